This is an optimization exercise on Yosys and OpenROAD, whose aim is small area and few clock cycles, not a production implementation. Only simulation tests tie the RTL to the original design; equivalence was not proved. The runs stand in the order in which they began. Some may have run side by side, so a run need not build on the results above it, and the first need not be the original design. Some runs may be left out. An edit can pass the tests and still lose a function that they never use. Power is estimated from default activity; no workload was simulated.

File: design/flow/run.sh
#!/bin/bash
# synth_recipe.tcl (not shown) runs the flow's synth.tcl, then flattens the netlist and writes it again
# the make line also repeats each setting of config.mk as NAME=value (left out here)
make -C /OpenROAD-flow-scripts/flow DESIGN_CONFIG=/design/flow/config.mk WORK_HOME=/design/flow/orfs CLKGATE_MAP_FILE= SYNTH_SCRIPT=/design/flow/synth_recipe.tcl finish
File: design/flow/config.mk
export PLATFORM = sky130hd
export DESIGN_NAME = d_cache
export DESIGN_NICKNAME = d_cache
export VERILOG_FILES = /design/flow/design.v
export SDC_FILE = /design/flow/constraint.sdc
export NUM_CORES = 4
export LEC_CHECK = 0
export CAP_MARGIN = 20
export CORE_MARGIN = 2
export CORE_UTILIZATION = 45
export SLEW_MARGIN = 20
File: design/flow/constraint.sdc
create_clock -name core_clock -period 9.0 [get_ports {clk}]
set_input_delay 1.8000 -clock core_clock [delete_from_list [all_inputs] [get_ports {clk}]]
set_output_delay 1.8000 -clock core_clock [all_outputs]
set_load 0.01 [all_outputs]
File: design/flow/design.v
`timescale 1ns/1ps
module d_cache #(
  parameter ADDR_WIDTH = 32,
  parameter DATA_WIDTH = 32,
  parameter NUM_SETS = 8,
  parameter ASSOC = 4,
  parameter LINE_WORDS = 1
)(
  input  logic                    clk,
  input  logic                    rst_n,
  input  logic [ADDR_WIDTH-1:0]   cpu_addr,
  input  logic                    cpu_rd,
  input  logic                    cpu_wr,
  input  logic [DATA_WIDTH-1:0]   cpu_wdata,
  output logic [DATA_WIDTH-1:0]   cpu_rdata,
  output logic                    cpu_ready,
  output logic [ADDR_WIDTH-1:0]   mem_addr,
  output logic                    mem_rd,
  output logic                    mem_wr,
  output logic [DATA_WIDTH-1:0]   mem_wdata,
  input  logic [DATA_WIDTH-1:0]   mem_rdata,
  input  logic                    mem_ready
);
  localparam SET_BITS = $clog2(NUM_SETS);
  localparam WAY_BITS = $clog2(ASSOC);
  localparam TAG_BITS = ADDR_WIDTH - SET_BITS;
  localparam LINES = NUM_SETS * ASSOC;
  wire [SET_BITS-1:0] set = cpu_addr[SET_BITS-1:0];
  wire [TAG_BITS-1:0] tag = cpu_addr[ADDR_WIDTH-1 -: TAG_BITS];
  logic [LINES-1:0]                 line_valid;
  logic [LINES-1:0]                 line_dirty;
  logic [LINES-1:0][TAG_BITS-1:0]   line_tag;
  logic [LINES-1:0][DATA_WIDTH-1:0] line_data;
  logic [LINES-1:0][WAY_BITS-1:0]   lru_age;
  function automatic [SET_BITS+WAY_BITS-1:0] idx(input [SET_BITS-1:0] s, input [WAY_BITS-1:0] w);
    idx = {s, w};
  endfunction
  logic hit;
  logic [WAY_BITS-1:0] hit_way;
  integer i;
  always_comb begin
    hit = 0;
    hit_way = '0;
    for (i=0;i<ASSOC;i=i+1) begin
      if (line_valid[idx(set, i)] && line_tag[idx(set, i)] == tag) begin
        hit = 1;
        hit_way = i;
      end
    end
  end
  logic pending_miss;
  logic pending_writeback;
  logic [WAY_BITS-1:0] repl_way;
  logic [WAY_BITS-1:0] wb_way;
  logic [WAY_BITS-1:0] victim;
  always_comb begin
    victim = 0;
    for (int w=0; w<ASSOC; w=w+1) begin
      if (lru_age[idx(set, w)] > lru_age[idx(set, victim)]) victim = w;
    end
  end
  always_ff @(posedge clk or negedge rst_n) begin
    if (!rst_n) begin
      cpu_ready <= 0;
      cpu_rdata <= '0;
      mem_rd <= 0;
      mem_wr <= 0;
      mem_addr <= '0;
      mem_wdata <= '0;
      pending_miss <= 0;
      pending_writeback <= 0;
      repl_way <= '0;
      wb_way <= '0;
      for (int s=0; s<NUM_SETS; s=s+1) begin
        for (int w=0; w<ASSOC; w=w+1) begin
          line_valid[idx(s, w)] <= 1'b0;
          line_dirty[idx(s, w)] <= 1'b0;
          line_tag[idx(s, w)] <= '0;
          line_data[idx(s, w)] <= '0;
          lru_age[idx(s, w)] <= w;
        end
      end
    end else begin
      cpu_ready <= 0;
      mem_rd <= 0;
      mem_wr <= 0;
      if (!pending_miss && !pending_writeback) begin
        if (cpu_rd || cpu_wr) begin
          if (hit) begin
            cpu_ready <= 1;
            if (cpu_rd) cpu_rdata <= line_data[idx(set, hit_way)];
            if (cpu_wr) begin
              line_data[idx(set, hit_way)] <= cpu_wdata;
              line_dirty[idx(set, hit_way)] <= 1;
            end
            for (int w=0; w<ASSOC; w=w+1) begin
              if (w==hit_way) lru_age[idx(set, w)] <= 0;
              else if (lru_age[idx(set, w)] < lru_age[idx(set, hit_way)]) lru_age[idx(set, w)] <= lru_age[idx(set, w)] + 1;
            end
          end else begin
            repl_way <= victim;
            if (line_valid[idx(set, victim)] && line_dirty[idx(set, victim)]) begin
              pending_writeback <= 1;
              wb_way <= victim;
              mem_addr <= {line_tag[idx(set, victim)], set};
              mem_wdata <= line_data[idx(set, victim)];
              mem_wr <= 1;
            end else begin
              pending_miss <= 1;
              mem_addr <= cpu_addr;
              mem_rd <= 1;
            end
          end
        end
      end else if (pending_writeback) begin
        if (mem_ready) begin
          pending_writeback <= 0;
          pending_miss <= 1;
          mem_addr <= cpu_addr;
          mem_rd <= 1;
        end
      end else if (pending_miss) begin
        if (mem_ready) begin
          line_data[idx(set, repl_way)] <= mem_rdata;
          line_tag[idx(set, repl_way)] <= tag;
          line_valid[idx(set, repl_way)] <= 1;
          line_dirty[idx(set, repl_way)] <= 0;
          for (int w=0; w<ASSOC; w=w+1) begin
            if (w==repl_way) lru_age[idx(set, w)] <= 0;
            else lru_age[idx(set, w)] <= lru_age[idx(set, w)] + 1;
          end
          cpu_ready <= 1;
          if (cpu_rd) cpu_rdata <= mem_rdata;
          else if (cpu_wr) begin
            line_data[idx(set, repl_way)] <= cpu_wdata;
            line_dirty[idx(set, repl_way)] <= 1;
          end
          pending_miss <= 0;
        end
      end
    end
  end
endmodule
==> PnR_summary.wiki, run 1 <==
{| class="wikitable"
! Metric !! Value
|-
| Critical path required time || around 9.8 ns
|-
| Crit path DAT || approximately 9.1 ns
|-
| Drt via density || 7.36
|-
| Headroom to the max-slew limit || 0.118
|-
| Mean instance size in the synthesized netlist || about 8.6 µm²
|-
| Max FO, Critical Path || 50
|-
| Share of the clock period used by the worst path after layout || 0.921
|-
| Setup Fix Bufs, Post-CTS || 0
|-
| Max incr delay on CP || just over 0.7 ns
|-
| Global-route wire length before repair || about 1000000 µm
|-
| Overall routed net length || roughly 730000 µm
|-
| Maximum number of pins on one net before global-route repair || 207
|-
| Part of the Yosys area used for sequential elements || 0.398
|-
| Clock tree skew after final layout || about 0.046 ns
|-
| Worst setup path class || primary input to flop
|-
| Post-synth ARST share || 1.00
|-
| Ratio of total power to cell area || 408 mW/mm²
|-
| Final Instance Count excl. Fillers || approximately 20000
|-
| Total Die Area || 0.310 mm²
|-
| Number of vias after detailed routing || about 140k
|-
| Synth-to-Final Area Change || 12.2%
|-
| Clock tree from TritonCTS || built
|-
| All-Layer GR Usage || 0.458
|-
| Nets@finish || around 15000
|-
| Setup repair after global routing missed its margin || no
|-
| Design area || approximately 0.15 mm²
|-
| Cell count after synthesis || roughly 16000
|-
| Root buf cell || clkbuf_16
|-
| Synth cell types || a little under 100
|-
| Starting density of the core || 0.453
|-
| Cts repair resizes || 0
|-
| Pins over their slew limit || 0
|-
| Number of H-tree levels || 5
|-
| Synth Area in Simple Gates || 0.147
|-
| Fraction of power consumed by sequential logic || 0.268
|-
| Number of inserted filler cells in the final layout || ~28000
|-
| Total internal power || 31.5 mW
|-
| Num rows || about 200
|-
| Number of global-route vias before repair || ~130k
|-
| Post-Syn Nets || 16160
|-
| DRC violations left || 0
|-
| Outcome || finished clean
|-
| Setup slack after placement || -0.0948 ns
|-
| Adder and majority cell fraction of the synthesized area || 0.00255
|-
| Critical path capture point type || flop
|-
| Count of warnings emitted by yosys || 1
|-
| Number of buffers created by CTS || 267
|-
| Switching share of power || 0.500
|-
| Reported leakage power || 63.9 nW
|-
| Post-layout total power || ~63 mW
|-
| Slowest stage cell, crit path || a211oi_1
|-
| Tmin final || around 8.3 ns
|-
| Accumulated negative setup slack || 0 ns
|-
| Cell total after placement || between 15000 and 20000
|-
| Post-DP HPWL || between 400000 and 500000 µm
|-
| Peak supply drop || between 0.0005 and 0.0006 V
|-
| Transition at the pin with the smallest max-transition slack || approximately 1.3 ns
|-
| Height of the die || 557 µm
|-
| WL/cell || roughly 37 µm
|-
| HP Class || flop to flop
|-
| Dominant combinational cell family by area after synthesis || compound AO/OA/AOI/OAI gates
|-
| Aggregate global routing overflow || 0
|-
| Upper clock frequency limit || ~120 MHz
|-
| Most used flip-flop cell after synthesis || dfrtp_1
|-
| Number of buffers between clock root and the deepest sink || 4
|-
| Number of detailed-route iterations in the first pass || 9
|-
| Share of the synthesized area in compound gates (AO/OA/AOI/OAI) || 0.274
|-
| Number of top-level design ports || 200
|-
| Finish-stage setup viols || 0
|-
| Clock Pin Slew Worst Setup and Hold Paths || roughly 0.060 ns
|-
| Startpoint kind of the worst setup timing path || primary input
|-
| Post-synthesis register bit count || roughly 2200
|-
| Psw || between 30 and 40 mW
|-
| Initial antenna violation count || 75
|-
| Buffers added on ports || 199
|-
| Share of power burned in the clock network || 0.178
|-
| Worst Setup Slack, final || slightly above 0.7 ns
|-
| Clock latency reported for the late side of the worst-skew pair || 0.97 ns
|-
| First-iteration detailed-routing DRC count || ~24000
|-
| Portion of netlist area occupied by mux cells || 0.120
|-
| Cell mode on critical path || mux4_2
|-
| Number of buffers added to fix hold violations after cts || 0
|-
| Width of the chip || 557 µm
|-
| Number of clock sinks || roughly 2200
|-
| Post-synthesis share of cell area spent on xor and xnor gates || 0.00529
|-
| Area of the mapped netlist || between 0.1 and 0.15 mm²
|-
| Count of flip-flops with a built-in enable after synthesis || 0
|-
| Detail Route Antenna Nets || 0
|-
| Layout cell share with drive strength beyond 1 || 0.140
|-
| Post-DP Area || ~0.15 mm²
|-
| Gate power share || 0.555
|-
| Routability congestion estimate || between 0.9 and 1
|-
| Final Hold Fails || 0
|-
| Core outline area || between 0.3 and 0.4 mm²
|-
| Maximum capacitance violations || 0
|}
cell type report:
cell class / count / area, µm² / area share
clock buffers: 394 / 7830 / 0.0508
diodes: 62 / 155 / 0.00101
inverters: 36 / 148 / 0.000958
clock inverters: 79 / 825 / 0.00535
repair buffers: 866 / 8640 / 0.0560
well taps: 3978 / 4980 / 0.0323
multi-input cells: 11976 / 76900 / 0.499
flip-flops and latches: 2183 / 54700 / 0.355
worst max-delay path: cells and delay by family:
kind,cells,cell delay (ns)
and+or+nand+nor,3,0.47
adders and majority gates,3,0.83
buffers and inverters,6,1.13
AOI/OAI and AO/OA,10,2.57
muxes,5,2.27
placed cells by master, fill, tap and decap left out, types with 378 or more instances in the layout:
cell / netlist / routed
nand2_1: 2597 / 2527
dfrtp_1: 2151 / 2151
nor2_1: 1633 / 1585
o21ai_0: 1514 / 1496
a21oi_1: 1200 / 1192
a211oi_1: 595 / 594
buf_4: 25 / 540
mux2_2: 493 / 493
a32o_1: 480 / 480
a22o_1: 420 / 420
a311oi_1: 378 / 378
worst paths after layout:
path	start	cells past startpoint	slack [ns]	to
setup / recovery	cpu_addr[0]	27	0.71	mem_wdata[0]$_DFFE_PN0P_
hold / removal	cpu_rdata[5]$_DFFE_PN0P_	2	0.48	cpu_rdata[5]$_DFFE_PN0P_
setup reg to reg	lru_age[51]$_DFFE_PN0P_	26	1.22	mem_wdata[0]$_DFFE_PN0P_
hold reg to reg	cpu_rdata[5]$_DFFE_PN0P_	2	0.48	cpu_rdata[5]$_DFFE_PN0P_
max in group asynchronous	rst_n	3	6.04	line_tag[139]$_DFFE_PN0P_
min in group asynchronous	rst_n	1	0.81	line_data[284]$_DFFE_PN0P_
cell usage after synthesis, types with 167 or more instances:
master    number  area [µm²]
a211oi_1     595        4470
a21oi_1     1200        6010
a22o_1       420        3680
a311oi_1     378        3310
a31oi_1      186        1160
a32o_1       480        4800
buf_1        167         627
clkbuf_1    1514        5680
dfrtp_1     2151       53800
mux2_2       493        5550
mux2i_1      396        3960
mux4_2       308        6940
nand2_1     2597        9750
nand3_1      299        1500
nor2_1      1633        6130
o211ai_1     190        1430
o21ai_0     1514        7580
o22ai_1      335        2100
flip-flops by register name, summed over array words and instances, names as in the netlist, 2 cells and up, named ones only:
register	flops
cpu_rdata	32
mem_addr	32
line_tag	928
mem_wdata	32
line_data	1024
lru_age	64
line_valid	32
repl_way	2
kinds of logic (layout without fill, tap and decap cells):
logic type,Yosys count,in the layout
mux,1198,1198
compound gates,5690,5690
xor+xnor,83,83
flops,2183,2183
simple gates,4977,4977
fa+ha+maj,28,28
other cells,0,62
buf+inv,1872,1375
routing by layer:
layer | share of wire | track usage
met1 | 0.35 | 0.561
met2 | 0.40 | 0.625
met3 | 0.15 | 0.174
met4 | 0.11 | 0.404
met5 | 0.00049 | 0.000156
power groups by stage:
stage	clock network (mW)	logic, mW	registers [mW]
floorplan	0	22.8	15.5
global placement	0	33.0	16.7
detailed placement	0	33.2	16.8
CTS	11.1	33.3	16.7
global route	11.5	36.5	17.2
finish	11.2	34.9	16.9
metrics by stage:
step	util	hold WS, ns
floorplan	-	0.451
global placement	0.479	0.468
detailed placement	0.479	0.471
CTS	0.507	0.483
global route	0.508	0.506
finish	0.508	0.481
Testbench counts, summed over its fixed seeds: cycles 80,897.
==> inputs of run 2 (changes only) <==
==> design/flow/design.v (replaced) <==
`timescale 1ns/1ps
module d_cache #(
  parameter ADDR_WIDTH = 32,
  parameter DATA_WIDTH = 32,
  parameter NUM_SETS = 8,
  parameter ASSOC = 4,
  parameter LINE_WORDS = 1
)(
  input  logic                    clk,
  input  logic                    rst_n,
  input  logic [ADDR_WIDTH-1:0]   cpu_addr,
  input  logic                    cpu_rd,
  input  logic                    cpu_wr,
  input  logic [DATA_WIDTH-1:0]   cpu_wdata,
  output logic [DATA_WIDTH-1:0]   cpu_rdata,
  output logic                    cpu_ready,
  output logic [ADDR_WIDTH-1:0]   mem_addr,
  output logic                    mem_rd,
  output logic                    mem_wr,
  output logic [DATA_WIDTH-1:0]   mem_wdata,
  input  logic [DATA_WIDTH-1:0]   mem_rdata,
  input  logic                    mem_ready
);
  localparam SET_BITS = 3;
  localparam WAY_BITS = 2;
  localparam TAG_BITS = ADDR_WIDTH - SET_BITS;
  localparam LINES = NUM_SETS * ASSOC;
  wire [SET_BITS-1:0] set = cpu_addr[SET_BITS-1:0];
  wire [TAG_BITS-1:0] tag = cpu_addr[ADDR_WIDTH-1 -: TAG_BITS];
  logic [LINES-1:0]                 line_dirty;
  logic [LINES-1:0][TAG_BITS-1:0]   line_tag;
  logic [LINES-1:0][DATA_WIDTH-1:0] line_data;
  logic [NUM_SETS-1:0][5:0] mru;
  logic [NUM_SETS-1:0]      v0;
  logic st_wb;     
  logic st_rd;     
  logic [SET_BITS+WAY_BITS-1:0] ridx;   
  logic [5:0] m;
  logic [3:0] valid;
  logic [ASSOC-1:0][TAG_BITS-1:0] stag;
  logic [ASSOC-1:0] sdirty;
  always_comb begin
    m = mru[set];
    valid[0] = v0[set];
    valid[1] = v0[set] | m[0];
    valid[2] = v0[set] | m[1];
    valid[3] = v0[set] | m[2];
    stag = '0;
    sdirty = '0;
    for (int s = 0; s < NUM_SETS; s++)
      for (int w = 0; w < ASSOC; w++) begin
        stag[w] = stag[w] | (line_tag[s*ASSOC+w] & {TAG_BITS{set == s}});
        sdirty[w] = sdirty[w] | (line_dirty[s*ASSOC+w] & (set == s));
      end
  end
  logic hit;
  logic [WAY_BITS-1:0] hit_way;
  always_comb begin
    hit = 0;
    hit_way = '0;
    for (int w = 0; w < ASSOC; w++) begin
      if (valid[w] && stag[w] == tag) begin
        hit = 1;
        hit_way = w;
      end
    end
  end
  logic [WAY_BITS-1:0] victim;
  always_comb begin
    if (m[0] && m[1] && m[2])         victim = 2'd0;
    else if (!m[0] && m[3] && m[4])   victim = 2'd1;
    else if (!m[1] && !m[3] && m[5])  victim = 2'd2;
    else                              victim = 2'd3;
  end
  wire idle = !st_wb && !st_rd;
  wire req  = cpu_rd || cpu_wr;
  wire miss_start = idle && req && !hit;
  wire victim_dirty = valid[victim] && sdirty[victim];
  wire fill = st_rd && mem_ready;
  wire hit_wr = idle && cpu_wr && hit;
  wire touch = (idle && req && hit) || fill;
  wire [WAY_BITS-1:0] tway = fill ? ridx[1:0] : hit_way;
  logic [5:0] mnew;
  always_comb begin
    mnew = m;
    case (tway)
      2'd0: begin mnew[0] = 0; mnew[1] = 0; mnew[2] = 0; end
      2'd1: begin mnew[0] = 1; mnew[3] = 0; mnew[4] = 0; end
      2'd2: begin mnew[1] = 1; mnew[3] = 1; mnew[5] = 0; end
      2'd3: begin mnew[2] = 1; mnew[4] = 1; mnew[5] = 1; end
    endcase
  end
  always_ff @(posedge clk or negedge rst_n) begin
    if (!rst_n) begin
      cpu_ready <= 0;
      mem_rd <= 0;
      mem_wr <= 0;
      st_wb <= 0;
      st_rd <= 0;
      ridx <= '0;
      mru <= '0;
      v0 <= '0;
    end else begin
      cpu_ready <= (idle && req && hit) || fill;
      mem_wr <= miss_start && victim_dirty;
      mem_rd <= (miss_start && !victim_dirty) || (st_wb && mem_ready);
      if (miss_start && victim_dirty) st_wb <= 1;
      else if (mem_ready) st_wb <= 0;
      if ((miss_start && !victim_dirty) || (st_wb && mem_ready)) st_rd <= 1;
      else if (mem_ready) st_rd <= 0;
      if (idle) ridx <= {set, hit ? hit_way : victim};
      if (touch) mru[set] <= mnew;
      if (fill && ridx[1:0] == 2'd0) v0[set] <= 1;
    end
  end
  wire [SET_BITS+WAY_BITS-1:0] widx = fill ? ridx : {set, hit_way};
  wire [DATA_WIDTH-1:0] wdata = (fill && !cpu_wr) ? mem_rdata : cpu_wdata;
  wire data_we = fill || hit_wr;
  always_ff @(posedge clk) begin
    for (int l = 0; l < LINES; l++) begin
      if (data_we && widx == l) begin
        line_data[l] <= wdata;
        line_dirty[l] <= cpu_wr;
      end
      if (fill && ridx == l) line_tag[l] <= tag;
    end
  end
  logic [DATA_WIDTH-1:0] rdata;
  always_comb begin
    rdata = '0;
    for (int l = 0; l < LINES; l++)
      rdata = rdata | (line_data[l] & {DATA_WIDTH{ridx == l}});
  end
  assign cpu_rdata = rdata;
  assign mem_wdata = rdata;
  assign mem_addr  = mem_wr ? {stag[ridx[1:0]], set} : cpu_addr;
endmodule
==> run 2 against run 1 <==
Still clean on timing, DRC and antenna. Clock skew increased by 0.0037 ns. Sequential share of layout area increased by 30 points. Non-clock buffer count decreased by 410. Via count decreased by 64%. Clock power decreased by 25%. Final area decreased by 40%. Combinational power decreased by 86%. Count of clock-buffer cells in the layout decreased by 149. Total power decreased by 61%. Fmax increased by 0.47%. Register-to-register slack improved by 2.2 ns. Utilization increased by 1.9 points. Critical path type is now primary input to primary output.
==> PnR_summary.wiki, run 2 <==
{| class="wikitable"
! Metric !! Value
|-
| Leading cell type in the layout, fill and taps excluded || edfxtp_1
|-
| Registers with the most flip-flops || line_data (1024), line_tag (928), mru (48)
|-
| Clock latency reported for the late side of the worst-skew pair || 0.88 ns (-0.09 ns)
|-
| Routability congestion estimate || 0.979 (-0.92%)
|-
| Portion of netlist area occupied by mux cells || 0.0193 (-0.101)
|-
| Accumulated negative setup slack || 0 ns (unchanged)
|-
| Cell accounting for the most synthesized area || edfxtp_1
|-
| Initial antenna violation count || 5 (-93%)
|-
| Critical path required time || 7.20 ns (-2.63 ns)
|-
| Cts repair resizes || 0 (unchanged)
|-
| Crit path DAT || 6.45 ns (-2.67 ns)
|-
| Finish-stage setup viols || 0 (unchanged)
|-
| Post-synth ARST share || 0.0322 (-0.968)
|-
| Most frequent cells after synthesis || 1984 x edfxtp_1, 477 x a22oi_1, 176 x nor2_1
|-
| Num rows || 154 (-24%)
|-
| Number of buffers between clock root and the deepest sink || 3 (-1)
|-
| Post-Syn Nets || 4944 (-69%)
|-
| Startpoint kind of the worst setup timing path || primary input
|-
| Number of top-level design ports || 200 (unchanged)
|-
| Global-route wire length before repair || 390000 µm (-62%)
|-
| Post-DP HPWL || 165000 µm (-62%)
|-
| Setup Fix Bufs, Post-CTS || 0 (unchanged)
|-
| DRC violations left || 0 (unchanged)
|-
| Part of the Yosys area used for sequential elements || 0.763 (+0.366)
|-
| Share of the synthesized area in compound gates (AO/OA/AOI/OAI) || 0.133 (-0.142)
|-
| Count of flip-flops with a built-in enable after synthesis || 1984 (+1984)
|-
| Maximum capacitance violations || 0 (unchanged)
|-
| First-iteration detailed-routing DRC count || 9295 (-61%)
|-
| Peak supply drop || 0.000234 V (-60%)
|-
| Reported leakage power || 29.7 nW (-54%)
|-
| Nets@finish || 5277 (-66%)
|-
| Launching instance or port of the critical path || cpu_addr[1]
|-
| Max FO, Critical Path || 71 (+42%)
|-
| Largest register by flop count || line_data
|-
| Number of buffers added to fix hold violations after cts || 0 (unchanged)
|-
| Cells along the critical path || clkdlybuf4s50_1, buf_4, ha_4, buf_12, inv_1, o22ai_1, nor3_1, a311oi_1, a31oi_1, a21oi_1, clkdlybuf4s50_1
|-
| Slowest stage cell, crit path || a311oi_1
|-
| Layout cell share with drive strength beyond 1 || 0.142 (+0.00169)
|-
| Setup slack after placement || 0.694 ns (+0.789 ns)
|-
| Upper clock frequency limit || 121 MHz (+0.47%)
|-
| Cells taking the most area after synthesis || edfxtp_1 74%, a22oi_1 4.5%, dfrtp_1 2.1%
|-
| Headroom to the max-slew limit || 0.180 (+0.0615)
|-
| Max reg flops || 1024 (unchanged)
|-
| All-Layer GR Usage || 0.307 (-0.152)
|-
| Tmin final || 8.25 ns (-0.0386 ns)
|-
| Buffers added on ports || 199 (unchanged)
|-
| HP Class || flop to flop
|-
| Number of buffers created by CTS || 203 (-24%)
|-
| Number of detailed-route iterations in the first pass || 8 (-1)
|-
| Adder and majority cell fraction of the synthesized area || 0.00290 (+0.000352)
|-
| Root buf cell || clkbuf_16
|-
| Detail Route Antenna Nets || 0 (unchanged)
|-
| Clock tree skew after final layout || 0.0501 ns (+0.00366 ns)
|-
| Outcome || finished clean
|-
| Most repeated cell in the gate-level netlist after synthesis || edfxtp_1
|-
| Share of the clock period used by the worst path after layout || 0.917 (-0.00429)
|-
| Post-synthesis register bit count || 2050 (-6.1%)
|-
| Number of global-route vias before repair || 49039 (-63%)
|-
| Cell count after synthesis || 4825 (-70%)
|-
| Drt via density || 6.76 (-8.2%)
|-
| Height of the die || 426 µm (-23%)
|-
| Max incr delay on CP || 0.64 ns (-0.07 ns)
|-
| Setup repair after global routing missed its margin || no
|-
| Dominant combinational cell family by area after synthesis || compound AO/OA/AOI/OAI gates
|-
| Synth Area in Simple Gates || 0.0564 (-0.0902)
|-
| Transition at the pin with the smallest max-transition slack || 1.20 ns (-0.126 ns)
|-
| Overall routed net length || 282000 µm (-61%)
|-
| Final Hold Fails || 0 (unchanged)
|-
| Synth-to-Final Area Change || 16.1%
|-
| Area of the mapped netlist || 0.0802 mm² (-42%)
|-
| Synth cell types || 91 (-7.1%)
|-
| WL/cell || 36.7 µm (-1.7%)
|-
| Count of warnings emitted by yosys || 1 (unchanged)
|-
| Launch instance of the worst min-delay path || v0[4]$_DFFE_PN0P_
|-
| Maximum number of pins on one net before global-route repair || 93 (-55%)
|-
| Clock tree from TritonCTS || built
|-
| Mean instance size in the synthesized netlist || 16.6 µm² (+94%)
|-
| Number of clock sinks || 2050 (-6.1%)
|-
| Number of H-tree levels || 4 (-1)
|-
| Number of vias after detailed routing || 51868 (-64%)
|-
| Critical R2R Launch || v0[1]$_DFFE_PN0P_
|-
| Fraction of post-synthesis cell area in the top cell type by area || 0.743 (+0.351)
|-
| Critical path capture point type || primary output
|-
| Starting density of the core || 0.454 (+0.000844)
|-
| Aggregate global routing overflow || 0 (unchanged)
|-
| Worst setup path class || primary input to primary output
|-
| Cell mode on critical path || clkdlybuf4s50_1
|-
| Total Die Area || 0.182 mm² (-41%)
|-
| Clock Pin Slew Worst Setup and Hold Paths || 0.06 ns (about the same)
|-
| Post-synthesis share of cell area spent on xor and xnor gates || 0.00273 (-0.00256)
|-
| Most used flip-flop cell after synthesis || edfxtp_1
|-
| Worst Setup Slack, final || 0.747 ns (+0.0386 ns)
|-
| Commonest cells after routing, fill and taps aside || 1984 x edfxtp_1, 477 x a22oi_1, 228 x buf_4
|-
| Pins over their slew limit || 0 (unchanged)
|-
| Ratio of total power to cell area || 264 mW/mm² (-35%)
|-
| Core outline area || 0.177 mm² (-42%)
|-
| Width of the chip || 426 µm (-23%)
|}
## run 2: worst max-delay path: cells and delay by family
kind | cells | cell delay (ns)
compound gates | 4 | 1.59
fa+ha+maj | 1 | 0.53
buf+inv | 5 | 2.16
simple gates | 1 | 0.14
## run 2: metal layers
metal | vias up | share of wire | global-route usage
li1 | 20833 | - | -
met1 | 26736 | 0.38 | 0.429
met2 | 3748 | 0.46 | 0.477
met3 | 551 | 0.12 | 0.0617
met4 | 0 | 0.040 | 0.112
met5 | - | 0 | 0
## run 2: final cells by class
class	count	area, µm²
diodes	2	5.00
fillers	14142	83600
clock inverters	132	1320
flip-flops and latches	2050	61200
clock buffers	245	5260
repair buffers	456	4280
well taps	2340	2930
inverters	41	154
multi-input cells	2406	17900
## run 2: path summary, 6_finish.rpt
kind,end,cells past startpoint,slack [ns]
min in group asynchronous,mru[26]$_DFFE_PN0P_,1,1.08
worst min-delay path,v0[4]$_DFFE_PN0P_,1,0.46
worst max register to register,line_data[600]$_DFFE_PP_,12,3.45
max in group asynchronous,ridx[4]$_DFFE_PN0P_,1,7.23
worst max-delay path,mem_addr[4],11,0.75
worst min register to register,v0[4]$_DFFE_PN0P_,1,0.46
## run 2: stage by stage
| stage | util | power, mW | area, µm² | instances | hold slack (ns) |
|---|---|---|---|---|---|
| 5_1_grt | 0.527 | 25.2 | 93100 | 7670 | 0.479 |
| 4_1_cts | 0.527 | 24.5 | 93100 | 7669 | 0.459 |
| 3_3_place_gp | 0.490 | 16.2 | 86500 | 7292 | 0.437 |
| 6_report | 0.527 | 24.5 | 93100 | 7672 | 0.457 |
| 3_5_place_dp | 0.489 | 16.2 | 86500 | 7292 | 0.445 |
| 2_1_floorplan | - | 13.7 | 80200 | 4825 | 0.423 |
## run 2: cells by family after synthesis
| family | count (synthesis) |
|---|---|
| XOR/XNOR | 25 |
| AO/OA/AOI/OAI | 1367 |
| adder cells (fa/ha/maj) | 18 |
| AND/OR/NAND/NOR | 873 |
| flip-flops | 2050 |
| buffers and inverters | 369 |
| multiplexers | 123 |
## run 2: report_power, final
part	internal, mW	switching [mW]
sequential	10.9	0.170
combinational	1.72	3.27
clock	4.75	3.69
total	17.4	7.13
Testbench counts for the RTL of run 2, summed over its fixed seeds: cycles 80,897.
==> inputs of run 3 (changes only) <==
--- a/design/flow/design.v
+++ b/design/flow/design.v
@@ -133,5 +133,11 @@
   end
   assign cpu_rdata = rdata;
   assign mem_wdata = rdata;
-  assign mem_addr  = mem_wr ? {stag[ridx[1:0]], set} : cpu_addr;
+  logic [TAG_BITS-1:0] atag;
+  always_comb begin
+    atag = tag & {TAG_BITS{!mem_wr}};
+    for (int w = 0; w < ASSOC; w++)
+      atag = atag | (stag[w] & {TAG_BITS{mem_wr && ridx[1:0] == w}});
+  end
+  assign mem_addr = {atag, set};
 endmodule
==> design/flow/flow/run.sh (new file) <==
#!/bin/bash
# The standard layout, with two changes: synthesis maps the logic with an
# area-recovery ABC script (flow/area.abc), and the layout uses small port
# buffers and a clock tree of clkbuf_16 leaf clusters of up to 20 sinks without dummy loads.
# make's output goes to flow_make.log; each tool's log is under orfs/logs.
set -euo pipefail
W=$(pwd)
ORFS=$W/orfs
RES=$ORFS/results/$FLOW_PLATFORM/d_cache/base
export AREA_ABC_SCRIPT=$W/flow/area.abc
{ echo "source $W/flow/abc_wrap.tcl"; cat $W/synth_recipe.tcl; } > $W/flow_synth.tcl
export BUFFER_PORTS_ARGS="-buffer_cell sky130_fd_sc_hd__buf_1"
export CTS_ARGS="-sink_clustering_enable -repair_clock_nets -sink_clustering_size 20 -sink_clustering_max_diameter 80 -buf_list sky130_fd_sc_hd__clkbuf_16 -dont_use_dummy_load"
make -C $FLOW_HOME DESIGN_CONFIG=$FLOW_CONFIG WORK_HOME=$ORFS CLKGATE_MAP_FILE= \
  SYNTH_SCRIPT=$W/flow_synth.tcl finish > $W/flow_make.log 2>&1
: # left out here: write the final layout as DEF
==> design/flow/flow/abc_wrap.tcl (new file) <==
# Run ABC with the area-recovery mapping script beside this file instead of
# the one the synthesis script names. Registers are mapped before this step,
# so they stay exactly as the standard synthesis makes them.
proc abc {args} {
  set i [lsearch -exact $args -script]
  if {$i >= 0} { lset args [expr {$i + 1}] $::env(AREA_ABC_SCRIPT) }
  yosys abc {*}$args
}
==> design/flow/flow/area.abc (new file) <==
strash
&get -n
&st
&dch
&nf -R 1000
&put
==> design/flow/standard.sh (new file) <==
#!/bin/bash
# synth_recipe.tcl (not shown) runs the flow's synth.tcl, then flattens the netlist and writes it again
# the make line also repeats each setting of config.mk as NAME=value (left out here)
make -C /OpenROAD-flow-scripts/flow DESIGN_CONFIG=/design/flow/config.mk WORK_HOME=/design/flow/orfs CLKGATE_MAP_FILE= SYNTH_SCRIPT=/design/flow/synth_recipe.tcl "${@:-finish}"
removed: design/flow/run.sh
==> run 3 against run 2 <==
Still clean on timing, DRC and antenna. Count of clock-buffer cells in the layout fell by 130. Sequential power is essentially flat. Sequential cell count is the same. Final cell count decreased by 11%. Critical path type is now primary input to flop. Largest power group unchanged.
==> PnR_summary.wiki, run 3 <==
{| class="wikitable"
! Metric !! Value
|-
| Outcome || finished clean
|-
| Aggregate global routing overflow || 0 (unchanged)
|-
| Number of top-level design ports || 200 (unchanged)
|-
| Setup repair after global routing missed its margin || no
|-
| Reg2reg setup slack || 3.15 ns (-0.30 ns)
|-
| Endpoint of the most critical register-to-register path || line_data[252]$_DFFE_PP_
|-
| Clock tree skew after final layout || 0.102 ns (+0.0518 ns)
|-
| Number of buffers created by CTS || 115 (-43%)
|-
| Number of cells on the worst reg-to-reg path || 15 (+3)
|-
| Post-layout total power || 20.1 mW (-18%)
|-
| Critical path capture point type || flop
|-
| Post-synthesis register bit count || 2050 (unchanged)
|-
| Width of the chip || 414 µm (-2.8%)
|-
| Initial antenna violation count || 7 (+2)
|-
| Switching share of power || 0.292 (+0.00153)
|-
| Tmin final || 8.08 ns (-0.169 ns)
|-
| Maximum number of pins on one net before global-route repair || 67 (-28%)
|-
| Drt via density || 6.58 (-2.6%)
|-
| Launch instance of the worst min-delay path || mru[40]$_DFFE_PN0P_
|-
| Endpoint of the worst hold path || mru[40]$_DFFE_PN0P_
|-
| Registers with the most flip-flops || line_data (1024), line_tag (928), mru (48)
|-
| Synth cell types || 55 (-40%)
|-
| Peak supply drop || 0.000232 V (-0.81%)
|-
| Cells taking the most area after synthesis || edfxtp_1 79%, a222oi_1 5.9%, dfrtp_1 2.2%
|-
| Fraction of post-synthesis cell area in the top cell type by area || 0.786 (+0.0433)
|-
| Transition at the pin with the smallest max-transition slack || 1.17 ns (-0.0294 ns)
|-
| Global-route wire length before repair || 324000 µm (-17%)
|-
| Most repeated cell in the gate-level netlist after synthesis || edfxtp_1
|-
| Buffers added on ports || 199 (unchanged)
|-
| WL/cell || 33.6 µm (-8.5%)
|-
| Gate power share || 0.192 (-0.011)
|-
| Synth-to-Final Area Change || 11.3%
|-
| Number of clock sinks || 2050 (unchanged)
|-
| Root buf cell || clkbuf_16
|-
| Worst Setup Slack, final || 0.915 ns (+0.169 ns)
|-
| Number of global-route vias before repair || 43808 (-11%)
|-
| Maximum capacitance violations || 0 (unchanged)
|-
| Headroom to the max-slew limit || 0.219 (+0.0395)
|-
| Largest register by flop count || line_data
|-
| Upper clock frequency limit || 124 MHz (+2.1%)
|-
| Layout cell share with drive strength beyond 1 || 0.100 (-0.0419)
|-
| Pins over their slew limit || 0 (unchanged)
|-
| Ratio of total power to cell area || 238 mW/mm² (-9.6%)
|-
| Hold depth || 2 (+1)
|-
| Cell accounting for the most synthesized area || edfxtp_1
|-
| Max reg flops || 1024 (unchanged)
|-
| Most frequent cells after synthesis || 1984 x edfxtp_1, 443 x a222oi_1, 347 x nand2_1
|-
| Finish-stage setup viols || 0 (unchanged)
|-
| Critical R2R Launch || mru[0]$_DFFE_PN0P_
|-
| HP Class || flop to flop
|-
| Reported leakage power || 26.2 nW (-12%)
|-
| Count of flip-flops with a built-in enable after synthesis || 1984 (unchanged)
|-
| Worst setup path class || primary input to flop
|-
| Post-synth ARST share || 0.0322 (unchanged)
|-
| Leading cell type in the layout, fill and taps excluded || edfxtp_1
|-
| Clock Pin Slew Worst Setup and Hold Paths || 0.08 ns (+0.02 ns)
|-
| Cts repair resizes || 0 (unchanged)
|-
| Psw || 5.87 mW (-18%)
|-
| Total Die Area || 0.172 mm² (-5.5%)
|-
| Critical path required time || 9.38 ns (+2.18 ns)
|-
| Number of H-tree levels || 3 (-1)
|-
| First-iteration detailed-routing DRC count || 7772 (-16%)
|-
| Startpoint kind of the worst setup timing path || primary input
|-
| Setup slack after placement || 0.234 ns (-0.460 ns)
|-
| Mean instance size in the synthesized netlist || 18.2 µm² (+9.6%)
|-
| Cell count after synthesis || 4160 (-14%)
|-
| Share of power burned in the clock network || 0.255 (-0.089)
|-
| Part of the Yosys area used for sequential elements || 0.808 (+0.0445)
|-
| Final Hold Fails || 0 (unchanged)
|-
| Height of the die || 414 µm (-2.8%)
|-
| Starting density of the core || 0.453 (-0.000696)
|-
| Most used flip-flop cell after synthesis || edfxtp_1
|-
| Number of buffers between clock root and the deepest sink || 3 (unchanged)
|-
| Fraction of power consumed by sequential logic || 0.553 (+0.100)
|-
| Core outline area || 0.167 mm² (-5.4%)
|-
| Overall routed net length || 230000 µm (-18%)
|-
| Area of the mapped netlist || 0.0758 mm² (-5.5%)
|-
| Hold WS || 0.475 ns (+0.0181 ns)
|-
| Post-Syn Nets || 4281 (-13%)
|-
| Crit path DAT || 8.47 ns (+2.02 ns)
|-
| Detail Route Antenna Nets || 0 (unchanged)
|-
| Total internal power || 14.2 mW (-18%)
|-
| Utilization of the core after routing || 0.504 (-0.0226)
|-
| Number of detailed-route iterations in the first pass || 7 (-1)
|-
| Clock tree from TritonCTS || built
|-
| Count of warnings emitted by yosys || 1 (unchanged)
|-
| Nets@finish || 4768 (-9.6%)
|-
| DRC violations left || 0 (unchanged)
|-
| Post-DP HPWL || 129000 µm (-22%)
|-
| Routability congestion estimate || 0.877 (-10%)
|-
| Max FO, Critical Path || 32 (-55%)
|-
| Number of buffers added to fix hold violations after cts || 0 (unchanged)
|-
| Setup Fix Bufs, Post-CTS || 0 (unchanged)
|-
| Share of the clock period used by the worst path after layout || 0.898 (-0.0188)
|-
| Commonest cells after routing, fill and taps aside || 1984 x edfxtp_1, 443 x a222oi_1, 347 x nand2_1
|-
| Number of vias after detailed routing || 45098 (-13%)
|-
| Clock latency reported for the late side of the worst-skew pair || 0.79 ns (-0.09 ns)
|-
| All-Layer GR Usage || 0.261 (-0.0451)
|-
| Num rows || 150 (-2.6%)
|}
[run 3: cell count changes after synthesis, sizes merged, moves of 54 or more]
cell    delta
clkbuf   -137
a22o     -143
nand2    +194
buf      -156
a221oi    -92
a22oi    -258
and3      +79
nand3     -68
a222oi   +372
xnor2     +54
[run 3: how the worst max path moves through the flow]
stage                     start                  endpoint  slack (ns)
floorplan           cpu_addr[0]  line_data[192]$_DFFE_PP_       -0.73
global placement    cpu_addr[1]       mru[13]$_DFFE_PN0P_        0.26
detailed placement  cpu_addr[1]       mru[10]$_DFFE_PN0P_        0.23
CTS                 cpu_addr[1]       mru[13]$_DFFE_PN0P_        1.07
global route        cpu_addr[1]       mru[10]$_DFFE_PN0P_        0.50
finish              cpu_addr[1]  line_data[252]$_DFFE_PP_        0.92
[run 3: layout make-up]
type,instances,area [µm²]
antenna,2,5.00
clock buffer,115,2880
fill,13592,82900
inverter,28,105
multi-input combinational,2047,14800
sequential,2050,61200
tap,2204,2760
timing repair buffer,405,2520
[run 3: cells by family (layout without fill, tap and decap cells)]
kind of cell,after synthesis,after routing,synth area share
flops,2050,2050,0.808
fa+ha+maj,20,20,0.00340
buf+inv,63,548,0.00485
other cells,0,2,0
mux,55,55,0.0101
simple gates,919,919,0.0561
compound gates,951,951,0.106
xor+xnor,102,102,0.0118
[run 3: worst max-delay path, stage by stage]
cell,delay (ns)
buf_1,0.27
clkinv_1,0.32
ha_1,0.39
ha_4,0.38
buf_4,0.30
a222oi_1,0.35
clkinv_1,0.12
a221oi_1,0.26
nand2_1,0.14
xor2_1,0.16
nor4_1,0.55
nand4_1,0.27
nor4_1,0.91
nand2_1,0.13
nand2_1,0.14
mux2i_1,0.22
clkinv_1,0.17
ha_1,0.24
nand2_1,0.39
nor3_4,0.32
buf_4,0.54
[run 3: per-stage QoR]
stage | TNS [ns] | std cells | cell area (µm²)
after floorplan | -140.63 | 4160 | 75900
after global placement | 0 | 6734 | 81400
after detailed placement | 0 | 6734 | 81400
after CTS | 0 | 6849 | 84300
after global routing | 0 | 6851 | 84300
final | 0 | 6851 | 84300
[run 3: power by group through the flow]
stage                     clock [mW]  combinational [mW]  sequential (mW)
after floorplan                    0                2.20             11.3
after detailed placement           0                3.83             11.3
after CTS                       5.18                3.84             11.1
after global routing            5.50                4.08             11.1
final                           5.13                3.85             11.1
after global placement             0                3.82             11.3
[run 3: per-layer routing]
layer,track usage,part of all wire
met2,0.442,0.49
met1,0.346,0.37
met3,0.0345,0.092
met4,0.0988,0.043
met5,0,0.000056
Testbench counts for the RTL of run 3, summed over its fixed seeds: cycles 80,897.
==> inputs of run 4 (changes only) <==
==> design/flow/flow/run.sh (replaced) <==
#!/bin/bash
# The standard layout, with two changes: synthesis maps the logic with an
# area-recovery ABC script (flow/area.abc), and the layout uses small port
# buffers and a clock tree of clkbuf_16 leaf clusters of up to 25 sinks without dummy loads.
# make's output goes to flow_make.log; each tool's log is under orfs/logs.
set -euo pipefail
W=$(pwd)
ORFS=$W/orfs
RES=$ORFS/results/$FLOW_PLATFORM/d_cache/base
export AREA_ABC_SCRIPT=$W/flow/area.abc
{ echo "source $W/flow/abc_wrap.tcl"; cat $W/synth_recipe.tcl; } > $W/flow_synth.tcl
export BUFFER_PORTS_ARGS="-buffer_cell sky130_fd_sc_hd__buf_1"
export CTS_ARGS="-sink_clustering_enable -repair_clock_nets -sink_clustering_size 25 -sink_clustering_max_diameter 80 -buf_list sky130_fd_sc_hd__clkbuf_16 -dont_use_dummy_load"
make -C $FLOW_HOME DESIGN_CONFIG=$FLOW_CONFIG WORK_HOME=$ORFS CLKGATE_MAP_FILE= \
  SYNTH_SCRIPT=$W/flow_synth.tcl finish > $W/flow_make.log 2>&1
: # left out here: write the final layout as DEF
==> run 4 against run 3 <==
Clock skew decreased by 0.017 ns. Highest routed layer is now met4. Synthesized cell count did not move. Total power decreased by 1.8%. Combinational power about the same. Clock power down 7.2%. Critical path type unchanged.
==> PnR_summary.wiki, run 4 <==
{| class="wikitable"
! Metric !! Value
|-
| Outcome || finished clean
|-
| CP Capture Point || mru[10]$_DFFE_PN0P_
|-
| Num rows || 150 (unchanged)
|-
| Area of the mapped netlist || 0.0758 mm² (unchanged)
|-
| Maximum number of pins on one net before global-route repair || 67 (unchanged)
|-
| Layout cell share with drive strength beyond 1 || 0.0970 (-0.00311)
|-
| Cell accounting for the most synthesized area || edfxtp_1
|-
| Finish-stage setup viols || 0 (unchanged)
|-
| Worst Setup Slack, final || 0.880 ns (-0.0357 ns)
|-
| Tmin final || 8.12 ns (+0.0357 ns)
|-
| Count of warnings emitted by yosys || 1 (unchanged)
|-
| Clock tree skew after final layout || 0.0853 ns (-0.0166 ns)
|-
| Cell count after synthesis || 4160 (unchanged)
|-
| Number of vias after detailed routing || 45129 (+0.069%)
|-
| Cts repair resizes || 0 (unchanged)
|-
| Core outline area || 0.167 mm² (unchanged)
|-
| Headroom to the max-slew limit || 0.220 (+0.000381)
|-
| Nets@finish || 4752 (-0.34%)
|-
| Buffers added on ports || 199 (unchanged)
|-
| Setup slack after placement || 0.234 ns (unchanged)
|-
| Root buf cell || clkbuf_16
|-
| Cells taking the most area after synthesis || edfxtp_1 79%, a222oi_1 5.9%, dfrtp_1 2.2%
|-
| Number of cells on the worst reg-to-reg path || 15 (unchanged)
|-
| WL/cell || 33.6 µm (about the same)
|-
| Critical R2R Launch || mru[0]$_DFFE_PN0P_
|-
| Commonest cells after routing, fill and taps aside || 1984 x edfxtp_1, 443 x a222oi_1, 347 x nand2_1
|-
| Pins over their slew limit || 0 (unchanged)
|-
| Detail Route Antenna Nets || 0 (unchanged)
|-
| Drt via density || 6.60 (+0.30%)
|-
| Max reg flops || 1024 (unchanged)
|-
| Post-synthesis register bit count || 2050 (unchanged)
|-
| Count of flip-flops with a built-in enable after synthesis || 1984 (unchanged)
|-
| Largest register by flop count || line_data
|-
| Aggregate global routing overflow || 0 (unchanged)
|-
| Critical path required time || 9.60 ns (+0.22 ns)
|-
| Share of the clock period used by the worst path after layout || 0.902 (+0.00397)
|-
| Clock Pin Slew Worst Setup and Hold Paths || 0.10 ns (+0.02 ns)
|-
| Height of the die || 414 µm (unchanged)
|-
| Number of detailed-route iterations in the first pass || 8 (+1)
|-
| DRC violations left || 0 (unchanged)
|-
| Clock tree from TritonCTS || built
|-
| Registers with the most flip-flops || line_data (1024), line_tag (928), mru (48)
|-
| Number of top-level design ports || 200 (unchanged)
|-
| Peak supply drop || 0.000256 V (+10%)
|-
| First-iteration detailed-routing DRC count || 7494 (-3.6%)
|-
| Most frequent cells after synthesis || 1984 x edfxtp_1, 443 x a222oi_1, 347 x nand2_1
|-
| Number of buffers added to fix hold violations after cts || 0 (unchanged)
|-
| HP Class || flop to flop
|-
| All-Layer GR Usage || 0.261 (-0.000267)
|-
| Transition at the pin with the smallest max-transition slack || 1.17 ns (-0.000570 ns)
|-
| Upper clock frequency limit || 123 MHz (-0.44%)
|-
| Total Die Area || 0.172 mm² (unchanged)
|-
| Reg2reg setup slack || 3.19 ns (+0.04 ns)
|-
| Leading cell type in the layout, fill and taps excluded || edfxtp_1
|-
| Overall routed net length || 230000 µm (-0.15%)
|-
| Crit path DAT || 8.72 ns (+0.25 ns)
|-
| Number of buffers created by CTS || 99 (-14%)
|-
| Worst setup path class || primary input to flop
|-
| Part of the Yosys area used for sequential elements || 0.808 (unchanged)
|-
| Clock latency reported for the late side of the worst-skew pair || 0.77 ns (-0.02 ns)
|-
| Maximum capacitance violations || 0 (unchanged)
|-
| Width of the chip || 414 µm (unchanged)
|-
| Global-route wire length before repair || 323000 µm (-0.20%)
|-
| Post-synth ARST share || 0.0322 (unchanged)
|-
| Most repeated cell in the gate-level netlist after synthesis || edfxtp_1
|-
| Synth cell types || 55 (unchanged)
|-
| Post-Syn Nets || 4281 (unchanged)
|-
| Utilization of the core after routing || 0.502 (-0.00239)
|-
| Endpoint of the most critical register-to-register path || line_data[237]$_DFFE_PP_
|-
| Number of clock sinks || 2050 (unchanged)
|-
| Max FO, Critical Path || 31 (-3.1%)
|-
| Fraction of post-synthesis cell area in the top cell type by area || 0.786 (unchanged)
|-
| Number of global-route vias before repair || 43621 (-0.43%)
|-
| Synth-to-Final Area Change || 10.7%
|-
| Final Hold Fails || 0 (unchanged)
|-
| Number of H-tree levels || 3 (unchanged)
|-
| Most used flip-flop cell after synthesis || edfxtp_1
|-
| Launching instance or port of the critical path || cpu_addr[1]
|-
| Post-DP HPWL || 129000 µm (unchanged)
|-
| Starting density of the core || 0.453 (unchanged)
|-
| Setup repair after global routing missed its margin || no
|-
| Startpoint kind of the worst setup timing path || primary input
|-
| Reported leakage power || 26.0 nW (-0.75%)
|-
| Mean instance size in the synthesized netlist || 18.2 µm² (unchanged)
|-
| Critical path capture point type || flop
|-
| Setup Fix Bufs, Post-CTS || 0 (unchanged)
|-
| Initial antenna violation count || 6 (-1)
|-
| Routability congestion estimate || 0.877 (unchanged)
|-
| Number of buffers between clock root and the deepest sink || 3 (unchanged)
|-
| Ratio of total power to cell area || 235 mW/mm² (-1.4%)
|}
[run 4: cell counts after synthesis]
Identical to the previous run, type by type.
[run 4: worst min path at each step]
| stage | start | to | slack [ns] | cells after the start |
|---|---|---|---|---|
| floorplan | v0[0]$_DFFE_PN0P_ | v0[0]$_DFFE_PN0P_ | 0.43 | 1 |
| global placement | v0[3]$_DFFE_PN0P_ | v0[3]$_DFFE_PN0P_ | 0.45 | 1 |
| detailed placement | v0[1]$_DFFE_PN0P_ | v0[1]$_DFFE_PN0P_ | 0.46 | 1 |
| CTS | v0[6]$_DFFE_PN0P_ | v0[6]$_DFFE_PN0P_ | 0.48 | 1 |
| global route | v0[2]$_DFFE_PN0P_ | v0[2]$_DFFE_PN0P_ | 0.49 | 1 |
| finish | mru[40]$_DFFE_PN0P_ | mru[40]$_DFFE_PN0P_ | 0.47 | 2 |
[run 4: routing by layer]
metal,vias up,GRT usage,part of all wire
met4,0,0.0984,0.043
met5,-,0,0
li1,18711,-,-
met2,2753,0.440,0.49
met3,411,0.0368,0.093
met1,23254,0.345,0.37
[run 4: cells by family (layout without fill, tap and decap cells)]
logic type | after synthesis | after routing | share of synthesized area
buf+inv | 63 | 532 | 0.00485
flops | 2050 | 2050 | 0.808
xor+xnor | 102 | 102 | 0.0118
fa+ha+maj | 20 | 20 | 0.00340
mux | 55 | 55 | 0.0101
other cells | 0 | 2 | 0
compound gates | 951 | 951 | 0.106
simple gates | 919 | 919 | 0.0561
[run 4: layout make-up]
class | instances | area, µm²
clock buffer | 99 | 2480
inverter | 28 | 105
fill | 13608 | 83300
sequential | 2050 | 61200
tap | 2204 | 2760
antenna | 2 | 5.00
timing repair buffer | 405 | 2520
multi-input combinational | 2047 | 14800
[run 4: where the power goes]
part           internal (mW)  switching, mW  total [mW]
Clock                   1.96           2.80        4.76
Combinational           1.03           2.82        3.84
Sequential              10.9          0.172        11.1
[run 4: metrics by stage]
stage	TNS, ns	instances	instance area, µm²	hold WS, ns	total power, mW
after CTS	0	6833	83900	0.479	19.8
after global routing	0	6835	83900	0.494	20.3
after floorplan	-140.63	4160	75900	0.432	13.5
after detailed placement	0	6734	81400	0.457	15.2
after global placement	0	6734	81400	0.447	15.1
final	0	6835	83900	0.474	19.7
[run 4: worst max-delay path, cell delays in order]
cell and delay [ns]:
buf_1 0.26, clkinv_1 0.31, ha_1 0.39, ha_4 0.38, buf_4 0.31, a222oi_1 0.34, nand4_1 0.16, a221oi_1 0.62
xnor2_1 0.31, nand4_1 0.17, nor4_1 0.60, nand4_1 0.43, nand2_1 0.17, nand2_1 0.08, mux2i_1 0.51, clkinv_1 0.27
ha_1 0.30, a21oi_1 0.14, nor2_1 0.08, nand2_1 0.09, nor2_1 0.05, a31oi_1 0.22, nor2_1 0.10, o21ai_0 0.34
or2_0 0.17, o21ai_0 0.09
==> inputs of run 5 (changes only) <==
==> design/flow/config.mk (replaced) <==
export PLATFORM = sky130hd
export DESIGN_NAME = d_cache
export DESIGN_NICKNAME = d_cache
export VERILOG_FILES = /design/flow/design.v
export SDC_FILE = /design/flow/constraint.sdc
export NUM_CORES = 4
export LEC_CHECK = 0
export CAP_MARGIN = 0
export CORE_MARGIN = 2
export CORE_UTILIZATION = 60
export SLEW_MARGIN = 0
==> run 5 against run 4 <==
Still clean. Non-clock buffer count rose by 11. Total power is 0.94% lower. Setup slack gained 0.35 ns. Clock power fell by 3%. Sequential share of layout area up 0.44 points. First-iteration DRC count grew 2.7%. Sequential cell count unchanged. Combinational power fell by 2%. Area after synthesis stayed put. Critical path depth is 3 higher. Synthesized cell count stayed put. Final area down 0.60%. Highest routed layer is now met5.
==> PnR_summary.wiki, run 5 <==
{| class="wikitable"
! Metric !! Value
|-
| Detailed-routed wire length on met2 || 109000 µm (-3.0%)
|-
| HP Class || flop to flop
|-
| Gate power share || 0.192 (-0.003)
|-
| Post-synthesis register bit count || 2050 (unchanged)
|-
| Number of buffers added to fix hold violations after cts || 0 (unchanged)
|-
| Psw || 5.67 mW (-2.0%)
|-
| Switching share of power || 0.290 (-0.00325)
|-
| Part of the Yosys area used for sequential elements || 0.808 (unchanged)
|-
| WL/cell || 35.2 µm (+4.8%)
|-
| Length of routed met3 wiring || 20400 µm (-4.2%)
|-
| Worst setup path class || primary input to flop
|-
| First-iteration detailed-routing DRC count || 7695 (+2.7%)
|-
| Number of clock sinks || 2050 (unchanged)
|-
| Post-Syn Nets || 4281 (unchanged)
|-
| Number of buffers between clock root and the deepest sink || 3 (unchanged)
|-
| DRC violations left || 0 (unchanged)
|-
| Cells taking the most area after synthesis || edfxtp_1 79%, a222oi_1 5.9%, dfrtp_1 2.2%
|-
| Final Instance Count excl. Fillers || 6286 (-8.0%)
|-
| Synth cell types || 55 (unchanged)
|-
| Number of cells on the worst reg-to-reg path || 23 (+8)
|-
| All-Layer GR Usage || 0.338 (+0.0773)
|-
| Pins over their slew limit || 0 (unchanged)
|-
| Setup repair after global routing missed its margin || no
|-
| Launch instance of the worst min-delay path || v0[7]$_DFFE_PN0P_
|-
| Hold depth || 1 (-1)
|-
| Endpoint of the most critical register-to-register path || mru[7]$_DFFE_PN0P_
|-
| Num rows || 130 (-13%)
|-
| Global-route wire length before repair || 313000 µm (-3.2%)
|-
| Finish-stage setup viols || 0 (unchanged)
|-
| Crit path DAT || 8.37 ns (-0.35 ns)
|-
| Number of H-tree levels || 3 (unchanged)
|-
| Starting density of the core || 0.604 (+0.151)
|-
| Clock tree from TritonCTS || built
|-
| Area of the mapped netlist || 0.0758 mm² (unchanged)
|-
| Commonest cells after routing, fill and taps aside || 1984 x edfxtp_1, 443 x a222oi_1, 347 x nand2_1
|-
| Most used flip-flop cell after synthesis || edfxtp_1
|-
| Upper clock frequency limit || 129 MHz (+4.6%)
|-
| Width of the chip || 359 µm (-13%)
|-
| Critical path capture point type || flop
|-
| Initial antenna violation count || 2 (-4)
|-
| Count of warnings emitted by yosys || 1 (unchanged)
|-
| Aggregate global routing overflow || 0 (unchanged)
|-
| Startpoint kind of the worst setup timing path || primary input
|-
| Number of vias after detailed routing || 44913 (-0.48%)
|-
| Mean instance size in the synthesized netlist || 18.2 µm² (unchanged)
|-
| Share of the clock period used by the worst path after layout || 0.863 (-0.0393)
|-
| Cell accounting for the most synthesized area || edfxtp_1
|-
| Largest register by flop count || line_data
|-
| Setup Fix Bufs, Post-CTS || 0 (unchanged)
|-
| Endpoint of the worst hold path || v0[7]$_DFFE_PN0P_
|-
| Detail Route Antenna Nets || 0 (unchanged)
|-
| Routability congestion estimate || 0.905 (+3.2%)
|-
| Transition at the pin with the smallest max-transition slack || 1.34 ns (+0.171 ns)
|-
| Clock Pin Slew Worst Setup and Hold Paths || 0.10 ns (about the same)
|-
| Height of the die || 359 µm (-13%)
|-
| Post-layout total power || 19.5 mW (-0.94%)
|-
| Ratio of total power to cell area || 234 mW/mm² (-0.34%)
|-
| Most repeated cell in the gate-level netlist after synthesis || edfxtp_1
|-
| Reg2reg setup slack || 3.36 ns (+0.17 ns)
|-
| Count of flip-flops with a built-in enable after synthesis || 1984 (unchanged)
|-
| Registers with the most flip-flops || line_data (1024), line_tag (928), mru (48)
|-
| Cts repair resizes || 0 (unchanged)
|-
| Cell total after placement || 6191 (-8.1%)
|-
| Max incr delay on CP || 0.56 ns (-0.06 ns)
|-
| Number of detailed-route iterations in the first pass || 8 (unchanged)
|-
| Detailed-routing wirelength on met1 || 82000 µm (-4.4%)
|-
| Clock latency reported for the late side of the worst-skew pair || 0.73 ns (-0.04 ns)
|-
| Antenna diode count || 0 (-2)
|-
| Most frequent cells after synthesis || 1984 x edfxtp_1, 443 x a222oi_1, 347 x nand2_1
|-
| Layout cell share with drive strength beyond 1 || 0.0962 (-0.000794)
|-
| Buffers added on ports || 199 (unchanged)
|-
| Synth-to-Final Area Change || 10.1%
|-
| Number of buffers created by CTS || 95 (-4.0%)
|-
| Leading cell type in the layout, fill and taps excluded || edfxtp_1
|-
| Share of power burned in the clock network || 0.236 (-0.005)
|-
| Cell count after synthesis || 4160 (unchanged)
|-
| Final Hold Fails || 0 (unchanged)
|-
| Clock tree skew after final layout || 0.0585 ns (-0.0268 ns)
|-
| Post-DP HPWL || 129000 µm (-0.20%)
|-
| Peak supply drop || 0.000269 V (+5.4%)
|-
| Fraction of post-synthesis cell area in the top cell type by area || 0.786 (unchanged)
|-
| Uppermost signal routing layer after detailed routing || met5
|-
| Number of global-route vias before repair || 42844 (-1.8%)
|-
| Tmin final || 7.77 ns (-0.354 ns)
|-
| Post-synth ARST share || 0.0322 (unchanged)
|-
| Maximum number of pins on one net before global-route repair || 67 (unchanged)
|-
| Max FO, Critical Path || 41 (+32%)
|-
| Cell mode on critical path || nor2_1
|-
| Maximum capacitance violations || 0 (unchanged)
|-
| Max reg flops || 1024 (unchanged)
|-
| Outcome || finished clean
|-
| Nets@finish || 4759 (+0.15%)
|-
| Fraction of power consumed by sequential logic || 0.571 (+0.007)
|-
| Headroom to the max-slew limit || 0.106 (-0.114)
|-
| Overall routed net length || 221000 µm (-3.6%)
|-
| Total internal power || 13.9 mW (-0.48%)
|-
| Root buf cell || clkbuf_16
|-
| Critical R2R Launch || v0[5]$_DFFE_PN0P_
|-
| Utilization of the core after routing || 0.665 (+0.163)
|-
| Core outline area || 0.125 mm² (-25%)
|-
| Number of top-level design ports || 200 (unchanged)
|-
| Drt via density || 7.14 (+8.2%)
|-
| Critical path required time || 9.60 ns (about the same)
|-
| Reported leakage power || 26.1 nW (+0.25%)
|-
| Slowest stage cell, crit path || nor4_1
|-
| Total Die Area || 0.129 mm² (-25%)
|}
run 5: cell counts after synthesis:
Identical to the previous run, type by type.
run 5: cell type report:
type / instances / area [µm²]
Clock buffer: 95 / 2380
Fill cell: 8586 / 42000
Inverter: 28 / 105
Multi-Input combinational cell: 2047 / 14800
Sequential cell: 2050 / 61200
Tap cell: 1650 / 2060
Timing Repair Buffer: 416 / 2810
run 5: how the worst max path moves through the flow:
stage / startpoint / slack, ns / end / cells past startpoint
floorplan: cpu_addr[0] / -0.73 / line_data[192]$_DFFE_PP_ / 15
global placement: cpu_addr[1] / 0.76 / mru[7]$_DFFE_PN0P_ / 29
detailed placement: cpu_addr[1] / 0.61 / mru[15]$_DFFE_PN0P_ / 26
CTS: cpu_addr[1] / 1.38 / mru[7]$_DFFE_PN0P_ / 26
global route: cpu_addr[1] / 0.96 / mru[7]$_DFFE_PN0P_ / 26
finish: cpu_addr[1] / 1.23 / mru[7]$_DFFE_PN0P_ / 29
run 5: logic make-up (layout without fill, tap and decap cells):
group	Yosys count	in the layout	synth area share
AO/OA/AOI/OAI	951	951	0.106
XOR/XNOR	102	102	0.0118
adder cells (fa/ha/maj)	20	20	0.00340
buffers and inverters	63	539	0.00485
flip-flops	2050	2050	0.808
multiplexers	55	55	0.0101
AND/OR/NAND/NOR	919	919	0.0561
run 5: power groups by stage:
stage               registers [mW]  logic [mW]  clock network [mW]
floorplan                     11.3        2.20                   0
global placement              11.4        3.72                   0
detailed placement            11.4        3.74                   0
CTS                           11.2        3.75                4.65
global route                  11.2        3.97                4.96
finish                        11.2        3.76                4.62
run 5: critical path, delay by kind of cell:
family	cells	cell delay [ns]
AO/OA/AOI/OAI	5	1.31
XOR/XNOR	1	0.12
adder cells (fa/ha/maj)	3	1.01
buffers and inverters	7	1.50
multiplexers	1	0.30
AND/OR/NAND/NOR	12	2.29
run 5: per-stage QoR:
stage          instance area [µm²]  TNS (ns)  hold WS, ns  setup WS (ns)
6_report                     83400         0        0.472           1.23
5_1_grt                      83400         0        0.495          0.955
4_1_cts                      83400         0        0.476           1.38
3_5_place_dp                 81000         0        0.453          0.614
3_3_place_gp                 81000         0        0.445          0.760
2_1_floorplan                75900   -140.63        0.432         -0.729
run 5: per-layer routing:
metal,up-vias,track usage
met2,2722,0.564
met1,23063,0.457
met5,-,0
li1,18722,-
met4,2,0.137
met3,404,0.0453
==> inputs of run 6 (changes only) <==
==> design/flow/flow/run.sh (replaced) <==
#!/bin/bash
# The standard layout, with two changes: synthesis maps the logic with an
# area-recovery ABC script (flow/area.abc), and the layout uses small port
# buffers and a clock tree of clkbuf_16 leaf clusters of up to 30 sinks without dummy loads.
# make's output goes to flow_make.log; each tool's log is under orfs/logs.
set -euo pipefail
W=$(pwd)
ORFS=$W/orfs
RES=$ORFS/results/$FLOW_PLATFORM/d_cache/base
export AREA_ABC_SCRIPT=$W/flow/area.abc
{ echo "source $W/flow/abc_wrap.tcl"; cat $W/synth_recipe.tcl; } > $W/flow_synth.tcl
export BUFFER_PORTS_ARGS="-buffer_cell sky130_fd_sc_hd__buf_1"
export CTS_ARGS="-sink_clustering_enable -repair_clock_nets -sink_clustering_size 30 -sink_clustering_max_diameter 60 -buf_list sky130_fd_sc_hd__clkbuf_16 -dont_use_dummy_load"
make -C $FLOW_HOME DESIGN_CONFIG=$FLOW_CONFIG WORK_HOME=$ORFS CLKGATE_MAP_FILE= \
  SYNTH_SCRIPT=$W/flow_synth.tcl finish > $W/flow_make.log 2>&1
: # left out here: write the final layout as DEF
==> run 6 against run 5 <==
Still clean on timing, DRC and antenna. Total power is 5.5% higher. Utilization increased by 0.92 points. Non-clock buffer count did not move. Clock skew shrank 0.0016 ns. Setup slack got worse by 0.11 ns. Fmax fell by 1.4%. Die area did not move. Sequential share of layout area down 1.0 points. Clock power increased by 23%. Final cell count rose by 0.75%. Via count rose by 0.64%. Global-route usage rose by 0.38 points.
==> PnR_summary.wiki, run 6 <==
{| class="wikitable"
! Metric !! Value
|-
| Share of the synthesized area in compound gates (AO/OA/AOI/OAI) || 0.106 (unchanged)
|-
| Count of flip-flops with a built-in enable after synthesis || 1984 (unchanged)
|-
| Number of clock sinks || 2050 (unchanged)
|-
| Utilization of the core after routing || 0.674 (+0.00920)
|-
| Number of detailed-route iterations in the first pass || 8 (unchanged)
|-
| Post-synthesis share of cell area spent on xor and xnor gates || 0.0118 (unchanged)
|-
| Share of the clock period used by the worst path after layout || 0.876 (+0.0126)
|-
| Number of top-level design ports || 200 (unchanged)
|-
| Number of global-route vias before repair || 43226 (+0.89%)
|-
| Dominant combinational cell family by area after synthesis || compound AO/OA/AOI/OAI gates
|-
| Routability congestion estimate || 0.905 (unchanged)
|-
| Maximum number of pins on one net before global-route repair || 67 (unchanged)
|-
| Number of inserted filler cells in the final layout || 8488 (-1.1%)
|-
| Cell count after synthesis || 4160 (unchanged)
|-
| Clock Pin Slew Worst Setup and Hold Paths || 0.07 ns (-0.03 ns)
|-
| Accumulated negative setup slack || 0 ns (unchanged)
|-
| DRC violations left || 0 (unchanged)
|-
| Adder and majority cell fraction of the synthesized area || 0.00340 (unchanged)
|-
| All-Layer GR Usage || 0.342 (+0.00378)
|-
| Setup repair after global routing missed its margin || no
|-
| Cell accounting for the most synthesized area || edfxtp_1
|-
| Leading cell type in the layout, fill and taps excluded || edfxtp_1
|-
| Post-synth ARST share || 0.0322 (unchanged)
|-
| Core outline area || 0.125 mm² (unchanged)
|-
| First-iteration detailed-routing DRC count || 7691 (-0.052%)
|-
| Post-synthesis register bit count || 2050 (unchanged)
|-
| Layout cell share with drive strength beyond 1 || 0.105 (+0.00888)
|-
| Most frequent cells after synthesis || 1984 x edfxtp_1, 443 x a222oi_1, 347 x nand2_1
|-
| Post-DP Area || 0.0810 mm² (unchanged)
|-
| Drt via density || 7.14 (-0.11%)
|-
| Upper clock frequency limit || 127 MHz (-1.4%)
|-
| Commonest cells after routing, fill and taps aside || 1984 x edfxtp_1, 443 x a222oi_1, 347 x nand2_1
|-
| Clock tree from TritonCTS || built
|-
| Startpoint kind of the worst setup timing path || primary input
|-
| Nets@finish || 4805 (+0.97%)
|-
| Total Die Area || 0.129 mm² (unchanged)
|-
| Fraction of post-synthesis cell area in the top cell type by area || 0.786 (unchanged)
|-
| Overall routed net length || 223000 µm (+0.51%)
|-
| Maximum capacitance violations || 0 (unchanged)
|-
| Final Instance Count excl. Fillers || 6333 (+0.75%)
|-
| Num rows || 130 (unchanged)
|-
| Cells taking the most area after synthesis || edfxtp_1 79%, a222oi_1 5.9%, dfrtp_1 2.2%
|-
| Part of the Yosys area used for sequential elements || 0.808 (unchanged)
|-
| Worst setup path class || primary input to flop
|-
| Aggregate global routing overflow || 0 (unchanged)
|-
| Post-layout total power || 20.6 mW (+5.5%)
|-
| Clock latency reported for the late side of the worst-skew pair || 0.80 ns (+0.07 ns)
|-
| Max reg flops || 1024 (unchanged)
|-
| Synth cell types || 55 (unchanged)
|-
| Mean instance size in the synthesized netlist || 18.2 µm² (unchanged)
|-
| Worst Setup Slack, final || 1.12 ns (-0.114 ns)
|-
| Length of routed met3 wiring || 21300 µm (+4.1%)
|-
| Post-DP HPWL || 129000 µm (unchanged)
|-
| Finish-stage setup viols || 0 (unchanged)
|-
| Detailed-routing wirelength on met1 || 81700 µm (-0.32%)
|-
| Most repeated cell in the gate-level netlist after synthesis || edfxtp_1
|-
| Setup slack after placement || 0.614 ns (unchanged)
|-
| Number of buffers added to fix hold violations after cts || 0 (unchanged)
|-
| Number of buffers created by CTS || 141 (+48%)
|-
| Number of vias after detailed routing || 45201 (+0.64%)
|-
| Outcome || finished clean
|-
| Critical path capture point type || flop
|-
| Post-Syn Nets || 4281 (unchanged)
|-
| Synth-to-Final Area Change || 11.6%
|-
| Largest register by flop count || line_data
|-
| Most used flip-flop cell after synthesis || edfxtp_1
|-
| Starting density of the core || 0.604 (unchanged)
|-
| Global-route wire length before repair || 315000 µm (+0.66%)
|-
| Peak supply drop || 0.000261 V (-3.2%)
|-
| Height of the die || 359 µm (unchanged)
|-
| WL/cell || 35.1 µm (-0.23%)
|-
| Critical path required time || 9.65 ns (+0.05 ns)
|-
| HP Class || flop to flop
|-
| Final Hold Fails || 0 (unchanged)
|-
| Crit path DAT || 8.53 ns (+0.16 ns)
|-
| Cell total after placement || 6191 (unchanged)
|-
| Headroom to the max-slew limit || 0.0890 (-0.0169)
|-
| Buffers added on ports || 199 (unchanged)
|-
| Hold WS || 0.466 ns (-0.00598 ns)
|-
| Number of H-tree levels || 4 (+1)
|-
| Count of warnings emitted by yosys || 1 (unchanged)
|-
| Ratio of total power to cell area || 244 mW/mm² (+4.0%)
|-
| Uppermost signal routing layer after detailed routing || met5
|-
| Number of buffers between clock root and the deepest sink || 3 (unchanged)
|-
| Area of the mapped netlist || 0.0758 mm² (unchanged)
|-
| Root buf cell || clkbuf_16
|-
| Reported leakage power || 26.7 nW (+2.2%)
|-
| Detailed-routed wire length on met2 || 109000 µm (about the same)
|-
| Design area || 0.0846 mm² (+1.4%)
|-
| Initial antenna violation count || 2 (unchanged)
|-
| Tmin final || 7.88 ns (+0.114 ns)
|-
| Cts repair resizes || 0 (unchanged)
|-
| Setup Fix Bufs, Post-CTS || 0 (unchanged)
|-
| Synth Area in Simple Gates || 0.0561 (unchanged)
|-
| Detail Route Antenna Nets || 0 (unchanged)
|-
| Clock tree skew after final layout || 0.0570 ns (-0.00156 ns)
|-
| Pins over their slew limit || 0 (unchanged)
|-
| Registers with the most flip-flops || line_data (1024), line_tag (928), mru (48)
|-
| Portion of netlist area occupied by mux cells || 0.0101 (unchanged)
|-
| Max FO, Critical Path || 36 (-12%)
|-
| Width of the chip || 359 µm (unchanged)
|-
| Transition at the pin with the smallest max-transition slack || 1.36 ns (+0.0253 ns)
|}
## run 6: logic make-up after synthesis
kind of cell | Yosys count
DFF | 2050
AOI/OAI and AO/OA | 951
and+or+nand+nor | 919
xor gates and xnor gates | 102
buffers and inverters | 63
muxes | 55
adders and majority gates | 20
## run 6: routing by layer
metal | global-route usage | vias up
met5 | 0 | -
met4 | 0.145 | 2
met3 | 0.0509 | 456
met2 | 0.567 | 2746
met1 | 0.459 | 23155
li1 | - | 18842
## run 6: critical path, cell delays in order
cell and delay [ns]:
buf_1 0.30, clkinv_1 0.11, buf_4 0.18, ha_1 0.30
ha_4 0.32, buf_12 0.22, a222oi_1 0.38, nand4_1 0.13
a221oi_1 0.56, xnor2_1 0.13, nor4_1 1.12, nand4_1 0.29
nand2_1 0.24, mux2_1 0.30, clkinv_1 0.19, ha_1 0.35
nor2_1 0.11, nor2_1 0.05, nor2_1 0.20, and2_0 0.20
nor2_1 0.05, a21oi_1 0.24, o21ai_0 0.17, nor2_1 0.18
nand2_1 0.09, o21ai_0 0.20
## run 6: area by class of cell
class | count | area, µm² | area share
multi-input cells | 2047 | 14800 | 0.175
well taps | 1650 | 2060 | 0.0244
inverters | 28 | 105 | 0.00124
diodes | 1 | 2.50 | 0.0000296
repair buffers | 416 | 2810 | 0.0332
clock buffers | 141 | 3530 | 0.0417
flip-flops and latches | 2050 | 61200 | 0.724
## run 6: report_power, final
group	switching [mW]	internal (mW)
registers	0.218	11.0
clock network	2.92	2.77
logic	2.72	1.04
## run 6: worst paths after layout
path	to	cells after the start	slack, ns	startpoint
worst max-delay path	mru[7]$_DFFE_PN0P_	26	1.12	cpu_addr[1]
worst min-delay path	v0[7]$_DFFE_PN0P_	1	0.47	v0[7]$_DFFE_PN0P_
worst max register to register	mru[7]$_DFFE_PN0P_	20	3.29	line_tag[76]$_DFFE_PP_
worst min register to register	v0[7]$_DFFE_PN0P_	1	0.47	v0[7]$_DFFE_PN0P_
max in group asynchronous	ridx[4]$_DFFE_PN0P_	2	7.14	rst_n
min in group asynchronous	v0[3]$_DFFE_PN0P_	2	1.24	rst_n
==> inputs of run 7 (changes only) <==
--- a/design/flow/design.v
+++ b/design/flow/design.v
@@ -34,7 +34,11 @@
   logic [NUM_SETS-1:0]      v0;
   logic st_wb;     
   logic st_rd;     
+  logic st_ww;     
+  logic bg_wr;     
+  logic bg_rd;     
   logic [SET_BITS+WAY_BITS-1:0] ridx;   
+  logic [ADDR_WIDTH-1:0] maddr;
   logic [5:0] m;
   logic [3:0] valid;
   logic [ASSOC-1:0][TAG_BITS-1:0] stag;
@@ -72,18 +76,23 @@
     else if (!m[1] && !m[3] && m[5])  victim = 2'd2;
     else                              victim = 2'd3;
   end
-  wire idle = !st_wb && !st_rd;
   wire req  = cpu_rd || cpu_wr;
-  wire miss_start = idle && req && !hit;
+  wire idle = !st_wb && !st_rd && !st_ww;
+  wire mem_free = !bg_wr && (!bg_rd || mem_ready);
   wire victim_dirty = valid[victim] && sdirty[victim];
-  wire fill = st_rd && mem_ready;
-  wire hit_wr = idle && cpu_wr && hit;
-  wire touch = (idle && req && hit) || fill;
-  wire [WAY_BITS-1:0] tway = fill ? ridx[1:0] : hit_way;
+  wire hit_ok   = idle && req && hit;
+  wire miss_go  = idle && req && !hit && mem_free;
+  wire wm_clean = miss_go && cpu_wr && !victim_dirty;   
+  wire ww_done  = st_ww;                                
+  wire fill     = st_rd && mem_ready;
+  wire hit_wr   = hit_ok && cpu_wr;
+  wire alloc    = wm_clean || ww_done || fill;          
+  wire [WAY_BITS-1:0] wway = idle ? (hit ? hit_way : victim) : ridx[1:0];
+  wire touch = hit_ok || alloc;
   logic [5:0] mnew;
   always_comb begin
     mnew = m;
-    case (tway)
+    case (wway)
       2'd0: begin mnew[0] = 0; mnew[1] = 0; mnew[2] = 0; end
       2'd1: begin mnew[0] = 1; mnew[3] = 0; mnew[4] = 0; end
       2'd2: begin mnew[1] = 1; mnew[3] = 1; mnew[5] = 0; end
@@ -97,32 +106,39 @@
       mem_wr <= 0;
       st_wb <= 0;
       st_rd <= 0;
+      st_ww <= 0;
+      bg_wr <= 0;
+      bg_rd <= 0;
       ridx <= '0;
+      maddr <= '0;
       mru <= '0;
       v0 <= '0;
     end else begin
-      cpu_ready <= (idle && req && hit) || fill;
-      mem_wr <= miss_start && victim_dirty;
-      mem_rd <= (miss_start && !victim_dirty) || (st_wb && mem_ready);
-      if (miss_start && victim_dirty) st_wb <= 1;
-      else if (mem_ready) st_wb <= 0;
-      if ((miss_start && !victim_dirty) || (st_wb && mem_ready)) st_rd <= 1;
-      else if (mem_ready) st_rd <= 0;
-      if (idle) ridx <= {set, hit ? hit_way : victim};
+      cpu_ready <= hit_ok || alloc;
+      mem_wr <= miss_go && victim_dirty;
+      mem_rd <= (miss_go && !victim_dirty) || (st_wb && mem_ready) || (bg_wr && mem_ready);
+      st_wb <= miss_go && victim_dirty && cpu_rd || st_wb && !mem_ready;
+      st_rd <= miss_go && !victim_dirty && cpu_rd || st_wb && mem_ready || st_rd && !mem_ready;
+      st_ww <= miss_go && victim_dirty && cpu_wr;
+      bg_wr <= ww_done || bg_wr && !mem_ready;
+      bg_rd <= wm_clean || bg_wr && mem_ready || bg_rd && !mem_ready;
+      if (idle) ridx <= {set, wway};
+      if (miss_go || ww_done || (st_wb && mem_ready))
+        maddr <= (miss_go && victim_dirty) ? {stag[victim], set} : cpu_addr;
       if (touch) mru[set] <= mnew;
-      if (fill && ridx[1:0] == 2'd0) v0[set] <= 1;
+      if (alloc && wway == 2'd0) v0[set] <= 1;
     end
   end
-  wire [SET_BITS+WAY_BITS-1:0] widx = fill ? ridx : {set, hit_way};
-  wire [DATA_WIDTH-1:0] wdata = (fill && !cpu_wr) ? mem_rdata : cpu_wdata;
-  wire data_we = fill || hit_wr;
+  wire [SET_BITS+WAY_BITS-1:0] widx = {set, wway};
+  wire [DATA_WIDTH-1:0] wdata = fill ? mem_rdata : cpu_wdata;
+  wire data_we = hit_wr || alloc;
   always_ff @(posedge clk) begin
     for (int l = 0; l < LINES; l++) begin
       if (data_we && widx == l) begin
         line_data[l] <= wdata;
-        line_dirty[l] <= cpu_wr;
+        line_dirty[l] <= !fill;
       end
-      if (fill && ridx == l) line_tag[l] <= tag;
+      if (alloc && widx == l) line_tag[l] <= tag;
     end
   end
   logic [DATA_WIDTH-1:0] rdata;
@@ -133,11 +149,5 @@
   end
   assign cpu_rdata = rdata;
   assign mem_wdata = rdata;
-  logic [TAG_BITS-1:0] atag;
-  always_comb begin
-    atag = tag & {TAG_BITS{!mem_wr}};
-    for (int w = 0; w < ASSOC; w++)
-      atag = atag | (stag[w] & {TAG_BITS{mem_wr && ridx[1:0] == w}});
-  end
-  assign mem_addr = {atag, set};
+  assign mem_addr  = maddr;
 endmodule
==> design/flow/flow/run.sh (replaced) <==
#!/bin/bash
# The standard layout, with two changes: synthesis maps the logic with an
# area-recovery ABC script (flow/area.abc), and the layout uses small port
# buffers and a clock tree of clkbuf_16 leaf clusters of up to 25 sinks without dummy loads.
# make's output goes to flow_make.log; each tool's log is under orfs/logs.
set -euo pipefail
W=$(pwd)
ORFS=$W/orfs
RES=$ORFS/results/$FLOW_PLATFORM/d_cache/base
export AREA_ABC_SCRIPT=$W/flow/area.abc
{ echo "source $W/flow/abc_wrap.tcl"; cat $W/synth_recipe.tcl; } > $W/flow_synth.tcl
export BUFFER_PORTS_ARGS="-buffer_cell sky130_fd_sc_hd__buf_1"
export CTS_ARGS="-sink_clustering_enable -repair_clock_nets -sink_clustering_size 25 -sink_clustering_max_diameter 80 -buf_list sky130_fd_sc_hd__clkbuf_16 -dont_use_dummy_load"
make -C $FLOW_HOME DESIGN_CONFIG=$FLOW_CONFIG WORK_HOME=$ORFS CLKGATE_MAP_FILE= \
  SYNTH_SCRIPT=$W/flow_synth.tcl finish > $W/flow_make.log 2>&1
: # left out here: write the final layout as DEF
==> design/flow/config.mk (replaced) <==
export PLATFORM = sky130hd
export DESIGN_NAME = d_cache
export DESIGN_NICKNAME = d_cache
export VERILOG_FILES = /design/flow/design.v
export SDC_FILE = /design/flow/constraint.sdc
export NUM_CORES = 4
export LEC_CHECK = 0
export CAP_MARGIN = 20
export CORE_MARGIN = 2
export CORE_UTILIZATION = 45
export SLEW_MARGIN = 20
==> run 7 against run 6 <==
Still clean on timing, DRC and antenna. Critical path depth grew 3. Global-route usage shrank 9.0 points. Count of clock-buffer cells in the layout shrank 38. Synthesized cell count grew 5.0%. Clock skew grew 0.062 ns. Register-to-register slack lost 0.37 ns. Sequential share of layout area shrank 0.81 points. Wire length grew 0.70%. Non-clock buffer count grew 52. Hold slack is essentially flat. Critical path type unchanged. Largest cell class unchanged.
==> PnR_summary.wiki, run 7 <==
{| class="wikitable"
! Metric !! Value
|-
| Share of the synthesized area in compound gates (AO/OA/AOI/OAI) || 0.0995 (-0.00629)
|-
| Peak supply drop || 0.000211 V (-19%)
|-
| Number of global-route vias before repair || 44503 (+3.0%)
|-
| WL/cell || 31.4 µm (-11%)
|-
| Clock tree skew after final layout || 0.119 ns (+0.0619 ns)
|-
| Post-synth ARST share || 0.0484 (+0.0162)
|-
| Commonest cells after routing, fill and taps aside || 1984 x edfxtp_1, 448 x nand2_1, 390 x a222oi_1
|-
| Number of top-level design ports || 200 (unchanged)
|-
| Detail Route Antenna Nets || 0 (unchanged)
|-
| Headroom to the max-slew limit || 0.212 (+0.123)
|-
| Most repeated cell in the gate-level netlist after synthesis || edfxtp_1
|-
| Worst setup path class || primary input to flop
|-
| Core outline area || 0.171 mm² (+36%)
|-
| Upper clock frequency limit || 123 MHz (-2.8%)
|-
| Tmin final || 8.11 ns (+0.231 ns)
|-
| Share of the clock period used by the worst path after layout || 0.901 (+0.0257)
|-
| First-iteration detailed-routing DRC count || 7425 (-3.5%)
|-
| Post-Syn Nets || 4485 (+4.8%)
|-
| Maximum capacitance violations || 0 (unchanged)
|-
| Critical path capture point type || flop
|-
| Number of buffers created by CTS || 103 (-27%)
|-
| Synth cell types || 52 (-5.5%)
|-
| Length of routed met3 wiring || 19200 µm (-9.7%)
|-
| Height of the die || 418 µm (+16%)
|-
| Uppermost signal routing layer after detailed routing || met5
|-
| Num rows || 152 (+17%)
|-
| Cell count after synthesis || 4367 (+5.0%)
|-
| Overall routed net length || 224000 µm (+0.70%)
|-
| Buffers added on ports || 199 (unchanged)
|-
| Critical path required time || 9.61 ns (-0.04 ns)
|-
| Hold depth || 1 (unchanged)
|-
| Detailed-routed wire length on met2 || 109000 µm (-0.38%)
|-
| Synth-to-Final Area Change || 12.2%
|-
| Startpoint kind of the worst setup timing path || primary input
|-
| Adder and majority cell fraction of the synthesized area || 0.00285 (-0.000553)
|-
| Aggregate global routing overflow || 0 (unchanged)
|-
| Portion of netlist area occupied by mux cells || 0.0138 (+0.00364)
|-
| Hold WS || 0.467 ns (+0.000188 ns)
|-
| Transition at the pin with the smallest max-transition slack || 1.18 ns (-0.181 ns)
|-
| Initial antenna violation count || 2 (unchanged)
|-
| Clock Pin Slew Worst Setup and Hold Paths || 0.05 ns (-0.02 ns)
|-
| Part of the Yosys area used for sequential elements || 0.803 (-0.00460)
|-
| Ratio of total power to cell area || 244 mW/mm² (+0.15%)
|-
| Clock latency reported for the late side of the worst-skew pair || 0.81 ns (about the same)
|-
| DRC violations left || 0 (unchanged)
|-
| Number of vias after detailed routing || 46149 (+2.1%)
|-
| Pins over their slew limit || 0 (unchanged)
|-
| Maximum number of pins on one net before global-route repair || 65 (-3.0%)
|-
| Cts repair resizes || 0 (unchanged)
|-
| Starting density of the core || 0.452 (-0.153)
|-
| Post-synthesis register bit count || 2085 (+1.7%)
|-
| Crit path DAT || 8.72 ns (+0.19 ns)
|-
| Number of cells on the worst reg-to-reg path || 18 (-10%)
|-
| Cell mode on critical path || nor2_1
|-
| Fraction of post-synthesis cell area in the top cell type by area || 0.771 (-0.0155)
|-
| Number of clock sinks || 2085 (+1.7%)
|-
| Most used flip-flop cell after synthesis || edfxtp_1
|-
| Routability congestion estimate || 0.845 (-6.6%)
|-
| Outcome || finished clean
|-
| Post-layout total power || 21.2 mW (+2.7%)
|-
| Setup repair after global routing missed its margin || no
|-
| Max reg flops || 1024 (unchanged)
|-
| Detailed-routing wirelength on met1 || 88200 µm (+8.0%)
|-
| Count of warnings emitted by yosys || 1 (unchanged)
|-
| Number of detailed-route iterations in the first pass || 9 (+1)
|-
| Dominant combinational cell family by area after synthesis || compound AO/OA/AOI/OAI gates
|-
| Setup Fix Bufs, Post-CTS || 0 (unchanged)
|-
| Drt via density || 6.46 (-9.4%)
|-
| Finish-stage setup viols || 0 (unchanged)
|-
| Count of flip-flops with a built-in enable after synthesis || 1984 (unchanged)
|-
| Max FO, Critical Path || 56 (+56%)
|-
| All-Layer GR Usage || 0.253 (-0.0896)
|-
| Total Die Area || 0.175 mm² (+36%)
|-
| Number of buffers added to fix hold violations after cts || 0 (unchanged)
|-
| Layout cell share with drive strength beyond 1 || 0.107 (+0.00152)
|-
| Number of H-tree levels || 3 (-1)
|-
| Clock tree from TritonCTS || built
|-
| Largest register by flop count || line_data
|-
| Leading cell type in the layout, fill and taps excluded || edfxtp_1
|-
| Number of inserted filler cells in the final layout || 13987 (+65%)
|-
| Number of buffers between clock root and the deepest sink || 3 (unchanged)
|-
| HP Class || flop to flop
|-
| Post-synthesis share of cell area spent on xor and xnor gates || 0.0137 (+0.00192)
|-
| Slowest stage cell, crit path || or4_1
|-
| Mean instance size in the synthesized netlist || 17.7 µm² (-2.8%)
|-
| Root buf cell || clkbuf_16
|-
| Global-route wire length before repair || 321000 µm (+2.0%)
|-
| Most frequent cells after synthesis || 1984 x edfxtp_1, 450 x nand2_1, 390 x a222oi_1
|-
| Cell accounting for the most synthesized area || edfxtp_1
|-
| Antenna diode count || 0 (-1)
|-
| Post-DP HPWL || 132000 µm (+3.0%)
|-
| Cells taking the most area after synthesis || edfxtp_1 77%, a222oi_1 5.0%, dfrtp_1 3.3%
|-
| Width of the chip || 418 µm (+16%)
|-
| Nets@finish || 5026 (+4.6%)
|-
| Max incr delay on CP || 0.58 ns (-0.54 ns)
|-
| Area of the mapped netlist || 0.0773 mm² (+2.0%)
|-
| Synth Area in Simple Gates || 0.0631 (+0.00700)
|-
| Reported leakage power || 26.9 nW (+0.93%)
|-
| Registers with the most flip-flops || line_data (1024), line_tag (928), mru (48)
|-
| Final Hold Fails || 0 (unchanged)
|}
==> run 7: kinds of logic (layout without fill, tap and decap cells) <==
logic type      after synthesis  in the layout
compound gates              936            936
xor+xnor                    121            121
mux                          81             81
fa+ha+maj                    17             17
buf+inv                      45            584
simple gates               1082           1082
flops                      2085           2085
==> run 7: per-stage QoR <==
stage / TNS (ns) / util / cells / worst slack, ns / instance area, µm²
finish: 0 / 0.507 / 7139 / 0.889 / 86700
global route: 0 / 0.507 / 7139 / 0.602 / 86700
CTS: 0 / 0.507 / 7137 / 0.923 / 86700
detailed placement: 0 / 0.492 / 7034 / 0.155 / 84100
global placement: 0 / 0.491 / 7027 / 0.183 / 84000
floorplan: -452.65 / - / 4367 / -0.514 / 77400
==> run 7: per-layer routing <==
layer | track usage | up-vias
met4 | 0.0829 | 2
met5 | 0 | -
met3 | 0.0293 | 310
li1 | - | 19424
met2 | 0.419 | 2510
met1 | 0.349 | 23903
==> run 7: worst max-delay path: cells and delay by family <==
kind                       cells  cell delay [ns]
xor gates and xnor gates       1             0.11
AOI/OAI and AO/OA              8             1.93
adders and majority gates      2             0.57
and+or+nand+nor               13             3.13
buffers and inverters          5             1.10
==> run 7: final cells by class <==
class	count	area, µm²	share of cell area
repair buffers	468	3600	0.0415
flip-flops and latches	2085	62100	0.716
inverters	13	48.8	0.000563
multi-input cells	2237	15600	0.180
well taps	2233	2790	0.0322
clock buffers	103	2580	0.0297
==> run 7: power by group <==
part | leakage, nW | switching [mW] | internal [mW]
combinational | 6.57 | 3.42 | 1.37
clock | 1.27 | 2.86 | 2.03
sequential | 19.1 | 0.221 | 11.3
total | 26.9 | 6.50 | 14.7
==> run 7: path summary, 6_finish.rpt <==
| path | startpoint | to | slack [ns] |
|---|---|---|---|
| setup reg to reg | line_tag[100]$_DFFE_PP_ | line_tag[167]$_DFFE_PP_ | 2.92 |
| min in group asynchronous | rst_n | mru[4]$_DFFE_PN0P_ | 1.17 |
| hold reg to reg | v0[5]$_DFFE_PN0P_ | v0[5]$_DFFE_PN0P_ | 0.47 |
| hold / removal | v0[5]$_DFFE_PN0P_ | v0[5]$_DFFE_PN0P_ | 0.47 |
| setup / recovery | cpu_addr[1] | mru[13]$_DFFE_PN0P_ | 0.89 |
| max in group asynchronous | rst_n | maddr[19]$_DFFE_PN0P_ | 6.53 |
Testbench counts for the RTL of run 7, summed over its fixed seeds: cycles 74,111.
==> inputs of run 8 (changes only) <==
--- a/design/flow/design.v
+++ b/design/flow/design.v
@@ -109,8 +109,6 @@
       st_ww <= 0;
       bg_wr <= 0;
       bg_rd <= 0;
-      ridx <= '0;
-      maddr <= '0;
       mru <= '0;
       v0 <= '0;
     end else begin
@@ -122,12 +120,14 @@
       st_ww <= miss_go && victim_dirty && cpu_wr;
       bg_wr <= ww_done || bg_wr && !mem_ready;
       bg_rd <= wm_clean || bg_wr && mem_ready || bg_rd && !mem_ready;
-      if (idle) ridx <= {set, wway};
-      if (miss_go || ww_done || (st_wb && mem_ready))
-        maddr <= (miss_go && victim_dirty) ? {stag[victim], set} : cpu_addr;
       if (touch) mru[set] <= mnew;
       if (alloc && wway == 2'd0) v0[set] <= 1;
     end
+  end
+  always_ff @(posedge clk) begin
+    if (idle) ridx <= {set, wway};
+    if (miss_go || ww_done || (st_wb && mem_ready))
+      maddr <= (miss_go && victim_dirty) ? {stag[victim], set} : cpu_addr;
   end
   wire [SET_BITS+WAY_BITS-1:0] widx = {set, wway};
   wire [DATA_WIDTH-1:0] wdata = fill ? mem_rdata : cpu_wdata;
==> run 8 against run 7 <==
Fmax shrank 1.2%. Sequential share of layout area is 0.57 points higher. Critical path depth grew 2. Non-clock buffer count down 8. Area after synthesis about the same. Utilization shrank 0.20 points. Sequential power is essentially flat. Global-route usage up 0.39 points.
==> PnR_summary.wiki, run 8 <==
{| class="wikitable"
! Metric !! Value
|-
| Slowest stage cell, crit path || nor3_1
|-
| Number of vias after detailed routing || 45812 (-0.73%)
|-
| Launch instance of the worst min-delay path || v0[1]$_DFFE_PN0P_
|-
| Crit path DAT || 8.85 ns (+0.13 ns)
|-
| Pins over their slew limit || 0 (unchanged)
|-
| Number of buffers between clock root and the deepest sink || 3 (unchanged)
|-
| Detail Route Antenna Nets || 0 (unchanged)
|-
| Psw || 6.72 mW (+3.4%)
|-
| Startpoint kind of the worst setup timing path || primary input
|-
| Post-DP HPWL || 132000 µm (-0.22%)
|-
| Registers with the most flip-flops || line_data (1024), line_tag (928), mru (48)
|-
| Accumulated negative setup slack || 0 ns (unchanged)
|-
| Mean instance size in the synthesized netlist || 17.7 µm² (+0.23%)
|-
| Routability congestion estimate || 0.832 (-1.5%)
|-
| Num rows || 152 (unchanged)
|-
| Cell total after placement || 7013 (-0.30%)
|-
| Endpoint of the worst hold path || v0[1]$_DFFE_PN0P_
|-
| Number of top-level design ports || 200 (unchanged)
|-
| Number of global-route vias before repair || 44349 (-0.35%)
|-
| Post-synthesis register bit count || 2085 (unchanged)
|-
| Setup Fix Bufs, Post-CTS || 0 (unchanged)
|-
| Peak supply drop || 0.000244 V (+16%)
|-
| Buffers added on ports || 199 (unchanged)
|-
| Synth-to-Final Area Change || 11.8%
|-
| Outcome || finished clean
|-
| Largest register by flop count || line_data
|-
| Total area of multi-input combinational cells || 0.0153 mm² (-2.0%)
|-
| Number of H-tree levels || 3 (unchanged)
|-
| Count of flip-flops with a built-in enable after synthesis || 2021 (+1.9%)
|-
| Critical path capture point type || flop
|-
| Commonest cells after routing, fill and taps aside || 2021 x edfxtp_1, 536 x nand2_1, 383 x a222oi_1
|-
| Gate power share || 0.231 (+0.005)
|-
| Clock tree skew after final layout || 0.152 ns (+0.0334 ns)
|-
| Clock tree from TritonCTS || built
|-
| Setup repair after global routing missed its margin || no
|-
| Transition at the pin with the smallest max-transition slack || 1.16 ns (-0.0202 ns)
|-
| Cts repair resizes || 0 (unchanged)
|-
| Post-Syn Nets || 4474 (-0.25%)
|-
| Final Hold Fails || 0 (unchanged)
|-
| Aggregate global routing overflow || 0 (unchanged)
|-
| Critical R2R Launch || line_tag[13]$_DFFE_PP_
|-
| Most repeated cell in the gate-level netlist after synthesis || edfxtp_1
|-
| Height of the die || 418 µm (about the same)
|-
| Leading cell type in the layout, fill and taps excluded || edfxtp_1
|-
| Starting density of the core || 0.452 (about the same)
|-
| Most frequent cells after synthesis || 2021 x edfxtp_1, 538 x nand2_1, 383 x a222oi_1
|-
| Max FO, Critical Path || 30 (-46%)
|-
| Overall routed net length || 228000 µm (+1.7%)
|-
| Number of buffers created by CTS || 103 (unchanged)
|-
| HP Class || flop to flop
|-
| Global-route wire length before repair || 323000 µm (+0.69%)
|-
| Max incr delay on CP || 0.50 ns (-0.08 ns)
|-
| Cell mode on critical path || o21ai_0
|-
| Nets@finish || 5007 (-0.38%)
|-
| Initial antenna violation count || 4 (+2)
|-
| First-iteration detailed-routing DRC count || 6843 (-7.8%)
|-
| Reported leakage power || 26.9 nW (-0.15%)
|-
| Endpoint of the most critical register-to-register path || mru[38]$_DFFE_PN0P_
|-
| Count of warnings emitted by yosys || 1 (unchanged)
|-
| Critical path required time || 9.64 ns (+0.03 ns)
|-
| Share of power burned in the clock network || 0.226 (-0.005)
|-
| Post-synth ARST share || 0.0307 (-0.0177)
|-
| Share of the clock period used by the worst path after layout || 0.912 (+0.0110)
|-
| Number of detailed-route iterations in the first pass || 10 (+1)
|-
| Cell count after synthesis || 4353 (-0.32%)
|-
| Number of clock sinks || 2085 (unchanged)
|-
| Max reg flops || 1024 (unchanged)
|-
| Cells taking the most area after synthesis || edfxtp_1 79%, a222oi_1 5.0%, nand2_1 2.6%
|-
| Area of the mapped netlist || 0.0772 mm² (about the same)
|-
| Cell accounting for the most synthesized area || edfxtp_1
|-
| Layout cell share with drive strength beyond 1 || 0.101 (-0.00546)
|-
| WL/cell || 32.0 µm (+1.9%)
|-
| Final Instance Count excl. Fillers || 7119 (-0.28%)
|-
| Part of the Yosys area used for sequential elements || 0.806 (+0.00311)
|-
| Headroom to the max-slew limit || 0.226 (+0.0134)
|-
| Ratio of total power to cell area || 249 mW/mm² (+2.1%)
|-
| Root buf cell || clkbuf_16
|-
| Worst setup path class || primary input to flop
|-
| Number of inserted filler cells in the final layout || 13925 (-0.44%)
|-
| Tmin final || 8.21 ns (+0.0988 ns)
|-
| Width of the chip || 418 µm (about the same)
|-
| Fraction of power consumed by sequential logic || 0.543 (about the same)
|-
| Number of cells on the worst reg-to-reg path || 26 (+8)
|-
| DRC violations left || 0 (unchanged)
|-
| Number of buffers added to fix hold violations after cts || 0 (unchanged)
|-
| All-Layer GR Usage || 0.257 (+0.00391)
|-
| Total Die Area || 0.175 mm² (about the same)
|-
| Maximum number of pins on one net before global-route repair || 65 (unchanged)
|-
| Drt via density || 6.44 (-0.45%)
|-
| Reg2reg setup slack || 3.05 ns (+0.13 ns)
|-
| Seq. cell area || 0.0623 mm² (+0.30%)
|-
| Most used flip-flop cell after synthesis || edfxtp_1
|-
| Total internal power || 14.8 mW (+0.85%)
|-
| Hold depth || 1 (unchanged)
|-
| Upper clock frequency limit || 122 MHz (-1.2%)
|-
| Switching share of power || 0.312 (+0.00526)
|-
| Core outline area || 0.171 mm² (-0.11%)
|-
| Fraction of post-synthesis cell area in the top cell type by area || 0.786 (+0.0151)
|-
| Finish-stage setup viols || 0 (unchanged)
|-
| Maximum capacitance violations || 0 (unchanged)
|-
| Synth cell types || 49 (-5.8%)
|-
| Clock Pin Slew Worst Setup and Hold Paths || 0.10 ns (+0.05 ns)
|-
| Clock latency reported for the late side of the worst-skew pair || 0.79 ns (-0.02 ns)
|}
[run 8: cell count changes after synthesis, sizes merged, moves of 15 or more]
cell and delta:
nor2 -91, nand2 +88, dfrtp -37, edfxtp +37, mux2 -27, nand4 -17, a221oi +15
[run 8: power groups by stage]
stage               Sequential (mW)  Clock [mW]  Combinational [mW]
finish                         11.7        4.86                4.96
CTS                            11.7        4.93                4.96
global placement               11.9           0                4.91
global route                   11.7        5.23                5.31
floorplan                      11.9           0                2.68
detailed placement             11.9           0                4.95
[run 8: per-stage QoR]
| stage | area [µm²] | total power, mW | setup slack, ns | hold WS [ns] | util |
|---|---|---|---|---|---|
| 3_3_place_gp | 83700 | 16.8 | 0.102 | 0.447 | 0.490 |
| 3_5_place_dp | 83700 | 16.9 | 0.193 | 0.456 | 0.490 |
| 2_1_floorplan | 77300 | 14.6 | 0.0391 | 0.432 | - |
| 4_1_cts | 86300 | 21.6 | 0.965 | 0.474 | 0.505 |
| 6_report | 86300 | 21.5 | 0.790 | 0.472 | 0.505 |
| 5_1_grt | 86300 | 22.3 | 0.380 | 0.495 | 0.505 |
[run 8: worst max-delay path by stage]
stage                start                       to  slack, ns  depth (start not counted)
6_report       cpu_addr[1]      mru[38]$_DFFE_PN0P_       0.79                         31
5_1_grt        cpu_addr[1]      mru[38]$_DFFE_PN0P_       0.38                         31
4_1_cts        cpu_addr[1]      mru[18]$_DFFE_PN0P_       0.96                         29
3_5_place_dp   cpu_addr[1]      mru[18]$_DFFE_PN0P_       0.19                         29
3_3_place_gp   cpu_addr[1]      mru[19]$_DFFE_PN0P_       0.10                         30
2_1_floorplan  cpu_addr[1]  line_tag[100]$_DFFE_PP_       0.04                         20
[run 8: logic make-up (layout without fill, tap and decap cells)]
group                    Yosys count  after routing  synth area share
flip-flops                      2085           2085             0.806
AND/OR/NAND/NOR                 1078           1078            0.0630
AO/OA/AOI/OAI                    935            935            0.0988
XOR/XNOR                         123            123            0.0139
multiplexers                      57             57            0.0102
buffers and inverters             55            586           0.00423
adder cells (fa/ha/maj)           20             20           0.00334
other                              0              2                 0
[run 8: cell type report]
class,count,area share
diodes,2,0.0000580
repair buffers,460,0.0377
multi-input cells,2213,0.177
well taps,2233,0.0324
flip-flops and latches,2085,0.722
clock buffers,103,0.0299
inverters,23,0.00100
[run 8: layer usage]
metal  vias up  GRT usage  part of all wire
met1     23765      0.351              0.39
met4         0     0.0789             0.029
li1      19299          -                 -
met2      2463      0.431              0.50
met5         -          0                 0
met3       285     0.0322             0.089
[run 8: critical path: cells and delay by family]
family	cells	cell delay (ns)
simple gates	12	2.66
xor+xnor	1	0.08
compound gates	9	1.62
fa+ha+maj	3	1.10
buf+inv	6	1.60
Testbench counts for the RTL of run 8, summed over its fixed seeds: cycles 74,111.
==> inputs of run 9 (changes only) <==
--- a/design/flow/config.mk
+++ b/design/flow/config.mk
@@ -8,4 +8,5 @@
 export CAP_MARGIN = 20
 export CORE_MARGIN = 2
 export CORE_UTILIZATION = 45
+export GPL_TIMING_DRIVEN = 0
 export SLEW_MARGIN = 20
==> run 9 against run 8 <==
Register-to-register slack worse by 0.55 ns. Wire length down 1.8%. Fmax down 7.0%. Critical path type unchanged.
==> PnR_summary.wiki, run 9 <==
{| class="wikitable"
! Metric !! Value
|-
| Registers with the most flip-flops || line_data (1024), line_tag (928), mru (48)
|-
| Mean instance size in the synthesized netlist || 17.7 µm² (unchanged)
|-
| Synth-to-Final Area Change || 15.4%
|-
| Most frequent cells after synthesis || 2021 x edfxtp_1, 538 x nand2_1, 383 x a222oi_1
|-
| Most used flip-flop cell after synthesis || edfxtp_1
|-
| Synth cell types || 49 (unchanged)
|-
| Transition at the pin with the smallest max-transition slack || 1.23 ns (+0.0721 ns)
|-
| Startpoint kind of the worst setup timing path || primary input
|-
| Cell total after placement || 7061 (+0.68%)
|-
| Maximum number of pins on one net before global-route repair || 48 (-26%)
|-
| Clock latency reported for the late side of the worst-skew pair || 0.78 ns (about the same)
|-
| Worst Setup Slack, final || 0.170 ns (-0.620 ns)
|-
| Number of detailed-route iterations in the first pass || 11 (+1)
|-
| Commonest cells after routing, fill and taps aside || 2021 x edfxtp_1, 534 x nand2_1, 383 x a222oi_1
|-
| Finish-stage setup viols || 0 (unchanged)
|-
| Cell count after synthesis || 4353 (unchanged)
|-
| Count of flip-flops with a built-in enable after synthesis || 2021 (unchanged)
|-
| Max FO, Critical Path || 34 (+13%)
|-
| WL/cell || 31.1 µm (-2.7%)
|-
| First-iteration detailed-routing DRC count || 7063 (+3.2%)
|-
| Count of warnings emitted by yosys || 1 (unchanged)
|-
| Layout cell share with drive strength beyond 1 || 0.127 (+0.0263)
|-
| Cell mode on critical path || nand2_1
|-
| Post-synthesis register bit count || 2085 (unchanged)
|-
| Max reg flops || 1024 (unchanged)
|-
| Seq. cell area || 0.0623 mm² (unchanged)
|-
| Number of top-level design ports || 200 (unchanged)
|-
| Core outline area || 0.171 mm² (unchanged)
|-
| Number of vias after detailed routing || 46145 (+0.73%)
|-
| Share of the clock period used by the worst path after layout || 0.981 (+0.0688)
|-
| Peak supply drop || 0.000202 V (-17%)
|-
| Aggregate global routing overflow || 0 (unchanged)
|-
| Number of H-tree levels || 3 (unchanged)
|-
| DRC violations left || 0 (unchanged)
|-
| Critical path required time || 9.42 ns (-0.22 ns)
|-
| Initial antenna violation count || 10 (+6)
|-
| Global-route wire length before repair || 318000 µm (-1.5%)
|-
| Height of the die || 418 µm (unchanged)
|-
| Root buf cell || clkbuf_16
|-
| Worst setup path class || primary input to flop
|-
| Width of the chip || 418 µm (unchanged)
|-
| Number of global-route vias before repair || 44641 (+0.66%)
|-
| Critical path capture point type || flop
|-
| Setup slack after placement || -2.24 ns (-2.43 ns)
|-
| Num rows || 152 (unchanged)
|-
| Upper clock frequency limit || 113 MHz (-7.0%)
|-
| Clock tree from TritonCTS || built
|-
| Detail Route Antenna Nets || 0 (unchanged)
|-
| Overall routed net length || 224000 µm (-1.8%)
|-
| Outcome || finished clean
|-
| All-Layer GR Usage || 0.251 (-0.00525)
|-
| Cell accounting for the most synthesized area || edfxtp_1
|-
| Final Hold Fails || 0 (unchanged)
|-
| Post-synth ARST share || 0.0307 (unchanged)
|-
| Drt via density || 6.43 (-0.13%)
|-
| Number of buffers created by CTS || 107 (+3.9%)
|-
| Area of the mapped netlist || 0.0772 mm² (unchanged)
|-
| Ratio of total power to cell area || 248 mW/mm² (-0.60%)
|-
| Headroom to the max-slew limit || 0.169 (-0.0568)
|-
| Part of the Yosys area used for sequential elements || 0.806 (unchanged)
|-
| Crit path DAT || 9.25 ns (+0.40 ns)
|-
| Cells taking the most area after synthesis || edfxtp_1 79%, a222oi_1 5.0%, nand2_1 2.6%
|-
| Slowest stage cell, crit path || nor3_2
|-
| Max incr delay on CP || 0.65 ns (+0.15 ns)
|-
| Tmin final || 8.83 ns (+0.620 ns)
|-
| Number of clock sinks || 2085 (unchanged)
|-
| Hold WS || 0.483 ns (+0.0103 ns)
|-
| Leading cell type in the layout, fill and taps excluded || edfxtp_1
|-
| Maximum capacitance violations || 0 (unchanged)
|-
| Starting density of the core || 0.452 (unchanged)
|-
| Clock Pin Slew Worst Setup and Hold Paths || 0.10 ns (about the same)
|-
| Fraction of post-synthesis cell area in the top cell type by area || 0.786 (unchanged)
|-
| Most repeated cell in the gate-level netlist after synthesis || edfxtp_1
|-
| Clock tree skew after final layout || 0.129 ns (-0.0233 ns)
|-
| Post-Syn Nets || 4474 (unchanged)
|-
| Final Instance Count excl. Fillers || 7180 (+0.86%)
|-
| Total Die Area || 0.175 mm² (unchanged)
|-
| Buffers added on ports || 199 (unchanged)
|-
| Number of inserted filler cells in the final layout || 13486 (-3.2%)
|-
| Routability congestion estimate || 0.841 (+1.1%)
|-
| Total area of multi-input combinational cells || 0.0155 mm² (+1.3%)
|-
| HP Class || flop to flop
|-
| Nets@finish || 5066 (+1.2%)
|-
| Reported leakage power || 27.9 nW (+4.0%)
|-
| Number of buffers between clock root and the deepest sink || 3 (unchanged)
|-
| Pins over their slew limit || 0 (unchanged)
|-
| Largest register by flop count || line_data
|-
| Post-DP HPWL || 148000 µm (+12%)
|}
[run 9: cell counts after synthesis]
Identical to the previous run, type by type.
[run 9: worst paths after layout]
kind / start / to / slack (ns) / depth (start not counted)
min in group asynchronous: rst_n / cpu_ready$_DFF_PN0_ / 0.99 / 1
setup reg to reg: mru[37]$_DFFE_PN0P_ / line_data[153]$_DFFE_PP_ / 2.50 / 16
hold / removal: v0[7]$_DFFE_PN0P_ / v0[7]$_DFFE_PN0P_ / 0.48 / 1
setup / recovery: cpu_addr[0] / line_tag[81]$_DFFE_PP_ / 0.17 / 29
hold reg to reg: v0[7]$_DFFE_PN0P_ / v0[7]$_DFFE_PN0P_ / 0.48 / 1
max in group asynchronous: rst_n / mru[32]$_DFFE_PN0P_ / 7.30 / 3
[run 9: critical path: cells and delay by family]
| kind | cells | cell delay, ns |
|---|---|---|
| AO/OA/AOI/OAI | 6 | 1.32 |
| XOR/XNOR | 1 | 0.12 |
| adder cells (fa/ha/maj) | 3 | 1.17 |
| buffers and inverters | 9 | 2.09 |
| AND/OR/NAND/NOR | 10 | 2.60 |
[run 9: power by group]
group	switching [mW]	internal (mW)	leakage, nW
logic	3.71	1.74	7.63
clock network	2.86	2.11	1.32
registers	0.212	11.5	19.0
total	6.78	15.3	27.9
[run 9: logic make-up after synthesis]
family / synth area share
DFF: 0.806
and+or+nand+nor: 0.0630
adders and majority gates: 0.00334
buffers and inverters: 0.00423
AOI/OAI and AO/OA: 0.0988
muxes: 0.0102
xor gates and xnor gates: 0.0139
[run 9: area by class of cell]
type	count	area share
Antenna cell	4	0.000112
Buffer	32	0.00270
Clock buffer	107	0.0301
Inverter	23	0.00110
Multi-Input combinational cell	2214	0.174
Sequential cell	2085	0.699
Tap cell	2233	0.0314
Timing Repair Buffer	482	0.0614
[run 9: what timing repair did]
item                       4_1_cts  5_1_grt
hold buffers                     0        0
pin swaps                        3        0
gates cloned                     1        0
gates resized for setup         21       14
buffers inserted                 6        0
setup endpoints to repair     2041      185
[run 9: through the flow]
stage	TNS (ns)	power (mW)	util	cell area, µm²
floorplan	0	14.6	-	77300
global placement	-	16.7	0.473	80800
detailed placement	-2976.62	17.2	0.504	86200
CTS	0	22.1	0.521	89000
global route	-0.170	22.9	0.521	89100
finish	0	22.1	0.521	89100
[run 9: routing by layer]
| layer | track usage | part of all wire | vias to the layer above |
|---|---|---|---|
| met4 | 0.0991 | 0.043 | 6 |
| li1 | - | - | 19447 |
| met5 | 0 | 0.00018 | - |
| met1 | 0.340 | 0.39 | 23780 |
| met3 | 0.0343 | 0.086 | 427 |
| met2 | 0.413 | 0.48 | 2485 |
==> inputs of run 10 (changes only) <==
==> design/flow/flow/area.abc (replaced) <==
strash
&get -n
&st
&syn2
&dch
&nf -R 1000
&put
--- a/design/flow/config.mk
+++ b/design/flow/config.mk
@@ -8,5 +8,4 @@
 export CAP_MARGIN = 20
 export CORE_MARGIN = 2
 export CORE_UTILIZATION = 45
-export GPL_TIMING_DRIVEN = 0
 export SLEW_MARGIN = 20
==> run 10 against run 9 <==
Still clean on timing, DRC and antenna. Register-to-register slack improved by 0.72 ns. Hold slack got worse by 0.018 ns. Fmax up 13%. Largest power group unchanged. Setup slack gained 0.99 ns. Total power is 5.3% lower. Non-clock buffer count is 114 lower.
==> PnR_summary.wiki, run 10 <==
{| class="wikitable"
! Metric !! Value
|-
| Outcome || finished clean
|-
| Layout cell share with drive strength beyond 1 || 0.102 (-0.0254)
|-
| Global-route wire length before repair || 320000 µm (+0.33%)
|-
| Critical R2R Launch || mru[36]$_DFFE_PN0P_
|-
| Area of the mapped netlist || 0.0766 mm² (-0.83%)
|-
| Initial antenna violation count || 4 (-6)
|-
| Final Hold Fails || 0 (unchanged)
|-
| Synth cell types || 49 (unchanged)
|-
| Number of clock sinks || 2085 (unchanged)
|-
| Share of the clock period used by the worst path after layout || 0.871 (-0.110)
|-
| Finish-stage setup viols || 0 (unchanged)
|-
| Launch instance of the worst min-delay path || v0[2]$_DFFE_PN0P_
|-
| Number of buffers created by CTS || 103 (-3.7%)
|-
| Routability congestion estimate || 0.892 (+6.0%)
|-
| Drt via density || 6.53 (+1.7%)
|-
| Number of vias after detailed routing || 44100 (-4.4%)
|-
| First-iteration detailed-routing DRC count || 7182 (+1.7%)
|-
| Post-Syn Nets || 4179 (-6.6%)
|-
| Synth-to-Final Area Change || 11.3%
|-
| Critical path capture point type || flop
|-
| Part of the Yosys area used for sequential elements || 0.813 (+0.00678)
|-
| Width of the chip || 417 µm (-0.41%)
|-
| Clock tree from TritonCTS || built
|-
| Transition at the pin with the smallest max-transition slack || 1.10 ns (-0.138 ns)
|-
| Launching instance or port of the critical path || cpu_addr[1]
|-
| Number of inserted filler cells in the final layout || 13749 (+2.0%)
|-
| Peak supply drop || 0.000197 V (-2.2%)
|-
| Overall routed net length || 226000 µm (+1.2%)
|-
| Aggregate global routing overflow || 0 (unchanged)
|-
| Commonest cells after routing, fill and taps aside || 2021 x edfxtp_1, 432 x a222oi_1, 231 x a22oi_1
|-
| Max incr delay on CP || 0.60 ns (-0.05 ns)
|-
| Setup Fix Bufs, Post-CTS || 0 (-6)
|-
| Cells taking the most area after synthesis || edfxtp_1 79%, a222oi_1 5.6%, a22oi_1 2.3%
|-
| Registers with the most flip-flops || line_data (1024), line_tag (928), mru (48)
|-
| Cts repair resizes || 0 (-100%)
|-
| Most repeated cell in the gate-level netlist after synthesis || edfxtp_1
|-
| Accumulated negative setup slack || 0 ns (unchanged)
|-
| WL/cell || 33.5 µm (+7.7%)
|-
| Crit path DAT || 8.43 ns (-0.82 ns)
|-
| Number of global-route vias before repair || 42667 (-4.4%)
|-
| Worst Setup Slack, final || 1.16 ns (+0.988 ns)
|-
| Number of detailed-route iterations in the first pass || 9 (-2)
|-
| Slowest stage cell, crit path || nor2_1
|-
| Starting density of the core || 0.452 (+0.000708)
|-
| Num rows || 151 (-0.66%)
|-
| Worst setup path class || primary input to flop
|-
| Total area of multi-input combinational cells || 0.0148 mm² (-4.7%)
|-
| Root buf cell || clkbuf_16
|-
| Most frequent cells after synthesis || 2021 x edfxtp_1, 432 x a222oi_1, 231 x a22oi_1
|-
| Largest register by flop count || line_data
|-
| Clock latency reported for the late side of the worst-skew pair || 0.79 ns (about the same)
|-
| Detail Route Antenna Nets || 0 (unchanged)
|-
| Number of buffers between clock root and the deepest sink || 3 (unchanged)
|-
| Max FO, Critical Path || 32 (-5.9%)
|-
| Maximum number of pins on one net before global-route repair || 65 (+35%)
|-
| Nets@finish || 4652 (-8.2%)
|-
| Upper clock frequency limit || 128 MHz (+13%)
|-
| Height of the die || 417 µm (-0.41%)
|-
| Post-DP HPWL || 131000 µm (-12%)
|-
| Core outline area || 0.169 mm² (-0.99%)
|-
| Leading cell type in the layout, fill and taps excluded || edfxtp_1
|-
| Cell count after synthesis || 4058 (-6.8%)
|-
| Setup slack after placement || 0.595 ns (+2.83 ns)
|-
| DRC violations left || 0 (unchanged)
|-
| HP Class || flop to flop
|-
| Post-synthesis register bit count || 2085 (unchanged)
|-
| Clock tree skew after final layout || 0.102 ns (-0.0272 ns)
|-
| Seq. cell area || 0.0623 mm² (unchanged)
|-
| Cells along the critical path || buf_1, clkinv_1, ha_1, ha_4, buf_4, buf_4, a222oi_1, and3_1, xnor2_1, nor4_1, nand2_1, nor3_1, nand2b_1, or2_0, or3_1, nor2_1, nand2_1, nand3_1, nand3_1, nor2_1, nand2_1, o21ai_0, o21ai_0
|-
| Buffers added on ports || 199 (unchanged)
|-
| Cell accounting for the most synthesized area || edfxtp_1
|-
| Number of H-tree levels || 3 (unchanged)
|-
| Startpoint kind of the worst setup timing path || primary input
|-
| Count of warnings emitted by yosys || 1 (unchanged)
|-
| Most used flip-flop cell after synthesis || edfxtp_1
|-
| Count of flip-flops with a built-in enable after synthesis || 2021 (unchanged)
|-
| Cell mode on critical path || nand2_1
|-
| All-Layer GR Usage || 0.256 (+0.00497)
|-
| Total Die Area || 0.174 mm² (-0.83%)
|-
| Ratio of total power to cell area || 245 mW/mm² (-1.0%)
|-
| Mean instance size in the synthesized netlist || 18.9 µm² (+6.4%)
|-
| Critical path required time || 9.59 ns (+0.17 ns)
|-
| Post-synth ARST share || 0.0307 (unchanged)
|-
| Headroom to the max-slew limit || 0.269 (+0.100)
|-
| Number of buffers added to fix hold violations after cts || 0 (unchanged)
|-
| Pins over their slew limit || 0 (unchanged)
|-
| Clock Pin Slew Worst Setup and Hold Paths || 0.09 ns (about the same)
|-
| Number of top-level design ports || 200 (unchanged)
|-
| Tmin final || 7.84 ns (-0.988 ns)
|-
| Reported leakage power || 26.1 nW (-6.6%)
|-
| Setup repair after global routing missed its margin || no
|-
| Maximum capacitance violations || 0 (unchanged)
|-
| Max reg flops || 1024 (unchanged)
|-
| Utilization of the core after routing || 0.504 (-0.0176)
|-
| Fraction of post-synthesis cell area in the top cell type by area || 0.792 (+0.00661)
|}
==> run 10: metrics by stage <==
stage / power (mW) / std cells / cell area [µm²] / hold slack [ns]
floorplan: 14.2 / 4058 / 76600 / 0.423
detailed placement: 16.3 / 6644 / 82700 / 0.439
global placement: 16.2 / 6644 / 82700 / 0.442
global route: 21.6 / 6750 / 85200 / 0.485
finish: 20.9 / 6750 / 85200 / 0.465
CTS: 21.0 / 6747 / 85200 / 0.468
==> run 10: power by group <==
group | switching (mW) | internal, mW
Sequential | 0.191 | 11.4
Clock | 2.84 | 2.03
Combinational | 3.22 | 1.19
==> run 10: routing by layer <==
| metal | wire length, µm | track usage | vias up |
|---|---|---|---|
| met2 | 112000 | 0.430 | 2357 |
| met4 | 8910 | 0.0926 | 0 |
| met1 | 86300 | 0.343 | 22902 |
| met3 | 19200 | 0.0362 | 350 |
| li1 | - | - | 18491 |
| met5 | 0 | 0 | - |
==> run 10: logic make-up (layout without fill, tap and decap cells) <==
group / count (synthesis) / after routing / share of synthesized area
other cells: 0 / 3 / 0
flops: 2085 / 2085 / 0.813
xor+xnor: 123 / 123 / 0.0141
mux: 50 / 50 / 0.00936
simple gates: 754 / 754 / 0.0479
compound gates: 972 / 972 / 0.108
fa+ha+maj: 20 / 20 / 0.00337
buf+inv: 54 / 525 / 0.00421
==> run 10: area by class of cell <==
| class | instances | area share |
|---|---|---|
| inverter | 22 | 0.000969 |
| antenna | 3 | 0.0000881 |
| sequential | 2085 | 0.731 |
| tap | 2218 | 0.0326 |
| clock buffer | 103 | 0.0302 |
| multi-input combinational | 1919 | 0.174 |
| timing repair buffer | 400 | 0.0319 |
==> run 10: final timing paths <==
check / to / slack, ns / cells after the start
setup / recovery: mru[30]$_DFFE_PN0P_ / 1.16 / 23
hold / removal: v0[2]$_DFFE_PN0P_ / 0.46 / 1
setup reg to reg: mru[30]$_DFFE_PN0P_ / 3.22 / 16
hold reg to reg: v0[2]$_DFFE_PN0P_ / 0.46 / 1
max in group asynchronous: v0[1]$_DFFE_PN0P_ / 7.17 / 2
min in group asynchronous: v0[5]$_DFFE_PN0P_ / 1.22 / 2
==> run 10: critical path: cells and delay by family <==
kind,cells,cell delay (ns)
AO/OA/AOI/OAI,3,0.64
AND/OR/NAND/NOR,13,3.78
XOR/XNOR,1,0.17
buffers and inverters,4,1.15
adder cells (fa/ha/maj),2,0.85
==> inputs of run 11 (changes only) <==
--- a/design/flow/config.mk
+++ b/design/flow/config.mk
@@ -8,4 +8,5 @@
 export CAP_MARGIN = 20
 export CORE_MARGIN = 2
 export CORE_UTILIZATION = 45
+export PLACE_DENSITY = 0.8
 export SLEW_MARGIN = 20
==> run 11 against run 10 <==
Still clean. Total power is 0.67% lower. First-iteration DRC count is 39% higher. Area after synthesis unchanged. Sequential power about the same. Final area decreased by 0.55%. Combinational power increased by 0.9%. Non-clock buffer count is 33 lower. Critical endpoint is now mru[15]$_DFFE_PN0P_.
==> PnR_summary.wiki, run 11 <==
{| class="wikitable"
! Metric !! Value
|-
| Psw || 6.25 mW (about the same)
|-
| WP buf/inv || 6 (+2)
|-
| Accumulated negative setup slack || 0 ns (unchanged)
|-
| Number of detailed-route iterations in the first pass || 10 (+1)
|-
| Post-synthesis register bit count || 2085 (unchanged)
|-
| Width of the chip || 417 µm (unchanged)
|-
| Max reg flops || 1024 (unchanged)
|-
| Clock latency reported for the late side of the worst-skew pair || 0.76 ns (-0.03 ns)
|-
| All-Layer GR Usage || 0.244 (-0.0118)
|-
| Max FO, Critical Path || 36 (+13%)
|-
| Fraction of post-synthesis cell area in the top cell type by area || 0.792 (unchanged)
|-
| Total internal power || 14.5 mW (-0.96%)
|-
| Most repeated cell in the gate-level netlist after synthesis || edfxtp_1
|-
| WL/cell || 32.5 µm (-3.2%)
|-
| DRC violations left || 0 (unchanged)
|-
| Number of top-level design ports || 200 (unchanged)
|-
| Number of H-tree levels || 3 (unchanged)
|-
| Post-synth ARST share || 0.0307 (unchanged)
|-
| Number of buffers added to fix hold violations after cts || 0 (unchanged)
|-
| Part of the Yosys area used for sequential elements || 0.813 (unchanged)
|-
| Root buf cell || clkbuf_16
|-
| Post-DP Area || 0.0823 mm² (-0.44%)
|-
| Count of flip-flops with a built-in enable after synthesis || 2021 (unchanged)
|-
| Cells taking the most area after synthesis || edfxtp_1 79%, a222oi_1 5.6%, a22oi_1 2.3%
|-
| Number of buffers between clock root and the deepest sink || 3 (unchanged)
|-
| Slowest stage cell, crit path || a21oi_1
|-
| Cell mode on critical path || o21ai_0
|-
| Crit path DAT || 8.69 ns (+0.26 ns)
|-
| Mean instance size in the synthesized netlist || 18.9 µm² (unchanged)
|-
| First-iteration detailed-routing DRC count || 9962 (+39%)
|-
| Registers with the most flip-flops || line_data (1024), line_tag (928), mru (48)
|-
| Clock tree skew after final layout || 0.0661 ns (-0.0356 ns)
|-
| Cts repair resizes || 0 (unchanged)
|-
| Seq. cell area || 0.0623 mm² (unchanged)
|-
| Cell accounting for the most synthesized area || edfxtp_1
|-
| Initial antenna violation count || 9 (+5)
|-
| Core outline area || 0.169 mm² (unchanged)
|-
| Overall routed net length || 218000 µm (-3.8%)
|-
| Upper clock frequency limit || 124 MHz (-3.0%)
|-
| Largest register by flop count || line_data
|-
| Number of inserted filler cells in the final layout || 13139 (-4.4%)
|-
| Post-DP HPWL || 121000 µm (-7.0%)
|-
| Share of power burned in the clock network || 0.224 (-0.009)
|-
| Maximum number of pins on one net before global-route repair || 85 (+31%)
|-
| Gate power share || 0.215 (+0.004)
|-
| Max incr delay on CP || 0.59 ns (about the same)
|-
| Reg2reg setup slack || 3.12 ns (-0.10 ns)
|-
| HP Class || flop to flop
|-
| Finish-stage setup viols || 0 (unchanged)
|-
| Aggregate global routing overflow || 0 (unchanged)
|-
| Detail Route Antenna Nets || 0 (unchanged)
|-
| Leading cell type in the layout, fill and taps excluded || edfxtp_1
|-
| Number of global-route vias before repair || 44228 (+3.7%)
|-
| Worst setup path class || primary input to flop
|-
| Buffers added on ports || 199 (unchanged)
|-
| Critical path capture point type || flop
|-
| Total Die Area || 0.174 mm² (unchanged)
|-
| Ratio of total power to cell area || 245 mW/mm² (-0.12%)
|-
| Routability congestion estimate || 0.898 (+0.74%)
|-
| Headroom to the max-slew limit || 0.225 (-0.0441)
|-
| Number of buffers created by CTS || 95 (-7.8%)
|-
| Count of warnings emitted by yosys || 1 (unchanged)
|-
| Pins over their slew limit || 0 (unchanged)
|-
| Area of the mapped netlist || 0.0766 mm² (unchanged)
|-
| Cell count after synthesis || 4058 (unchanged)
|-
| Commonest cells after routing, fill and taps aside || 2021 x edfxtp_1, 432 x a222oi_1, 231 x a22oi_1
|-
| Number of vias after detailed routing || 45869 (+4.0%)
|-
| Peak supply drop || 0.000232 V (+18%)
|-
| Final Hold Fails || 0 (unchanged)
|-
| Number of clock sinks || 2085 (unchanged)
|-
| Setup repair after global routing missed its margin || no
|-
| Global-route wire length before repair || 310000 µm (-3.1%)
|-
| Startpoint kind of the worst setup timing path || primary input
|-
| Clock tree from TritonCTS || built
|-
| Maximum capacitance violations || 0 (unchanged)
|-
| Design area || 0.0848 mm² (-0.55%)
|-
| Gate family responsible for the most delay along the worst path || compound AO/OA/AOI/OAI gates
|-
| Clock Pin Slew Worst Setup and Hold Paths || 0.09 ns (about the same)
|-
| Outcome || finished clean
|-
| Most used flip-flop cell after synthesis || edfxtp_1
|-
| Synth cell types || 49 (unchanged)
|-
| Reported leakage power || 25.8 nW (-1.1%)
|-
| Layout cell share with drive strength beyond 1 || 0.0929 (-0.00909)
|-
| Transition at the pin with the smallest max-transition slack || 1.16 ns (+0.0662 ns)
|-
| Num rows || 151 (unchanged)
|-
| Most frequent cells after synthesis || 2021 x edfxtp_1, 432 x a222oi_1, 231 x a22oi_1
|-
| Critical path required time || 9.60 ns (about the same)
|-
| Drt via density || 6.84 (+4.6%)
|-
| Starting density of the core || 0.452 (unchanged)
|-
| Nets@finish || 4611 (-0.88%)
|-
| Total area of multi-input combinational cells || 0.0148 mm² (about the same)
|-
| Tmin final || 8.09 ns (+0.244 ns)
|-
| Setup Fix Bufs, Post-CTS || 0 (unchanged)
|-
| Share of the clock period used by the worst path after layout || 0.898 (+0.0271)
|-
| Height of the die || 417 µm (unchanged)
|-
| Fraction of power consumed by sequential logic || 0.561 (+0.005)
|-
| Post-Syn Nets || 4179 (unchanged)
|-
| Switching share of power || 0.301 (+0.00208)
|-
| Synth-to-Final Area Change || 10.7%
|}
[run 11: path summary, 6_finish.rpt]
kind / depth (start not counted) / to / startpoint
worst max-delay path: 26 / mru[15]$_DFFE_PN0P_ / cpu_addr[1]
worst max register to register: 21 / mru[15]$_DFFE_PN0P_ / line_tag[430]$_DFFE_PP_
min in group asynchronous: 2 / mru[25]$_DFFE_PN0P_ / rst_n
max in group asynchronous: 2 / mru[37]$_DFFE_PN0P_ / rst_n
worst min register to register: 1 / v0[6]$_DFFE_PN0P_ / v0[6]$_DFFE_PN0P_
worst min-delay path: 1 / v0[6]$_DFFE_PN0P_ / v0[6]$_DFFE_PN0P_
[run 11: layout make-up]
| class | instances | share of cell area |
|---|---|---|
| inverters | 22 | 0.000974 |
| multi-input cells | 1919 | 0.174 |
| repair buffers | 367 | 0.0289 |
| flip-flops and latches | 2085 | 0.735 |
| clock buffers | 95 | 0.0280 |
| well taps | 2218 | 0.0327 |
| diodes | 3 | 0.0000886 |
[run 11: per-stage QoR]
step	utilization	hold WS [ns]	instances	worst slack (ns)	power, mW
floorplan	-	0.423	4058	0.142	14.2
global placement	0.485	0.433	6600	0.573	16.1
detailed placement	0.486	0.457	6607	0.473	16.2
CTS	0.500	0.475	6702	1.25	20.7
global route	0.501	0.497	6709	0.682	21.3
finish	0.501	0.478	6709	0.915	20.8
[run 11: kinds of logic (layout without fill, tap and decap cells)]
family	count (synthesis)	in the layout	synth area share
XOR/XNOR	123	123	0.0141
AND/OR/NAND/NOR	754	754	0.0479
adder cells (fa/ha/maj)	20	20	0.00337
AO/OA/AOI/OAI	972	972	0.108
flip-flops	2085	2085	0.813
multiplexers	50	50	0.00936
other	0	3	0
buffers and inverters	54	484	0.00421
[run 11: power groups by stage]
stage               combinational [mW]  clock, mW  sequential, mW
finish                            4.46       4.65            11.7
global route                      4.68       4.95            11.7
CTS                               4.37       4.64            11.7
detailed placement                4.35          0            11.9
global placement                  4.26          0            11.8
floorplan                         2.41          0            11.8
[run 11: worst reg2reg max path, stage by stage (launching register included)]
cell	delay (ns)
edfxtp_1	0.39
a221oi_1	0.31
a21oi_1	0.16
a221o_1	0.32
a221oi_1	0.57
xnor2_1	0.16
nor4_1	0.25
nand3_1	0.11
nor3_1	0.46
o21ai_0	0.29
nor4_1	0.24
o21ai_0	0.13
o21a_1	0.22
ha_1	0.35
clkinv_1	0.08
a21oi_1	0.17
nor3_1	0.12
o21ai_0	0.26
or2_0	0.29
nor2_1	0.07
a21oi_1	0.59
o21ai_0	0.20
[run 11: layer usage]
metal | vias to the layer above | track usage | wire [µm]
met2 | 4283 | 0.392 | 102000
met5 | - | 0 | 35
li1 | 18371 | - | -
met1 | 22565 | 0.317 | 71800
met3 | 644 | 0.0582 | 32100
met4 | 6 | 0.113 | 11500
==> inputs of run 12 (changes only) <==
--- a/design/flow/config.mk
+++ b/design/flow/config.mk
@@ -8,5 +8,5 @@
 export CAP_MARGIN = 20
 export CORE_MARGIN = 2
 export CORE_UTILIZATION = 45
-export PLACE_DENSITY = 0.8
+export PLACE_DENSITY = 0.9
 export SLEW_MARGIN = 20
==> run 12 against run 11 <==
Highest routed layer unchanged. Sequential cell count unchanged. Critical path type unchanged. Setup slack worse by 0.21 ns. Register-to-register slack better by 0.25 ns. Sequential power about the same. Synthesized cell count unchanged. Still clean. Count of clock-buffer cells in the layout up 1. Global-route usage up 0.50 points. Total power up 0.64%. First-iteration DRC count up 20%. Clock power up 1%. Utilization about the same. Final cell count up 0.37%. Critical endpoint is now line_data[352]$_DFFE_PP_.
==> PnR_summary.wiki, run 12 <==
{| class="wikitable"
! Metric !! Value
|-
| Outcome || finished clean
|-
| Leading cell type in the layout, fill and taps excluded || edfxtp_1
|-
| Fraction of post-synthesis cell area in the top cell type by area || 0.792 (unchanged)
|-
| Total Die Area || 0.174 mm² (unchanged)
|-
| Design area || 0.0848 mm² (about the same)
|-
| Maximum capacitance violations || 0 (unchanged)
|-
| Clock latency reported for the late side of the worst-skew pair || 0.76 ns (about the same)
|-
| Maximum number of pins on one net before global-route repair || 65 (-24%)
|-
| Part of the Yosys area used for sequential elements || 0.813 (unchanged)
|-
| Number of inserted filler cells in the final layout || 12693 (-3.4%)
|-
| Routability congestion estimate || 0.923 (+2.7%)
|-
| Accumulated negative setup slack || 0 ns (unchanged)
|-
| Area of the mapped netlist || 0.0766 mm² (unchanged)
|-
| Slowest stage cell, crit path || nor2b_4
|-
| Buffers added on ports || 199 (unchanged)
|-
| Max reg flops || 1024 (unchanged)
|-
| Registers with the most flip-flops || line_data (1024), line_tag (928), mru (48)
|-
| Number of detailed-route iterations in the first pass || 12 (+2)
|-
| Critical path required time || 9.42 ns (-0.18 ns)
|-
| Clock tree from TritonCTS || built
|-
| Crit path DAT || 8.71 ns (+0.02 ns)
|-
| Cell mode on critical path || buf_4
|-
| Width of the chip || 417 µm (unchanged)
|-
| Post-DP Area || 0.0822 mm² (about the same)
|-
| Count of warnings emitted by yosys || 1 (unchanged)
|-
| Number of buffers between clock root and the deepest sink || 3 (unchanged)
|-
| Core outline area || 0.169 mm² (unchanged)
|-
| Most used flip-flop cell after synthesis || edfxtp_1
|-
| Setup Fix Bufs, Post-CTS || 0 (unchanged)
|-
| Setup repair after global routing missed its margin || no
|-
| Num rows || 151 (unchanged)
|-
| Finish-stage setup viols || 0 (unchanged)
|-
| Nets@finish || 4630 (+0.41%)
|-
| Number of vias after detailed routing || 47594 (+3.8%)
|-
| Commonest cells after routing, fill and taps aside || 2021 x edfxtp_1, 432 x a222oi_1, 231 x a22oi_1
|-
| Clock Pin Slew Worst Setup and Hold Paths || 0.10 ns (about the same)
|-
| Detail Route Antenna Nets || 0 (unchanged)
|-
| Max FO, Critical Path || 58 (+61%)
|-
| Post-synthesis register bit count || 2085 (unchanged)
|-
| Cell accounting for the most synthesized area || edfxtp_1
|-
| Headroom to the max-slew limit || 0.215 (-0.0104)
|-
| Peak supply drop || 0.000247 V (+6.5%)
|-
| HP Class || flop to flop
|-
| Global-route wire length before repair || 318000 µm (+2.7%)
|-
| Starting density of the core || 0.452 (unchanged)
|-
| Startpoint kind of the worst setup timing path || primary input
|-
| Number of buffers created by CTS || 96 (+1.1%)
|-
| Post-DP HPWL || 125000 µm (+2.6%)
|-
| First-iteration detailed-routing DRC count || 11965 (+20%)
|-
| Post-synth ARST share || 0.0307 (unchanged)
|-
| Post-Syn Nets || 4179 (unchanged)
|-
| DRC violations left || 0 (unchanged)
|-
| Initial antenna violation count || 17 (+8)
|-
| Drt via density || 7.07 (+3.4%)
|-
| Aggregate global routing overflow || 0 (unchanged)
|-
| Mean instance size in the synthesized netlist || 18.9 µm² (unchanged)
|-
| Cts repair resizes || 0 (unchanged)
|-
| Transition at the pin with the smallest max-transition slack || 1.18 ns (+0.0157 ns)
|-
| Cells taking the most area after synthesis || edfxtp_1 79%, a222oi_1 5.6%, a22oi_1 2.3%
|-
| Clock tree skew after final layout || 0.0883 ns (+0.0222 ns)
|-
| Number of clock sinks || 2085 (unchanged)
|-
| Number of global-route vias before repair || 46725 (+5.6%)
|-
| Cells along the critical path || buf_1, buf_4, ha_1, nor2b_4, buf_12, buf_4, a22oi_1, and3_1, xor2_1, nand4_1, nor4_1, nand4_1, o21ai_0, nor4_1, o21ai_0, o21a_1, ha_1, nand2_1, nor2_4, buf_4
|-
| Most frequent cells after synthesis || 2021 x edfxtp_1, 432 x a222oi_1, 231 x a22oi_1
|-
| Largest register by flop count || line_data
|-
| WL/cell || 33.4 µm (+2.7%)
|-
| Root buf cell || clkbuf_16
|-
| Max incr delay on CP || 0.75 ns (+0.16 ns)
|-
| Synth-to-Final Area Change || 10.7% (about the same)
|-
| Upper clock frequency limit || 121 MHz (-2.5%)
|-
| Number of buffers added to fix hold violations after cts || 0 (unchanged)
|-
| Number of H-tree levels || 3 (unchanged)
|-
| Critical path capture point type || flop
|-
| Overall routed net length || 225000 µm (+3.1%)
|-
| Most repeated cell in the gate-level netlist after synthesis || edfxtp_1
|-
| Worst setup path class || primary input to flop
|-
| Number of top-level design ports || 200 (unchanged)
|-
| Height of the die || 417 µm (unchanged)
|-
| Layout cell share with drive strength beyond 1 || 0.0923 (-0.000614)
|-
| Synth cell types || 49 (unchanged)
|-
| Ratio of total power to cell area || 246 mW/mm² (+0.61%)
|-
| Reported leakage power || 25.9 nW (+0.10%)
|-
| Share of the clock period used by the worst path after layout || 0.922 (+0.0232)
|-
| Pins over their slew limit || 0 (unchanged)
|-
| Count of flip-flops with a built-in enable after synthesis || 2021 (unchanged)
|-
| All-Layer GR Usage || 0.249 (+0.00502)
|-
| Tmin final || 8.29 ns (+0.209 ns)
|-
| Cell count after synthesis || 4058 (unchanged)
|-
| Final Hold Fails || 0 (unchanged)
|}
-- run 12: changes by cell type in the layout (fill, tap and decap cells not counted), sizes merged --
cell,change
buf,+33
clkbuf,-14
diode,+6
-- run 12: cell families (layout without fill, tap and decap cells) --
kind of cell / Yosys count / count (layout) / share of synthesized area
buffers and inverters: 54 / 503 / 0.00421
adders and majority gates: 20 / 20 / 0.00337
xor gates and xnor gates: 123 / 123 / 0.0141
and+or+nand+nor: 754 / 754 / 0.0479
AOI/OAI and AO/OA: 972 / 972 / 0.108
muxes: 50 / 50 / 0.00936
other: 0 / 9 / 0
DFF: 2085 / 2085 / 0.813
-- run 12: metrics by stage --
stage          worst slack [ns]  hold slack [ns]  instances  power, mW  utilization
4_1_cts                    1.10            0.468       6719       20.7        0.500
3_5_place_dp              0.364            0.446       6623       16.2        0.486
5_1_grt                   0.616            0.486       6731       21.3        0.501
3_3_place_gp              0.537            0.436       6621       16.0        0.485
6_report                  0.706            0.472       6734       20.9        0.501
2_1_floorplan             0.142            0.423       4058       14.2            -
-- run 12: layout make-up --
| type | count | area [µm²] | area share |
|---|---|---|---|
| diodes | 9 | 22.5 | 0.000266 |
| well taps | 2218 | 2780 | 0.0327 |
| clock buffers | 96 | 2400 | 0.0283 |
| flip-flops and latches | 2085 | 62300 | 0.735 |
| inverters | 22 | 82.6 | 0.000974 |
| multi-input cells | 1919 | 14800 | 0.174 |
| repair buffers | 385 | 2430 | 0.0287 |
-- run 12: worst max-delay path, delay by kind of cell --
kind	cells	cell delay [ns]
simple gates	8	3.33
compound gates	4	0.86
fa+ha+maj	2	0.92
buf+inv	5	1.58
xor+xnor	1	0.13
-- run 12: final timing paths --
check / startpoint / to / slack [ns] / depth (start not counted)
max: cpu_addr[1] / line_data[352]$_DFFE_PP_ / 0.71 / 20
min: v0[6]$_DFFE_PN0P_ / v0[6]$_DFFE_PN0P_ / 0.47 / 1
max reg2reg: mru[1]$_DFFE_PN0P_ / mru[30]$_DFFE_PN0P_ / 3.37 / 17
min reg2reg: v0[6]$_DFFE_PN0P_ / v0[6]$_DFFE_PN0P_ / 0.47 / 1
max in group asynchronous: rst_n / mru[29]$_DFFE_PN0P_ / 7.05 / 2
min in group asynchronous: rst_n / mru[33]$_DFFE_PN0P_ / 1.25 / 2
-- run 12: layer usage --
layer / vias to the layer above / routed length (µm) / global-route usage
met3: 967 / 37100 / 0.0718
met4: 16 / 14900 / 0.138
met2: 5267 / 105000 / 0.404
met1: 22915 / 67400 / 0.302
li1: 18429 / - / -
met5: - / 93 / 0
-- run 12: power by group --
group / leakage [nW] / total [mW] / switching (mW) / internal [mW]
combinational: 5.64 / 4.53 / 3.34 / 1.19
sequential: 19.0 / 11.7 / 0.224 / 11.4
clock: 1.18 / 4.71 / 2.80 / 1.91
total: 25.9 / 20.9 / 6.37 / 14.5
==> inputs of run 13 (changes only) <==
==> design/flow/flow/run.sh (replaced) <==
#!/bin/bash
# The standard layout, with two changes: synthesis maps the logic with an
# area-recovery ABC script (flow/area.abc), and the layout uses small port
# buffers and a clock tree of clkbuf_16 leaf clusters of up to 28 sinks without dummy loads.
# make's output goes to flow_make.log; each tool's log is under orfs/logs.
set -euo pipefail
W=$(pwd)
ORFS=$W/orfs
RES=$ORFS/results/$FLOW_PLATFORM/d_cache/base
export AREA_ABC_SCRIPT=$W/flow/area.abc
{ echo "source $W/flow/abc_wrap.tcl"; cat $W/synth_recipe.tcl; } > $W/flow_synth.tcl
export BUFFER_PORTS_ARGS="-buffer_cell sky130_fd_sc_hd__buf_1"
export CTS_ARGS="-sink_clustering_enable -repair_clock_nets -sink_clustering_size 28 -sink_clustering_max_diameter 80 -buf_list sky130_fd_sc_hd__clkbuf_16 -dont_use_dummy_load"
make -C $FLOW_HOME DESIGN_CONFIG=$FLOW_CONFIG WORK_HOME=$ORFS CLKGATE_MAP_FILE= \
  SYNTH_SCRIPT=$W/flow_synth.tcl finish > $W/flow_make.log 2>&1
: # left out here: write the final layout as DEF
--- a/design/flow/config.mk
+++ b/design/flow/config.mk
@@ -8,5 +8,5 @@
 export CAP_MARGIN = 20
 export CORE_MARGIN = 2
 export CORE_UTILIZATION = 45
-export PLACE_DENSITY = 0.9
+export PLACE_DENSITY = 0.8
 export SLEW_MARGIN = 20
==> run 13 against run 12 <==
Wire length is 3.1% lower. Count of clock-buffer cells in the layout is 9 lower. Die area stayed put. Non-clock buffer count is 18 lower.
==> PnR_summary.wiki, run 13 <==
{| class="wikitable"
! Metric !! Value
|-
| Outcome || finished clean
|-
| Overall routed net length || 218000 µm (-3.1%)
|-
| Post-layout total power || 20.6 mW (-1.6%)
|-
| Synth-to-Final Area Change || 10.4%
|-
| Number of cells on the worst reg-to-reg path || 21 (+4)
|-
| Post-DP HPWL || 121000 µm (-2.5%)
|-
| Clock latency reported for the late side of the worst-skew pair || 0.76 ns (about the same)
|-
| Uppermost signal routing layer after detailed routing || met5
|-
| Height of the die || 417 µm (unchanged)
|-
| Number of detailed-route iterations in the first pass || 14 (+2)
|-
| Part of the Yosys area used for sequential elements || 0.813 (unchanged)
|-
| Finish-stage setup viols || 0 (unchanged)
|-
| Pins over their slew limit || 0 (unchanged)
|-
| Number of H-tree levels || 3 (unchanged)
|-
| Mean instance size in the synthesized netlist || 18.9 µm² (unchanged)
|-
| Total internal power || 14.4 mW (-1.1%)
|-
| HP Class || flop to flop
|-
| Fraction of post-synthesis cell area in the top cell type by area || 0.792 (unchanged)
|-
| Initial antenna violation count || 9 (-8)
|-
| Design area || 0.0846 mm² (-0.25%)
|-
| Detail Route Antenna Nets || 0 (unchanged)
|-
| Ratio of total power to cell area || 243 mW/mm² (-1.3%)
|-
| Leading cell type in the layout, fill and taps excluded || edfxtp_1
|-
| Width of the chip || 417 µm (unchanged)
|-
| Startpoint kind of the worst setup timing path || primary input
|-
| Most repeated cell in the gate-level netlist after synthesis || edfxtp_1
|-
| Reported leakage power || 25.7 nW (-0.47%)
|-
| Utilization of the core after routing || 0.500 (-0.00126)
|-
| Maximum capacitance violations || 0 (unchanged)
|-
| Commonest cells after routing, fill and taps aside || 2021 x edfxtp_1, 432 x a222oi_1, 231 x a22oi_1
|-
| CP Capture Point || mru[7]$_DFFE_PN0P_
|-
| Share of power burned in the clock network || 0.217 (-0.008)
|-
| DRC violations left || 0 (unchanged)
|-
| Transition at the pin with the smallest max-transition slack || 1.15 ns (-0.0296 ns)
|-
| Layout cell share with drive strength beyond 1 || 0.0913 (-0.00101)
|-
| Setup Fix Bufs, Post-CTS || 0 (unchanged)
|-
| Endpoint of the most critical register-to-register path || mru[7]$_DFFE_PN0P_
|-
| Largest register by flop count || line_data
|-
| Max reg flops || 1024 (unchanged)
|-
| Portion of netlist area occupied by mux cells || 0.00936 (unchanged)
|-
| Peak supply drop || 0.000207 V (-16%)
|-
| Cts repair resizes || 0 (unchanged)
|-
| Number of buffers created by CTS || 87 (-9.4%)
|-
| Upper clock frequency limit || 123 MHz (+1.7%)
|-
| Post-synth ARST share || 0.0307 (unchanged)
|-
| Aggregate global routing overflow || 0 (unchanged)
|-
| Nets@finish || 4603 (-0.58%)
|-
| Cell count after synthesis || 4058 (unchanged)
|-
| Core outline area || 0.169 mm² (unchanged)
|-
| Number of top-level design ports || 200 (unchanged)
|-
| Most frequent cells after synthesis || 2021 x edfxtp_1, 432 x a222oi_1, 231 x a22oi_1
|-
| Setup repair after global routing missed its margin || no
|-
| Accumulated negative setup slack || 0 ns (unchanged)
|-
| Post-synthesis share of cell area spent on xor and xnor gates || 0.0141 (unchanged)
|-
| Switching share of power || 0.301 (-0.00321)
|-
| Total Die Area || 0.174 mm² (unchanged)
|-
| Post-Syn Nets || 4179 (unchanged)
|-
| Final Hold Fails || 0 (unchanged)
|-
| Critical path capture point type || flop
|-
| Global-route wire length before repair || 309000 µm (-2.8%)
|-
| Share of the clock period used by the worst path after layout || 0.906 (-0.0151)
|-
| Root buf cell || clkbuf_16
|-
| Maximum number of pins on one net before global-route repair || 85 (+31%)
|-
| Share of the synthesized area in compound gates (AO/OA/AOI/OAI) || 0.108 (unchanged)
|-
| Area of the mapped netlist || 0.0766 mm² (unchanged)
|-
| All-Layer GR Usage || 0.244 (-0.00559)
|-
| Num rows || 151 (unchanged)
|-
| Fraction of power consumed by sequential logic || 0.567 (+0.009)
|-
| WL/cell || 32.5 µm (-2.7%)
|-
| Number of vias after detailed routing || 45771 (-3.8%)
|-
| Length of routed met3 wiring || 32000 µm (-14%)
|-
| Cell accounting for the most synthesized area || edfxtp_1
|-
| Detailed-routed wire length on met2 || 101000 µm (-3.8%)
|-
| Routability congestion estimate || 0.898 (-2.7%)
|-
| Count of warnings emitted by yosys || 1 (unchanged)
|-
| Number of clock sinks || 2085 (unchanged)
|-
| Critical path required time || 9.56 ns (+0.14 ns)
|-
| Post-synthesis register bit count || 2085 (unchanged)
|-
| Crit path DAT || 8.72 ns (about the same)
|-
| Most used flip-flop cell after synthesis || edfxtp_1
|-
| First-iteration detailed-routing DRC count || 9857 (-18%)
|-
| Gate power share || 0.217 (about the same)
|-
| Number of global-route vias before repair || 44156 (-5.5%)
|-
| Number of buffers added to fix hold violations after cts || 0 (unchanged)
|-
| Buffers added on ports || 199 (unchanged)
|-
| Psw || 6.20 mW (-2.6%)
|-
| Worst setup path class || primary input to flop
|-
| Number of buffers between clock root and the deepest sink || 3 (unchanged)
|-
| Reg2reg setup slack || 3.10 ns (-0.27 ns)
|-
| Synth Area in Simple Gates || 0.0479 (unchanged)
|-
| Detailed-routing wirelength on met1 || 71900 µm (+6.7%)
|-
| Max FO, Critical Path || 36 (-38%)
|-
| Synth cell types || 49 (unchanged)
|-
| Critical R2R Launch || line_tag[430]$_DFFE_PP_
|-
| Tmin final || 8.16 ns (-0.136 ns)
|-
| Clock tree skew after final layout || 0.0878 ns (-0.000436 ns)
|-
| Adder and majority cell fraction of the synthesized area || 0.00337 (unchanged)
|-
| Number of inserted filler cells in the final layout || 13137 (+3.5%)
|-
| Registers with the most flip-flops || line_data (1024), line_tag (928), mru (48)
|-
| Drt via density || 6.83 (-3.4%)
|-
| Clock tree from TritonCTS || built
|-
| Dominant combinational cell family by area after synthesis || compound AO/OA/AOI/OAI gates
|-
| Post-DP Area || 0.0823 mm² (about the same)
|-
| Headroom to the max-slew limit || 0.235 (+0.0197)
|-
| Starting density of the core || 0.452 (unchanged)
|-
| Clock Pin Slew Worst Setup and Hold Paths || 0.10 ns (about the same)
|-
| Launching instance or port of the critical path || cpu_addr[1]
|-
| Cells taking the most area after synthesis || edfxtp_1 79%, a222oi_1 5.6%, a22oi_1 2.3%
|-
| Count of flip-flops with a built-in enable after synthesis || 2021 (unchanged)
|}
==> run 13: cell counts after synthesis <==
Identical to the previous run, type by type.
==> run 13: layer usage <==
metal	vias up	track usage
met5	-	0
li1	18364	-
met4	6	0.116
met3	651	0.0592
met2	4196	0.389
met1	22554	0.316
==> run 13: cells by family after synthesis <==
logic type | count (synthesis)
AND/OR/NAND/NOR | 754
adder cells (fa/ha/maj) | 20
XOR/XNOR | 123
multiplexers | 50
buffers and inverters | 54
flip-flops | 2085
AO/OA/AOI/OAI | 972
==> run 13: power by group through the flow <==
stage	logic, mW	registers, mW	clock network [mW]
final	4.46	11.7	4.46
after global routing	4.69	11.7	4.75
after CTS	4.37	11.7	4.45
after detailed placement	4.35	11.9	0
after global placement	4.26	11.8	0
after floorplan	2.41	11.8	0
==> run 13: critical path, stage by stage <==
cell and delay (ns):
buf_1 0.11, clkinv_1 0.25, ha_1 0.32, buf_4 0.20
ha_4 0.39, buf_12 0.28, buf_4 0.19, a222oi_1 0.48
and3_1 0.52, xnor2_1 0.17, nor4_1 0.33, nand3_1 0.11
nor3_1 0.52, o21ai_0 0.32, nor4_1 0.25, o21ai_0 0.13
o21a_1 0.22, ha_1 0.35, clkinv_1 0.08, a21oi_1 0.15
nor3_1 0.11, o21ai_0 0.26, or2_0 0.30, nor2_1 0.07
a21oi_1 0.59, o21ai_0 0.19
==> run 13: how the worst min path moves through the flow <==
stage	startpoint	endpoint	slack, ns	cells past startpoint
final	v0[6]$_DFFE_PN0P_	v0[6]$_DFFE_PN0P_	0.48	1
after global routing	v0[0]$_DFFE_PN0P_	v0[0]$_DFFE_PN0P_	0.50	1
after CTS	v0[6]$_DFFE_PN0P_	v0[6]$_DFFE_PN0P_	0.48	1
after detailed placement	v0[3]$_DFFE_PN0P_	v0[3]$_DFFE_PN0P_	0.46	1
after global placement	v0[6]$_DFFE_PN0P_	v0[6]$_DFFE_PN0P_	0.43	1
after floorplan	v0[6]$_DFFE_PN0P_	v0[6]$_DFFE_PN0P_	0.42	1
==> run 13: area by class of cell <==
type / count / area [µm²] / share of cell area
well taps: 2218 / 2780 / 0.0328
multi-input cells: 1919 / 14800 / 0.175
clock buffers: 87 / 2180 / 0.0257
inverters: 22 / 82.6 / 0.000976
diodes: 5 / 12.5 / 0.000148
flip-flops and latches: 2085 / 62300 / 0.736
repair buffers: 367 / 2460 / 0.0291
==> run 13: stage by stage <==
stage / cells / hold WS, ns / worst slack (ns)
3_3_place_gp: 6600 / 0.433 / 0.573
3_5_place_dp: 6607 / 0.457 / 0.473
4_1_cts: 6694 / 0.477 / 1.22
2_1_floorplan: 4058 / 0.423 / 0.142
6_report: 6703 / 0.481 / 0.843
5_1_grt: 6701 / 0.499 / 0.604

-- afterwards: timing with drivers on the ports --
How much do the figures lean on ideal ports? The routed layouts below were timed once more, with nothing changed but the port constraints. Step 1 sets driving cells, clkbuf_16 on the clock port and buf_2 on the other inputs (assumed; they add their load-dependent delay and slew). Step 2 moves the port delays by t, midway between the first and last clock arrival at a register: inputs arrive t later, outputs are due t later. That takes back most of the time a late clock gives input paths. Slacks: ideal ports / drivers / drivers and shift; pairs: ideal ports / drivers.
run	t, ns	setup WS [ns]	worst data-port slew with drivers (ns)
run 1	1.058	0.708 / 0.773 / -0.286	0.28
run 2	0.943	0.747 / 0.724 / 0.353	0.10
run 3	0.822	0.915 / 0.943 / 0.121	0.19
run 4	0.808	0.880 / 0.907 / 0.099	0.19
run 5	0.784	1.234 / 1.290 / 0.505	0.19
run 6	0.853	1.120 / 1.172 / 0.319	0.17
run 7	0.833	0.889 / 0.923 / 0.090	0.11
run 8	0.801	0.790 / 0.847 / 0.046	0.15
run 9	0.816	0.170 / 0.225 / -0.590	0.15
run 10	0.832	1.158 / 1.125 / 0.293	0.12
run 11	0.812	0.915 / 0.928 / 0.116	0.20
run 12	0.796	0.706 / 0.762 / -0.034	0.20
run 13	0.801	0.843 / 0.857 / 0.056	0.21
With both steps, setup timing fails in run 1, run 9 and run 12, where it was met with ideal ports. For run 1, which loses most, drivers alone change the setup slack by +0.065 ns; drivers and shift together by -0.994 ns.
